Background: an optimization exercise with open tools, aiming at small area. Do not read the settings as production practice.
Function was checked by simulation only, so behaviour that the tests miss may differ from the original.
Runs are listed by start time; runs that overlapped did not see each other's results, and the first one shown may already differ from the original design.
Some runs may be left out. An edit can pass the tests and still lose a function that they never use.
The clock cells of runs 13, 14, 16 and 18 come from the design's own scripts or RTL, not from TritonCTS.
The clock port is modelled as an ideal driver, which makes a skipped or thinned clock tree look cheaper than it is; a real chip needs a root buffer or a tree.
Power is estimated from default activity; no workload was simulated.

File: flow/constraint.sdc
create_clock -name core_clock -period 20.0 [get_ports {Clock}]
set_input_delay 4.0000 -clock core_clock [delete_from_list [all_inputs] [get_ports {Clock}]]
set_output_delay 4.0000 -clock core_clock [all_outputs]
set_load 0.01 [all_outputs]
File: flow/config.mk
export PLATFORM = sky130hd
export DESIGN_NAME = EECS3216_Lab4
export DESIGN_NICKNAME = EECS3216_Lab4
export VERILOG_FILES = /design/flow/design.v
export SDC_FILE = /design/flow/constraint.sdc
export NUM_CORES = 4
export LEC_CHECK = 0
export CAP_MARGIN = 20
export CORE_MARGIN = 2
export CORE_UTILIZATION = 40
export SLEW_MARGIN = 20
File: flow/run.sh
#!/bin/bash
# synth_recipe.tcl (not shown) runs the flow's synth.tcl, then flattens the netlist and writes it again
# the make line also repeats each setting of config.mk as NAME=value (left out here)
make -C /OpenROAD-flow-scripts/flow DESIGN_CONFIG=/design/flow/config.mk WORK_HOME=/design/flow/orfs CLKGATE_MAP_FILE= SYNTH_SCRIPT=/design/flow/synth_recipe.tcl finish
File: flow/design.v
module EECS3216_Lab4 (input Clock,
							 input TimerON,  
							 input Coin5,
							 input Coin10,
							 input Coin20,
							 input Reset,
							 output reg [6:0] tenSec,
							 output reg [6:0] oneSec,
							 output reg C5Enable,
							 output reg C10Enable,
							 output reg C20Enable);
  parameter ON  = 1'b1;
  parameter OFF = 1'b0;
  enum logic [5:0] {RST, C5, C10, C20, Timer} State, NextState;
  integer count;
  integer Time;
  integer IgnoreTimer;
  reg toggle;
  reg ignore;  
  parameter TRUE = 1'b1;
  parameter FALSE = 1'b0;
  parameter D = 32'd1000;
  parameter DEBOUNCE = 23'd200;
  always @(posedge Clock)
  begin
	if (TimerON)
		State <= Timer;
	else if (!TimerON && !Coin5 && !Coin10 && !Coin20)
		State <= RST;
	else
		State <= NextState;
  end
  always @(posedge Clock)
  begin
		if (Reset == 1'b0) begin
			Time <= 0;
			count <= 0;
			toggle <= 0;
			ignore <= 0;
			IgnoreTimer <= 0;
			C5Enable <= 1;
			C10Enable <= 1;
			C20Enable <= 1;
		end
		else begin
		if(State == RST) begin
			C5Enable <= 1;
			C10Enable <= 1;
			C20Enable <= 1;
		end
		if(State == C5 && C5Enable == 1) begin
			if (ignore == 1)
				IgnoreTimer <= IgnoreTimer + 23'b1;
			else if (ignore == 0) begin
				if(Time > 93)
					Time <= 99;
				else
					Time <= Time + 5;
				C5Enable <= 0;
				ignore <= 1;
			end
		end
		if(State == C10 && C10Enable == 1) begin
			if (ignore == 1)
				IgnoreTimer <= IgnoreTimer + 23'b1;
			else if (ignore == 0) begin
				if(Time > 88)
					Time <= 99;
				else
					Time <= Time + 10;
				C10Enable <= 0;
				ignore <= 1;
			end
		end
		if(State == C20 && C20Enable == 1) begin
			if (ignore == 1)
				IgnoreTimer <= IgnoreTimer + 23'b1;
			else if (ignore == 0) begin
				if(Time > 78)
					Time <= 99;
				else
					Time <= Time + 20;
				C20Enable <= 0;
				ignore <= 1;
			end
		end
		if (IgnoreTimer  == DEBOUNCE) begin
			IgnoreTimer <= 23'd0;
			ignore <= 0;
		end
		count <= count + 32'd1;
		if (count >= (D - 32'd1)) begin
			count <= 32'd0;
			toggle <= ~toggle;
			if(State == Timer && toggle) begin
				Time <= Time - 1;
				if(Time < 1)
					Time <= 0;
			end
		end
		end
		case (Time / 10)
			5'd1: tenSec <= 7'b1111001;
			5'd2: tenSec <= 7'b0100100;
			5'd3: tenSec <= 7'b0110000;
			5'd4: tenSec <= 7'b0011001;
			5'd5: tenSec <= 7'b0010010;
			5'd6: tenSec <= 7'b0000010;
			5'd7: tenSec <= 7'b1111000;
			5'd8: tenSec <= 7'b0000000;
			5'd9: tenSec <= 7'b0011000;
			default: tenSec <= 7'b1000000;  
		endcase
		case (Time % 10)
			5'd1: oneSec <= 7'b1111001;
			5'd2: oneSec <= 7'b0100100;
			5'd3: oneSec <= 7'b0110000;
			5'd4: oneSec <= 7'b0011001;
			5'd5: oneSec <= 7'b0010010;
			5'd6: oneSec <= 7'b0000010;
			5'd7: oneSec <= 7'b1111000;
			5'd8: oneSec <= 7'b0000000;
			5'd9: oneSec <= 7'b0011000;
			default: oneSec <= 7'b1000000;  
		endcase
	end
  always @(*)
  begin
  case (State)
		C5:		begin
					if (!Coin5)
						NextState = RST;
					else
						NextState = C5;
					end
		C10:		begin
					if (!Coin10)
						NextState = RST;
					else
						NextState = C10;
					end
		C20:		begin
					if (!Coin20)
						NextState = RST;
					else
						NextState = C20;
					end
	  default:	begin
					if(Coin5)
						NextState = C5;
					else if (Coin10)
						NextState = C10;
					else if (Coin20)
						NextState = C20;
					else
						NextState = RST;
					end
  endcase
  end
endmodule
==> impl_metrics.env, run 1 <==
export IMPL_timing_critical_path_from="Time[3]"
export IMPL_grt_antenna_before_repair=0
export IMPL_die_h_um=181
export IMPL_die_area_um2=32700
export IMPL_route_antenna_remaining_nets=0
export IMPL_synth_area_per_cell_um2=7.38
export IMPL_drtIter0Drc=1377
export IMPL_final_gp_congestion=0.983
export IMPL_yosysSeqAreaShare=0.189
export IMPL_antenna_diode_count=0
export IMPL_finalNetCount=1706
export IMPL_reg2reg_depth=44
export IMPL_core_region_area_um2=30700
export IMPL_relSlewSlack=0.288
export IMPL_num_rows=64
export IMPL_async_flop_share=0
export IMPL_yosys_area_top_type="sky130_fd_sc_hd__dfxtp_1"
export IMPL_dp_final_hpwl_um=27700
export IMPL_synth_lib_cells_used_distinct=126
export IMPL_post_cts_hold_buffer_count=0
export IMPL_avgViaCountPerCell=6.38
export IMPL_drv_slew=0
export IMPL_grt_start_max_net_pins=40
export IMPL_cp_required_ns=20.34
export IMPL_grt_pass1_vias=12021
export IMPL_final_cell_area_um2=13600
export IMPL_cts_made_buffers=17
export IMPL_critical_path_max_stage_delay_ns=0.91
export IMPL_timing_critical_path_slowest_stage_cell="sky130_fd_sc_hd__dfxtp_1"
export IMPL_grt_overflow_total=0
export IMPL_tightest_slew_ns=1.06
export IMPL_fin_crit_sh=0.801
export IMPL_endpoint="oneSec[3]"
export IMPL_worst_endpoint_arrival_ns=16.35
export IMPL_routed_wire_length_per_instance_um=18.8
export IMPL_synth_top_cell_area_share=0.189
export IMPL_synth_warnings=1
export IMPL_clock_sinks=118
export IMPL_setup_worst_path_start_class="flip-flop"
export IMPL_wire_length_of_the_first_global_routing_pass_um=63800
export IMPL_h_tree_depth=4
export IMPL_clk_root_buffer_cell="sky130_fd_sc_hd__clkbuf_16"
export IMPL_grt_setup_unrepaired="no"
export IMPL_path_delay_family="compound AO/OA/AOI/OAI gates"
export IMPL_drt_pass1_iter_count=5
export IMPL_cpMostUsedCell="sky130_fd_sc_hd__nor3_1"
export IMPL_dr_total_vias=13271
export IMPL_cts_path_max_buffers=2
export IMPL_hold_path_class="reg2reg"
export IMPL_critPathBufInv=2
export IMPL_finalSetupViolCount=0
export IMPL_synth_seq_cells=118
export IMPL_status="no timing/DRC/antenna violations"
export IMPL_drt_wl_total_um=39200
export IMPL_cts_resized_gates=0
export IMPL_final_layout_size_suffix_gt1_frac=0.0956
export IMPL_dpl_cell_area_um2=13000
export IMPL_setup_tns_final_ns=0
export IMPL_clk_latency_ns=0.42
export IMPL_area_growth_syn_to_layout_pct=8.87
export IMPL_skew_ns=0.0141
export IMPL_buffer_ports_inserted=22
export IMPL_max_cap_viol_count=0
export IMPL_number_of_instances_in_the_synthesized_netlist=1697
export IMPL_global_route_usage_total=0.233
export IMPL_ys_dominant_reg_cell="sky130_fd_sc_hd__dfxtp_1"
export IMPL_fmaxAchievable_ghz=0.0625
export IMPL_synth_edf_count=0
export IMPL_postCtsSetupRepairBufs=0
export IMPL_reg2reg_slack_ns=3.99
export IMPL_cp_num_cells=44
export IMPL_critPathMaxFanout=25
export IMPL_period_needed_ns=16.01
export IMPL_reg2reg_to="oneSec[3]"
export IMPL_clkTransAtPathRegs_ns=0.06
export IMPL_timing_worst_setup_path_type="reg2reg"
export IMPL_synth_area_um2=12500
export IMPL_setup_worst_path_end_class="flip-flop"
export IMPL_io_pins=23
export IMPL_die_x_um=181
export IMPL_hold_path_depth=1
export IMPL_synth_top_cells_by_area="sky130_fd_sc_hd__dfxtp_1, sky130_fd_sc_hd__nor2_1, sky130_fd_sc_hd__xnor2_1, sky130_fd_sc_hd__nand2_1, sky130_fd_sc_hd__a21oi_1"
export IMPL_timing_hold_violations_final=0
export IMPL_worst_r2r_src="Time[3]"
export IMPL_cts_tree="done"
export IMPL_drcViolationCount=0
export IMPL_initial_utilization=0.408
==> synthesized netlist by cell type (30+ instances only) <==
cell type                  count
sky130_fd_sc_hd__nor2_1      184
sky130_fd_sc_hd__nand2_1     156
sky130_fd_sc_hd__dfxtp_1     118
sky130_fd_sc_hd__clkbuf_1     82
sky130_fd_sc_hd__a21oi_1      81
sky130_fd_sc_hd__o21ai_0      81
sky130_fd_sc_hd__xnor2_1      72
sky130_fd_sc_hd__nand3_1      69
sky130_fd_sc_hd__nor3_1       63
sky130_fd_sc_hd__xor2_1       45
sky130_fd_sc_hd__and2_1       37
sky130_fd_sc_hd__inv_1        33
sky130_fd_sc_hd__o22ai_1      31
sky130_fd_sc_hd__nor4_1       30
==> metrics by stage <==
step / hold WS (ns) / util / cells / worst slack (ns)
3_5_place_dp: 0.441 / 0.424 / 2048 / 4.35
6_report: 0.455 / 0.444 / 2080 / 3.99
4_1_cts: 0.454 / 0.444 / 2080 / 4.33
5_1_grt: 0.491 / 0.444 / 2080 / 2.57
3_3_place_gp: 0.434 / 0.424 / 2048 / 4.84
2_1_floorplan: 0.418 / - / 1718 / 7.68
==> cells by family after synthesis <==
group	count (synthesis)	share of synthesized area
buffers and inverters	160	0.0547
xor gates and xnor gates	123	0.0914
AOI/OAI and AO/OA	525	0.317
muxes	26	0.0251
other	1	0.000300
adders and majority gates	30	0.0298
DFF	118	0.189
and+or+nand+nor	714	0.293
==> layer usage <==
metal | global-route usage | wire (µm)
met4 | 0.0752 | 1040
met3 | 0.0329 | 3140
met5 | 0 | 0
met2 | 0.354 | 17000
met1 | 0.337 | 18000
==> layout by cell type (no fill, tap or decap), types with 23 or more instances in the layout <==
cell and count:
sky130_fd_sc_hd__o211ai_1 23, sky130_fd_sc_hd__nand2_1 156, sky130_fd_sc_hd__and3_1 25, sky130_fd_sc_hd__dfxtp_1 118
sky130_fd_sc_hd__nor4_1 30, sky130_fd_sc_hd__o22ai_1 31, sky130_fd_sc_hd__nor2_1 183, sky130_fd_sc_hd__xnor2_1 72
sky130_fd_sc_hd__nand4_1 27, sky130_fd_sc_hd__or3_1 29, sky130_fd_sc_hd__o21ai_0 81, sky130_fd_sc_hd__buf_4 30
sky130_fd_sc_hd__a31oi_1 24, sky130_fd_sc_hd__nor3_1 63, sky130_fd_sc_hd__ha_1 29, sky130_fd_sc_hd__inv_1 33
sky130_fd_sc_hd__a21oi_1 81, sky130_fd_sc_hd__nand3_1 69, sky130_fd_sc_hd__o21ai_1 23, sky130_fd_sc_hd__xor2_1 45
sky130_fd_sc_hd__and2_1 37
==> cell type report <==
cell class,count,area [µm²]
clock buffer,18,439
timing repair buffer,52,445
inverter,42,158
tap,396,495
sequential,118,2360
fill,3125,17000
clock inverter,14,173
multi-input combinational,1440,9560
==> how the worst min path moves through the flow <==
stage	startpoint	to	slack [ns]
after floorplan	count[0]	count[0]	0.42
after CTS	count[0]	count[0]	0.45
after detailed placement	count[0]	count[0]	0.44
after global routing	count[0]	count[0]	0.49
after global placement	count[0]	count[0]	0.43
final	count[0]	count[0]	0.45
Power of run 1 is not shown: default switching activity piles up to over one toggle a cycle in this logic, so the estimate is an artifact.
==> run 2, diff against run 1 <==
==> flow/design.v (replaced) <==
module EECS3216_Lab4 (input Clock,
                      input TimerON,
                      input Coin5,
                      input Coin10,
                      input Coin20,
                      input Reset,
                      output [6:0] tenSec,
                      output [6:0] oneSec,
                      output reg C5Enable,
                      output reg C10Enable,
                      output reg C20Enable);
  reg       mt;
  reg [1:0] mc;
  reg [10:0] nh;
  reg [7:0] s;
  reg [2:0] u, b;
  reg       v, a;
  reg [2:0] op;
  localparam OP_NONE = 3'd0, OP_ADD5 = 3'd1, OP_ADD10 = 3'd2, OP_ADD20 = 3'd3,
             OP_DEC = 3'd4, OP_CLR = 3'd5;
  wire is_idle = ~mt & (mc == 2'd0);
  wire is_c5   = (mc == 2'd1);
  wire is_c10  = (mc == 2'd2);
  wire is_c20  = (mc == 2'd3);
  wire held = (is_c5 & Coin5) | (is_c10 & Coin10) | (is_c20 & Coin20);
  wire [1:0] prio = Coin5 ? 2'd1 : Coin10 ? 2'd2 : Coin20 ? 2'd3 : 2'd0;
  wire [1:0] mc_n = TimerON ? 2'd0 : (mc == 2'd0) ? prio : held ? mc : 2'd0;
  always @(posedge Clock) begin
    mt <= TimerON;
    mc <= mc_n;
  end
  wire nh_end = (nh == 11'b10010000000);
  wire nh_clr = nh_end | ~Reset;
  always @(posedge Clock)
    nh <= nh_clr ? 11'd0 : {nh[9:0], ~(nh[10] ^ nh[1])};
  wire cw = (is_c5 & C5Enable) | (is_c10 & C10Enable) | (is_c20 & C20Enable);
  wire s_zero = (s == 8'd0);
  wire s_end  = (s == 8'b10000011);
  always @(posedge Clock)
    if (~Reset | s_end) s <= 8'd0;
    else if (cw) s <= {s[6:0], ~(s[7] ^ s[2])};
  wire acc = cw & s_zero;
  always @(posedge Clock) begin
    if (~Reset | is_idle) begin
      C5Enable <= 1'b1; C10Enable <= 1'b1; C20Enable <= 1'b1;
    end else if (acc) begin
      if (is_c5)  C5Enable <= 1'b0;
      if (is_c10) C10Enable <= 1'b0;
      if (is_c20) C20Enable <= 1'b0;
    end
  end
  always @(posedge Clock)
    op <= ~Reset ? OP_CLR : acc ? {1'b0, mc} : (mt & nh_end) ? OP_DEC : OP_NONE;
  localparam [2:0] Q0 = 3'b000, Q4 = 3'b100;
  function [2:0] up5(input [2:0] c);   up5 = {c[1:0], ~(c[2] | c[1])}; endfunction
  function [2:0] down5(input [2:0] c); down5 = {~(c[1] | c[0]), c[2:1]}; endfunction
  reg [2:0] nu, nb;
  reg       nv, na;
  wire u4 = (u == Q4);
  wire t0 = (u == Q0) & ~v & ~a & (b == Q0);
  always @(*) begin
    nu = u; nv = v; na = a; nb = b;
    case (op)
      OP_ADD5:  if (u4 & v & a) begin nv = 1'b1; na = 1'b1; nb = Q4; end
                else begin
                  na = ~a;
                  if (a) begin nv = ~v; if (v) nu = up5(u); end
                end
      OP_ADD10: if (u4 & v) begin na = 1'b1; nb = Q4; end
                else begin nv = ~v; if (v) nu = up5(u); end
      OP_ADD20: if (u4) begin nv = 1'b1; na = 1'b1; nb = Q4; end
                else nu = up5(u);
      OP_DEC:   if (!t0) begin
                  nb = down5(b);
                  if (b == Q0) begin
                    na = ~a;
                    if (!a) begin nv = ~v; if (!v) nu = down5(u); end
                  end
                end
      OP_CLR:   begin nu = Q0; nv = 1'b0; na = 1'b0; nb = Q0; end
      default: ;
    endcase
  end
  always @(posedge Clock) begin
    u <= nu; v <= nv; a <= na; b <= nb;
  end
  wire [3:0] ten_code = {u, v};
  wire [3:0] one_code = {a, b};
  localparam [15:0] TEN0 = 16'b0000000001000010, TEN1 = 16'b0001000010000000, TEN2 = 16'b0000000000000100, TEN3 = 16'b0010001001000010, TEN4 = 16'b0010001011001010, TEN5 = 16'b0010000000001110, TEN6 = 16'b1110110000110011;
  localparam [15:0] ONE0 = 16'b0000000000010010, ONE1 = 16'b0000001100000000, ONE2 = 16'b0000000000001000, ONE3 = 16'b0001100000010010, ONE4 = 16'b0001100101010010, ONE5 = 16'b0000100001001010, ONE6 = 16'b1010110010100111;
  assign tenSec = {TEN6[ten_code], TEN5[ten_code], TEN4[ten_code], TEN3[ten_code], TEN2[ten_code], TEN1[ten_code], TEN0[ten_code]};
  assign oneSec = {ONE6[one_code], ONE5[one_code], ONE4[one_code], ONE3[one_code], ONE2[one_code], ONE1[one_code], ONE0[one_code]};
endmodule
==> impl_metrics.env, run 2 <==
export IMPL_buffer_ports_inserted=22
export IMPL_power_per_cell_area_nw_per_um2=81.0
export IMPL_postCtsSetupRepairBufs=0
export IMPL_cts_resized_gates=0
export IMPL_largest_register="nh"
export IMPL_dr_total_vias=1538
export IMPL_tightest_slew_ns=0.507
export IMPL_synth_area_um2=1920
export IMPL_post_synth_top_count_cell="sky130_fd_sc_hd__nor2_1"
export IMPL_period_needed_ns=5.99
export IMPL_grt_start_max_net_pins=20
export IMPL_finalNetCount=251
export IMPL_sequential_cell_area_um2=801
export IMPL_critPathMaxFanout=9
export IMPL_dp_slack_ns=14.31
export IMPL_global_route_usage_total=0.143
export IMPL_async_flop_share=0
export IMPL_grt_overflow_total=0
export IMPL_routed_wire_length_per_instance_um=12.2
export IMPL_cts_tree="done"
export IMPL_mostFrequentLayoutCell="sky130_fd_sc_hd__nor2_1"
export IMPL_worst_endpoint_arrival_ns=1.99
export IMPL_hold_path_depth=1
export IMPL_initial_utilization=0.412
export IMPL_path_delay_family="buffers and inverters"
export IMPL_grt_pass1_vias=1328
export IMPL_relSlewSlack=0.661
export IMPL_route_antenna_remaining_nets=0
export IMPL_final_gp_congestion=0.796
export IMPL_setup_worst_path_start_class="flip-flop"
export IMPL_clkTransAtPathRegs_ns=0.07
export IMPL_multi_input_comb_area_um2=1030
export IMPL_cp_num_cells=5
export IMPL_ys_dominant_reg_cell="sky130_fd_sc_hd__dfxtp_1"
export IMPL_hold_path_class="reg2reg"
export IMPL_clk_latency_ns=0.28
export IMPL_setup_worst_path_end_class="primary output"
export IMPL_drcViolationCount=0
export IMPL_antenna_diode_count=0
export IMPL_critical_path_max_stage_delay_ns=0.55
export IMPL_yosys_area_top_type="sky130_fd_sc_hd__dfxtp_1"
export IMPL_synth_warnings=1
export IMPL_num_rows=25
export IMPL_core_region_area_um2=4660
export IMPL_reg_top3="nh: 11 flops, s: 8 flops"
export IMPL_leakage_uw=0.000883
export IMPL_fin_worst_hold_slack_ns=0.463
export IMPL_max_cap_viol_count=0
export IMPL_grt_setup_unrepaired="no"
export IMPL_wire_length_of_the_first_global_routing_pass_um=5910
export IMPL_io_pins=23
export IMPL_post_cts_hold_buffer_count=0
export IMPL_area_growth_syn_to_layout_pct=17.2
export IMPL_critPathBufInv=1
export IMPL_power_ir_vdd_worst_mv=0.0431
export IMPL_skew_ns=0.00525
export IMPL_synth_seq_cells=36
export IMPL_setup_tns_final_ns=0
export IMPL_synth_lib_cells_used_distinct=44
export IMPL_synth_top_cells_by_area="sky130_fd_sc_hd__dfxtp_1, sky130_fd_sc_hd__edfxtp_1, sky130_fd_sc_hd__nor2_1, sky130_fd_sc_hd__mux2i_1, sky130_fd_sc_hd__ha_1"
export IMPL_synth_edf_count=8
export IMPL_synth_common_cells="sky130_fd_sc_hd__nor2_1, sky130_fd_sc_hd__dfxtp_1, sky130_fd_sc_hd__a21oi_1, sky130_fd_sc_hd__o21ai_0"
export IMPL_number_of_instances_in_the_synthesized_netlist=221
export IMPL_h_tree_depth=2
export IMPL_die_h_um=73.3
export IMPL_clock_sinks=36
export IMPL_worstPathCellList="nand2b_1 -> o21ai_0 -> a22o_1 -> a21boi_1 -> clkdlybuf4s50_1"
export IMPL_finalSetupViolCount=0
export IMPL_drt_pass1_iter_count=4
export IMPL_filler_cell_count=449
export IMPL_drt_wl_total_um=3590
export IMPL_drv_slew=0
export IMPL_clk_root_buffer_cell="sky130_fd_sc_hd__clkbuf_8"
export IMPL_reg2reg_depth=6
export IMPL_grt_antenna_before_repair=0
export IMPL_final_layout_size_suffix_gt1_frac=0.0460
export IMPL_layout_common_cells="sky130_fd_sc_hd__nor2_1, sky130_fd_sc_hd__dfxtp_1, sky130_fd_sc_hd__clkdlybuf4s50_1"
export IMPL_cp_required_ns=16.00
export IMPL_yosysSeqAreaShare=0.417
export IMPL_drtIter0Drc=100
export IMPL_cts_path_max_buffers=2
export IMPL_die_x_um=73.3
export IMPL_largest_register_ffs=11
export IMPL_timing_critical_path_slowest_stage_cell="sky130_fd_sc_hd__clkdlybuf4s50_1"
export IMPL_fin_crit_sh=0.300
export IMPL_avgViaCountPerCell=5.25
export IMPL_synth_area_per_cell_um2=8.69
export IMPL_dp_final_hpwl_um=2600
export IMPL_status="no timing/DRC/antenna violations"
export IMPL_cts_made_buffers=5
export IMPL_timing_worst_setup_path_type="reg2out"
export IMPL_fmaxAchievable_ghz=0.167
export IMPL_die_area_um2=5370
export IMPL_fin_ws_ns=14.01
export IMPL_timing_hold_violations_final=0
export IMPL_synth_top_cell_area_share=0.292
==> run 2: changes by cell type after synthesis, sizes merged, moves of 30 or more <==
cell    previous run  this run
a21oi             89        15
buf               36         2
clkbuf            82        10
dfxtp            118        28
nand2            156         9
nand3             69         8
nor2             185        30
nor3              66         8
nor4              37         1
o21ai            110        18
o22ai             31         1
or3               30         0
xnor2             77         2
xor2              46         0
==> run 2: worst register-to-register path: cells and delay by family, from the launching register on <==
| family | cells | cell delay (ns) |
|---|---|---|
| adder cells (fa/ha/maj) | 1 | 0.25 |
| AO/OA/AOI/OAI | 3 | 0.69 |
| AND/OR/NAND/NOR | 1 | 0.50 |
| buffers and inverters | 1 | 0.14 |
| flip-flops | 1 | 0.48 |
==> run 2: where the power goes <==
group / switching (µW) / leakage [µW] / internal [µW]
clock network: 24.6 / 0.0000510 / 27.5
registers: 9.93 / 0.000309 / 79.7
logic: 19.1 / 0.000523 / 21.5
total: 53.6 / 0.000883 / 129
==> run 2: cell type report <==
type	instances	area share
clock buffer	6	0.0367
inverter	11	0.0183
clock inverter	2	0.00445
sequential	36	0.356
timing repair buffer	22	0.0978
tap	54	0.0300
multi-input combinational	162	0.457
==> run 2: cell families (layout without fill, tap and decap cells) <==
logic type | Yosys count | in the layout | share of synthesized area
and+or+nand+nor | 85 | 85 | 0.226
AOI/OAI and AO/OA | 56 | 56 | 0.186
DFF | 36 | 36 | 0.417
buffers and inverters | 23 | 41 | 0.0476
muxes | 12 | 12 | 0.0691
adders and majority gates | 7 | 7 | 0.0456
xor gates and xnor gates | 2 | 2 | 0.00912
==> run 2: layer usage <==
layer | global-route usage | share of wire | vias up
met5 | 0 | 0 | -
met4 | 0.0606 | 0.012 | 0
met3 | 0.0453 | 0.034 | 5
met2 | 0.236 | 0.48 | 26
met1 | 0.171 | 0.48 | 696
li1 | - | - | 811
==> run 2: worst paths after layout <==
check / end / slack [ns] / startpoint
max: tenSec[3] / 14.01 / u[0]
min: nh[5] / 0.46 / nh[4]
max reg2reg: b[2] / 17.70 / b[1]
min reg2reg: nh[5] / 0.46 / nh[4]
==> run 2: stage by stage <==
stage | util | instance area [µm²] | std cells | power [µW]
after floorplan | - | 1920 | 221 | 116
after global placement | 0.463 | 2160 | 285 | 132
after detailed placement | 0.463 | 2160 | 285 | 132
after CTS | 0.483 | 2250 | 293 | 185
after global routing | 0.483 | 2250 | 293 | 194
final | 0.483 | 2250 | 293 | 182
==> run 3, diff against run 2 <==
--- a/flow/config.mk
+++ b/flow/config.mk
@@ -8,4 +8,7 @@
 export CAP_MARGIN = 20
 export CORE_MARGIN = 2
 export CORE_UTILIZATION = 40
+export CTS_BUF_LIST = sky130_fd_sc_hd__clkbuf_4
+export CTS_CLUSTER_DIAMETER = 100
+export CTS_CLUSTER_SIZE = 40
 export SLEW_MARGIN = 20
==> impl_metrics.env, run 3 <==
export IMPL_filler_cell_count=455
export IMPL_worst_endpoint_arrival_ns=2.05
export IMPL_drt_wl_total_um=3600
export IMPL_grt_setup_unrepaired="no"
export IMPL_reg2reg_to="b[2]"
export IMPL_largest_register_ffs=11
export IMPL_synth_seq_cells=36
export IMPL_period_needed_ns=6.05
export IMPL_setup_worst_path_start_class="flip-flop"
export IMPL_grt_antenna_before_repair=0
export IMPL_drtIter0Drc=112
export IMPL_skew_ns=0.0101
export IMPL_grt_pass1_vias=1325
export IMPL_drt_pass1_iter_count=4
export IMPL_status="no timing/DRC/antenna violations"
export IMPL_clk_latency_ns=0.33
export IMPL_hp_start="nh[4]"
export IMPL_timing_worst_setup_path_type="reg2out"
export IMPL_relSlewSlack=0.661
export IMPL_route_antenna_remaining_nets=0
export IMPL_die_h_um=73.3
export IMPL_synth_lib_cells_used_distinct=44
export IMPL_antenna_diode_count=0
export IMPL_synth_area_um2=1920
export IMPL_finalSetupViolCount=0
export IMPL_post_cts_hold_buffer_count=0
export IMPL_core_region_area_um2=4660
export IMPL_drv_slew=0
export IMPL_cts_path_max_buffers=2
export IMPL_hold_path_depth=1
export IMPL_postCtsSetupRepairBufs=0
export IMPL_max_cap_viol_count=0
export IMPL_drcViolationCount=0
export IMPL_async_flop_share=0
export IMPL_reg_top3="nh: 11 flops, s: 8 flops"
export IMPL_largest_register="nh"
export IMPL_dpl_cell_area_um2=2160
export IMPL_post_synth_top_count_cell="sky130_fd_sc_hd__nor2_1"
export IMPL_power_per_cell_area_nw_per_um2=75.3
export IMPL_cts_resized_gates=0
export IMPL_endpoint="tenSec[3]"
export IMPL_mostFrequentLayoutCell="sky130_fd_sc_hd__nor2_1"
export IMPL_synth_common_cells="sky130_fd_sc_hd__nor2_1, sky130_fd_sc_hd__dfxtp_1, sky130_fd_sc_hd__a21oi_1, sky130_fd_sc_hd__o21ai_0"
export IMPL_setup_tns_final_ns=0
export IMPL_die_x_um=73.3
export IMPL_reg2reg_depth=6
export IMPL_clkTransAtPathRegs_ns=0.11
export IMPL_clock_sinks=36
export IMPL_avgViaCountPerCell=5.19
export IMPL_final_gp_congestion=0.796
export IMPL_critPathMaxFanout=13
export IMPL_cts_made_buffers=5
export IMPL_number_of_instances_in_the_synthesized_netlist=221
export IMPL_global_route_usage_total=0.141
export IMPL_buffer_ports_inserted=22
export IMPL_fin_crit_sh=0.303
export IMPL_grt_start_max_net_pins=20
export IMPL_synth_edf_count=8
export IMPL_die_area_um2=5370
export IMPL_leakage_uw=0.000864
export IMPL_final_core_utilization=0.474
export IMPL_synth_area_per_cell_um2=8.69
export IMPL_final_cell_area_um2=2210
export IMPL_synth_warnings=1
export IMPL_num_rows=25
export IMPL_hold_path_class="reg2reg"
export IMPL_clk_root_buffer_cell="sky130_fd_sc_hd__clkbuf_4"
export IMPL_dp_final_hpwl_um=2600
export IMPL_post_route_non_filler_standard_cell_count=293
export IMPL_cts_tree="done"
export IMPL_synth_top_cell_area_share=0.292
export IMPL_reg2reg_slack_ns=17.69
export IMPL_ys_dominant_reg_cell="sky130_fd_sc_hd__dfxtp_1"
export IMPL_layout_common_cells="sky130_fd_sc_hd__nor2_1, sky130_fd_sc_hd__dfxtp_1, sky130_fd_sc_hd__clkdlybuf4s50_1"
export IMPL_dr_total_vias=1522
export IMPL_grt_overflow_total=0
export IMPL_placedCellCount=285
export IMPL_cp_required_ns=16.00
export IMPL_synth_top_cells_by_area="sky130_fd_sc_hd__dfxtp_1, sky130_fd_sc_hd__edfxtp_1, sky130_fd_sc_hd__nor2_1, sky130_fd_sc_hd__mux2i_1, sky130_fd_sc_hd__ha_1"
export IMPL_wire_length_of_the_first_global_routing_pass_um=5890
export IMPL_yosysSeqAreaShare=0.417
export IMPL_final_layout_size_suffix_gt1_frac=0.0418
export IMPL_area_growth_syn_to_layout_pct=15.0
export IMPL_fmaxAchievable_ghz=0.165
export IMPL_setup_worst_path_end_class="primary output"
export IMPL_worst_r2r_src="b[1]"
export IMPL_tightest_slew_ns=0.507
export IMPL_routed_wire_length_per_instance_um=12.3
export IMPL_power_ir_vdd_worst_mv=0.0382
export IMPL_finalNetCount=251
export IMPL_timing_critical_path_from="u[2]"
export IMPL_timing_hold_violations_final=0
export IMPL_yosys_area_top_type="sky130_fd_sc_hd__dfxtp_1"
export IMPL_initial_utilization=0.412
export IMPL_io_pins=23
export IMPL_h_tree_depth=2
-- run 3: cell counts after synthesis --
Identical to the previous run, type by type.
-- run 3: metal layers --
| metal | global-route usage | part of all wire |
|---|---|---|
| met5 | 0 | 0 |
| met4 | 0.0606 | 0.012 |
| met3 | 0.0370 | 0.026 |
| met2 | 0.235 | 0.47 |
| met1 | 0.171 | 0.49 |
-- run 3: final cells by class --
cell class              instances  area (µm²)  area share
repair buffers                 22         220      0.0997
clock inverters                 3        13.8     0.00623
multi-input cells             162        1030       0.465
inverters                      11        41.3      0.0187
clock buffers                   5        37.5      0.0170
flip-flops and latches         36         801       0.362
well taps                      54        67.6      0.0306
-- run 3: worst min-delay path by stage --
| stage | slack (ns) | endpoint |
|---|---|---|
| final | 0.47 | nh[5] |
| after global placement | 0.44 | nh[5] |
| after floorplan | 0.44 | nh[4] |
| after global routing | 0.49 | nh[5] |
| after CTS | 0.48 | nh[5] |
| after detailed placement | 0.45 | nh[6] |
-- run 3: kinds of logic (layout without fill, tap and decap cells) --
logic type | Yosys count | after routing | synth area share
multiplexers | 12 | 12 | 0.0691
AO/OA/AOI/OAI | 56 | 56 | 0.186
XOR/XNOR | 2 | 2 | 0.00912
buffers and inverters | 23 | 41 | 0.0476
AND/OR/NAND/NOR | 85 | 85 | 0.226
adder cells (fa/ha/maj) | 7 | 7 | 0.0456
flip-flops | 36 | 36 | 0.417
-- run 3: stage by stage --
step | power, µW | hold WS [ns] | setup slack [ns]
after floorplan | 116 | 0.435 | 14.75
after CTS | 169 | 0.476 | 13.92
after global routing | 177 | 0.486 | 13.73
after detailed placement | 132 | 0.452 | 14.31
after global placement | 132 | 0.442 | 14.36
final | 166 | 0.468 | 13.95
-- run 3: where the power goes --
group | switching, µW | internal, µW | leakage (µW) | total, µW
clock network | 23.0 | 12.9 | 0.0000324 | 35.9
logic | 19.1 | 21.5 | 0.000523 | 40.7
registers | 10.0 | 79.7 | 0.000309 | 89.7
total | 52.2 | 114 | 0.000864 | 166
-- run 3: critical path, cell delays in order, from the launching register on --
cell and delay [ns]:
sky130_fd_sc_hd__edfxtp_1 0.60, sky130_fd_sc_hd__nand2b_1 0.17, sky130_fd_sc_hd__o21ai_0 0.11, sky130_fd_sc_hd__a22o_1 0.16
sky130_fd_sc_hd__a21boi_1 0.15, sky130_fd_sc_hd__clkdlybuf4s50_1 0.55
==> run 4, diff against run 3 <==
==> flow/design.v (replaced) <==
module EECS3216_Lab4 (input Clock,
                      input TimerON,
                      input Coin5,
                      input Coin10,
                      input Coin20,
                      input Reset,
                      output [6:0] tenSec,
                      output [6:0] oneSec,
                      output C5Enable,
                      output C10Enable,
                      output C20Enable);
  localparam        INV_MT = 1'b0;
  localparam  [1:0] INV_MC = 2'b00;
  localparam [10:0] INV_NH = 11'b10101010101;
  localparam  [7:0] INV_S  = 8'b10101010;
  localparam  [2:0] INV_E  = 3'b000;
  localparam  [2:0] INV_OP = 3'b000;
  localparam  [2:0] INV_U  = 3'b000;
  localparam  [2:0] INV_B  = 3'b000;
  localparam        INV_V  = 1'b0;
  localparam        INV_A  = 1'b0;
  reg        mt_r;
  reg  [1:0] mc_r;
  reg [10:0] nh_r;
  reg  [7:0] s_r;
  reg  [2:0] e_r;
  reg  [2:0] op_r;
  reg  [2:0] u_r, b_r;
  reg        v_r, a_r;
  wire        mt = mt_r ^ INV_MT;
  wire  [1:0] mc = mc_r ^ INV_MC;
  wire [10:0] nh = nh_r ^ INV_NH;
  wire  [7:0] s  = s_r ^ INV_S;
  wire  [2:0] op = op_r ^ INV_OP;
  wire  [2:0] u  = u_r ^ INV_U;
  wire  [2:0] b  = b_r ^ INV_B;
  wire        v  = v_r ^ INV_V;
  wire        a  = a_r ^ INV_A;
  assign {C20Enable, C10Enable, C5Enable} = e_r ^ INV_E;
  wire no_coin = ~mc[1] & ~mc[0];
  wire is_idle = ~mt & no_coin;
  wire is_c5   = ~mc[1] &  mc[0];
  wire is_c10  =  mc[1] & ~mc[0];
  wire is_c20  =  mc[1] &  mc[0];
  wire held    = (is_c5 & Coin5) | (is_c10 & Coin10) | (is_c20 & Coin20);
  wire p0 = Coin5 | (~Coin10 & Coin20);
  wire p1 = ~Coin5 & (Coin10 | Coin20);
  always @(posedge Clock) begin
    mt_r  <= TimerON ^ INV_MT;
    mc_r  <= {~TimerON & (no_coin ? p1 : held & mc[1]),
              ~TimerON & (no_coin ? p0 : held & mc[0])} ^ INV_MC;
  end
  wire nh_end = (nh == 11'b10010000000);    
  wire nh_clr = nh_end | ~Reset;
  always @(posedge Clock)
    nh_r <= (nh_clr ? 11'd0 : {nh[9:0], ~(nh[10] ^ nh[1])}) ^ INV_NH;
  wire cw     = (is_c5 & C5Enable) | (is_c10 & C10Enable) | (is_c20 & C20Enable);
  wire s_zero = (s == 8'd0);                 
  wire s_end  = (s == 8'b10000011);          
  always @(posedge Clock)
    if (~Reset | s_end) s_r <= INV_S;
    else if (cw) s_r <= {s[6:0], ~(s[7] ^ s[2])} ^ INV_S;
  wire acc = cw & s_zero;                    
  always @(posedge Clock) begin
    e_r <= {~Reset | is_idle | (C20Enable & ~(is_c20 & s_zero)),
            ~Reset | is_idle | (C10Enable & ~(is_c10 & s_zero)),
            ~Reset | is_idle | (C5Enable  & ~(is_c5  & s_zero))} ^ INV_E;
  end
  always @(posedge Clock) begin
    op_r <= {~Reset | (mt & nh_end), ~Reset | (acc & mc[1]), ~Reset | (acc & mc[0])} ^ INV_OP;
  end
  wire o_clr = op[2] & op[1];
  wire o_dec = op[2] & ~op[1];
  wire o5    = ~op[2] & ~op[1] & op[0];
  wire o10   = ~op[2] & op[1] & ~op[0];
  wire o20   = ~op[2] & op[1] & op[0];
  wire u4 = (u[0] & ~u[1] & ~u[2]);
  wire u0 = (~u[0] & ~u[1]);
  wire b0 = (~b[0] & ~b[1]);
  wire [2:0] u_up = {(u[0] & ~u[2]), (~u[1]), (~u[2])};
  wire [2:0] u_dn = {(~u[0]), (~u[1]), (~u[0]) | (u[2])};
  wire [2:0] b_dn = {(b[0] & b[1]), (~b[0] & ~b[1]) | (b[2]), (~b[0]) | (b[1])};
  wire up_raw = o20 | (v & (o10 | (o5 & a)));
  wire sat    = u4 & up_raw;                 
  wire up     = ~u4 & up_raw;
  wire nz     = ~(u0 & ~v & ~a & b0);        
  wire tb     = o_dec & nz;
  wire bor    = tb & b0;
  wire dn     = bor & ~a & ~v;
  wire tv     = o10 | (o5 & a) | (bor & ~a);
  wire ta     = o5 | bor;
  always @(posedge Clock) begin
    u_r <= (o_clr ? 3'b000 : sat ? 3'b001 : up ? u_up : dn ? u_dn : u) ^ INV_U;
    v_r <= (~o_clr & (sat | (v ^ tv))) ^ INV_V;
    a_r <= (~o_clr & (sat | (a ^ ta))) ^ INV_A;
    b_r <= (o_clr ? 3'b000 : sat ? 3'b011 : tb ? b_dn : b) ^ INV_B;
  end
  assign tenSec[0] = (v & ~u[0] & ~u[1]) | (~v & u[2]);
  assign tenSec[1] = (v & u[2]) | (~v & ~u[0] & u[1]);
  assign tenSec[2] = (~v & u[0] & u[1]);
  assign tenSec[3] = ~((~v & ~u[2]) | (v & u[2]) | (u[0] & u[1]));
  assign tenSec[4] = (v) | (u[2]);
  assign tenSec[5] = (v & ~u[0]) | (u[0] & u[1]);
  assign tenSec[6] = ~((u[0]) | (~v & u[1]));
  assign oneSec[0] = (b[0] & ~b[2] & ~a);
  assign oneSec[1] = (~b[1] & ~b[2] & a);
  assign oneSec[2] = (~b[0] & b[1] & ~a);
  assign oneSec[3] = (b[0] & ~b[2] & ~a) | (b[1] & a);
  assign oneSec[4] = ~((~b[0] & ~a) | (b[0] & ~b[1] & a));
  assign oneSec[5] = (b[0] & ~b[1] & ~a) | (~b[0] & b[1]);
  assign oneSec[6] = (~b[1] & ~b[2] & ~a) | (~b[0] & b[1] & a);
endmodule
==> flow/flow/run.sh (new file) <==
#!/bin/bash
# Own layout flow: the standard ORFS flow (standard.sh) with two changes.
#  - Synthesis maps the logic with the area-oriented ABC script flow/abc_area.script and does
#    not extract half/full adders. Everything else in synthesis (synth_recipe.tcl, ORFS's
#    synth.tcl, register mapping, flattening, renaming) is unchanged, so the registers are the
#    standard synthesis's.
#  - Port buffering uses the platform's smallest buffer, sky130_fd_sc_hd__buf_1.
# The scripts are ORFS's own, copied here so that only abc_area.script differs.
set -euo pipefail
W=$(pwd)
rm -rf "$W/scripts_area"
mkdir -p "$W/scripts_area"
cp -r "$FLOW_HOME/scripts/." "$W/scripts_area/"
cp "$W/flow/abc_area.script" "$W/scripts_area/abc_area.script"
bash standard.sh finish SCRIPTS_DIR="$W/scripts_area" ABC_AREA=1 ADDER_MAP_FILE= \
  "BUFFER_PORTS_ARGS=-buffer_cell sky130_fd_sc_hd__buf_1" > "$W/orfs_make.log" 2>&1
==> flow/flow/abc_area.script (new file) <==
strash
dc2
dch -f
amap
topo
dnsize -c
==> flow/standard.sh (new file) <==
#!/bin/bash
# synth_recipe.tcl (not shown) runs the flow's synth.tcl, then flattens the netlist and writes it again
# the make line also repeats each setting of config.mk as NAME=value (left out here)
make -C /OpenROAD-flow-scripts/flow DESIGN_CONFIG=/design/flow/config.mk WORK_HOME=/design/flow/orfs CLKGATE_MAP_FILE= SYNTH_SCRIPT=/design/flow/synth_recipe.tcl "${@:-finish}"
removed: flow/run.sh
==> impl_metrics.env, run 4 <==
export IMPL_die_x_um=64.3
export IMPL_fmaxAchievable_ghz=0.180
export IMPL_power_ir_vdd_worst_mv=0.0541
export IMPL_final_core_utilization=0.479
export IMPL_finalNetCount=220
export IMPL_period_needed_ns=5.57
export IMPL_grt_busiest_layer="met2"
export IMPL_grt_use_met2=0.271
export IMPL_sw_ratio=0.414
export IMPL_drt_wl_total_um=2880
export IMPL_synth_xor_area_share=0
export IMPL_grt_antenna_before_repair=0
export IMPL_layout_common_cells="sky130_fd_sc_hd__dfxtp_1, sky130_fd_sc_hd__nor2_1, sky130_fd_sc_hd__clkinv_1"
export IMPL_final_layout_size_suffix_gt1_frac=0.0234
export IMPL_critPathMaxFanout=5
export IMPL_num_rows=21
export IMPL_mostFrequentLayoutCell="sky130_fd_sc_hd__dfxtp_1"
export IMPL_setup_worst_path_start_class="flip-flop"
export IMPL_adder_cell_area_share_of_the_yosys_netlist=0
export IMPL_synth_lib_cells_used_distinct=27
export IMPL_largest_register_ffs=11
export IMPL_postCtsSetupRepairBufs=0
export IMPL_clk_root_buffer_cell="sky130_fd_sc_hd__clkbuf_4"
export IMPL_drcViolationCount=0
export IMPL_die_h_um=64.3
export IMPL_area_growth_syn_to_layout_pct=12.7
export IMPL_post_cts_hold_buffer_count=0
export IMPL_cp_required_ns=16.00
export IMPL_tightest_slew_ns=0.981
export IMPL_critical_path_max_stage_delay_ns=0.42
export IMPL_dp_slack_ns=14.81
export IMPL_routed_wire_length_per_instance_um=11.1
export IMPL_synth_top_family_by_area="compound AO/OA/AOI/OAI gates"
export IMPL_cts_tree="done"
export IMPL_grt_pass1_vias=1221
export IMPL_fin_ws_ns=14.43
export IMPL_worstPathCellList="clkinv_1 -> nor2_1 -> clkinv_1 -> o21ai_0 -> buf_1"
export IMPL_timing_critical_path_slowest_stage_cell="sky130_fd_sc_hd__dfxtp_1"
export IMPL_yosysSeqAreaShare=0.496
export IMPL_post_synth_top_count_cell="sky130_fd_sc_hd__dfxtp_1"
export IMPL_yosys_area_top_type="sky130_fd_sc_hd__dfxtp_1"
export IMPL_core_region_area_um2=3420
export IMPL_worst_endpoint_arrival_ns=1.57
export IMPL_async_flop_share=0
export IMPL_clkTransAtPathRegs_ns=0.10
export IMPL_finalSetupViolCount=0
export IMPL_status="no timing/DRC/antenna violations"
export IMPL_h_tree_depth=2
export IMPL_synth_area_per_cell_um2=7.85
export IMPL_final_gp_congestion=0.771
export IMPL_number_of_instances_in_the_synthesized_netlist=185
export IMPL_synth_edf_count=0
export IMPL_dpl_cell_area_um2=1590
export IMPL_grt_setup_unrepaired="no"
export IMPL_reg_top3="nh_r: 11 flops, s_r: 8 flops"
export IMPL_ys_dominant_reg_cell="sky130_fd_sc_hd__dfxtp_1"
export IMPL_route_antenna_remaining_nets=0
export IMPL_setup_worst_path_end_class="primary output"
export IMPL_fin_crit_sh=0.278
export IMPL_io_pins=23
export IMPL_post_synth_mux_area_share=0
export IMPL_buffer_ports_inserted=22
export IMPL_avgViaCountPerCell=5.18
export IMPL_timing_worst_setup_path_type="reg2out"
export IMPL_use_met1=0.181
export IMPL_grt_overflow_total=0
export IMPL_synth_seq_cells=36
export IMPL_comb_power_share=0.383
export IMPL_cpMostUsedCell="sky130_fd_sc_hd__clkinv_1"
export IMPL_cts_path_max_buffers=2
export IMPL_filler_cell_count=349
export IMPL_synth_warnings=1
export IMPL_drt_pass1_iter_count=4
export IMPL_wire_length_of_the_first_global_routing_pass_um=5150
export IMPL_cts_resized_gates=0
export IMPL_setup_tns_final_ns=0
export IMPL_drv_slew=0
export IMPL_cts_made_buffers=5
export IMPL_synth_compound_area_share=0.226
export IMPL_die_area_um2=4130
export IMPL_hold_path_class="reg2reg"
export IMPL_power_per_cell_area_nw_per_um2=129
export IMPL_clk_latency_ns=0.33
export IMPL_leakage_uw=0.000616
export IMPL_antenna_diode_count=0
export IMPL_clock_sinks=36
export IMPL_drtIter0Drc=45
export IMPL_relSlewSlack=0.338
export IMPL_synth_top_cells_by_area="sky130_fd_sc_hd__dfxtp_1, sky130_fd_sc_hd__nor2_1, sky130_fd_sc_hd__clkinv_1, sky130_fd_sc_hd__nand2_1, sky130_fd_sc_hd__o21ai_0"
export IMPL_synth_simple_gate_area_frac=0.208
export IMPL_global_route_usage_total=0.159
export IMPL_internal_power_uw=124
export IMPL_synth_common_cells="sky130_fd_sc_hd__dfxtp_1, sky130_fd_sc_hd__nor2_1, sky130_fd_sc_hd__clkinv_1"
export IMPL_dr_total_vias=1346
export IMPL_largest_register="nh_r"
export IMPL_max_cap_viol_count=0
export IMPL_grt_start_max_net_pins=12
export IMPL_final_cell_area_um2=1640
export IMPL_skew_ns=0.0127
export IMPL_initial_utilization=0.425
export IMPL_synth_top_cell_area_share=0.496
export IMPL_globalRouteMet3Util=0.0528
export IMPL_synth_area_um2=1450
export IMPL_clock_power_share=0.158
export IMPL_dp_final_hpwl_um=2190
export IMPL_pwr_share_seq=0.460
export IMPL_net_switching_power_uw=87.6
export IMPL_path_delay_family="buffers and inverters"
export IMPL_timing_hold_violations_final=0
export IMPL_critPathBufInv=3
==> run 4: area by class of cell <==
cell class / count / area, µm² / area share
clock buffers: 5 / 37.5 / 0.0229
multi-input cells: 122 / 631 / 0.385
well taps: 46 / 57.6 / 0.0351
clock inverters: 2 / 7.51 / 0.00458
flip-flops and latches: 36 / 721 / 0.440
repair buffers: 22 / 82.6 / 0.0504
inverters: 27 / 101 / 0.0619
==> run 4: cells by family after synthesis <==
kind of cell,count (synthesis)
AOI/OAI and AO/OA,51
buffers and inverters,27
DFF,36
and+or+nand+nor,71
==> run 4: power by group through the flow <==
stage          registers (µW)  clock network, µW  logic (µW)
2_1_floorplan            95.4                  0        58.5
3_3_place_gp             98.2                  0        78.6
3_5_place_dp             98.7                  0        81.2
4_1_cts                  97.0               35.4        81.5
5_1_grt                  99.5               38.8        92.5
6_report                 97.3               33.4        81.0
==> run 4: path summary, 6_finish.rpt <==
| kind | from | to | slack, ns | depth (start not counted) |
|---|---|---|---|---|
| worst max register to register | v_r | u_r[2] | 17.28 | 11 |
| worst min register to register | nh_r[7] | nh_r[8] | 0.38 | 1 |
| worst max-delay path | u_r[0] | tenSec[5] | 14.43 | 5 |
| worst min-delay path | nh_r[7] | nh_r[8] | 0.38 | 1 |
==> run 4: per-layer routing <==
metal,vias to the layer above,wire [µm]
li1,705,-
met1,611,1350
met2,25,1390
met3,5,114
met4,0,31
met5,-,0
==> run 4: worst register-to-register path, stage by stage, from the launching register on <==
cell                       delay, ns
sky130_fd_sc_hd__dfxtp_1        0.41
sky130_fd_sc_hd__clkinv_1       0.23
sky130_fd_sc_hd__nand2_1        0.17
sky130_fd_sc_hd__nor4_1         0.06
sky130_fd_sc_hd__nor3_1         0.40
sky130_fd_sc_hd__clkinv_1       0.23
sky130_fd_sc_hd__nor2_1         0.26
sky130_fd_sc_hd__nand3_1        0.17
sky130_fd_sc_hd__o21ai_0        0.15
sky130_fd_sc_hd__clkinv_1       0.16
sky130_fd_sc_hd__a221oi_1       0.26
sky130_fd_sc_hd__a211oi_1       0.10
==> run 4: through the flow <==
| stage | cells | power, µW | hold slack (ns) |
|---|---|---|---|
| floorplan | 185 | 154 | 0.353 |
| global placement | 253 | 177 | 0.358 |
| global route | 260 | 231 | 0.406 |
| finish | 260 | 212 | 0.383 |
| detailed placement | 253 | 180 | 0.369 |
| CTS | 260 | 214 | 0.387 |
==> run 5, diff against run 4 <==
==> flow/flow/abc_area.script (replaced) <==
strash
&get -n
&deepsyn -T 20
&put
dch -f
amap
topo
dnsize -c
==> impl_metrics.env, run 5 <==
export IMPL_status="no timing/DRC/antenna violations"
export IMPL_yosys_area_top_type="sky130_fd_sc_hd__dfxtp_1"
export IMPL_skew_ns=0.00270
export IMPL_finalNetCount=205
export IMPL_wire_length_of_the_first_global_routing_pass_um=5240
export IMPL_leakage_uw=0.000575
export IMPL_synth_area_per_cell_um2=8.34
export IMPL_fmaxAchievable_ghz=0.183
export IMPL_cts_path_max_buffers=2
export IMPL_drv_slew=0
export IMPL_power_ir_vdd_worst_mv=0.0454
export IMPL_clkTransAtPathRegs_ns=0.10
export IMPL_post_synth_top_count_cell="sky130_fd_sc_hd__dfxtp_1"
export IMPL_timing_critical_path_slowest_stage_cell="sky130_fd_sc_hd__dfxtp_1"
export IMPL_comb_power_share=0.366
export IMPL_tightest_slew_ns=0.745
export IMPL_synth_lib_cells_used_distinct=29
export IMPL_finalSetupViolCount=0
export IMPL_grt_start_max_net_pins=12
export IMPL_core_region_area_um2=3360
export IMPL_critical_path_max_stage_delay_ns=0.43
export IMPL_dr_total_vias=1276
export IMPL_synth_top_cells_by_area="sky130_fd_sc_hd__dfxtp_1, sky130_fd_sc_hd__nor2_1, sky130_fd_sc_hd__clkinv_1, sky130_fd_sc_hd__o22ai_1, sky130_fd_sc_hd__o22a_1"
export IMPL_final_gp_congestion=0.829
export IMPL_reg_top3="nh_r: 11 flops, s_r: 8 flops"
export IMPL_global_route_usage_total=0.163
export IMPL_yosysSeqAreaShare=0.508
export IMPL_grt_overflow_total=0
export IMPL_clk_latency_ns=0.33
export IMPL_synth_seq_cells=36
export IMPL_clock_sinks=36
export IMPL_io_pins=23
export IMPL_sw_ratio=0.413
export IMPL_synth_top_cell_area_share=0.508
export IMPL_largest_register_ffs=11
export IMPL_drt_pass1_iter_count=7
export IMPL_layout_common_cells="sky130_fd_sc_hd__dfxtp_1, sky130_fd_sc_hd__nor2_1, sky130_fd_sc_hd__clkinv_1"
export IMPL_cts_tree="done"
export IMPL_drt_wl_total_um=2830
export IMPL_avgViaCountPerCell=5.19
export IMPL_fin_worst_hold_slack_ns=0.404
export IMPL_grt_antenna_before_repair=0
export IMPL_power_per_cell_area_nw_per_um2=130
export IMPL_grt_pass1_vias=1214
export IMPL_cts_resized_gates=0
export IMPL_grt_setup_unrepaired="no"
export IMPL_dp_final_hpwl_um=2180
export IMPL_clk_root_buffer_cell="sky130_fd_sc_hd__clkbuf_4"
export IMPL_filler_cell_count=369
export IMPL_max_cap_viol_count=0
export IMPL_setup_worst_path_start_class="flip-flop"
export IMPL_period_needed_ns=5.48
export IMPL_setup_tns_final_ns=0
export IMPL_routed_wire_length_per_instance_um=11.5
export IMPL_cts_made_buffers=5
export IMPL_critPathMaxFanout=5
export IMPL_largest_register="nh_r"
export IMPL_drcViolationCount=0
export IMPL_clock_power_share=0.171
export IMPL_area_growth_syn_to_layout_pct=13.5
export IMPL_timing_worst_setup_path_type="reg2out"
export IMPL_worstPathCellList="clkinv_1 -> nor2_1 -> clkinv_1 -> o22ai_1 -> buf_1"
export IMPL_h_tree_depth=2
export IMPL_die_x_um=63.5
export IMPL_final_layout_size_suffix_gt1_frac=0.0350
export IMPL_setup_worst_path_end_class="primary output"
export IMPL_fin_crit_sh=0.274
export IMPL_synth_edf_count=0
export IMPL_die_h_um=63.5
export IMPL_post_cts_hold_buffer_count=0
export IMPL_final_core_utilization=0.478
export IMPL_initial_utilization=0.422
export IMPL_mostFrequentLayoutCell="sky130_fd_sc_hd__dfxtp_1"
export IMPL_postCtsSetupRepairBufs=0
export IMPL_ys_dominant_reg_cell="sky130_fd_sc_hd__dfxtp_1"
export IMPL_route_antenna_remaining_nets=0
export IMPL_synth_common_cells="sky130_fd_sc_hd__dfxtp_1, sky130_fd_sc_hd__nor2_1, sky130_fd_sc_hd__clkinv_1"
export IMPL_antenna_diode_count=0
export IMPL_hold_path_class="reg2reg"
export IMPL_buffer_ports_inserted=22
export IMPL_timing_hold_violations_final=0
export IMPL_cp_required_ns=16.00
export IMPL_worst_endpoint_arrival_ns=1.48
export IMPL_number_of_instances_in_the_synthesized_netlist=170
export IMPL_async_flop_share=0
export IMPL_pwr_share_seq=0.463
export IMPL_num_rows=21
export IMPL_die_area_um2=4040
export IMPL_synth_warnings=1
export IMPL_internal_power_uw=123
export IMPL_drtIter0Drc=76
export IMPL_cpMostUsedCell="sky130_fd_sc_hd__clkinv_1"
export IMPL_net_switching_power_uw=86.3
export IMPL_synth_area_um2=1420
export IMPL_relSlewSlack=0.499
## run 5: changes by cell type in the layout (fill, tap and decap cells not counted), moves of 4 or more
cell	previous run	this run
sky130_fd_sc_hd__o221ai_1	4	0
sky130_fd_sc_hd__nand2_1	22	11
sky130_fd_sc_hd__o21ai_0	14	8
sky130_fd_sc_hd__a21oi_1	9	5
sky130_fd_sc_hd__or2_0	2	6
sky130_fd_sc_hd__o22a_1	0	5
## run 5: cells by family after synthesis
kind of cell | synth area share
buf+inv | 0.0688
simple gates | 0.194
flops | 0.508
compound gates | 0.229
## run 5: metal layers
metal	routed length (µm)	vias to the layer above	track usage	share of wire
met4	52	0	0.0652	0.018
li1	-	660	-	-
met2	1310	28	0.255	0.46
met5	0	-	0	0
met1	1320	582	0.209	0.47
met3	149	6	0.0500	0.053
## run 5: power groups by stage
stage / registers (µW) / clock network [µW] / logic [µW]
2_1_floorplan: 94.7 / 0 / 55.5
3_3_place_gp: 97.5 / 0 / 75.3
3_5_place_dp: 98.5 / 0 / 76.9
4_1_cts: 96.8 / 37.1 / 77.1
5_1_grt: 99.8 / 40.9 / 86.8
6_report: 96.9 / 35.7 / 76.5
## run 5: worst max-delay path, delay by kind of cell (launching register included)
family | cells | cell delay [ns]
flops | 1 | 0.43
buf+inv | 3 | 0.42
simple gates | 1 | 0.17
compound gates | 1 | 0.12
## run 5: final cells by class
cell class | count | area (µm²) | area share
flip-flops and latches | 36 | 721 | 0.448
multi-input cells | 108 | 599 | 0.372
repair buffers | 22 | 82.6 | 0.0513
clock inverters | 3 | 13.8 | 0.00855
inverters | 26 | 97.6 | 0.0607
clock buffers | 5 | 37.5 | 0.0233
well taps | 46 | 57.6 | 0.0358
## run 5: through the flow
step                      area (µm²)  total power (µW)  std cells  worst slack [ns]
after floorplan                 1420               150        170             15.10
after global placement          1560               173        238             14.87
after detailed placement        1560               175        238             14.83
after CTS                       1610               211        246             14.52
after global routing            1610               227        246             14.38
final                           1610               209        246             14.52
## run 5: final timing paths
path	start	end	slack, ns	cells past startpoint
worst min-delay path	nh_r[3]	nh_r[4]	0.40	1
worst max-delay path	u_r[1]	tenSec[1]	14.52	5
worst min register to register	nh_r[3]	nh_r[4]	0.40	1
worst max register to register	v_r	u_r[0]	17.88	8
==> run 6, diff against run 5 <==
==> flow/flow/abc_area.script (replaced) <==
strash
dc2
dch -f
amap
topo
dnsize -c
--- a/flow/config.mk
+++ b/flow/config.mk
@@ -8,7 +8,7 @@
 export CAP_MARGIN = 20
 export CORE_MARGIN = 2
 export CORE_UTILIZATION = 40
-export CTS_BUF_LIST = sky130_fd_sc_hd__clkbuf_4
-export CTS_CLUSTER_DIAMETER = 100
-export CTS_CLUSTER_SIZE = 40
+export CTS_BUF_LIST = sky130_fd_sc_hd__clkbuf_8
+export CTS_CLUSTER_DIAMETER = 500
+export CTS_CLUSTER_SIZE = 100
 export SLEW_MARGIN = 20
==> impl_metrics.env, run 6 <==
export IMPL_status="no timing/DRC/antenna violations"
export IMPL_clkTransAtPathRegs_ns=0.07
export IMPL_fin_crit_sh=0.276
export IMPL_clk_root_buffer_cell="sky130_fd_sc_hd__clkbuf_8"
export IMPL_synth_lib_cells_used_distinct=27
export IMPL_wire_length_of_the_first_global_routing_pass_um=5110
export IMPL_skew_ns=0.00582
export IMPL_ys_dominant_reg_cell="sky130_fd_sc_hd__dfxtp_1"
export IMPL_power_ir_vdd_worst_mv=0.0519
export IMPL_critPathMaxFanout=5
export IMPL_largest_register="nh_r"
export IMPL_yosysSeqAreaShare=0.496
export IMPL_die_h_um=64.3
export IMPL_largest_register_ffs=11
export IMPL_timing_hold_violations_final=0
export IMPL_synth_area_per_cell_um2=7.85
export IMPL_tightest_slew_ns=0.943
export IMPL_h_tree_depth=2
export IMPL_synth_top_cell_area_share=0.496
export IMPL_number_of_instances_in_the_synthesized_netlist=185
export IMPL_synth_edf_count=0
export IMPL_reg2reg_slack_ns=17.28
export IMPL_mostFrequentLayoutCell="sky130_fd_sc_hd__dfxtp_1"
export IMPL_setup_worst_path_start_class="flip-flop"
export IMPL_worst_endpoint_arrival_ns=1.52
export IMPL_cts_resized_gates=0
export IMPL_initial_utilization=0.425
export IMPL_die_x_um=64.3
export IMPL_grt_setup_unrepaired="no"
export IMPL_fmaxAchievable_ghz=0.181
export IMPL_cpMostUsedCell="sky130_fd_sc_hd__clkinv_1"
export IMPL_synth_warnings=1
export IMPL_reg_top3="nh_r: 11 flops, s_r: 8 flops"
export IMPL_finalNetCount=220
export IMPL_power_per_cell_area_nw_per_um2=137
export IMPL_routed_wire_length_per_instance_um=10.9
export IMPL_route_antenna_remaining_nets=0
export IMPL_drt_pass1_iter_count=4
export IMPL_synth_common_cells="sky130_fd_sc_hd__dfxtp_1, sky130_fd_sc_hd__nor2_1, sky130_fd_sc_hd__clkinv_1"
export IMPL_drcViolationCount=0
export IMPL_final_layout_size_suffix_gt1_frac=0.0327
export IMPL_post_synth_top_count_cell="sky130_fd_sc_hd__dfxtp_1"
export IMPL_setup_worst_path_end_class="primary output"
export IMPL_async_flop_share=0
export IMPL_buffer_ports_inserted=22
export IMPL_synth_seq_cells=36
export IMPL_timing_worst_setup_path_type="reg2out"
export IMPL_drt_wl_total_um=2830
export IMPL_grt_start_max_net_pins=12
export IMPL_max_cap_viol_count=0
export IMPL_post_layout_total_power_uw=232
export IMPL_cp_required_ns=16.00
export IMPL_grt_overflow_total=0
export IMPL_relSlewSlack=0.363
export IMPL_global_route_usage_total=0.157
export IMPL_critPathBufInv=3
export IMPL_hold_path_class="reg2reg"
export IMPL_dp_final_hpwl_um=2190
export IMPL_final_core_utilization=0.495
export IMPL_worstPathCellList="clkinv_1 -> nor2_1 -> clkinv_1 -> o21ai_0 -> buf_1"
export IMPL_die_area_um2=4130
export IMPL_critical_path_max_stage_delay_ns=0.41
export IMPL_postCtsSetupRepairBufs=0
export IMPL_clock_sinks=36
export IMPL_grt_pass1_vias=1212
export IMPL_period_needed_ns=5.52
export IMPL_drv_slew=0
export IMPL_timing_critical_path_slowest_stage_cell="sky130_fd_sc_hd__dfxtp_1"
export IMPL_dr_total_vias=1335
export IMPL_antenna_diode_count=0
export IMPL_core_region_area_um2=3420
export IMPL_leakage_uw=0.000640
export IMPL_path_delay_family="buffers and inverters"
export IMPL_clk_latency_ns=0.28
export IMPL_cts_path_max_buffers=2
export IMPL_finalSetupViolCount=0
export IMPL_area_growth_syn_to_layout_pct=16.3
export IMPL_synth_top_cells_by_area="sky130_fd_sc_hd__dfxtp_1, sky130_fd_sc_hd__nor2_1, sky130_fd_sc_hd__clkinv_1, sky130_fd_sc_hd__nand2_1, sky130_fd_sc_hd__o21ai_0"
export IMPL_io_pins=23
export IMPL_post_cts_hold_buffer_count=0
export IMPL_final_gp_congestion=0.771
export IMPL_cts_tree="done"
export IMPL_layout_common_cells="sky130_fd_sc_hd__dfxtp_1, sky130_fd_sc_hd__nor2_1, sky130_fd_sc_hd__clkinv_1"
export IMPL_setup_tns_final_ns=0
export IMPL_filler_cell_count=344
export IMPL_yosys_area_top_type="sky130_fd_sc_hd__dfxtp_1"
export IMPL_synth_area_um2=1450
export IMPL_grt_antenna_before_repair=0
export IMPL_avgViaCountPerCell=5.13
export IMPL_num_rows=21
export IMPL_cts_made_buffers=5
export IMPL_drtIter0Drc=48
[run 6: cell count changes after synthesis, moves of 3 or more]
| cell | change |
|---|---|
| sky130_fd_sc_hd__a31oi_1 | +3 |
| sky130_fd_sc_hd__o221ai_1 | +4 |
| sky130_fd_sc_hd__a21oi_1 | +4 |
| sky130_fd_sc_hd__o22a_1 | -5 |
| sky130_fd_sc_hd__o21ai_0 | +6 |
| sky130_fd_sc_hd__or2_0 | -4 |
| sky130_fd_sc_hd__nand2_1 | +11 |
| sky130_fd_sc_hd__o21bai_1 | +3 |
| sky130_fd_sc_hd__o31ai_1 | -3 |
[run 6: worst paths after layout]
| check | cells after the start | to | from |
|---|---|---|---|
| max | 5 | tenSec[5] | u_r[0] |
| max reg2reg | 11 | u_r[2] | v_r |
| min | 1 | nh_r[8] | nh_r[7] |
| min reg2reg | 1 | nh_r[8] | nh_r[7] |
[run 6: cell type report]
type / count / area [µm²] / share of cell area
Sequential cell: 36 / 721 / 0.427
Multi-Input combinational cell: 122 / 631 / 0.373
Inverter: 27 / 101 / 0.0600
Clock buffer: 7 / 96.3 / 0.0570
Timing Repair Buffer: 22 / 82.6 / 0.0489
Tap cell: 46 / 57.6 / 0.0341
[run 6: where the power goes]
group	total (µW)	switching, µW	internal [µW]
sequential	97.5	13.5	83.9
combinational	80.9	52.8	28.1
clock	53.3	22.6	30.6
[run 6: kinds of logic after synthesis]
| logic type | after synthesis | synth area share |
|---|---|---|
| simple gates | 71 | 0.208 |
| compound gates | 51 | 0.226 |
| flops | 36 | 0.496 |
| buf+inv | 27 | 0.0698 |
[run 6: metal layers]
metal  GRT usage  routed length, µm  up-vias
met4      0.0638                 46        0
met1       0.179               1320      603
li1            -                  -      700
met5           0                  0        -
met3      0.0528                113        6
met2       0.268               1350       26
[run 6: worst reg2reg max path, stage by stage (launching register included)]
cell                       delay, ns
sky130_fd_sc_hd__dfxtp_1        0.40
sky130_fd_sc_hd__clkinv_1       0.23
sky130_fd_sc_hd__nand2_1        0.17
sky130_fd_sc_hd__nor4_1         0.06
sky130_fd_sc_hd__nor3_1         0.40
sky130_fd_sc_hd__clkinv_1       0.23
sky130_fd_sc_hd__nor2_1         0.26
sky130_fd_sc_hd__nand3_1        0.17
sky130_fd_sc_hd__o21ai_0        0.15
sky130_fd_sc_hd__clkinv_1       0.16
sky130_fd_sc_hd__a221oi_1       0.26
sky130_fd_sc_hd__a211oi_1       0.10
[run 6: per-stage QoR]
stage | cell area (µm²) | std cells | hold slack [ns] | setup WS (ns)
floorplan | 1450 | 185 | 0.353 | 15.08
global placement | 1590 | 253 | 0.358 | 14.90
detailed placement | 1590 | 253 | 0.369 | 14.81
CTS | 1690 | 260 | 0.381 | 14.50
global route | 1690 | 260 | 0.396 | 14.30
finish | 1690 | 260 | 0.380 | 14.48
==> run 7, diff against run 6 <==
--- a/flow/flow/run.sh
+++ b/flow/flow/run.sh
@@ -13,4 +13,5 @@
 cp -r "$FLOW_HOME/scripts/." "$W/scripts_area/"
 cp "$W/flow/abc_area.script" "$W/scripts_area/abc_area.script"
 bash standard.sh finish SCRIPTS_DIR="$W/scripts_area" ABC_AREA=1 ADDER_MAP_FILE= \
-  "BUFFER_PORTS_ARGS=-buffer_cell sky130_fd_sc_hd__buf_1" > "$W/orfs_make.log" 2>&1
+  "BUFFER_PORTS_ARGS=-buffer_cell sky130_fd_sc_hd__buf_1" \
+  "CTS_ARGS=-buf_list sky130_fd_sc_hd__clkbuf_8 -root_buf sky130_fd_sc_hd__clkbuf_8 -sink_clustering_enable -sink_clustering_size 50 -sink_clustering_max_diameter 300 -sink_clustering_levels 1 -dont_use_dummy_load -repair_clock_nets" > "$W/orfs_make.log" 2>&1
--- a/flow/config.mk
+++ b/flow/config.mk
@@ -8,7 +8,7 @@
 export CAP_MARGIN = 20
 export CORE_MARGIN = 2
 export CORE_UTILIZATION = 40
-export CTS_BUF_LIST = sky130_fd_sc_hd__clkbuf_8
-export CTS_CLUSTER_DIAMETER = 500
-export CTS_CLUSTER_SIZE = 100
+export CTS_BUF_LIST = sky130_fd_sc_hd__clkbuf_4
+export CTS_CLUSTER_DIAMETER = 100
+export CTS_CLUSTER_SIZE = 40
 export SLEW_MARGIN = 20
==> impl_metrics.env, run 7 <==
export IMPL_synth_top_cell_area_share=0.496
export IMPL_async_flop_share=0
export IMPL_synth_lib_cells_used_distinct=27
export IMPL_drt_pass1_iter_count=4
export IMPL_synth_seq_cells=36
export IMPL_buffer_ports_inserted=22
export IMPL_die_x_um=64.3
export IMPL_finalNetCount=220
export IMPL_largest_register_ffs=11
export IMPL_postCtsSetupRepairBufs=0
export IMPL_dr_total_vias=1333
export IMPL_cts_made_buffers=5
export IMPL_cts_path_max_buffers=2
export IMPL_skew_ns=0.0111
export IMPL_timing_critical_path_slowest_stage_cell="sky130_fd_sc_hd__dfxtp_1"
export IMPL_synth_warnings=1
export IMPL_timing_worst_setup_path_type="reg2out"
export IMPL_grt_pass1_vias=1212
export IMPL_cpMostUsedCell="sky130_fd_sc_hd__clkinv_1"
export IMPL_grt_busiest_layer="met2"
export IMPL_die_area_um2=4130
export IMPL_setup_worst_path_start_class="flip-flop"
export IMPL_grt_start_max_net_pins=12
export IMPL_avgViaCountPerCell=5.17
export IMPL_post_synth_top_count_cell="sky130_fd_sc_hd__dfxtp_1"
export IMPL_reg_top3="nh_r: 11 flops, s_r: 8 flops"
export IMPL_critical_path_max_stage_delay_ns=0.41
export IMPL_worst_endpoint_arrival_ns=1.51
export IMPL_power_per_cell_area_nw_per_um2=134
export IMPL_synth_area_per_cell_um2=7.85
export IMPL_final_gp_congestion=0.771
export IMPL_timing_hold_violations_final=0
export IMPL_mostFrequentLayoutCell="sky130_fd_sc_hd__dfxtp_1"
export IMPL_critPathBufInv=3
export IMPL_io_pins=23
export IMPL_tightest_slew_ns=0.943
export IMPL_synth_edf_count=0
export IMPL_setup_worst_path_end_class="primary output"
export IMPL_power_ir_vdd_worst_mv=0.0519
export IMPL_status="no timing/DRC/antenna violations"
export IMPL_antenna_diode_count=0
export IMPL_drcViolationCount=0
export IMPL_area_growth_syn_to_layout_pct=14.4
export IMPL_dp_final_hpwl_um=2190
export IMPL_dp_slack_ns=14.81
export IMPL_synth_top_cells_by_area="sky130_fd_sc_hd__dfxtp_1, sky130_fd_sc_hd__nor2_1, sky130_fd_sc_hd__clkinv_1, sky130_fd_sc_hd__nand2_1, sky130_fd_sc_hd__o21ai_0"
export IMPL_grt_use_met2=0.268
export IMPL_fin_ws_ns=14.49
export IMPL_routed_wire_length_per_instance_um=10.9
export IMPL_yosysSeqAreaShare=0.496
export IMPL_ys_dominant_reg_cell="sky130_fd_sc_hd__dfxtp_1"
export IMPL_globalRouteMet3Util=0.0528
export IMPL_die_h_um=64.3
export IMPL_period_needed_ns=5.51
export IMPL_synth_area_um2=1450
export IMPL_critPathMaxFanout=5
export IMPL_num_rows=21
export IMPL_clk_latency_ns=0.28
export IMPL_drtIter0Drc=41
export IMPL_wire_length_of_the_first_global_routing_pass_um=5100
export IMPL_hold_path_class="reg2reg"
export IMPL_h_tree_depth=2
export IMPL_max_cap_viol_count=0
export IMPL_setup_tns_final_ns=0
export IMPL_final_layout_size_suffix_gt1_frac=0.0236
export IMPL_cp_required_ns=16.00
export IMPL_cts_tree="done"
export IMPL_grt_overflow_total=0
export IMPL_initial_utilization=0.425
export IMPL_number_of_instances_in_the_synthesized_netlist=185
export IMPL_drt_wl_total_um=2820
export IMPL_worstPathCellList="clkinv_1 -> nor2_1 -> clkinv_1 -> o21ai_0 -> buf_1"
export IMPL_finalSetupViolCount=0
export IMPL_clock_sinks=36
export IMPL_relSlewSlack=0.363
export IMPL_route_antenna_remaining_nets=0
export IMPL_clk_root_buffer_cell="sky130_fd_sc_hd__clkbuf_8"
export IMPL_largest_register="nh_r"
export IMPL_post_layout_total_power_uw=222
export IMPL_global_route_usage_total=0.157
export IMPL_yosys_area_top_type="sky130_fd_sc_hd__dfxtp_1"
export IMPL_grt_antenna_before_repair=0
export IMPL_grt_setup_unrepaired="no"
export IMPL_post_cts_hold_buffer_count=0
export IMPL_core_region_area_um2=3420
export IMPL_layout_common_cells="sky130_fd_sc_hd__dfxtp_1, sky130_fd_sc_hd__nor2_1, sky130_fd_sc_hd__clkinv_1"
export IMPL_fmaxAchievable_ghz=0.182
export IMPL_fin_crit_sh=0.275
export IMPL_synth_common_cells="sky130_fd_sc_hd__dfxtp_1, sky130_fd_sc_hd__nor2_1, sky130_fd_sc_hd__clkinv_1"
export IMPL_path_delay_family="buffers and inverters"
export IMPL_clkTransAtPathRegs_ns=0.07
export IMPL_drv_slew=0
export IMPL_cts_resized_gates=0
export IMPL_use_met1=0.178
export IMPL_leakage_uw=0.000625
## run 7: cell count changes in the layout (fill, tap and decap cells not counted)
cell                       delta
sky130_fd_sc_hd__clkbuf_8     -2
## run 7: worst paths after layout
kind / from / to / slack (ns) / depth (start not counted)
worst max-delay path: u_r[0] / tenSec[5] / 14.49 / 5
worst min-delay path: nh_r[7] / nh_r[8] / 0.38 / 1
worst max register to register: v_r / u_r[2] / 17.28 / 11
worst min register to register: nh_r[7] / nh_r[8] / 0.38 / 1
## run 7: metal layers
metal,share of wire,routed length (µm)
met1,0.46,1280
met2,0.48,1370
met3,0.043,120
met4,0.017,48
met5,0,0
## run 7: worst register-to-register path, cell delays in order (launching register included)
cell and delay (ns):
sky130_fd_sc_hd__dfxtp_1 0.40, sky130_fd_sc_hd__clkinv_1 0.23, sky130_fd_sc_hd__nand2_1 0.17, sky130_fd_sc_hd__nor4_1 0.06, sky130_fd_sc_hd__nor3_1 0.40, sky130_fd_sc_hd__clkinv_1 0.23
sky130_fd_sc_hd__nor2_1 0.26, sky130_fd_sc_hd__nand3_1 0.17, sky130_fd_sc_hd__o21ai_0 0.15, sky130_fd_sc_hd__clkinv_1 0.16, sky130_fd_sc_hd__a221oi_1 0.26, sky130_fd_sc_hd__a211oi_1 0.10
## run 7: layout make-up
type                            count  area [µm²]
Fill cell                         345        1750
Clock buffer                        5        68.8
Multi-Input combinational cell    122         631
Tap cell                           46        57.6
Sequential cell                    36         721
Inverter                           27         101
Timing Repair Buffer               22        82.6
## run 7: logic make-up after synthesis
| family | share of synthesized area |
|---|---|
| and+or+nand+nor | 0.208 |
| AOI/OAI and AO/OA | 0.226 |
| DFF | 0.496 |
| buffers and inverters | 0.0698 |
## run 7: metrics by stage
step | util | cell area, µm² | std cells | hold slack [ns]
6_report | 0.486 | 1660 | 258 | 0.380
5_1_grt | 0.486 | 1660 | 258 | 0.396
4_1_cts | 0.486 | 1660 | 258 | 0.381
3_5_place_dp | 0.466 | 1590 | 253 | 0.369
3_3_place_gp | 0.466 | 1590 | 253 | 0.358
2_1_floorplan | - | 1450 | 185 | 0.353
## run 7: report_power, final
| group | leakage, µW | total [µW] | switching, µW | internal [µW] |
|---|---|---|---|---|
| Sequential | 0.000298 | 97.4 | 13.5 | 84.0 |
| Clock | 0.0000359 | 43.6 | 21.2 | 22.4 |
| Combinational | 0.000292 | 80.9 | 52.8 | 28.1 |
| Total | 0.000625 | 222 | 87.5 | 134 |
==> run 8, diff against run 7 <==
--- a/flow/flow/run.sh
+++ b/flow/flow/run.sh
@@ -14,4 +14,4 @@
 cp "$W/flow/abc_area.script" "$W/scripts_area/abc_area.script"
 bash standard.sh finish SCRIPTS_DIR="$W/scripts_area" ABC_AREA=1 ADDER_MAP_FILE= \
   "BUFFER_PORTS_ARGS=-buffer_cell sky130_fd_sc_hd__buf_1" \
-  "CTS_ARGS=-buf_list sky130_fd_sc_hd__clkbuf_8 -root_buf sky130_fd_sc_hd__clkbuf_8 -sink_clustering_enable -sink_clustering_size 50 -sink_clustering_max_diameter 300 -sink_clustering_levels 1 -dont_use_dummy_load -repair_clock_nets" > "$W/orfs_make.log" 2>&1
+  "CTS_ARGS=-buf_list sky130_fd_sc_hd__clkbuf_4 -root_buf sky130_fd_sc_hd__clkbuf_4 -sink_clustering_enable -sink_clustering_size 40 -sink_clustering_max_diameter 300 -dont_use_dummy_load -repair_clock_nets" > "$W/orfs_make.log" 2>&1
==> impl_metrics.env, run 8 <==
export IMPL_status="no timing/DRC/antenna violations"
export IMPL_worst_r2r_src="v_r"
export IMPL_cp_required_ns=16.00
export IMPL_m1WireLength_um=1340
export IMPL_avgViaCountPerCell=5.20
export IMPL_yosys_area_top_type="sky130_fd_sc_hd__dfxtp_1"
export IMPL_hold_path_depth=1
export IMPL_layout_common_cells="sky130_fd_sc_hd__dfxtp_1, sky130_fd_sc_hd__nor2_1, sky130_fd_sc_hd__clkinv_1"
export IMPL_reg_top3="nh_r: 11 flops, s_r: 8 flops"
export IMPL_ys_dominant_reg_cell="sky130_fd_sc_hd__dfxtp_1"
export IMPL_grt_antenna_before_repair=0
export IMPL_io_pins=23
export IMPL_skew_ns=0.0168
export IMPL_grt_pass1_vias=1215
export IMPL_area_growth_syn_to_layout_pct=12.2
export IMPL_number_of_instances_in_the_synthesized_netlist=185
export IMPL_met2_wirelength_um=1380
export IMPL_timing_worst_setup_path_type="reg2out"
export IMPL_timing_hold_violations_final=0
export IMPL_max_cap_viol_count=0
export IMPL_critical_path_max_stage_delay_ns=0.42
export IMPL_dr_total_vias=1341
export IMPL_grt_overflow_total=0
export IMPL_initial_utilization=0.425
export IMPL_grt_setup_unrepaired="no"
export IMPL_cts_resized_gates=0
export IMPL_timing_critical_path_slowest_stage_cell="sky130_fd_sc_hd__dfxtp_1"
export IMPL_synth_area_um2=1450
export IMPL_worst_endpoint_arrival_ns=1.56
export IMPL_route_antenna_remaining_nets=0
export IMPL_core_region_area_um2=3420
export IMPL_synth_common_cells="sky130_fd_sc_hd__dfxtp_1, sky130_fd_sc_hd__nor2_1, sky130_fd_sc_hd__clkinv_1"
export IMPL_leakage_uw=0.000613
export IMPL_synth_warnings=1
export IMPL_post_route_non_filler_standard_cell_count=258
export IMPL_post_cts_hold_buffer_count=0
export IMPL_clk_root_buffer_cell="sky130_fd_sc_hd__clkbuf_4"
export IMPL_maxUsedRoutingLayer="met4"
export IMPL_dp_slack_ns=14.81
export IMPL_wl_met3_um=114
export IMPL_largest_register="nh_r"
export IMPL_synth_top_cell_area_share=0.496
export IMPL_clkTransAtPathRegs_ns=0.10
export IMPL_final_core_utilization=0.477
export IMPL_multi_input_comb_area_um2=631
export IMPL_cp_num_cells=5
export IMPL_yosysSeqAreaShare=0.496
export IMPL_relSlewSlack=0.338
export IMPL_reg2reg_depth=11
export IMPL_fin_crit_sh=0.278
export IMPL_synth_seq_cells=36
export IMPL_synth_lib_cells_used_distinct=27
export IMPL_postCtsSetupRepairBufs=0
export IMPL_finalSetupViolCount=0
export IMPL_sequential_cell_area_um2=721
export IMPL_cts_made_buffers=5
export IMPL_fmaxAchievable_ghz=0.180
export IMPL_die_area_um2=4130
export IMPL_setup_worst_path_start_class="flip-flop"
export IMPL_critPathBufInv=3
export IMPL_cts_tree="done"
export IMPL_die_h_um=64.3
export IMPL_die_x_um=64.3
export IMPL_worstPathCellList="clkinv_1 -> nor2_1 -> clkinv_1 -> o21ai_0 -> buf_1"
export IMPL_period_needed_ns=5.56
export IMPL_fin_ws_ns=14.44
export IMPL_num_rows=21
export IMPL_setup_tns_final_ns=0
export IMPL_largest_register_ffs=11
export IMPL_routed_wire_length_per_instance_um=11.1
export IMPL_cts_path_max_buffers=2
export IMPL_post_layout_total_power_uw=210
export IMPL_mostFrequentLayoutCell="sky130_fd_sc_hd__dfxtp_1"
export IMPL_power_ir_vdd_worst_mv=0.0541
export IMPL_drt_wl_total_um=2870
export IMPL_tightest_slew_ns=0.981
export IMPL_h_tree_depth=2
export IMPL_reg2reg_to="u_r[2]"
export IMPL_post_synth_top_count_cell="sky130_fd_sc_hd__dfxtp_1"
export IMPL_final_layout_size_suffix_gt1_frac=0.0236
export IMPL_drv_slew=0
export IMPL_dp_final_hpwl_um=2190
export IMPL_cpMostUsedCell="sky130_fd_sc_hd__clkinv_1"
export IMPL_hp_start="nh_r[7]"
export IMPL_wire_length_of_the_first_global_routing_pass_um=5110
export IMPL_finalNetCount=220
export IMPL_power_per_cell_area_nw_per_um2=129
export IMPL_async_flop_share=0
export IMPL_filler_cell_count=346
export IMPL_antenna_diode_count=0
export IMPL_grt_start_max_net_pins=12
export IMPL_setup_worst_path_end_class="primary output"
export IMPL_drtIter0Drc=27
export IMPL_critPathMaxFanout=5
export IMPL_clk_latency_ns=0.33
export IMPL_global_route_usage_total=0.157
export IMPL_hold_path_class="reg2reg"
export IMPL_drcViolationCount=0
export IMPL_min_delay_worst_endpoint="nh_r[8]"
export IMPL_final_gp_congestion=0.771
export IMPL_path_delay_family="buffers and inverters"
export IMPL_buffer_ports_inserted=22
export IMPL_reg2reg_slack_ns=17.28
export IMPL_placedCellCount=253
export IMPL_synth_top_cells_by_area="sky130_fd_sc_hd__dfxtp_1, sky130_fd_sc_hd__nor2_1, sky130_fd_sc_hd__clkinv_1, sky130_fd_sc_hd__nand2_1, sky130_fd_sc_hd__o21ai_0"
export IMPL_clock_sinks=36
export IMPL_synth_area_per_cell_um2=7.85
export IMPL_drt_pass1_iter_count=4
export IMPL_synth_edf_count=0
## run 8: cell counts after synthesis
Identical to the previous run, type by type.
## run 8: how the worst max path moves through the flow
stage,startpoint,endpoint,slack (ns)
floorplan,u_r[1],tenSec[2],15.08
global placement,u_r[1],tenSec[5],14.90
detailed placement,u_r[0],tenSec[5],14.81
CTS,u_r[1],tenSec[5],14.44
global route,u_r[0],tenSec[5],14.25
finish,u_r[0],tenSec[5],14.44
## run 8: area by class of cell
class	instances	share of cell area
clock buffer	5	0.0230
inverter	27	0.0622
multi-input combinational	122	0.387
sequential	36	0.442
tap	46	0.0353
timing repair buffer	22	0.0507
## run 8: per-stage QoR
stage,hold slack [ns],cell area [µm²]
after floorplan,0.353,1450
after global placement,0.358,1590
after detailed placement,0.369,1590
after CTS,0.387,1630
after global routing,0.406,1630
final,0.383,1630
## run 8: kinds of logic (layout without fill, tap and decap cells)
| kind of cell | count (synthesis) | in the layout | share of synthesized area |
|---|---|---|---|
| flops | 36 | 36 | 0.496 |
| buf+inv | 27 | 54 | 0.0698 |
| simple gates | 71 | 71 | 0.208 |
| compound gates | 51 | 51 | 0.226 |
## run 8: per-layer routing
metal,track usage,vias to the layer above
li1,-,703
met1,0.179,608
met2,0.270,25
met3,0.0528,5
met4,0.0638,0
met5,0,-
## run 8: power breakdown
part / leakage (µW) / total [µW] / switching [µW] / internal, µW
sequential: 0.000298 / 97.3 / 13.5 / 83.8
clock: 0.0000230 / 31.9 / 20.2 / 11.7
combinational: 0.000292 / 81.0 / 52.9 / 28.1
==> run 9, diff against run 8 <==
--- a/flow/flow/run.sh
+++ b/flow/flow/run.sh
@@ -14,4 +14,4 @@
 cp "$W/flow/abc_area.script" "$W/scripts_area/abc_area.script"
 bash standard.sh finish SCRIPTS_DIR="$W/scripts_area" ABC_AREA=1 ADDER_MAP_FILE= \
   "BUFFER_PORTS_ARGS=-buffer_cell sky130_fd_sc_hd__buf_1" \
-  "CTS_ARGS=-buf_list sky130_fd_sc_hd__clkbuf_4 -root_buf sky130_fd_sc_hd__clkbuf_4 -sink_clustering_enable -sink_clustering_size 40 -sink_clustering_max_diameter 300 -dont_use_dummy_load -repair_clock_nets" > "$W/orfs_make.log" 2>&1
+  "CTS_ARGS=-buf_list sky130_fd_sc_hd__clkbuf_4 -root_buf sky130_fd_sc_hd__clkbuf_4 -dont_use_dummy_load -repair_clock_nets -sink_clustering_size 40" > "$W/orfs_make.log" 2>&1
==> impl_metrics.env, run 9 <==
export IMPL_synth_area_per_cell_um2=7.85
export IMPL_antenna_diode_count=0
export IMPL_global_route_usage_total=0.157
export IMPL_fmaxAchievable_ghz=0.180
export IMPL_synth_warnings=1
export IMPL_synth_top_cells_by_area="sky130_fd_sc_hd__dfxtp_1, sky130_fd_sc_hd__nor2_1, sky130_fd_sc_hd__clkinv_1, sky130_fd_sc_hd__nand2_1, sky130_fd_sc_hd__o21ai_0"
export IMPL_finalSetupViolCount=0
export IMPL_synth_top_cell_area_share=0.496
export IMPL_clock_sinks=36
export IMPL_power_per_cell_area_nw_per_um2=129
export IMPL_async_flop_share=0
export IMPL_clkTransAtPathRegs_ns=0.10
export IMPL_filler_cell_count=346
export IMPL_synth_compound_area_share=0.226
export IMPL_grt_start_max_net_pins=12
export IMPL_die_x_um=64.3
export IMPL_synth_edf_count=0
export IMPL_postCtsSetupRepairBufs=0
export IMPL_cpMostUsedCell="sky130_fd_sc_hd__clkinv_1"
export IMPL_num_rows=21
export IMPL_sequential_cell_area_um2=721
export IMPL_post_synth_mux_area_share=0
export IMPL_max_cap_viol_count=0
export IMPL_cts_resized_gates=0
export IMPL_grt_pass1_vias=1215
export IMPL_fin_crit_sh=0.278
export IMPL_route_antenna_remaining_nets=0
export IMPL_final_cell_area_um2=1630
export IMPL_drt_pass1_iter_count=4
export IMPL_dpl_cell_area_um2=1590
export IMPL_leakage_uw=0.000613
export IMPL_yosysSeqAreaShare=0.496
export IMPL_cts_tree="done"
export IMPL_avgViaCountPerCell=5.20
export IMPL_critPathBufInv=3
export IMPL_post_layout_total_power_uw=210
export IMPL_buffer_ports_inserted=22
export IMPL_synth_seq_cells=36
export IMPL_layout_common_cells="sky130_fd_sc_hd__dfxtp_1, sky130_fd_sc_hd__nor2_1, sky130_fd_sc_hd__clkinv_1"
export IMPL_timing_hold_violations_final=0
export IMPL_dp_final_hpwl_um=2190
export IMPL_clk_root_buffer_cell="sky130_fd_sc_hd__clkbuf_4"
export IMPL_power_ir_vdd_worst_mv=0.0541
export IMPL_ys_dominant_reg_cell="sky130_fd_sc_hd__dfxtp_1"
export IMPL_mostFrequentLayoutCell="sky130_fd_sc_hd__dfxtp_1"
export IMPL_post_cts_hold_buffer_count=0
export IMPL_synth_area_um2=1450
export IMPL_setup_worst_path_start_class="flip-flop"
export IMPL_largest_register_ffs=11
export IMPL_synth_simple_gate_area_frac=0.208
export IMPL_timing_critical_path_slowest_stage_cell="sky130_fd_sc_hd__dfxtp_1"
export IMPL_cp_required_ns=16.00
export IMPL_reg2reg_slack_ns=17.28
export IMPL_largest_register="nh_r"
export IMPL_worst_endpoint_arrival_ns=1.56
export IMPL_drtIter0Drc=27
export IMPL_area_growth_syn_to_layout_pct=12.2
export IMPL_tightest_slew_ns=0.981
export IMPL_drt_wl_total_um=2870
export IMPL_die_h_um=64.3
export IMPL_setup_worst_path_end_class="primary output"
export IMPL_synth_xor_area_share=0
export IMPL_h_tree_depth=2
export IMPL_synth_top_family_by_area="compound AO/OA/AOI/OAI gates"
export IMPL_core_region_area_um2=3420
export IMPL_initial_utilization=0.425
export IMPL_io_pins=23
export IMPL_finalNetCount=220
export IMPL_dr_total_vias=1341
export IMPL_critical_path_max_stage_delay_ns=0.42
export IMPL_skew_ns=0.0168
export IMPL_post_synth_top_count_cell="sky130_fd_sc_hd__dfxtp_1"
export IMPL_hold_path_class="reg2reg"
export IMPL_routed_wire_length_per_instance_um=11.1
export IMPL_status="no timing/DRC/antenna violations"
export IMPL_critPathMaxFanout=5
export IMPL_adder_cell_area_share_of_the_yosys_netlist=0
export IMPL_final_layout_size_suffix_gt1_frac=0.0236
export IMPL_period_needed_ns=5.56
export IMPL_grt_setup_unrepaired="no"
export IMPL_multi_input_comb_area_um2=631
export IMPL_final_gp_congestion=0.771
export IMPL_timing_worst_setup_path_type="reg2out"
export IMPL_synth_common_cells="sky130_fd_sc_hd__dfxtp_1, sky130_fd_sc_hd__nor2_1, sky130_fd_sc_hd__clkinv_1"
export IMPL_wire_length_of_the_first_global_routing_pass_um=5110
export IMPL_synth_lib_cells_used_distinct=27
export IMPL_die_area_um2=4130
export IMPL_drcViolationCount=0
export IMPL_relSlewSlack=0.338
export IMPL_worstPathCellList="clkinv_1 -> nor2_1 -> clkinv_1 -> o21ai_0 -> buf_1"
export IMPL_yosys_area_top_type="sky130_fd_sc_hd__dfxtp_1"
export IMPL_reg_top3="nh_r: 11 flops, s_r: 8 flops"
export IMPL_cts_path_max_buffers=2
export IMPL_grt_overflow_total=0
export IMPL_setup_tns_final_ns=0
export IMPL_drv_slew=0
export IMPL_number_of_instances_in_the_synthesized_netlist=185
export IMPL_cts_made_buffers=5
export IMPL_path_delay_family="buffers and inverters"
export IMPL_grt_antenna_before_repair=0
export IMPL_clk_latency_ns=0.33
==> run 9: worst paths after layout <==
path / start / endpoint / depth (start not counted)
worst max-delay path: u_r[0] / tenSec[5] / 5
worst min-delay path: nh_r[7] / nh_r[8] / 1
worst max register to register: v_r / u_r[2] / 11
worst min register to register: nh_r[7] / nh_r[8] / 1
==> run 9: cells by family (layout without fill, tap and decap cells) <==
logic type / after synthesis / in the layout
DFF: 36 / 36
buffers and inverters: 27 / 54
AOI/OAI and AO/OA: 51 / 51
and+or+nand+nor: 71 / 71
==> run 9: worst reg2reg max path, stage by stage, from the launching register on <==
cell and delay [ns]:
sky130_fd_sc_hd__dfxtp_1 0.41, sky130_fd_sc_hd__clkinv_1 0.23, sky130_fd_sc_hd__nand2_1 0.17, sky130_fd_sc_hd__nor4_1 0.06, sky130_fd_sc_hd__nor3_1 0.40, sky130_fd_sc_hd__clkinv_1 0.23, sky130_fd_sc_hd__nor2_1 0.26, sky130_fd_sc_hd__nand3_1 0.17
sky130_fd_sc_hd__o21ai_0 0.15, sky130_fd_sc_hd__clkinv_1 0.16, sky130_fd_sc_hd__a221oi_1 0.26, sky130_fd_sc_hd__a211oi_1 0.10
==> run 9: area by class of cell <==
type / count / share of cell area
Tap cell: 46 / 0.0353
Sequential cell: 36 / 0.442
Clock buffer: 5 / 0.0230
Timing Repair Buffer: 22 / 0.0507
Inverter: 27 / 0.0622
Multi-Input combinational cell: 122 / 0.387
==> run 9: report_power, final <==
part	switching, µW	internal (µW)
registers	13.5	83.8
logic	52.9	28.1
clock network	20.2	11.7
total	86.6	124
==> run 9: routing by layer <==
metal / vias to the layer above / wire length [µm] / part of all wire / GRT usage
met2: 25 / 1380 / 0.48 / 0.270
met3: 5 / 114 / 0.040 / 0.0528
li1: 703 / - / - / -
met1: 608 / 1340 / 0.47 / 0.179
met4: 0 / 31 / 0.011 / 0.0638
met5: - / 0 / 0 / 0
==> run 9: per-stage QoR <==
stage	util	worst slack (ns)	std cells	hold WS [ns]
4_1_cts	0.477	14.44	258	0.387
2_1_floorplan	-	15.08	185	0.353
3_3_place_gp	0.466	14.90	253	0.358
3_5_place_dp	0.466	14.81	253	0.369
5_1_grt	0.477	14.25	258	0.406
6_report	0.477	14.44	258	0.383
==> run 10, diff against run 9 <==
--- a/flow/flow/run.sh
+++ b/flow/flow/run.sh
@@ -14,4 +14,4 @@
 cp "$W/flow/abc_area.script" "$W/scripts_area/abc_area.script"
 bash standard.sh finish SCRIPTS_DIR="$W/scripts_area" ABC_AREA=1 ADDER_MAP_FILE= \
   "BUFFER_PORTS_ARGS=-buffer_cell sky130_fd_sc_hd__buf_1" \
-  "CTS_ARGS=-buf_list sky130_fd_sc_hd__clkbuf_4 -root_buf sky130_fd_sc_hd__clkbuf_4 -dont_use_dummy_load -repair_clock_nets -sink_clustering_size 40" > "$W/orfs_make.log" 2>&1
+  "CTS_ARGS=-buf_list sky130_fd_sc_hd__clkbuf_8 -root_buf sky130_fd_sc_hd__clkbuf_8 -sink_clustering_enable -sink_clustering_size 40 -sink_clustering_max_diameter 1000 -num_static_layers 1 -dont_use_dummy_load -repair_clock_nets" > "$W/orfs_make.log" 2>&1
==> impl_metrics.env, run 10 <==
export IMPL_routed_wire_length_per_instance_um=11.2
export IMPL_reg_top3="nh_r: 11 flops, s_r: 8 flops"
export IMPL_grt_pass1_vias=1229
export IMPL_io_pins=23
export IMPL_cts_tree="done"
export IMPL_multi_input_comb_area_um2=631
export IMPL_clock_sinks=36
export IMPL_wire_length_of_the_first_global_routing_pass_um=5150
export IMPL_timing_hold_violations_final=0
export IMPL_grt_antenna_before_repair=0
export IMPL_finalSetupViolCount=0
export IMPL_avgViaCountPerCell=5.22
export IMPL_h_tree_depth=2
export IMPL_hp_start="nh_r[3]"
export IMPL_drtIter0Drc=47
export IMPL_yosysSeqAreaShare=0.496
export IMPL_dp_slack_ns=14.81
export IMPL_final_gp_congestion=0.771
export IMPL_clk_latency_ns=0.28
export IMPL_cts_made_buffers=5
export IMPL_critical_path_max_stage_delay_ns=0.41
export IMPL_worst_r2r_src="v_r"
export IMPL_global_route_usage_total=0.158
export IMPL_period_needed_ns=5.50
export IMPL_grt_overflow_total=0
export IMPL_synth_top_cells_by_area="sky130_fd_sc_hd__dfxtp_1, sky130_fd_sc_hd__nor2_1, sky130_fd_sc_hd__clkinv_1, sky130_fd_sc_hd__nand2_1, sky130_fd_sc_hd__o21ai_0"
export IMPL_die_area_um2=4130
export IMPL_cts_resized_gates=0
export IMPL_die_x_um=64.3
export IMPL_drt_pass1_iter_count=4
export IMPL_die_h_um=64.3
export IMPL_area_growth_syn_to_layout_pct=14.4
export IMPL_net_switching_power_uw=88.3
export IMPL_critPathMaxFanout=5
export IMPL_grt_setup_unrepaired="no"
export IMPL_cp_required_ns=16.00
export IMPL_antenna_diode_count=0
export IMPL_dp_final_hpwl_um=2190
export IMPL_fin_crit_sh=0.275
export IMPL_drcViolationCount=0
export IMPL_core_region_area_um2=3420
export IMPL_cts_path_max_buffers=2
export IMPL_synth_top_cell_area_share=0.496
export IMPL_num_rows=21
export IMPL_tightest_slew_ns=0.932
export IMPL_sequential_cell_area_um2=721
export IMPL_synth_seq_cells=36
export IMPL_internal_power_uw=134
export IMPL_synth_common_cells="sky130_fd_sc_hd__dfxtp_1, sky130_fd_sc_hd__nor2_1, sky130_fd_sc_hd__clkinv_1"
export IMPL_mostFrequentLayoutCell="sky130_fd_sc_hd__dfxtp_1"
export IMPL_finalNetCount=220
export IMPL_timing_critical_path_slowest_stage_cell="sky130_fd_sc_hd__dfxtp_1"
export IMPL_worst_endpoint_arrival_ns=1.50
export IMPL_grt_start_max_net_pins=13
export IMPL_setup_worst_path_start_class="flip-flop"
export IMPL_post_cts_hold_buffer_count=0
export IMPL_grt_use_met2=0.270
export IMPL_status="no timing/DRC/antenna violations"
export IMPL_cpMostUsedCell="sky130_fd_sc_hd__clkinv_1"
export IMPL_fin_ws_ns=14.50
export IMPL_power_ir_vdd_worst_mv=0.0437
export IMPL_hold_path_class="reg2reg"
export IMPL_pwr_share_seq=0.438
export IMPL_skew_ns=0.0157
export IMPL_fmaxAchievable_ghz=0.182
export IMPL_synth_area_um2=1450
export IMPL_synth_warnings=1
export IMPL_timing_critical_path_from="u_r[0]"
export IMPL_clock_power_share=0.197
export IMPL_number_of_instances_in_the_synthesized_netlist=185
export IMPL_ys_dominant_reg_cell="sky130_fd_sc_hd__dfxtp_1"
export IMPL_max_cap_viol_count=0
export IMPL_grt_busiest_layer="met2"
export IMPL_postCtsSetupRepairBufs=0
export IMPL_synth_lib_cells_used_distinct=27
export IMPL_clkTransAtPathRegs_ns=0.07
export IMPL_worstPathCellList="clkinv_1 -> nor2_1 -> clkinv_1 -> o21ai_0 -> buf_1"
export IMPL_drv_slew=0
export IMPL_globalRouteMet3Util=0.0370
export IMPL_clk_root_buffer_cell="sky130_fd_sc_hd__clkbuf_8"
export IMPL_timing_worst_setup_path_type="reg2out"
export IMPL_final_layout_size_suffix_gt1_frac=0.0236
export IMPL_comb_power_share=0.365
export IMPL_use_met1=0.184
export IMPL_relSlewSlack=0.370
export IMPL_leakage_uw=0.000625
export IMPL_synth_area_per_cell_um2=7.85
export IMPL_setup_tns_final_ns=0
export IMPL_setup_worst_path_end_class="primary output"
export IMPL_buffer_ports_inserted=22
export IMPL_power_per_cell_area_nw_per_um2=134
export IMPL_initial_utilization=0.425
export IMPL_filler_cell_count=341
export IMPL_synth_edf_count=0
export IMPL_yosys_area_top_type="sky130_fd_sc_hd__dfxtp_1"
export IMPL_critPathBufInv=3
export IMPL_sw_ratio=0.397
export IMPL_dr_total_vias=1348
export IMPL_largest_register_ffs=11
export IMPL_path_delay_family="buffers and inverters"
export IMPL_drt_wl_total_um=2890
export IMPL_layout_common_cells="sky130_fd_sc_hd__dfxtp_1, sky130_fd_sc_hd__nor2_1, sky130_fd_sc_hd__clkinv_1"
export IMPL_post_synth_top_count_cell="sky130_fd_sc_hd__dfxtp_1"
export IMPL_async_flop_share=0
export IMPL_largest_register="nh_r"
export IMPL_route_antenna_remaining_nets=0
-- run 10: cell count changes in the layout (fill, tap and decap cells not counted) --
cell and delta:
sky130_fd_sc_hd__clkbuf_4 -5, sky130_fd_sc_hd__clkbuf_8 +5
-- run 10: worst reg2reg max path: stages, from the launching register on --
cell,delay [ns]
sky130_fd_sc_hd__dfxtp_1,0.40
sky130_fd_sc_hd__clkinv_1,0.23
sky130_fd_sc_hd__nand2_1,0.17
sky130_fd_sc_hd__nor4_1,0.06
sky130_fd_sc_hd__nor3_1,0.40
sky130_fd_sc_hd__clkinv_1,0.23
sky130_fd_sc_hd__nor2_1,0.26
sky130_fd_sc_hd__nand3_1,0.17
sky130_fd_sc_hd__o21ai_0,0.15
sky130_fd_sc_hd__clkinv_1,0.16
sky130_fd_sc_hd__a221oi_1,0.26
sky130_fd_sc_hd__a211oi_1,0.10
-- run 10: per-stage QoR --
stage	hold slack, ns	cells	power [µW]	util	instance area, µm²
CTS	0.387	258	225	0.486	1660
finish	0.383	258	223	0.486	1660
floorplan	0.353	185	154	-	1450
detailed placement	0.369	253	180	0.466	1590
global placement	0.358	253	177	0.466	1590
global route	0.394	258	241	0.486	1660
-- run 10: cell type report --
cell class              count  share of cell area
clock buffers               5              0.0414
inverters                  27              0.0610
multi-input cells         122               0.380
repair buffers             22              0.0497
well taps                  46              0.0346
flip-flops and latches     36               0.434
-- run 10: logic make-up (layout without fill, tap and decap cells) --
family | count (synthesis) | in the layout | share of synthesized area
flip-flops | 36 | 36 | 0.496
buffers and inverters | 27 | 54 | 0.0698
AO/OA/AOI/OAI | 51 | 51 | 0.226
AND/OR/NAND/NOR | 71 | 71 | 0.208
-- run 10: per-layer routing --
| metal | wire [µm] | part of all wire |
|---|---|---|
| met3 | 94 | 0.033 |
| met2 | 1410 | 0.49 |
| met5 | 0 | 0 |
| met4 | 27 | 0.0094 |
| met1 | 1350 | 0.47 |
-- run 10: final timing paths --
| kind | depth (start not counted) | slack [ns] | end |
|---|---|---|---|
| setup / recovery | 5 | 14.50 | tenSec[5] |
| hold / removal | 1 | 0.38 | nh_r[4] |
| hold reg to reg | 1 | 0.38 | nh_r[4] |
| setup reg to reg | 11 | 17.28 | u_r[2] |
-- run 10: power groups by stage --
stage | Combinational [µW] | Sequential [µW] | Clock [µW]
global route | 92.9 | 99.6 | 48.6
floorplan | 58.5 | 95.4 | 0
finish | 81.4 | 97.5 | 43.8
global placement | 78.6 | 98.2 | 0
detailed placement | 81.2 | 98.7 | 0
CTS | 81.8 | 97.2 | 45.8
==> run 11, diff against run 10 <==
--- a/flow/flow/run.sh
+++ b/flow/flow/run.sh
@@ -14,4 +14,4 @@
 cp "$W/flow/abc_area.script" "$W/scripts_area/abc_area.script"
 bash standard.sh finish SCRIPTS_DIR="$W/scripts_area" ABC_AREA=1 ADDER_MAP_FILE= \
   "BUFFER_PORTS_ARGS=-buffer_cell sky130_fd_sc_hd__buf_1" \
-  "CTS_ARGS=-buf_list sky130_fd_sc_hd__clkbuf_8 -root_buf sky130_fd_sc_hd__clkbuf_8 -sink_clustering_enable -sink_clustering_size 40 -sink_clustering_max_diameter 1000 -num_static_layers 1 -dont_use_dummy_load -repair_clock_nets" > "$W/orfs_make.log" 2>&1
+  "CTS_ARGS=-buf_list sky130_fd_sc_hd__clkbuf_2 -root_buf sky130_fd_sc_hd__clkbuf_4 -sink_clustering_enable -sink_clustering_size 40 -sink_clustering_max_diameter 300 -dont_use_dummy_load -repair_clock_nets" > "$W/orfs_make.log" 2>&1
==> impl_metrics.env, run 11 <==
export IMPL_drcViolationCount=0
export IMPL_synth_top_family_by_area="compound AO/OA/AOI/OAI gates"
export IMPL_dr_total_vias=1341
export IMPL_global_route_usage_total=0.157
export IMPL_async_flop_share=0
export IMPL_clk_latency_ns=0.33
export IMPL_drt_pass1_iter_count=4
export IMPL_synth_xor_area_share=0
export IMPL_core_region_area_um2=3420
export IMPL_finalNetCount=220
export IMPL_fin_crit_sh=0.278
export IMPL_yosysSeqAreaShare=0.496
export IMPL_largest_register_ffs=11
export IMPL_status="no timing/DRC/antenna violations"
export IMPL_reg2reg_to="u_r[2]"
export IMPL_cp_required_ns=16.00
export IMPL_synth_warnings=1
export IMPL_setup_tns_final_ns=0
export IMPL_avgViaCountPerCell=5.20
export IMPL_synth_top_cell_area_share=0.496
export IMPL_fmaxAchievable_ghz=0.180
export IMPL_cts_resized_gates=0
export IMPL_power_per_cell_area_nw_per_um2=129
export IMPL_reg_top3="nh_r: 11 flops, s_r: 8 flops"
export IMPL_synth_top_cells_by_area="sky130_fd_sc_hd__dfxtp_1, sky130_fd_sc_hd__nor2_1, sky130_fd_sc_hd__clkinv_1, sky130_fd_sc_hd__nand2_1, sky130_fd_sc_hd__o21ai_0"
export IMPL_timing_hold_violations_final=0
export IMPL_tightest_slew_ns=0.981
export IMPL_buffer_ports_inserted=22
export IMPL_cts_made_buffers=5
export IMPL_setup_worst_path_start_class="flip-flop"
export IMPL_die_x_um=64.3
export IMPL_synth_simple_gate_area_frac=0.208
export IMPL_drtIter0Drc=27
export IMPL_post_layout_total_power_uw=210
export IMPL_grt_overflow_total=0
export IMPL_synth_common_cells="sky130_fd_sc_hd__dfxtp_1, sky130_fd_sc_hd__nor2_1, sky130_fd_sc_hd__clkinv_1"
export IMPL_yosys_area_top_type="sky130_fd_sc_hd__dfxtp_1"
export IMPL_route_antenna_remaining_nets=0
export IMPL_timing_worst_setup_path_type="reg2out"
export IMPL_synth_area_per_cell_um2=7.85
export IMPL_ys_dominant_reg_cell="sky130_fd_sc_hd__dfxtp_1"
export IMPL_reg2reg_depth=11
export IMPL_setup_worst_path_end_class="primary output"
export IMPL_die_h_um=64.3
export IMPL_finalSetupViolCount=0
export IMPL_clkTransAtPathRegs_ns=0.10
export IMPL_drv_slew=0
export IMPL_synth_edf_count=0
export IMPL_hold_path_class="reg2reg"
export IMPL_largest_register="nh_r"
export IMPL_antenna_diode_count=0
export IMPL_cts_tree="done"
export IMPL_drt_wl_total_um=2870
export IMPL_synth_seq_cells=36
export IMPL_num_rows=21
export IMPL_cts_path_max_buffers=2
export IMPL_reg2reg_slack_ns=17.28
export IMPL_h_tree_depth=2
export IMPL_grt_setup_unrepaired="no"
export IMPL_post_synth_mux_area_share=0
export IMPL_period_needed_ns=5.56
export IMPL_grt_pass1_vias=1215
export IMPL_grt_antenna_before_repair=0
export IMPL_wire_length_of_the_first_global_routing_pass_um=5110
export IMPL_io_pins=23
export IMPL_skew_ns=0.0168
export IMPL_leakage_uw=0.000613
export IMPL_synth_lib_cells_used_distinct=27
export IMPL_die_area_um2=4130
export IMPL_endpoint="tenSec[5]"
export IMPL_relSlewSlack=0.338
export IMPL_filler_cell_count=346
export IMPL_max_cap_viol_count=0
export IMPL_timing_critical_path_from="u_r[0]"
export IMPL_worst_endpoint_arrival_ns=1.56
export IMPL_synth_area_um2=1450
export IMPL_power_ir_vdd_worst_mv=0.0541
export IMPL_final_gp_congestion=0.771
export IMPL_critPathMaxFanout=5
export IMPL_grt_start_max_net_pins=12
export IMPL_worst_r2r_src="v_r"
export IMPL_adder_cell_area_share_of_the_yosys_netlist=0
export IMPL_final_layout_size_suffix_gt1_frac=0.0236
export IMPL_area_growth_syn_to_layout_pct=12.2
export IMPL_post_synth_top_count_cell="sky130_fd_sc_hd__dfxtp_1"
export IMPL_clk_root_buffer_cell="sky130_fd_sc_hd__clkbuf_4"
export IMPL_clock_sinks=36
export IMPL_synth_compound_area_share=0.226
export IMPL_postCtsSetupRepairBufs=0
export IMPL_routed_wire_length_per_instance_um=11.1
export IMPL_dp_final_hpwl_um=2190
export IMPL_post_cts_hold_buffer_count=0
export IMPL_layout_common_cells="sky130_fd_sc_hd__dfxtp_1, sky130_fd_sc_hd__nor2_1, sky130_fd_sc_hd__clkinv_1"
export IMPL_number_of_instances_in_the_synthesized_netlist=185
export IMPL_initial_utilization=0.425
export IMPL_mostFrequentLayoutCell="sky130_fd_sc_hd__dfxtp_1"
==> run 11: cell counts after synthesis <==
No cell type changed its count.
==> run 11: final cells by class <==
cell class,instances,area [µm²],share of cell area
sequential,36,721,0.442
inverter,27,101,0.0622
multi-input combinational,122,631,0.387
tap,46,57.6,0.0353
clock buffer,5,37.5,0.0230
timing repair buffer,22,82.6,0.0507
==> run 11: kinds of logic (layout without fill, tap and decap cells) <==
family                 after synthesis  after routing
buffers and inverters               27             54
AND/OR/NAND/NOR                     71             71
AO/OA/AOI/OAI                       51             51
flip-flops                          36             36
==> run 11: metal layers <==
metal | up-vias | GRT usage | routed length [µm]
li1 | 703 | - | -
met1 | 608 | 0.179 | 1340
met2 | 25 | 0.270 | 1380
met3 | 5 | 0.0528 | 114
met4 | 0 | 0.0638 | 31
met5 | - | 0 | 0
==> run 11: power by group <==
group | leakage (µW) | switching, µW | total [µW] | internal [µW]
clock | 0.0000230 | 20.2 | 31.9 | 11.7
sequential | 0.000298 | 13.5 | 97.3 | 83.8
combinational | 0.000292 | 52.9 | 81.0 | 28.1
total | 0.000613 | 86.6 | 210 | 124
==> run 11: critical path: stages, from the launching register on <==
cell,delay [ns]
sky130_fd_sc_hd__dfxtp_1,0.42
sky130_fd_sc_hd__clkinv_1,0.17
sky130_fd_sc_hd__nor2_1,0.24
sky130_fd_sc_hd__clkinv_1,0.13
sky130_fd_sc_hd__o21ai_0,0.10
sky130_fd_sc_hd__buf_1,0.18
==> run 11: how the worst min path moves through the flow <==
stage / start / endpoint / slack, ns / cells past startpoint
after floorplan: nh_r[5] / nh_r[6] / 0.35 / 1
after global placement: nh_r[5] / nh_r[6] / 0.36 / 1
after detailed placement: nh_r[5] / nh_r[6] / 0.37 / 1
after CTS: nh_r[7] / nh_r[8] / 0.39 / 1
after global routing: nh_r[9] / nh_r[10] / 0.41 / 1
final: nh_r[7] / nh_r[8] / 0.38 / 1
==> run 11: per-stage QoR <==
stage,hold WS (ns),setup slack [ns],std cells,utilization,instance area [µm²]
4_1_cts,0.387,14.44,258,0.477,1630
3_3_place_gp,0.358,14.90,253,0.466,1590
2_1_floorplan,0.353,15.08,185,-,1450
6_report,0.383,14.44,258,0.477,1630
5_1_grt,0.406,14.25,258,0.477,1630
3_5_place_dp,0.369,14.81,253,0.466,1590
==> run 12, diff against run 11 <==
==> flow/flow/run.sh (replaced) <==
#!/bin/bash
# Own layout flow: the standard ORFS flow (standard.sh) with these changes.
#  - Synthesis maps the logic with the area-oriented ABC script flow/abc_area.script and does
#    not extract half/full adders. Everything else in synthesis (synth_recipe.tcl, ORFS's
#    synth.tcl, register mapping, flattening, renaming) is unchanged, so the registers are the
#    standard synthesis's.
#  - Port buffering uses the platform's smallest buffer, sky130_fd_sc_hd__buf_1.
#  - Clock tree: the design has few registers, so the clock port drives one clock buffer
#    (sky130_fd_sc_hd__clkbuf_8) that drives every register's clock pin, in place of
#    TritonCTS's H-tree.
# The scripts are ORFS's own, copied here; only abc_area.script and cts.tcl's tree step differ.
set -euo pipefail
W=$(pwd)
rm -rf "$W/scripts_area"
mkdir -p "$W/scripts_area"
cp -r "$FLOW_HOME/scripts/." "$W/scripts_area/"
cp "$W/flow/abc_area.script" "$W/scripts_area/abc_area.script"
python3 - "$W/scripts_area/cts.tcl" <<'P'
import sys
f = sys.argv[1]
t = open(f).read()
old = "log_cmd clock_tree_synthesis {*}$cts_args"
assert old in t
new = """log_cmd insert_buffer -buffer_cell sky130_fd_sc_hd__clkbuf_8 -net Clock -buffer_name clkbuf_0_Clock -net_name clknet_0_Clock
[[ord::get_db_block] findNet clknet_0_Clock] setSigType CLOCK
set_propagated_clock [all_clocks]"""
open(f, "w").write(t.replace(old, new))
P
bash standard.sh finish SCRIPTS_DIR="$W/scripts_area" ABC_AREA=1 ADDER_MAP_FILE= \
  "BUFFER_PORTS_ARGS=-buffer_cell sky130_fd_sc_hd__buf_1" > "$W/orfs_make.log" 2>&1
==> impl_metrics.env, run 12 <==
export IMPL_synth_warnings=1
export IMPL_post_synth_top_count_cell="sky130_fd_sc_hd__dfxtp_1"
export IMPL_placedCellCount=253
export IMPL_synth_area_um2=1450
export IMPL_synth_top_cell_area_share=0.496
export IMPL_synth_top_cells_by_area="sky130_fd_sc_hd__dfxtp_1, sky130_fd_sc_hd__nor2_1, sky130_fd_sc_hd__clkinv_1, sky130_fd_sc_hd__nand2_1, sky130_fd_sc_hd__o21ai_0"
export IMPL_synth_seq_cells=36
export IMPL_status="stopped before the end"
export IMPL_error_line="Error: cts.tcl, 37 invalid command name \"NULL\""
export IMPL_buffer_ports_inserted=22
export IMPL_initial_utilization=0.425
export IMPL_async_flop_share=0
export IMPL_ys_dominant_reg_cell="sky130_fd_sc_hd__dfxtp_1"
export IMPL_last_stage_reached="4_1_cts"
export IMPL_die_h_um=64.3
export IMPL_die_x_um=64.3
export IMPL_dpl_cell_area_um2=1590
export IMPL_synth_edf_count=0
export IMPL_num_rows=21
export IMPL_yosys_area_top_type="sky130_fd_sc_hd__dfxtp_1"
export IMPL_synth_lib_cells_used_distinct=27
export IMPL_number_of_instances_in_the_synthesized_netlist=185
export IMPL_final_gp_congestion=0.771
export IMPL_synth_common_cells="sky130_fd_sc_hd__dfxtp_1, sky130_fd_sc_hd__nor2_1, sky130_fd_sc_hd__clkinv_1"
export IMPL_yosysSeqAreaShare=0.496
export IMPL_synth_area_per_cell_um2=7.85
export IMPL_io_pins=23
export IMPL_dp_final_hpwl_um=2190
run 12: cell counts after synthesis:
No cell type changed its count.
run 12: stage by stage:
stage	setup slack (ns)	util
floorplan	15.08	-
global placement	14.90	0.466
detailed placement	14.81	0.466
run 12: how the worst max path moves through the flow:
stage / from / endpoint / slack, ns / cells past startpoint
3_5_place_dp: u_r[0] / tenSec[5] / 14.81 / 5
3_3_place_gp: u_r[1] / tenSec[5] / 14.90 / 5
2_1_floorplan: u_r[1] / tenSec[2] / 15.08 / 4
run 12: cells by family after synthesis:
kind of cell	share of synthesized area
DFF	0.496
and+or+nand+nor	0.208
AOI/OAI and AO/OA	0.226
buffers and inverters	0.0698
==> run 13, diff against run 12 <==
--- a/flow/flow/run.sh
+++ b/flow/flow/run.sh
@@ -6,7 +6,7 @@
 #    standard synthesis's.
 #  - Port buffering uses the platform's smallest buffer, sky130_fd_sc_hd__buf_1.
 #  - Clock tree: the design has few registers, so the clock port drives one clock buffer
-#    (sky130_fd_sc_hd__clkbuf_8) that drives every register's clock pin, in place of
+#    (sky130_fd_sc_hd__clkbuf_16) that drives every register's clock pin, in place of
 #    TritonCTS's H-tree.
 # The scripts are ORFS's own, copied here; only abc_area.script and cts.tcl's tree step differ.
 set -euo pipefail
@@ -21,8 +21,18 @@
 t = open(f).read()
 old = "log_cmd clock_tree_synthesis {*}$cts_args"
 assert old in t
-new = """log_cmd insert_buffer -buffer_cell sky130_fd_sc_hd__clkbuf_8 -net Clock -buffer_name clkbuf_0_Clock -net_name clknet_0_Clock
-[[ord::get_db_block] findNet clknet_0_Clock] setSigType CLOCK
+new = """# one clock buffer at the centre of the registers, driving all of them
+set sx 0
+set sy 0
+set ns 0
+foreach it [[[ord::get_db_block] findNet Clock] getITerms] {
+  set loc [[$it getInst] getLocation]
+  set sx [expr {$sx + [lindex $loc 0]}]
+  set sy [expr {$sy + [lindex $loc 1]}]
+  incr ns
+}
+set dbu [[ord::get_db_tech] getDbUnitsPerMicron]
+log_cmd insert_buffer -buffer_cell sky130_fd_sc_hd__clkbuf_16 -net Clock -buffer_name clkbuf_0_Clock -net_name clknet_0_Clock -location [list [expr {$sx / $ns / double($dbu)}] [expr {$sy / $ns / double($dbu)}]]
 set_propagated_clock [all_clocks]"""
 open(f, "w").write(t.replace(old, new))
 P
==> impl_metrics.env, run 13 <==
export IMPL_power_per_cell_area_nw_per_um2=127
export IMPL_reg2reg_slack_ns=17.28
export IMPL_reg2reg_to="u_r[2]"
export IMPL_synth_lib_cells_used_distinct=27
export IMPL_initial_utilization=0.425
export IMPL_die_area_um2=4130
export IMPL_antenna_diode_count=0
export IMPL_dp_final_hpwl_um=2190
export IMPL_timing_hold_violations_final=0
export IMPL_drtIter0Drc=37
export IMPL_routed_wire_length_per_instance_um=11.1
export IMPL_period_needed_ns=5.44
export IMPL_avgViaCountPerCell=5.22
export IMPL_setup_worst_path_end_class="primary output"
export IMPL_synth_area_um2=1450
export IMPL_final_gp_congestion=0.771
export IMPL_synth_edf_count=0
export IMPL_cp_required_ns=16.00
export IMPL_relSlewSlack=0.372
export IMPL_fin_worst_hold_slack_ns=0.394
export IMPL_setup_worst_path_start_class="flip-flop"
export IMPL_placedCellCount=253
export IMPL_hold_path_class="reg2reg"
export IMPL_async_flop_share=0
export IMPL_final_layout_size_suffix_gt1_frac=0.00481
export IMPL_core_region_area_um2=3420
export IMPL_critPathMaxFanout=5
export IMPL_yosys_area_top_type="sky130_fd_sc_hd__dfxtp_1"
export IMPL_largest_register="nh_r"
export IMPL_io_pins=23
export IMPL_hold_path_depth=1
export IMPL_num_rows=21
export IMPL_finalNetCount=216
export IMPL_post_synth_top_count_cell="sky130_fd_sc_hd__dfxtp_1"
export IMPL_reg2reg_depth=11
export IMPL_drcViolationCount=0
export IMPL_setup_tns_final_ns=0
export IMPL_drt_pass1_iter_count=4
export IMPL_die_x_um=64.3
export IMPL_worst_endpoint_arrival_ns=1.44
export IMPL_max_cap_viol_count=0
export IMPL_fin_crit_sh=0.272
export IMPL_tightest_slew_ns=0.929
export IMPL_ys_dominant_reg_cell="sky130_fd_sc_hd__dfxtp_1"
export IMPL_grt_setup_unrepaired="no"
export IMPL_yosysSeqAreaShare=0.496
export IMPL_min_delay_worst_endpoint="nh_r[6]"
export IMPL_grt_pass1_vias=1193
export IMPL_status="no timing/DRC/antenna violations"
export IMPL_drv_slew=0
export IMPL_dr_total_vias=1325
export IMPL_global_route_usage_total=0.141
export IMPL_synth_top_cell_area_share=0.496
export IMPL_wire_length_of_the_first_global_routing_pass_um=5000
export IMPL_buffer_ports_inserted=22
export IMPL_cts_resized_gates=0
export IMPL_finalSetupViolCount=0
export IMPL_layout_common_cells="sky130_fd_sc_hd__dfxtp_1, sky130_fd_sc_hd__nor2_1, sky130_fd_sc_hd__clkinv_1"
export IMPL_fmaxAchievable_ghz=0.184
export IMPL_route_antenna_remaining_nets=0
export IMPL_grt_overflow_total=0
export IMPL_largest_register_ffs=11
export IMPL_clk_latency_ns=0.18
export IMPL_grt_antenna_before_repair=0
export IMPL_reg_top3="nh_r: 11 flops, s_r: 8 flops"
export IMPL_synth_common_cells="sky130_fd_sc_hd__dfxtp_1, sky130_fd_sc_hd__nor2_1, sky130_fd_sc_hd__clkinv_1"
export IMPL_hp_start="nh_r[5]"
export IMPL_synth_seq_cells=36
export IMPL_die_h_um=64.3
export IMPL_synth_top_cells_by_area="sky130_fd_sc_hd__dfxtp_1, sky130_fd_sc_hd__nor2_1, sky130_fd_sc_hd__clkinv_1, sky130_fd_sc_hd__nand2_1, sky130_fd_sc_hd__o21ai_0"
export IMPL_drt_wl_total_um=2810
export IMPL_synth_warnings=1
export IMPL_worst_r2r_src="v_r"
export IMPL_area_growth_syn_to_layout_pct=11.4
export IMPL_postCtsSetupRepairBufs=0
export IMPL_post_route_non_filler_standard_cell_count=254
export IMPL_number_of_instances_in_the_synthesized_netlist=185
export IMPL_grt_start_max_net_pins=37
export IMPL_leakage_uw=0.000602
export IMPL_timing_worst_setup_path_type="reg2out"
export IMPL_power_ir_vdd_worst_mv=0.0635
export IMPL_post_cts_hold_buffer_count=0
export IMPL_mostFrequentLayoutCell="sky130_fd_sc_hd__dfxtp_1"
export IMPL_synth_area_per_cell_um2=7.85
export IMPL_clkTransAtPathRegs_ns=0.12
export IMPL_skew_ns=0.00174
## run 13: kinds of logic after synthesis
family          share of synthesized area
simple gates                        0.208
compound gates                      0.226
flops                               0.496
buf+inv                            0.0698
## run 13: worst max path at each step
| stage | startpoint | end | slack [ns] | cells past startpoint |
|---|---|---|---|---|
| 2_1_floorplan | u_r[1] | tenSec[2] | 15.08 | 4 |
| 3_3_place_gp | u_r[1] | tenSec[5] | 14.90 | 5 |
| 3_5_place_dp | u_r[0] | tenSec[5] | 14.81 | 5 |
| 4_1_cts | u_r[0] | tenSec[5] | 14.58 | 5 |
| 5_1_grt | u_r[0] | tenSec[5] | 14.38 | 5 |
| 6_report | u_r[0] | tenSec[5] | 14.56 | 5 |
## run 13: area by class of cell, clock buffers not listed
cell class | instances | area [µm²]
fill | 345 | 1800
inverter | 27 | 101
multi-input combinational | 122 | 631
sequential | 36 | 721
tap | 46 | 57.6
timing repair buffer | 22 | 82.6
## run 13: critical path: stages, from the launching register on
cell,delay [ns]
sky130_fd_sc_hd__dfxtp_1,0.44
sky130_fd_sc_hd__clkinv_1,0.17
sky130_fd_sc_hd__nor2_1,0.24
sky130_fd_sc_hd__clkinv_1,0.13
sky130_fd_sc_hd__o21ai_0,0.10
sky130_fd_sc_hd__buf_1,0.18
## run 13: power by group
group	switching, µW	total [µW]	internal (µW)
Combinational	52.9	81.0	28.1
Sequential	13.5	97.3	83.8
Clock	17.4	26.8	9.41
## run 13: stage by stage
step,cell area [µm²],total power (µW),util,setup WS (ns)
floorplan,1450,154,-,15.08
global placement,1590,177,0.466,14.90
detailed placement,1590,180,0.466,14.81
CTS,1620,206,0.474,14.58
global route,1620,222,0.474,14.38
finish,1620,205,0.474,14.56
## run 13: routing by layer
| metal | part of all wire | track usage |
|---|---|---|
| met4 | 0.0068 | 0.0106 |
| met1 | 0.47 | 0.177 |
| met2 | 0.49 | 0.275 |
| met3 | 0.029 | 0.00528 |
| met5 | 0 | 0 |
==> run 14, diff against run 13 <==
==> flow/flow/abc_area.script (replaced) <==
strash
&get -n
&deepsyn -T 20
&put
dch -f
amap
topo
dnsize -c
==> impl_metrics.env, run 14 <==
export IMPL_reg2reg_depth=8
export IMPL_clk_latency_ns=0.18
export IMPL_timing_hold_violations_final=0
export IMPL_post_synth_mux_area_share=0
export IMPL_synth_warnings=1
export IMPL_drtIter0Drc=47
export IMPL_period_needed_ns=5.32
export IMPL_yosysSeqAreaShare=0.508
export IMPL_worst_r2r_src="v_r"
export IMPL_grt_start_max_net_pins=37
export IMPL_fin_worst_hold_slack_ns=0.404
export IMPL_finalSetupViolCount=0
export IMPL_finalNetCount=201
export IMPL_final_core_utilization=0.471
export IMPL_synth_xor_area_share=0
export IMPL_post_cts_hold_buffer_count=0
export IMPL_final_cell_area_um2=1580
export IMPL_hold_path_class="reg2reg"
export IMPL_hold_path_depth=1
export IMPL_path_delay_family="flip-flops"
export IMPL_synth_compound_area_share=0.229
export IMPL_max_cap_viol_count=0
export IMPL_die_h_um=63.5
export IMPL_final_layout_size_suffix_gt1_frac=0.00518
export IMPL_synth_area_um2=1420
export IMPL_grt_pass1_vias=1187
export IMPL_setup_tns_final_ns=0
export IMPL_cts_resized_gates=0
export IMPL_initial_utilization=0.422
export IMPL_layout_common_cells="sky130_fd_sc_hd__dfxtp_1, sky130_fd_sc_hd__nor2_1, sky130_fd_sc_hd__clkinv_1"
export IMPL_final_gp_congestion=0.829
export IMPL_critPathBufInv=3
export IMPL_critical_path_max_stage_delay_ns=0.44
export IMPL_core_region_area_um2=3360
export IMPL_async_flop_share=0
export IMPL_drt_wl_total_um=2730
export IMPL_die_area_um2=4040
export IMPL_fin_crit_sh=0.266
export IMPL_timing_critical_path_slowest_stage_cell="sky130_fd_sc_hd__dfxtp_1"
export IMPL_dp_slack_ns=14.83
export IMPL_largest_register_ffs=11
export IMPL_reg_top3="nh_r: 11 flops, s_r: 8 flops"
export IMPL_postCtsSetupRepairBufs=0
export IMPL_grt_antenna_before_repair=0
export IMPL_critPathMaxFanout=5
export IMPL_ys_dominant_reg_cell="sky130_fd_sc_hd__dfxtp_1"
export IMPL_synth_area_per_cell_um2=8.34
export IMPL_yosys_area_top_type="sky130_fd_sc_hd__dfxtp_1"
export IMPL_filler_cell_count=373
export IMPL_power_ir_vdd_worst_mv=0.0667
export IMPL_largest_register="nh_r"
export IMPL_worstPathCellList="clkinv_1 -> nor2_1 -> clkinv_1 -> o22ai_1 -> buf_1"
export IMPL_grt_setup_unrepaired="no"
export IMPL_routed_wire_length_per_instance_um=11.4
export IMPL_fmaxAchievable_ghz=0.188
export IMPL_number_of_instances_in_the_synthesized_netlist=170
export IMPL_synth_top_family_by_area="compound AO/OA/AOI/OAI gates"
export IMPL_relSlewSlack=0.498
export IMPL_synth_edf_count=0
export IMPL_synth_top_cell_area_share=0.508
export IMPL_worst_endpoint_arrival_ns=1.32
export IMPL_power_per_cell_area_nw_per_um2=126
export IMPL_synth_lib_cells_used_distinct=29
export IMPL_io_pins=23
export IMPL_avgViaCountPerCell=5.19
export IMPL_timing_worst_setup_path_type="reg2out"
export IMPL_buffer_ports_inserted=22
export IMPL_tightest_slew_ns=0.747
export IMPL_synth_seq_cells=36
export IMPL_antenna_diode_count=0
export IMPL_synth_top_cells_by_area="sky130_fd_sc_hd__dfxtp_1, sky130_fd_sc_hd__nor2_1, sky130_fd_sc_hd__clkinv_1, sky130_fd_sc_hd__o22ai_1, sky130_fd_sc_hd__o22a_1"
export IMPL_global_route_usage_total=0.145
export IMPL_dr_total_vias=1241
export IMPL_setup_worst_path_end_class="primary output"
export IMPL_cp_required_ns=16.00
export IMPL_cpMostUsedCell="sky130_fd_sc_hd__clkinv_1"
export IMPL_min_delay_worst_endpoint="nh_r[4]"
export IMPL_mostFrequentLayoutCell="sky130_fd_sc_hd__dfxtp_1"
export IMPL_drt_pass1_iter_count=7
export IMPL_setup_worst_path_start_class="flip-flop"
export IMPL_synth_simple_gate_area_frac=0.194
export IMPL_dpl_cell_area_um2=1560
export IMPL_skew_ns=0.00382
export IMPL_area_growth_syn_to_layout_pct=11.7
export IMPL_die_x_um=63.5
export IMPL_fin_ws_ns=14.68
export IMPL_dp_final_hpwl_um=2180
export IMPL_num_rows=21
export IMPL_reg2reg_to="u_r[0]"
export IMPL_adder_cell_area_share_of_the_yosys_netlist=0
export IMPL_grt_overflow_total=0
export IMPL_clkTransAtPathRegs_ns=0.12
export IMPL_hp_start="nh_r[3]"
export IMPL_status="no timing/DRC/antenna violations"
export IMPL_drcViolationCount=0
export IMPL_leakage_uw=0.000555
export IMPL_drv_slew=0
export IMPL_wire_length_of_the_first_global_routing_pass_um=5090
export IMPL_post_synth_top_count_cell="sky130_fd_sc_hd__dfxtp_1"
export IMPL_synth_common_cells="sky130_fd_sc_hd__dfxtp_1, sky130_fd_sc_hd__nor2_1, sky130_fd_sc_hd__clkinv_1"
export IMPL_route_antenna_remaining_nets=0
export IMPL_reg2reg_slack_ns=17.88
==> run 14: cell types whose count changed after synthesis, sizes merged, moves of 3 or more <==
cell,change
or2,+4
o22a,+5
o21ai,-6
a31oi,-3
o31ai,+3
nand2,-11
a21oi,-4
o21bai,-3
o221ai,-4
==> run 14: worst reg2reg max path, delay by kind of cell, from the launching register on <==
family	cells	cell delay [ns]
flops	1	0.45
buf+inv	2	0.31
compound gates	2	0.79
simple gates	4	0.47
==> run 14: area by class of cell, clock buffers not listed <==
cell class,instances,area [µm²],share of cell area
repair buffers,22,82.6,0.0522
well taps,46,57.6,0.0364
inverters,26,97.6,0.0617
multi-input cells,108,599,0.379
flip-flops and latches,36,721,0.455
==> run 14: stage by stage <==
step,total power (µW),cells
after CTS,201,239
after global placement,173,238
final,199,239
after global routing,216,239
after floorplan,150,170
after detailed placement,175,238
==> run 14: worst max-delay path by stage <==
stage | to | slack (ns) | cells past startpoint | from
floorplan | tenSec[1] | 15.10 | 4 | u_r[1]
global placement | e_r[0] | 14.87 | 4 | Reset
detailed placement | e_r[1] | 14.83 | 4 | Reset
CTS | tenSec[1] | 14.68 | 5 | u_r[1]
global route | tenSec[1] | 14.54 | 5 | u_r[1]
finish | tenSec[1] | 14.68 | 5 | u_r[1]
==> run 14: logic make-up (layout without fill, tap and decap cells) <==
group           Yosys count  after routing
flops                    36             36
buf+inv                  26             49
compound gates           46             46
simple gates             62             62
==> run 14: where the power goes <==
| group | total [µW] | internal, µW | switching, µW |
|---|---|---|---|
| Sequential | 96.9 | 82.2 | 14.7 |
| Combinational | 76.7 | 27.7 | 48.9 |
| Clock | 25.9 | 9.38 | 16.5 |
==> run 14: per-layer routing <==
layer / global-route usage / routed length, µm / vias to the layer above
met3: 0.00714 / 87 / 0
li1: - / - / 651
met1: 0.208 / 1320 / 568
met5: 0 / 0 / -
met4: 0.00272 / 0 / 0
met2: 0.255 / 1320 / 22
==> run 15, diff against run 14 <==
==> flow/flow/run.sh (replaced) <==
#!/bin/bash
# Own layout flow: the standard ORFS flow (standard.sh) with two changes.
#  - Synthesis maps the logic with the area-oriented ABC script flow/abc_area.script and does
#    not extract half/full adders. Everything else in synthesis (synth_recipe.tcl, ORFS's
#    synth.tcl, register mapping, flattening, renaming) is unchanged, so the registers are the
#    standard synthesis's.
#  - Port buffering uses the platform's smallest buffer, sky130_fd_sc_hd__buf_1.
#  - Clock tree synthesis uses sky130_fd_sc_hd__clkbuf_4 and adds no dummy loads.
# The scripts are ORFS's own, copied here so that only abc_area.script differs.
set -euo pipefail
W=$(pwd)
rm -rf "$W/scripts_area"
mkdir -p "$W/scripts_area"
cp -r "$FLOW_HOME/scripts/." "$W/scripts_area/"
cp "$W/flow/abc_area.script" "$W/scripts_area/abc_area.script"
bash standard.sh finish SCRIPTS_DIR="$W/scripts_area" ABC_AREA=1 ADDER_MAP_FILE= \
  "BUFFER_PORTS_ARGS=-buffer_cell sky130_fd_sc_hd__buf_1" \
  "CTS_ARGS=-buf_list sky130_fd_sc_hd__clkbuf_4 -root_buf sky130_fd_sc_hd__clkbuf_4 -sink_clustering_enable -sink_clustering_size 40 -sink_clustering_max_diameter 300 -dont_use_dummy_load -repair_clock_nets" > "$W/orfs_make.log" 2>&1
==> impl_metrics.env, run 15 <==
export IMPL_drt_pass1_iter_count=5
export IMPL_grt_antenna_before_repair=0
export IMPL_final_cell_area_um2=1600
export IMPL_final_gp_congestion=0.829
export IMPL_die_x_um=63.5
export IMPL_layout_common_cells="sky130_fd_sc_hd__dfxtp_1, sky130_fd_sc_hd__nor2_1, sky130_fd_sc_hd__clkinv_1"
export IMPL_drv_slew=0
export IMPL_final_core_utilization=0.474
export IMPL_die_area_um2=4040
export IMPL_dp_final_hpwl_um=2180
export IMPL_synth_top_cells_by_area="sky130_fd_sc_hd__dfxtp_1, sky130_fd_sc_hd__nor2_1, sky130_fd_sc_hd__clkinv_1, sky130_fd_sc_hd__o22ai_1, sky130_fd_sc_hd__o22a_1"
export IMPL_synth_warnings=1
export IMPL_yosysSeqAreaShare=0.508
export IMPL_reg_top3="nh_r: 11 flops, s_r: 8 flops"
export IMPL_io_pins=23
export IMPL_antenna_diode_count=0
export IMPL_post_layout_total_power_uw=206
export IMPL_routed_wire_length_per_instance_um=11.6
export IMPL_tightest_slew_ns=0.752
export IMPL_grt_overflow_total=0
export IMPL_synth_area_per_cell_um2=8.34
export IMPL_route_antenna_remaining_nets=0
export IMPL_cts_resized_gates=0
export IMPL_mostFrequentLayoutCell="sky130_fd_sc_hd__dfxtp_1"
export IMPL_clkTransAtPathRegs_ns=0.10
export IMPL_setup_worst_path_end_class="primary output"
export IMPL_power_ir_vdd_worst_mv=0.0446
export IMPL_critPathMaxFanout=5
export IMPL_cp_required_ns=16.00
export IMPL_synth_area_um2=1420
export IMPL_fmaxAchievable_ghz=0.183
export IMPL_grt_start_max_net_pins=12
export IMPL_hold_path_class="reg2reg"
export IMPL_drtIter0Drc=63
export IMPL_drcViolationCount=0
export IMPL_placedCellCount=238
export IMPL_clk_latency_ns=0.33
export IMPL_clock_sinks=36
export IMPL_area_growth_syn_to_layout_pct=12.5
export IMPL_grt_pass1_vias=1221
export IMPL_power_per_cell_area_nw_per_um2=129
export IMPL_final_layout_size_suffix_gt1_frac=0.0254
export IMPL_avgViaCountPerCell=5.23
export IMPL_largest_register_ffs=11
export IMPL_timing_worst_setup_path_type="reg2out"
export IMPL_drt_wl_total_um=2820
export IMPL_async_flop_share=0
export IMPL_relSlewSlack=0.495
export IMPL_setup_worst_path_start_class="flip-flop"
export IMPL_max_cap_viol_count=0
export IMPL_worst_endpoint_arrival_ns=1.47
export IMPL_timing_critical_path_from="u_r[1]"
export IMPL_leakage_uw=0.000565
export IMPL_die_h_um=63.5
export IMPL_cts_made_buffers=5
export IMPL_number_of_instances_in_the_synthesized_netlist=170
export IMPL_finalNetCount=205
export IMPL_post_route_non_filler_standard_cell_count=243
export IMPL_reg2reg_depth=8
export IMPL_dpl_cell_area_um2=1560
export IMPL_timing_hold_violations_final=0
export IMPL_yosys_area_top_type="sky130_fd_sc_hd__dfxtp_1"
export IMPL_num_rows=21
export IMPL_finalSetupViolCount=0
export IMPL_post_cts_hold_buffer_count=0
export IMPL_synth_edf_count=0
export IMPL_post_synth_top_count_cell="sky130_fd_sc_hd__dfxtp_1"
export IMPL_reg2reg_slack_ns=17.89
export IMPL_largest_register="nh_r"
export IMPL_postCtsSetupRepairBufs=0
export IMPL_buffer_ports_inserted=22
export IMPL_status="no timing/DRC/antenna violations"
export IMPL_clk_root_buffer_cell="sky130_fd_sc_hd__clkbuf_4"
export IMPL_synth_common_cells="sky130_fd_sc_hd__dfxtp_1, sky130_fd_sc_hd__nor2_1, sky130_fd_sc_hd__clkinv_1"
export IMPL_synth_lib_cells_used_distinct=29
export IMPL_wire_length_of_the_first_global_routing_pass_um=5260
export IMPL_cts_tree="done"
export IMPL_h_tree_depth=2
export IMPL_cts_path_max_buffers=2
export IMPL_period_needed_ns=5.47
export IMPL_synth_seq_cells=36
export IMPL_grt_setup_unrepaired="no"
export IMPL_skew_ns=0.0118
export IMPL_initial_utilization=0.422
export IMPL_synth_top_cell_area_share=0.508
export IMPL_global_route_usage_total=0.164
export IMPL_ys_dominant_reg_cell="sky130_fd_sc_hd__dfxtp_1"
export IMPL_endpoint="tenSec[1]"
export IMPL_core_region_area_um2=3360
export IMPL_fin_crit_sh=0.273
export IMPL_dr_total_vias=1270
export IMPL_worst_r2r_src="v_r"
export IMPL_reg2reg_to="u_r[0]"
export IMPL_setup_tns_final_ns=0
-- run 15: how the worst min path moves through the flow --
stage,start,endpoint,slack (ns),cells after the start
CTS,nh_r[7],nh_r[8],0.40,1
global placement,nh_r[7],nh_r[8],0.38,1
detailed placement,nh_r[3],nh_r[4],0.38,1
global route,nh_r[7],nh_r[8],0.42,1
floorplan,nh_r[3],nh_r[4],0.36,1
finish,nh_r[7],nh_r[8],0.40,1
-- run 15: critical path: stages, from the launching register on --
cell	delay [ns]
sky130_fd_sc_hd__dfxtp_1	0.43
sky130_fd_sc_hd__clkinv_1	0.15
sky130_fd_sc_hd__nor2_1	0.17
sky130_fd_sc_hd__clkinv_1	0.10
sky130_fd_sc_hd__o22ai_1	0.12
sky130_fd_sc_hd__buf_1	0.17
-- run 15: logic make-up after synthesis --
| logic type | Yosys count | synth area share |
|---|---|---|
| DFF | 36 | 0.508 |
| buffers and inverters | 26 | 0.0688 |
| and+or+nand+nor | 62 | 0.194 |
| AOI/OAI and AO/OA | 46 | 0.229 |
-- run 15: final cells by class --
cell class | count | area [µm²]
multi-input combinational | 108 | 599
sequential | 36 | 721
fill | 372 | 1770
inverter | 26 | 97.6
timing repair buffer | 22 | 82.6
tap | 46 | 57.6
clock buffer | 5 | 37.5
-- run 15: stage by stage --
step,worst slack [ns],hold slack [ns]
floorplan,15.10,0.360
global placement,14.87,0.385
detailed placement,14.83,0.380
CTS,14.53,0.396
global route,14.39,0.421
finish,14.53,0.395
-- run 15: per-layer routing --
layer,share of wire,global-route usage,vias up
li1,-,-,656
met2,0.47,0.257,30
met4,0.018,0.0652,0
met3,0.051,0.0500,6
met5,0,0,-
met1,0.46,0.210,578
-- run 15: power breakdown --
| group | total [µW] | switching (µW) | internal, µW |
|---|---|---|---|
| logic | 76.5 | 48.8 | 27.7 |
| registers | 96.9 | 14.7 | 82.2 |
| clock network | 32.1 | 20.4 | 11.7 |
==> run 16, diff against run 15 <==
==> flow/flow/run.sh (replaced) <==
#!/bin/bash
# Own layout flow: the standard ORFS flow (standard.sh) with these changes.
#  - Synthesis maps the logic with the area-oriented ABC script flow/abc_area.script and does
#    not extract half/full adders. Everything else in synthesis (synth_recipe.tcl, ORFS's
#    synth.tcl, register mapping, flattening, renaming) is unchanged, so the registers are the
#    standard synthesis's.
#  - Port buffering uses the platform's smallest buffer, sky130_fd_sc_hd__buf_1.
#  - Clock tree: the design has few registers, so the clock port drives one clock buffer
#    (sky130_fd_sc_hd__clkbuf_8) that drives every register's clock pin, in place of
#    TritonCTS's H-tree.
# The scripts are ORFS's own, copied here; only abc_area.script and cts.tcl's tree step differ.
set -euo pipefail
W=$(pwd)
rm -rf "$W/scripts_area"
mkdir -p "$W/scripts_area"
cp -r "$FLOW_HOME/scripts/." "$W/scripts_area/"
cp "$W/flow/abc_area.script" "$W/scripts_area/abc_area.script"
cp "$W/flow/clock_clusters.tcl" "$W/scripts_area/clock_clusters.tcl"
python3 - "$W/scripts_area/cts.tcl" <<'P'
import sys
f = sys.argv[1]
t = open(f).read()
old = "log_cmd clock_tree_synthesis {*}$cts_args"
assert old in t
new = """source $::env(SCRIPTS_DIR)/clock_clusters.tcl
cluster_clock 4 sky130_fd_sc_hd__clkbuf_4
set_propagated_clock [all_clocks]"""
open(f, "w").write(t.replace(old, new))
P
bash standard.sh finish SCRIPTS_DIR="$W/scripts_area" ABC_AREA=1 ADDER_MAP_FILE= \
  "BUFFER_PORTS_ARGS=-buffer_cell sky130_fd_sc_hd__buf_1" > "$W/orfs_make.log" 2>&1
==> flow/flow/abc_area.script (replaced) <==
strash
dc2
dch -f
amap
topo
dnsize -c
==> flow/flow/clock_clusters.tcl (new file) <==
# K clock buffers, each driving a k-means cluster of the registers' clock pins
proc cluster_clock { K cell } {
  set block [ord::get_db_block]
  set clk [$block findNet Clock]
  set its {}
  set xs {}
  set ys {}
  foreach it [$clk getITerms] {
    if { ![$it isInputSignal] } { continue }
    set bb [[$it getInst] getBBox]
    lappend its $it
    lappend xs [expr {([$bb xMin] + [$bb xMax]) / 2.0}]
    lappend ys [expr {([$bb yMin] + [$bb yMax]) / 2.0}]
  }
  set n [llength $its]
  set order [lsort -indices -real $xs]
  set cx {}
  set cy {}
  for {set k 0} {$k < $K} {incr k} {
    set i [lindex $order [expr {int(($k + 0.5) * $n / $K)}]]
    lappend cx [lindex $xs $i]
    lappend cy [lindex $ys $i]
  }
  for {set iter 0} {$iter < 50} {incr iter} {
    set asg {}
    for {set i 0} {$i < $n} {incr i} {
      set best 0
      set bd 1e30
      for {set k 0} {$k < $K} {incr k} {
        set d [expr {abs([lindex $xs $i] - [lindex $cx $k]) + abs([lindex $ys $i] - [lindex $cy $k])}]
        if {$d < $bd} { set bd $d; set best $k }
      }
      lappend asg $best
    }
    for {set k 0} {$k < $K} {incr k} {
      set sx 0.0; set sy 0.0; set c 0
      for {set i 0} {$i < $n} {incr i} {
        if {[lindex $asg $i] == $k} { set sx [expr {$sx + [lindex $xs $i]}]; set sy [expr {$sy + [lindex $ys $i]}]; incr c }
      }
      if {$c > 0} { lset cx $k [expr {$sx / $c}]; lset cy $k [expr {$sy / $c}] }
    }
  }
  set master [[ord::get_db] findMaster $cell]
  for {set k 0} {$k < $K} {incr k} {
    set inst [odb::dbInst_create $block $master clkbuf_${k}_Clock]
    set net [odb::dbNet_create $block clknet_${k}_Clock]
    $net setSigType CLOCK
    [$inst findITerm A] connect $clk
    [$inst findITerm X] connect $net
    set c 0
    for {set i 0} {$i < $n} {incr i} {
      if {[lindex $asg $i] == $k} {
        set it [lindex $its $i]
        $it disconnect
        $it connect $net
        incr c
      }
    }
    $inst setLocation [expr {int([lindex $cx $k])}] [expr {int([lindex $cy $k])}]
    $inst setPlacementStatus PLACED
    puts "clock buffer $k ($cell): $c registers"
  }
  global_connect
}
==> impl_metrics.env, run 16 <==
export IMPL_reg_top3="nh_r: 11 flops, s_r: 8 flops"
export IMPL_avgViaCountPerCell=5.23
export IMPL_reg2reg_to="u_r[2]"
export IMPL_grt_antenna_before_repair=0
export IMPL_timing_hold_violations_final=0
export IMPL_postCtsSetupRepairBufs=0
export IMPL_area_growth_syn_to_layout_pct=11.7
export IMPL_initial_utilization=0.425
export IMPL_post_synth_top_count_cell="sky130_fd_sc_hd__dfxtp_1"
export IMPL_buffer_ports_inserted=22
export IMPL_final_layout_size_suffix_gt1_frac=0.0190
export IMPL_synth_edf_count=0
export IMPL_dp_final_hpwl_um=2190
export IMPL_drt_pass1_iter_count=4
export IMPL_fmaxAchievable_ghz=0.184
export IMPL_setup_worst_path_start_class="flip-flop"
export IMPL_fin_crit_sh=0.271
export IMPL_skew_ns=0.0384
export IMPL_grt_pass1_vias=1211
export IMPL_routed_wire_length_per_instance_um=11.0
export IMPL_grt_start_max_net_pins=13
export IMPL_finalNetCount=219
export IMPL_dpl_cell_area_um2=1590
export IMPL_route_antenna_remaining_nets=0
export IMPL_die_area_um2=4130
export IMPL_synth_common_cells="sky130_fd_sc_hd__dfxtp_1, sky130_fd_sc_hd__nor2_1, sky130_fd_sc_hd__clkinv_1"
export IMPL_timing_critical_path_from="u_r[0]"
export IMPL_ys_dominant_reg_cell="sky130_fd_sc_hd__dfxtp_1"
export IMPL_hold_path_depth=1
export IMPL_synth_seq_cells=36
export IMPL_final_cell_area_um2=1620
export IMPL_post_layout_total_power_uw=205
export IMPL_drt_wl_total_um=2830
export IMPL_final_core_utilization=0.475
export IMPL_global_route_usage_total=0.143
export IMPL_mostFrequentLayoutCell="sky130_fd_sc_hd__dfxtp_1"
export IMPL_dr_total_vias=1343
export IMPL_yosysSeqAreaShare=0.496
export IMPL_hp_start="nh_r[7]"
export IMPL_synth_top_cell_area_share=0.496
export IMPL_grt_overflow_total=0
export IMPL_core_region_area_um2=3420
export IMPL_layout_common_cells="sky130_fd_sc_hd__dfxtp_1, sky130_fd_sc_hd__nor2_1, sky130_fd_sc_hd__clkinv_1"
export IMPL_die_h_um=64.3
export IMPL_fin_ws_ns=14.58
export IMPL_synth_top_cells_by_area="sky130_fd_sc_hd__dfxtp_1, sky130_fd_sc_hd__nor2_1, sky130_fd_sc_hd__clkinv_1, sky130_fd_sc_hd__nand2_1, sky130_fd_sc_hd__o21ai_0"
export IMPL_tightest_slew_ns=0.906
export IMPL_post_cts_hold_buffer_count=0
export IMPL_filler_cell_count=345
export IMPL_clk_latency_ns=0.17
export IMPL_antenna_diode_count=0
export IMPL_synth_area_um2=1450
export IMPL_leakage_uw=0.000608
export IMPL_finalSetupViolCount=0
export IMPL_reg2reg_slack_ns=17.24
export IMPL_worst_endpoint_arrival_ns=1.42
export IMPL_critPathMaxFanout=5
export IMPL_setup_tns_final_ns=0
export IMPL_yosys_area_top_type="sky130_fd_sc_hd__dfxtp_1"
export IMPL_drcViolationCount=0
export IMPL_power_ir_vdd_worst_mv=0.0480
export IMPL_largest_register="nh_r"
export IMPL_dp_slack_ns=14.81
export IMPL_clkTransAtPathRegs_ns=0.11
export IMPL_async_flop_share=0
export IMPL_die_x_um=64.3
export IMPL_status="no timing/DRC/antenna violations"
export IMPL_period_needed_ns=5.42
export IMPL_relSlewSlack=0.388
export IMPL_setup_worst_path_end_class="primary output"
export IMPL_final_gp_congestion=0.771
export IMPL_wire_length_of_the_first_global_routing_pass_um=5060
export IMPL_reg2reg_depth=11
export IMPL_hold_path_class="reg2reg"
export IMPL_number_of_instances_in_the_synthesized_netlist=185
export IMPL_cts_resized_gates=0
export IMPL_power_per_cell_area_nw_per_um2=126
export IMPL_io_pins=23
export IMPL_timing_worst_setup_path_type="reg2out"
export IMPL_drtIter0Drc=41
export IMPL_min_delay_worst_endpoint="nh_r[8]"
export IMPL_drv_slew=0
export IMPL_grt_setup_unrepaired="no"
export IMPL_worst_r2r_src="v_r"
export IMPL_synth_area_per_cell_um2=7.85
export IMPL_max_cap_viol_count=0
export IMPL_largest_register_ffs=11
export IMPL_synth_lib_cells_used_distinct=27
export IMPL_cp_required_ns=16.00
export IMPL_num_rows=21
export IMPL_synth_warnings=1
[run 16: worst max-delay path, cell delays in order, from the launching register on]
cell and delay (ns):
sky130_fd_sc_hd__dfxtp_1 0.43, sky130_fd_sc_hd__clkinv_1 0.17, sky130_fd_sc_hd__nor2_1 0.24, sky130_fd_sc_hd__clkinv_1 0.13
sky130_fd_sc_hd__o21ai_0 0.10, sky130_fd_sc_hd__buf_1 0.18
[run 16: through the flow]
| step | instances | hold slack (ns) |
|---|---|---|
| 3_5_place_dp | 253 | 0.369 |
| 5_1_grt | 257 | 0.391 |
| 4_1_cts | 257 | 0.364 |
| 2_1_floorplan | 185 | 0.353 |
| 6_report | 257 | 0.367 |
| 3_3_place_gp | 253 | 0.358 |
[run 16: worst max path at each step]
stage                end  slack (ns)  depth (start not counted)
2_1_floorplan  tenSec[2]       15.08                          4
3_3_place_gp   tenSec[5]       14.90                          5
3_5_place_dp   tenSec[5]       14.81                          5
4_1_cts        tenSec[5]       14.60                          5
5_1_grt        tenSec[5]       14.39                          5
6_report       tenSec[5]       14.58                          5
[run 16: metal layers]
| layer | global-route usage | part of all wire | vias to the layer above |
|---|---|---|---|
| met5 | 0 | 0 | - |
| met4 | 0.0133 | 0.012 | 0 |
| met3 | 0.0176 | 0.044 | 4 |
| met2 | 0.271 | 0.48 | 27 |
| met1 | 0.177 | 0.46 | 613 |
| li1 | - | - | 699 |
[run 16: area by class of cell]
| class | count | area (µm²) | share of cell area |
|---|---|---|---|
| plain buffers | 4 | 30.0 | 0.0185 |
| flip-flops and latches | 36 | 721 | 0.444 |
| multi-input cells | 122 | 631 | 0.389 |
| well taps | 46 | 57.6 | 0.0355 |
| inverters | 27 | 101 | 0.0625 |
| repair buffers | 22 | 82.6 | 0.0509 |
[run 16: cell families after synthesis]
kind of cell	count (synthesis)	synth area share
buffers and inverters	27	0.0698
AO/OA/AOI/OAI	51	0.226
AND/OR/NAND/NOR	71	0.208
flip-flops	36	0.496
[run 16: power breakdown]
part / leakage, µW / internal [µW] / total, µW / switching, µW
combinational: 0.000292 / 28.1 / 81.3 / 53.2
sequential: 0.000298 / 83.8 / 97.3 / 13.4
clock: 0.0000184 / 9.55 / 26.0 / 16.5
total: 0.000608 / 121 / 205 / 83.1
==> run 17, diff against run 16 <==
==> flow/run.sh (new file) <==
#!/bin/bash
# synth_recipe.tcl (not shown) runs the flow's synth.tcl, then flattens the netlist and writes it again
# the make line also repeats each setting of config.mk as NAME=value (left out here)
make -C /OpenROAD-flow-scripts/flow DESIGN_CONFIG=/design/flow/config.mk WORK_HOME=/design/flow/orfs CLKGATE_MAP_FILE= SYNTH_SCRIPT=/design/flow/synth_recipe.tcl finish
removed: flow/flow/run.sh
removed: flow/flow/abc_area.script
removed: flow/flow/clock_clusters.tcl
removed: flow/standard.sh
==> impl_metrics.env, run 17 <==
export IMPL_finalNetCount=228
export IMPL_leakage_uw=0.000782
export IMPL_drtIter0Drc=92
export IMPL_synth_area_um2=1760
export IMPL_worst_r2r_src="op_r[2]"
export IMPL_synth_common_cells="sky130_fd_sc_hd__dfxtp_1, sky130_fd_sc_hd__nor2_1, sky130_fd_sc_hd__nand2_1"
export IMPL_avgViaCountPerCell=5.30
export IMPL_die_area_um2=4950
export IMPL_mostFrequentLayoutCell="sky130_fd_sc_hd__dfxtp_1"
export IMPL_period_needed_ns=5.95
export IMPL_io_pins=23
export IMPL_synth_top_cell_area_share=0.409
export IMPL_min_delay_worst_endpoint="nh_r[8]"
export IMPL_setup_tns_final_ns=0
export IMPL_routed_wire_length_per_instance_um=12.0
export IMPL_ys_dominant_reg_cell="sky130_fd_sc_hd__dfxtp_1"
export IMPL_clock_sinks=36
export IMPL_drcViolationCount=0
export IMPL_die_h_um=70.4
export IMPL_die_x_um=70.4
export IMPL_hold_path_class="reg2reg"
export IMPL_final_gp_congestion=0.736
export IMPL_post_synth_top_count_cell="sky130_fd_sc_hd__dfxtp_1"
export IMPL_synth_seq_cells=36
export IMPL_filler_cell_count=462
export IMPL_dr_total_vias=1442
export IMPL_finalSetupViolCount=0
export IMPL_grt_pass1_vias=1292
export IMPL_synth_edf_count=0
export IMPL_drt_wl_total_um=3250
export IMPL_status="no timing/DRC/antenna violations"
export IMPL_setup_worst_path_end_class="primary output"
export IMPL_cts_path_max_buffers=2
export IMPL_wire_length_of_the_first_global_routing_pass_um=5840
export IMPL_timing_hold_violations_final=0
export IMPL_layout_common_cells="sky130_fd_sc_hd__dfxtp_1, sky130_fd_sc_hd__clkdlybuf4s50_1, sky130_fd_sc_hd__nor2_1"
export IMPL_max_cap_viol_count=0
export IMPL_worst_endpoint_arrival_ns=1.95
export IMPL_clk_latency_ns=0.34
export IMPL_route_antenna_remaining_nets=0
export IMPL_cp_required_ns=16.00
export IMPL_power_per_cell_area_nw_per_um2=123
export IMPL_largest_register_ffs=11
export IMPL_async_flop_share=0
export IMPL_relSlewSlack=0.667
export IMPL_area_growth_syn_to_layout_pct=15.0
export IMPL_hold_path_depth=1
export IMPL_multi_input_comb_area_um2=913
export IMPL_grt_setup_unrepaired="no"
export IMPL_timing_critical_path_from="v_r"
export IMPL_final_core_utilization=0.472
export IMPL_post_layout_total_power_uw=250
export IMPL_cts_tree="done"
export IMPL_hp_start="nh_r[7]"
export IMPL_final_layout_size_suffix_gt1_frac=0.0818
export IMPL_grt_antenna_before_repair=0
export IMPL_core_region_area_um2=4290
export IMPL_fin_crit_sh=0.297
export IMPL_setup_worst_path_start_class="flip-flop"
export IMPL_drv_slew=0
export IMPL_synth_top_cells_by_area="sky130_fd_sc_hd__dfxtp_1, sky130_fd_sc_hd__nor2_1, sky130_fd_sc_hd__nand2_1, sky130_fd_sc_hd__o21ai_0, sky130_fd_sc_hd__a21oi_1"
export IMPL_number_of_instances_in_the_synthesized_netlist=203
export IMPL_clkTransAtPathRegs_ns=0.11
export IMPL_dp_final_hpwl_um=2320
export IMPL_fmaxAchievable_ghz=0.168
export IMPL_postCtsSetupRepairBufs=0
export IMPL_reg_top3="nh_r: 11 flops, s_r: 8 flops"
export IMPL_cts_resized_gates=0
export IMPL_timing_worst_setup_path_type="reg2out"
export IMPL_fin_ws_ns=14.05
export IMPL_grt_overflow_total=0
export IMPL_synth_warnings=1
export IMPL_initial_utilization=0.411
export IMPL_reg2reg_slack_ns=18.27
export IMPL_cts_made_buffers=5
export IMPL_reg2reg_depth=4
export IMPL_synth_area_per_cell_um2=8.68
export IMPL_tightest_slew_ns=0.500
export IMPL_yosys_area_top_type="sky130_fd_sc_hd__dfxtp_1"
export IMPL_reg2reg_to="u_r[2]"
export IMPL_antenna_diode_count=0
export IMPL_post_cts_hold_buffer_count=0
export IMPL_yosysSeqAreaShare=0.409
export IMPL_clk_root_buffer_cell="sky130_fd_sc_hd__clkbuf_4"
export IMPL_dp_slack_ns=14.30
export IMPL_grt_start_max_net_pins=16
export IMPL_num_rows=24
export IMPL_global_route_usage_total=0.147
export IMPL_sequential_cell_area_um2=721
export IMPL_power_ir_vdd_worst_mv=0.0525
export IMPL_skew_ns=0.0119
export IMPL_largest_register="nh_r"
export IMPL_synth_lib_cells_used_distinct=56
export IMPL_drt_pass1_iter_count=4
export IMPL_fin_worst_hold_slack_ns=0.391
export IMPL_h_tree_depth=2
export IMPL_critPathMaxFanout=10
export IMPL_buffer_ports_inserted=22
[run 17: cell count changes in the layout (fill, tap and decap cells not counted), sizes merged, moves of 6 or more]
cell           change
buf               -22
clkdlybuf4s50     +22
clkinv            -24
inv                +8
nand2              -7
nor2              -11
nor2b              +7
o22ai              -6
[run 17: report_power, final]
part	leakage [µW]	internal [µW]	switching (µW)
clock network	0.0000403	25.5	22.8
logic	0.000445	56.0	41.7
registers	0.000297	81.9	21.5
[run 17: metrics by stage]
step | std cells | cell area [µm²]
6_report | 272 | 2030
2_1_floorplan | 203 | 1760
3_3_place_gp | 264 | 1950
5_1_grt | 272 | 2030
4_1_cts | 272 | 2030
3_5_place_dp | 264 | 1950
[run 17: area by class of cell]
cell class                      instances  share of cell area
Multi-Input combinational cell        145               0.450
Tap cell                               52              0.0321
Inverter                                9              0.0167
Clock inverter                          3              0.0185
Sequential cell                        36               0.355
Timing Repair Buffer                   22               0.109
Clock buffer                            5              0.0185
[run 17: logic make-up (layout without fill, tap and decap cells)]
group / Yosys count / after routing / share of synthesized area
buffers and inverters: 22 / 39 / 0.0731
flip-flops: 36 / 36 / 0.409
adder cells (fa/ha/maj): 3 / 3 / 0.0213
AND/OR/NAND/NOR: 80 / 80 / 0.246
XOR/XNOR: 2 / 2 / 0.00994
multiplexers: 3 / 3 / 0.0213
AO/OA/AOI/OAI: 57 / 57 / 0.219
[run 17: how the worst max path moves through the flow]
stage,slack (ns),end,cells after the start
3_3_place_gp,14.38,s_r[5],4
2_1_floorplan,14.90,oneSec[3],3
6_report,14.05,tenSec[3],4
3_5_place_dp,14.30,s_r[5],4
4_1_cts,14.01,tenSec[3],4
5_1_grt,13.91,tenSec[3],4
[run 17: per-layer routing]
layer	vias up	wire, µm	track usage	part of all wire
li1	754	-	-	-
met1	651	1590	0.187	0.49
met2	31	1470	0.231	0.45
met3	6	142	0.0447	0.044
met4	0	52	0.0577	0.016
met5	-	0	0	0
[run 17: worst max-delay path: stages (launching register included)]
cell	delay [ns]
sky130_fd_sc_hd__dfxtp_1	0.52
sky130_fd_sc_hd__inv_1	0.16
sky130_fd_sc_hd__ha_1	0.29
sky130_fd_sc_hd__and2_1	0.11
sky130_fd_sc_hd__clkdlybuf4s50_1	0.52
==> run 18, diff against run 17 <==
==> flow/flow/run.sh (new file) <==
#!/bin/bash
# Own layout flow: the standard ORFS flow (standard.sh) with these changes.
#  - Synthesis maps the logic with the area-oriented ABC script flow/abc_area.script and does
#    not extract half/full adders. Everything else in synthesis (synth_recipe.tcl, ORFS's
#    synth.tcl, register mapping, flattening, renaming) is unchanged, so the registers are the
#    standard synthesis's.
#  - Port buffering uses the platform's smallest buffer, sky130_fd_sc_hd__buf_1.
#  - Clock tree: the design has few registers, so the clock port drives one clock buffer
#    (sky130_fd_sc_hd__clkbuf_16) that drives every register's clock pin, in place of
#    TritonCTS's H-tree.
# The scripts are ORFS's own, copied here; only abc_area.script and cts.tcl's tree step differ.
set -euo pipefail
W=$(pwd)
rm -rf "$W/scripts_area"
mkdir -p "$W/scripts_area"
cp -r "$FLOW_HOME/scripts/." "$W/scripts_area/"
cp "$W/flow/abc_area.script" "$W/scripts_area/abc_area.script"
python3 - "$W/scripts_area/cts.tcl" <<'P'
import sys
f = sys.argv[1]
t = open(f).read()
old = "log_cmd clock_tree_synthesis {*}$cts_args"
assert old in t
new = """# one clock buffer at the centre of the registers, driving all of them
set sx 0
set sy 0
set ns 0
foreach it [[[ord::get_db_block] findNet Clock] getITerms] {
  set loc [[$it getInst] getLocation]
  set sx [expr {$sx + [lindex $loc 0]}]
  set sy [expr {$sy + [lindex $loc 1]}]
  incr ns
}
set dbu [[ord::get_db_tech] getDbUnitsPerMicron]
log_cmd insert_buffer -buffer_cell sky130_fd_sc_hd__clkbuf_16 -net Clock -buffer_name clkbuf_0_Clock -net_name clknet_0_Clock -location [list [expr {$sx / $ns / double($dbu)}] [expr {$sy / $ns / double($dbu)}]]
set_propagated_clock [all_clocks]"""
open(f, "w").write(t.replace(old, new))
P
bash standard.sh finish SCRIPTS_DIR="$W/scripts_area" ABC_AREA=1 ADDER_MAP_FILE= \
  "BUFFER_PORTS_ARGS=-buffer_cell sky130_fd_sc_hd__buf_1" > "$W/orfs_make.log" 2>&1
==> flow/flow/abc_area.script (new file) <==
strash
&get -n
&deepsyn -T 20
&put
dch -f
amap -F 4 -A 10
topo
dnsize -c
==> flow/standard.sh (new file) <==
#!/bin/bash
# synth_recipe.tcl (not shown) runs the flow's synth.tcl, then flattens the netlist and writes it again
# the make line also repeats each setting of config.mk as NAME=value (left out here)
make -C /OpenROAD-flow-scripts/flow DESIGN_CONFIG=/design/flow/config.mk WORK_HOME=/design/flow/orfs CLKGATE_MAP_FILE= SYNTH_SCRIPT=/design/flow/synth_recipe.tcl "${@:-finish}"
removed: flow/run.sh
==> impl_metrics.env, run 18 <==
export IMPL_status="no timing/DRC/antenna violations"
export IMPL_placedCellCount=235
export IMPL_worst_r2r_src="b_r[0]"
export IMPL_final_gp_congestion=0.824
export IMPL_largest_register="nh_r"
export IMPL_post_synth_top_count_cell="sky130_fd_sc_hd__dfxtp_1"
export IMPL_synth_seq_cells=36
export IMPL_fin_worst_hold_slack_ns=0.397
export IMPL_async_flop_share=0
export IMPL_dr_total_vias=1226
export IMPL_fmaxAchievable_ghz=0.187
export IMPL_clk_latency_ns=0.18
export IMPL_grt_pass1_vias=1042
export IMPL_critPathBufInv=2
export IMPL_layout_common_cells="sky130_fd_sc_hd__dfxtp_1, sky130_fd_sc_hd__nor2_1, sky130_fd_sc_hd__clkinv_1"
export IMPL_skew_ns=0.00460
export IMPL_finalNetCount=198
export IMPL_cts_resized_gates=0
export IMPL_io_pins=23
export IMPL_cp_required_ns=16.00
export IMPL_synth_area_per_cell_um2=8.47
export IMPL_grt_start_max_net_pins=37
export IMPL_clkTransAtPathRegs_ns=0.12
export IMPL_grt_overflow_total=0
export IMPL_initial_utilization=0.420
export IMPL_final_cell_area_um2=1580
export IMPL_worstPathCellList="clkinv_1 -> nand2_1 -> o21ai_0 -> a21oi_1 -> buf_1"
export IMPL_route_antenna_remaining_nets=0
export IMPL_finalSetupViolCount=0
export IMPL_wire_length_of_the_first_global_routing_pass_um=4410
export IMPL_reg2reg_slack_ns=17.52
export IMPL_reg_top3="nh_r: 11 flops, s_r: 8 flops"
export IMPL_leakage_uw=0.000554
export IMPL_min_delay_worst_endpoint="nh_r[8]"
export IMPL_dp_final_hpwl_um=2030
export IMPL_die_x_um=63.5
export IMPL_critPathMaxFanout=9
export IMPL_hold_path_depth=1
export IMPL_synth_lib_cells_used_distinct=28
export IMPL_die_area_um2=4030
export IMPL_postCtsSetupRepairBufs=0
export IMPL_synth_edf_count=0
export IMPL_yosys_area_top_type="sky130_fd_sc_hd__dfxtp_1"
export IMPL_number_of_instances_in_the_synthesized_netlist=167
export IMPL_reg2reg_to="u_r[1]"
export IMPL_global_route_usage_total=0.126
export IMPL_grt_setup_unrepaired="no"
export IMPL_max_cap_viol_count=0
export IMPL_power_ir_vdd_worst_mv=0.0580
export IMPL_power_per_cell_area_nw_per_um2=126
export IMPL_yosysSeqAreaShare=0.510
export IMPL_setup_worst_path_end_class="primary output"
export IMPL_setup_tns_final_ns=0
export IMPL_avgViaCountPerCell=5.19
export IMPL_timing_worst_setup_path_type="reg2out"
export IMPL_path_delay_family="flip-flops"
export IMPL_largest_register_ffs=11
export IMPL_grt_antenna_before_repair=0
export IMPL_drt_wl_total_um=2600
export IMPL_mostFrequentLayoutCell="sky130_fd_sc_hd__dfxtp_1"
export IMPL_area_growth_syn_to_layout_pct=11.7
export IMPL_drv_slew=0
export IMPL_antenna_diode_count=0
export IMPL_post_layout_total_power_uw=199
export IMPL_fin_crit_sh=0.268
export IMPL_synth_warnings=1
export IMPL_buffer_ports_inserted=22
export IMPL_synth_area_um2=1410
export IMPL_post_route_non_filler_standard_cell_count=236
export IMPL_setup_worst_path_start_class="flip-flop"
export IMPL_timing_critical_path_slowest_stage_cell="sky130_fd_sc_hd__dfxtp_1"
export IMPL_drt_pass1_iter_count=4
export IMPL_num_rows=21
export IMPL_relSlewSlack=0.463
export IMPL_reg2reg_depth=9
export IMPL_routed_wire_length_per_instance_um=11.0
export IMPL_synth_common_cells="sky130_fd_sc_hd__dfxtp_1, sky130_fd_sc_hd__nor2_1, sky130_fd_sc_hd__clkinv_1"
export IMPL_final_layout_size_suffix_gt1_frac=0.00526
export IMPL_synth_top_cells_by_area="sky130_fd_sc_hd__dfxtp_1, sky130_fd_sc_hd__nor2_1, sky130_fd_sc_hd__clkinv_1, sky130_fd_sc_hd__nand2_1, sky130_fd_sc_hd__o22a_1"
export IMPL_worst_endpoint_arrival_ns=1.36
export IMPL_period_needed_ns=5.36
export IMPL_hold_path_class="reg2reg"
export IMPL_post_cts_hold_buffer_count=0
export IMPL_drtIter0Drc=71
export IMPL_critical_path_max_stage_delay_ns=0.50
export IMPL_timing_hold_violations_final=0
export IMPL_dpl_cell_area_um2=1550
export IMPL_core_region_area_um2=3360
export IMPL_synth_top_cell_area_share=0.510
export IMPL_hp_start="nh_r[7]"
export IMPL_ys_dominant_reg_cell="sky130_fd_sc_hd__dfxtp_1"
export IMPL_die_h_um=63.5
export IMPL_tightest_slew_ns=0.794
export IMPL_drcViolationCount=0
## run 18: cell count changes in the layout (fill, tap and decap cells not counted), sizes merged, moves of 6 or more
cell and delta:
o21ai -6, inv -8, buf +22, o211ai -6
nor2b -8, clkdlybuf4s50 -22, clkinv +21, nor2 +6
## run 18: per-stage QoR
stage               setup WS, ns  utilization
floorplan                  14.97            -
global placement           14.76        0.462
detailed placement         14.72        0.462
CTS                        14.62        0.469
global route               14.50        0.469
finish                     14.64        0.469
## run 18: cell type report, clock buffers not listed
cell class                 instances  area [µm²]
fill                             368        1780
inverter                          24        90.1
multi-input combinational        107         603
sequential                        36         721
tap                               46        57.6
timing repair buffer              22        82.6
## run 18: worst max path at each step
stage               startpoint   endpoint  slack [ns]  cells after the start
global route               v_r  tenSec[3]       14.50                      5
finish                     v_r  tenSec[3]       14.64                      5
detailed placement       Reset    nh_r[9]       14.72                      5
CTS                        v_r  tenSec[3]       14.62                      5
global placement         Reset    nh_r[3]       14.76                      5
floorplan               b_r[0]  oneSec[3]       14.97                      3
## run 18: power breakdown
part           total, µW  switching [µW]  leakage, µW  internal [µW]
clock               26.3            16.9    0.0000123           9.40
combinational       76.9            48.2     0.000246           28.7
sequential          96.2            14.2     0.000297           82.0
## run 18: routing by layer
layer / up-vias / wire, µm / track usage
met4: 0 / 19 / 0.00815
met3: 2 / 75 / 0.00893
li1: 642 / - / -
met2: 15 / 1270 / 0.228
met5: - / 0 / 0
met1: 567 / 1230 / 0.170
## run 18: logic make-up (layout without fill, tap and decap cells)
group,count (synthesis),in the layout,share of synthesized area
AOI/OAI and AO/OA,46,46,0.234
DFF,36,36,0.510
buffers and inverters,24,47,0.0637
and+or+nand+nor,61,61,0.193
==> run 19, diff against run 18 <==
==> flow/flow/run.sh (replaced) <==
#!/bin/bash
# Own layout flow: the standard ORFS flow (standard.sh) with these changes.
#  - Synthesis maps the logic with the area-oriented ABC script flow/abc_area.script and does
#    not extract half/full adders. Everything else in synthesis (synth_recipe.tcl, ORFS's
#    synth.tcl, register mapping, flattening, renaming) is unchanged, so the registers are the
#    standard synthesis's.
#  - Port buffering uses the platform's smallest buffer, sky130_fd_sc_hd__buf_1.
#  - Clock tree synthesis uses sky130_fd_sc_hd__clkbuf_4 and adds no dummy loads.
# The scripts are ORFS's own, copied here so that only abc_area.script differs from them.
set -euo pipefail
W=$(pwd)
rm -rf "$W/scripts_area"
mkdir -p "$W/scripts_area"
cp -r "$FLOW_HOME/scripts/." "$W/scripts_area/"
cp "$W/flow/abc_area.script" "$W/scripts_area/abc_area.script"
bash standard.sh finish SCRIPTS_DIR="$W/scripts_area" ABC_AREA=1 ADDER_MAP_FILE= \
  "BUFFER_PORTS_ARGS=-buffer_cell sky130_fd_sc_hd__buf_1" \
  "CTS_ARGS=-buf_list sky130_fd_sc_hd__clkbuf_4 -root_buf sky130_fd_sc_hd__clkbuf_4 -sink_clustering_enable -sink_clustering_size 40 -sink_clustering_max_diameter 300 -dont_use_dummy_load -repair_clock_nets" > "$W/orfs_make.log" 2>&1
==> impl_metrics.env, run 19 <==
export IMPL_routed_wire_length_per_instance_um=11.1
export IMPL_antenna_diode_count=0
export IMPL_timing_critical_path_slowest_stage_cell="sky130_fd_sc_hd__dfxtp_1"
export IMPL_grt_pass1_vias=1075
export IMPL_ys_dominant_reg_cell="sky130_fd_sc_hd__dfxtp_1"
export IMPL_finalNetCount=202
export IMPL_grt_start_max_net_pins=11
export IMPL_synth_top_cell_area_share=0.510
export IMPL_setup_tns_final_ns=0
export IMPL_cp_required_ns=16.00
export IMPL_die_x_um=63.5
export IMPL_skew_ns=0.0108
export IMPL_critical_path_max_stage_delay_ns=0.49
export IMPL_clk_latency_ns=0.33
export IMPL_worst_endpoint_arrival_ns=1.50
export IMPL_net_switching_power_uw=82.6
export IMPL_clk_root_buffer_cell="sky130_fd_sc_hd__clkbuf_4"
export IMPL_finalSetupViolCount=0
export IMPL_synth_seq_cells=36
export IMPL_buffer_ports_inserted=22
export IMPL_tightest_slew_ns=0.794
export IMPL_drt_pass1_iter_count=4
export IMPL_final_gp_congestion=0.824
export IMPL_placedCellCount=235
export IMPL_synth_edf_count=0
export IMPL_avgViaCountPerCell=5.21
export IMPL_drt_wl_total_um=2660
export IMPL_comb_power_share=0.375
export IMPL_h_tree_depth=2
export IMPL_fin_worst_hold_slack_ns=0.386
export IMPL_leakage_uw=0.000565
export IMPL_final_layout_size_suffix_gt1_frac=0.0258
export IMPL_largest_register="nh_r"
export IMPL_setup_worst_path_start_class="flip-flop"
export IMPL_yosys_area_top_type="sky130_fd_sc_hd__dfxtp_1"
export IMPL_route_antenna_remaining_nets=0
export IMPL_num_rows=21
export IMPL_cts_made_buffers=5
export IMPL_grt_setup_unrepaired="no"
export IMPL_critPathMaxFanout=9
export IMPL_clkTransAtPathRegs_ns=0.10
export IMPL_core_region_area_um2=3360
export IMPL_final_cell_area_um2=1590
export IMPL_power_per_cell_area_nw_per_um2=129
export IMPL_path_delay_family="flip-flops"
export IMPL_hold_path_class="reg2reg"
export IMPL_synth_top_cells_by_area="sky130_fd_sc_hd__dfxtp_1, sky130_fd_sc_hd__nor2_1, sky130_fd_sc_hd__clkinv_1, sky130_fd_sc_hd__nand2_1, sky130_fd_sc_hd__o22a_1"
export IMPL_timing_hold_violations_final=0
export IMPL_final_core_utilization=0.473
export IMPL_postCtsSetupRepairBufs=0
export IMPL_global_route_usage_total=0.143
export IMPL_power_ir_vdd_worst_mv=0.0487
export IMPL_period_needed_ns=5.50
export IMPL_layout_common_cells="sky130_fd_sc_hd__dfxtp_1, sky130_fd_sc_hd__nor2_1, sky130_fd_sc_hd__clkinv_1"
export IMPL_post_route_non_filler_standard_cell_count=240
export IMPL_status="no timing/DRC/antenna violations"
export IMPL_post_cts_hold_buffer_count=0
export IMPL_die_area_um2=4030
export IMPL_clock_power_share=0.156
export IMPL_sw_ratio=0.403
export IMPL_synth_warnings=1
export IMPL_timing_worst_setup_path_type="reg2out"
export IMPL_pwr_share_seq=0.469
export IMPL_grt_overflow_total=0
export IMPL_worstPathCellList="clkinv_1 -> nand2_1 -> o21ai_0 -> a21oi_1 -> buf_1"
export IMPL_dp_final_hpwl_um=2030
export IMPL_setup_worst_path_end_class="primary output"
export IMPL_dr_total_vias=1251
export IMPL_die_h_um=63.5
export IMPL_drv_slew=0
export IMPL_number_of_instances_in_the_synthesized_netlist=167
export IMPL_yosysSeqAreaShare=0.510
export IMPL_async_flop_share=0
export IMPL_clock_sinks=36
export IMPL_critPathBufInv=2
export IMPL_synth_area_um2=1410
export IMPL_post_synth_top_count_cell="sky130_fd_sc_hd__dfxtp_1"
export IMPL_io_pins=23
export IMPL_cts_tree="done"
export IMPL_initial_utilization=0.420
export IMPL_mostFrequentLayoutCell="sky130_fd_sc_hd__dfxtp_1"
export IMPL_fmaxAchievable_ghz=0.182
export IMPL_cts_path_max_buffers=2
export IMPL_synth_common_cells="sky130_fd_sc_hd__dfxtp_1, sky130_fd_sc_hd__nor2_1, sky130_fd_sc_hd__clkinv_1"
export IMPL_area_growth_syn_to_layout_pct=12.6
export IMPL_max_cap_viol_count=0
export IMPL_reg2reg_slack_ns=17.52
export IMPL_internal_power_uw=122
export IMPL_wire_length_of_the_first_global_routing_pass_um=4530
export IMPL_relSlewSlack=0.464
export IMPL_synth_lib_cells_used_distinct=28
export IMPL_largest_register_ffs=11
export IMPL_drcViolationCount=0
export IMPL_synth_area_per_cell_um2=8.47
export IMPL_cts_resized_gates=0
export IMPL_drtIter0Drc=99
export IMPL_fin_crit_sh=0.275
export IMPL_reg_top3="nh_r: 11 flops, s_r: 8 flops"
export IMPL_grt_antenna_before_repair=0
export IMPL_dpl_cell_area_um2=1550
-- run 19: cell types whose count changed in the layout (fill, tap and decap cells not counted) --
cell,change
sky130_fd_sc_hd__clkbuf_4,+5
sky130_fd_sc_hd__clkbuf_16,-1
-- run 19: worst paths after layout --
path,startpoint,to,cells after the start
worst min register to register,nh_r[9],nh_r[10],1
worst min-delay path,nh_r[9],nh_r[10],1
worst max register to register,b_r[0],u_r[1],9
worst max-delay path,v_r,tenSec[3],5
-- run 19: routing by layer --
| layer | routed length, µm | track usage | vias up |
|---|---|---|---|
| met5 | 0 | 0 | - |
| met4 | 60 | 0.0734 | 0 |
| met3 | 125 | 0.0518 | 6 |
| met2 | 1250 | 0.228 | 23 |
| met1 | 1220 | 0.169 | 571 |
| li1 | - | - | 651 |
-- run 19: stage by stage --
stage | setup slack, ns | total power, µW
5_1_grt | 14.35 | 222
3_3_place_gp | 14.76 | 173
4_1_cts | 14.47 | 207
6_report | 14.50 | 205
3_5_place_dp | 14.72 | 175
2_1_floorplan | 14.97 | 150
-- run 19: area by class of cell --
class	instances	area, µm²
Clock buffer	5	37.5
Tap cell	46	57.6
Multi-Input combinational cell	107	603
Sequential cell	36	721
Inverter	24	90.1
Timing Repair Buffer	22	82.6
Fill cell	370	1770
-- run 19: cell families after synthesis --
group,after synthesis,share of synthesized area
compound gates,46,0.234
flops,36,0.510
buf+inv,24,0.0637
simple gates,61,0.193
-- run 19: power by group through the flow --
stage / Sequential (µW) / Clock (µW) / Combinational [µW]
3_3_place_gp: 97.4 / 0 / 75.2
4_1_cts: 96.0 / 33.8 / 77.2
6_report: 96.2 / 32.0 / 76.9
3_5_place_dp: 97.8 / 0 / 76.9
2_1_floorplan: 94.6 / 0 / 55.7
5_1_grt: 98.4 / 37.4 / 86.3

static timing again, ports no longer ideal:
In the flow no input, the clock included, has a driving cell. The finished layouts below were timed again as built, in two steps.
Step 1 (the two cells are an assumption about what drives the block):
set clk [get_ports {Clock}]
set_driving_cell -lib_cell sky130_fd_sc_hd__clkbuf_16 $clk
set_driving_cell -lib_cell sky130_fd_sc_hd__buf_2 [delete_from_list [all_inputs] $clk]
Step 2, shift: input delay + t, output delay - t, t = (earliest + latest rising clock arrival at the registers) / 2. This alone moves slack from input paths to output paths.
Three values: ideal ports, drivers, drivers and shift; two values: the first two.
run | shift t [ns] | slack for setup (ns) | worst setup path at the end
run 1 | 0.463 | 3.990 / 3.990 / 3.990 | register to register
run 2 | 0.304 | 14.009 / 13.983 / 14.287 | register to output
run 3 | 0.349 | 13.946 / 13.922 / 14.271 | register to output
run 4 | 0.346 | 14.433 / 14.411 / 14.757 | register to output
run 5 | 0.352 | 14.524 / 14.502 / 14.830 | input to register
run 6 | 0.302 | 14.485 / 14.460 / 14.763 | register to output
run 7 | 0.300 | 14.493 / 14.468 / 14.768 | register to output
run 8 | 0.344 | 14.438 / 14.416 / 14.760 | register to output
run 9 | 0.344 | 14.438 / 14.416 / 14.760 | register to output
run 10 | 0.298 | 14.497 / 14.472 / 14.771 | register to output
run 11 | 0.344 | 14.438 / 14.416 / 14.760 | register to output
run 13 | 0.206 | 14.561 / 14.533 / 14.739 | register to output
run 14 | 0.200 | 14.677 / 14.651 / 14.831 | input to register
run 15 | 0.346 | 14.534 / 14.512 / 14.819 | input to register
run 16 | 0.193 | 14.579 / 14.533 / 14.726 | register to output
run 17 | 0.354 | 14.055 / 14.033 / 14.359 | input to register
run 18 | 0.204 | 14.642 / 14.615 / 14.728 | input to register
run 19 | 0.347 | 14.499 / 14.478 / 14.713 | input to register
After both steps every run listed still meets setup and hold.
